From an optimization exercise on the open Yosys and OpenROAD flow, aimed at small area; shortcuts taken in it are not production practice.
Only simulation tests tie the RTL to the original design; equivalence was not proved.
Runs are listed by start time; runs that overlapped did not see each other's results, and the first one shown may already differ from the original design.
The series may have gaps, and a smaller design here may also do less where the tests do not look.
No driver is modelled on the clock port, so clocking that relies on it looks cheaper here than on a real chip.
Power is estimated from default activity; no workload was simulated.

**flow/run.sh**
```bash
#!/bin/bash
# synth_recipe.tcl (not shown) runs the flow's synth.tcl, then flattens the netlist and writes it again
# the make line also repeats each setting of config.mk as NAME=value (left out here)
make -C /OpenROAD-flow-scripts/flow DESIGN_CONFIG=/design/flow/config.mk WORK_HOME=/design/flow/orfs CLKGATE_MAP_FILE= SYNTH_SCRIPT=/design/flow/synth_recipe.tcl finish
```
**flow/config.mk**
```make
export PLATFORM = sky130hd
export DESIGN_NAME = Pong_Top
export DESIGN_NICKNAME = Pong_Top
export VERILOG_FILES = /design/flow/design.v
export SDC_FILE = /design/flow/constraint.sdc
export NUM_CORES = 4
export LEC_CHECK = 0
export CAP_MARGIN = 20
export CORE_MARGIN = 2
export CORE_UTILIZATION = 40
export SLEW_MARGIN = 20
```
**flow/design.v**
```verilog
module debounce (input i_clk, input i_rst, input i_switch, output o_LED);
parameter MAX = 255;
reg [7:0] r_counter;
reg r_switch;
always @ (posedge i_clk)
	begin
	if (i_rst)
		begin
		r_switch <= 1'b0;
		r_counter <= 0;
		end
	else if (i_switch != r_switch && r_counter < MAX)
		begin
		r_counter <= r_counter + 1;
		end
	else if (r_counter == MAX)
		begin
		r_switch <= i_switch;
		r_counter <= 0;
		end
	else
		begin
		r_counter <= 0;
		end
	end
	assign o_LED = r_switch;
endmodule
module sync_generator(input i_Clk, input i_Rst, output reg [9:0] o_col_num, output reg[9:0] o_row_num, output o_h_sync, output o_v_sync);
parameter TOTAL_COLS = 800;
parameter TOTAL_ROWS = 525;
parameter ACTIVE_COLS = 640;
parameter ACTIVE_ROWS = 480;
always @ (posedge i_Clk)
	begin
	if (i_Rst)
		begin
		o_col_num <= 0;
		o_row_num <= 0;
		end
	else if (o_col_num < TOTAL_COLS)
		begin
		o_col_num <= o_col_num + 1;
		end
	else
		begin
		o_col_num <= 0;
		if (o_row_num < TOTAL_ROWS)
			begin
			o_row_num <= o_row_num + 1;
			end
		else
			begin
			o_row_num <= 0;
			end
		end
	end
assign o_h_sync = o_col_num < (ACTIVE_COLS) ? 1'b1 : 1'b0;
assign o_v_sync = o_row_num < (ACTIVE_ROWS) ? 1'b1 : 1'b0;
endmodule
module PorchShit(input i_Clk, input i_Rst, input i_Vsync, input i_Hsync, input [9:0] i_col_num, input [9:0] i_row_num, output o_Vsync, output o_Hsync);
parameter TOTAL_COLS = 800;
parameter TOTAL_ROWS = 525;
parameter ACTIVE_COLS = 640;
parameter ACTIVE_ROWS = 480;
parameter H_FrontPorch = 18;
parameter H_BackPorch = 50;
parameter V_FrontPorch = 10;
parameter V_BackPorch = 33;
reg r_Hporch;
reg r_Vporch;
always @ (posedge i_Clk) 
	begin
	if (i_Rst)
		r_Hporch <= 1'b0;
	else if ((i_col_num < (ACTIVE_COLS + H_FrontPorch)) | (i_col_num > (TOTAL_COLS - H_BackPorch - 2)))
		r_Hporch <= 1'b1;
	else 
		r_Hporch <= 1'b0;
	end
always @ (posedge i_Clk)
	begin
	if (i_Rst)
		r_Vporch <= 1'b0;
	else if ((i_row_num < (ACTIVE_ROWS + V_FrontPorch)) | (i_row_num > (TOTAL_ROWS - V_BackPorch)))
		r_Vporch <= 1'b1;
	else
		r_Vporch <= 1'b0;
	end
assign o_Hsync = i_Hsync | r_Hporch;
assign o_Vsync = i_Vsync | r_Vporch;
endmodule
module Pong (input i_Clk, input i_Rst, input i_left_up, input i_left_down, input i_right_up, input i_right_down, input [9:0] i_col_num, input [9:0] i_row_num, output [2:0] o_reds, output [2:0] o_greens, output [2:0] o_blues);
parameter ACTIVE_COLS = 640;
parameter ACTIVE_ROWS = 480;
reg [8:0] r_left_mover;
reg [8:0] r_right_mover;
reg r_left_up;
reg r_left_down;
reg r_right_up;
reg r_right_down;
always @ (posedge i_Clk)
	begin
	r_left_up <= i_left_up;
	r_left_down <= i_left_down;
	if (i_Rst)
		begin
		r_left_up <= 1'b0;
		r_left_down <= 1'b0;
		r_left_mover <= 240;
		end
	else if ((r_left_up == 0) && (i_left_up == 1))  
		begin
		if (r_left_mover > 31)
			r_left_mover <= r_left_mover - 30;
		else
			r_left_mover <= 450;
		end
	else if ((r_left_down == 0) && (i_left_down == 1))  
		begin
		if (r_left_mover < 449)
			r_left_mover <= r_left_mover + 30;
		else
			r_left_mover <= 30;
		end
	else
		r_left_mover <= r_left_mover;
	end
always @ (posedge i_Clk)
	begin
	r_right_up <= i_right_up;
	r_right_down <= i_right_down;
	if (i_Rst)
		begin
		r_right_up <= 1'b0;
		r_right_down <= 1'b0;
		r_right_mover <= 240;
		end
	else if ((r_right_down == 0) && (i_right_down == 1))	 
		begin
		if (r_right_mover < 449)
			r_right_mover <= r_right_mover + 30;
		else
			r_right_mover <= 30;
		end
	else if ((r_right_up == 0) && (i_right_up == 1))
		begin
		if (r_right_mover > 31)
			r_right_mover <= r_right_mover - 30;
		else
			r_right_mover <= 450;
		end
	else
		r_right_mover <= r_right_mover;
	end
reg [2:0] r_rightPaddle_blues;
reg [2:0] r_rightPaddle_greens;
reg [2:0] r_rightPaddle_reds;
reg [2:0] r_leftPaddle_blues;
reg [2:0] r_leftPaddle_greens;
reg [2:0] r_leftPaddle_reds;
always @ (posedge i_Clk)
	begin
	if (i_Rst)
		begin
		r_rightPaddle_blues <= 3'b000;
		r_rightPaddle_greens <= 3'b000;
		r_rightPaddle_reds <= 3'b000;
		r_leftPaddle_blues <= 3'b000;
		r_leftPaddle_greens <= 3'b000;
		r_leftPaddle_reds <= 3'b000;
		end
	else if (i_col_num > 5 && i_col_num < 10)
		begin
		if (i_row_num > (r_left_mover - 30) && i_row_num < (r_left_mover + 30))
			begin
			r_leftPaddle_blues <= 3'b111;
			r_leftPaddle_greens <= 3'b111;
			r_leftPaddle_reds <= 3'b111;
			end
		else
			begin
			r_leftPaddle_blues <= 3'b000;
			r_leftPaddle_greens <= 3'b000;
			r_leftPaddle_reds <= 3'b000;
			end
		end	
	else if (i_col_num > (ACTIVE_COLS - 10) && i_col_num < (ACTIVE_COLS - 5))
		begin
		if (i_row_num > (r_right_mover - 30) && i_row_num < (r_right_mover + 30))
			begin
			r_rightPaddle_blues <= 3'b111;
			r_rightPaddle_greens <= 3'b111;
			r_rightPaddle_reds <= 3'b111;
			end
		else
			begin
			r_rightPaddle_blues <= 3'b000;
			r_rightPaddle_greens <= 3'b000;
			r_rightPaddle_reds <= 3'b000;
			end
		end
	else
		begin
		r_rightPaddle_blues <= 3'b000;
		r_rightPaddle_greens <= 3'b000;
		r_rightPaddle_reds <= 3'b000;
		r_leftPaddle_blues <= 3'b000;
		r_leftPaddle_greens <= 3'b000;
		r_leftPaddle_reds <= 3'b000;
		end
	end
reg [8:0] r_ball_row_center;
reg [9:0] r_ball_col_center;
parameter START = 0;
parameter MOVERIGHT = 1;
parameter MOVELEFT = 2;
parameter OUT = 3;	
reg [2:0] BALLSTATE;  
parameter STRAIGHT = 0;
parameter UP = 1;
parameter DOWN = 2;
reg [2:0] VERTICALSTATE;
reg r_tenth;
reg [3:0] r_clk_divider;
parameter DIVIDER_MAX = 15;  
wire w_ball_step = (r_clk_divider >= DIVIDER_MAX) && (r_tenth == 1'b0);
always @ (posedge i_Clk)
	begin
	if (i_Rst)
		begin
		r_tenth <= 1'b0;
		r_clk_divider <= 0;
		end
	else if (r_clk_divider < DIVIDER_MAX)
		r_clk_divider <= r_clk_divider + 1;
	else
		begin
		r_tenth <= ~r_tenth;
		r_clk_divider <= 0;
		end
	end
reg [9:0] r_delay;  
always @ (posedge i_Clk)
	begin
	if (i_Rst)
		begin
		r_ball_row_center <= 240;
		r_ball_col_center <= 15;
		BALLSTATE <= OUT;
		VERTICALSTATE <= STRAIGHT;
		r_delay <= 0;
		end
	else if (w_ball_step)
	case(BALLSTATE)
		START:
			begin
			r_ball_row_center <= 240;
			r_ball_col_center <= 15;
			BALLSTATE <= MOVERIGHT;
			VERTICALSTATE <= STRAIGHT;
			end
		MOVERIGHT:	
			begin
			if (r_ball_col_center < (ACTIVE_COLS - 15))
				begin
				r_ball_col_center <= r_ball_col_center + 1;
				case (VERTICALSTATE)
					STRAIGHT:
						r_ball_row_center <= r_ball_row_center;
					UP:
						begin
						if (r_ball_row_center > 5)
							r_ball_row_center <= r_ball_row_center - 1;
						else
							r_ball_row_center <= 474;
						end
					DOWN:
						begin
						if (r_ball_row_center < 474)
							r_ball_row_center <= r_ball_row_center + 1;
						else
							r_ball_row_center <= 5;
						end
				endcase
				end
			else
				begin
				if ((r_ball_row_center >= r_right_mover - 30) && (r_ball_row_center <= r_right_mover + 30))
					begin
					BALLSTATE <= MOVELEFT;
					if (r_ball_row_center == r_right_mover)
						VERTICALSTATE <= STRAIGHT;
					else if (r_ball_row_center > r_right_mover)
						VERTICALSTATE <= DOWN;
					else
						VERTICALSTATE <= UP;
					end
				else
					BALLSTATE <= OUT;
				end
			end
		MOVELEFT:
			begin
			if (r_ball_col_center > 15)
				begin
				r_ball_col_center <= r_ball_col_center - 1;
				case (VERTICALSTATE)
					STRAIGHT:
						r_ball_row_center <= r_ball_row_center;
					UP:
						begin
						if (r_ball_row_center > 5)
							r_ball_row_center <= r_ball_row_center - 1;
						else
							r_ball_row_center <= 474;
						end
					DOWN:
						begin
						if (r_ball_row_center < 474)
							r_ball_row_center <= r_ball_row_center + 1;
						else
							r_ball_row_center <= 5;
						end
				endcase
				end
			else
				begin
				if ((r_ball_row_center >= r_left_mover - 30) && (r_ball_row_center <= r_left_mover + 30))
					begin
					BALLSTATE <= MOVERIGHT;
					if (r_ball_row_center == r_left_mover)
						VERTICALSTATE <= STRAIGHT;
					else if (r_ball_row_center > r_left_mover)
						VERTICALSTATE <= DOWN;
					else
						VERTICALSTATE <= UP;
					end
				else
					BALLSTATE <= OUT;
				end
			end
		OUT:
			begin
			if (r_delay < 1000)
				r_delay <= r_delay + 1;
			else
				begin
				r_delay <= 0;
				BALLSTATE <= START;
				end
			end
		endcase
	end
reg [2:0] r_ball_reds;
reg [2:0] r_ball_blues;
reg [2:0] r_ball_greens;
always @ (posedge i_Clk)
	begin
	if (i_Rst)
		begin
		r_ball_blues <= 3'b000;
		r_ball_reds <= 3'b000;
		r_ball_greens <= 3'b000;
		end
	else if ((i_col_num > r_ball_col_center - 5) && (i_col_num <= r_ball_col_center + 5))
		begin
		if ((i_row_num > r_ball_row_center - 5) && (i_row_num <= r_ball_row_center + 5))
			begin
			r_ball_blues <= 3'b111;
			r_ball_reds <= 3'b111;
			r_ball_greens <= 3'b111;
			end
		else
			begin
			r_ball_blues <= 3'b000;
			r_ball_reds <= 3'b000;
			r_ball_greens <= 3'b000;
			end
		end
	else
		begin
		r_ball_blues <= 3'b000;
		r_ball_reds <= 3'b000;
		r_ball_greens <= 3'b000;
		end
	end
assign o_reds = r_leftPaddle_reds | r_rightPaddle_reds | r_ball_reds;
assign o_blues = r_leftPaddle_blues | r_rightPaddle_blues | r_ball_blues;
assign o_greens = r_ball_greens | r_leftPaddle_greens | r_rightPaddle_greens;
endmodule
module Pong_Top (input i_Clk, input i_Rst, input i_Switch_2, input i_Switch_1, input i_Switch_3, input i_Switch_4,
   output o_VGA_HSync,
   output o_VGA_VSync,
   output o_VGA_Red_0,
   output o_VGA_Red_1,
   output o_VGA_Red_2,
   output o_VGA_Grn_0,
   output o_VGA_Grn_1,
   output o_VGA_Grn_2,
   output o_VGA_Blu_0,
   output o_VGA_Blu_1,
   output o_VGA_Blu_2);
wire w_switch_1;
wire w_switch_2;
wire w_switch_3;
wire w_switch_4;
debounce debounceinit(.i_clk(i_Clk), .i_rst(i_Rst), .i_switch(i_Switch_1), .o_LED(w_switch_1));
debounce debounceinit2(.i_clk(i_Clk), .i_rst(i_Rst), .i_switch(i_Switch_2), .o_LED(w_switch_2));
debounce debounceinit3(.i_clk(i_Clk), .i_rst(i_Rst), .i_switch(i_Switch_3), .o_LED(w_switch_3));
debounce debounceinit4(.i_clk(i_Clk), .i_rst(i_Rst), .i_switch(i_Switch_4), .o_LED(w_switch_4));
wire [9:0] w_col_num;
wire [9:0] w_row_num;
wire w_firstHsync;
wire w_firstVsync;
sync_generator sync_generatorinit(.i_Clk(i_Clk), .i_Rst(i_Rst), .o_col_num(w_col_num), .o_row_num(w_row_num), .o_h_sync(w_firstHsync), .o_v_sync(w_firstVsync));
wire [2:0] w_reds;
wire [2:0] w_blues;
wire [2:0] w_greens;
Pong Ponginit(.i_Clk(i_Clk), .i_Rst(i_Rst), .i_left_up(w_switch_1), .i_left_down(w_switch_2), .i_right_up(w_switch_3), .i_right_down(w_switch_4), .i_col_num(w_col_num), .i_row_num(w_row_num), .o_reds(w_reds), .o_greens(w_greens), .o_blues(w_blues));
wire w_FinalVsync;
wire w_FinalHsync;
PorchShit PorchShitinit(.i_Clk(i_Clk), .i_Rst(i_Rst), .i_Vsync(w_firstVsync), .i_Hsync(w_firstHsync), .i_col_num(w_col_num), .i_row_num(w_row_num), .o_Vsync(w_FinalVsync), .o_Hsync(w_FinalHsync));
assign o_VGA_HSync = w_FinalHsync;
assign o_VGA_VSync = w_FinalVsync;
assign o_VGA_Red_0 = w_reds[0];
assign o_VGA_Red_1 = w_reds[1];
assign o_VGA_Red_2 = w_reds[2];
assign o_VGA_Grn_0 = w_greens[0];
assign o_VGA_Grn_1 = w_greens[1];
assign o_VGA_Grn_2 = w_greens[2];
assign o_VGA_Blu_0 = w_blues[0];
assign o_VGA_Blu_1 = w_blues[1];
assign o_VGA_Blu_2 = w_blues[2];
endmodule	
```
**flow/constraint.sdc**
```tcl
create_clock -name core_clock -period 40.0 [get_ports {i_Clk}]
set_input_delay 8.0000 -clock core_clock [delete_from_list [all_inputs] [get_ports {i_Clk}]]
set_output_delay 8.0000 -clock core_clock [all_outputs]
set_load 0.01 [all_outputs]
```
==> results.ini, run 1 <==
[layout]
area_growth_pct = 9.46
diodes = 0
drive_gt1_frac = 0.0477
nets = 1350
final_area_mm2 = 0.0107

[clock_tree]
cts.repair.resized = 0
cts_hold_buf = 0
numCtsBuffers = 17
post_cts_buffers = 0
cts_tree = done
clk_transition_reported_paths_ps = 60
htree_levels = 4
cts-root-buf = clkbuf_16
cts_sinks = 119
clkLatencyLatePin_ps = 430
cts.path.max_buffers = 2

[floorplanning]
die_area_mm2 = 0.0257
initial_core_util = 0.404
io_pins = 17
num_rows = 57
fp.coreArea_mm2 = 0.0242
die_y_um = 160
die_w_um = 160

[yosys]
syn_area_mm2 = 0.00977
synth_simple_gate_area_frac = 0.225
synth-edff-count = 0
ys_top_cells_by_count = ha_1, nor2_1, dfxtp_1
synth.distinct_cells = 76
yosys.area.top_type = dfxtp_1
yosysWarnings = 4
synth_fp_nets = 1369
synth_xor_area_frac = 0.103
synth.area.top_cells = dfxtp_1, ha_1, xnor2_1, nor2_1, xor2_1
yosysSeqAreaShare = 0.244
synth_compound_area_frac = 0.189
synth_ff_type = dfxtp_1
synth.avg_cell_area_um2 = 8.00
synth_seq_cells = 119
synth_top_family_by_area = simple AND/OR/NAND/NOR gates
synthAdderAreaFrac = 0.190
synth_mux_area_frac = 0.00410
syn_inst = 1222
yosysMostFrequentCell = ha_1
synth_top_area_frac = 0.244
async_flop_share = 0

[global_routing]
antenna_found_initial = 0
track_usage = 0.196
grt-ovfl-total = 0
grt_pass1_vias = 8145
grt_start_max_net_pins = 45
grt_pass1_wl_um = 41300

[critical_path]
cpPeakStageDelay_ps = 660
worstPathRequired_ps = 32000
worstSetupStartpointType = flip-flop
path_class = reg2out
crit_path_max_fanout = 13
cp-end-kind = primary output
arrival_ps = 2000
path_cells = and4_1 > o21bai_1 > clkdlybuf4s50_1
slowest_stage = dfxtp_1

[power_and_ir_drop]
max-vdd-ir-drop_mv = 0.0270
power_density_mw_per_mm2 = 26.3
power.total_mw = 0.282
p_leak_nw = 4.41

[detailed_routing]
ant_nets = 0
wl_um = 24700
dr.pass1.iters = 6
drcViolationCount = 0
routed-via-count = 8561
via_per_inst = 5.56
drtIter0Drc = 547
post_drt_wl_per_cell_um = 16.0

[timing]
fin_ws_ps = 30000
setup_viol = 0
maxSlewViolCount = 0
period_minus_slack_ps = 10000
fmax_mhz = 100
finalHoldViolations = 0
tns_ps = 0
fin_crit_sh = 0.250
whs_ps = 446
slew_headroom = 0.377
skew_ps = 10.6
tightest_slew_ps = 927
rsz0062_at_grt = false

[min_path]
min_path_type = reg2reg

[placed_design]
hpwlAfterDp_um = 18100
gp_congestion = 0.890
io_buffers = 16
postPlaceCellArea_mm2 = 0.0101
pre_cts_ws_ps = 30210

[run]
drv_cap = 0

[run_status]
status = complete, no violations

## final timing paths
check        slack, ps                                         start                                     end  cells after the start
max              30000  sync_generatorinit.o_row_num[6]$_SDFFE_PP0P_                             o_VGA_VSync                      3
min                450         debounceinit3.r_counter[0]$_SDFF_PP0_   debounceinit3.r_counter[0]$_SDFF_PP0_                      1
max reg2reg      35980         Ponginit.r_left_mover[1]$_SDFFE_PP0P_  Ponginit.VERTICALSTATE[0]$_SDFFE_PP0P_                     13
min reg2reg        450         debounceinit3.r_counter[0]$_SDFF_PP0_   debounceinit3.r_counter[0]$_SDFF_PP0_                      1
## per-layer routing
layer  up-vias  share of wire  global-route usage  routed length [um]
li1       4361              -                   -                   -
met1      3998           0.47               0.257               11600
met2       168           0.47               0.331               11700
met3        34          0.033              0.0284                 819
met4         0          0.021              0.0651                 528
met5         -              0                   0                   0
## flip-flops by register name, indices dropped and copies added (netlist names), 4 cells and up
| name | count |
|---|---|
| Ponginit.r_ball_col_center | 10 |
| Ponginit.r_ball_row_center | 9 |
| Ponginit.r_clk_divider | 4 |
| Ponginit.r_delay | 10 |
| Ponginit.r_left_mover | 8 |
| Ponginit.r_right_mover | 8 |
| debounceinit.r_counter | 8 |
| debounceinit2.r_counter | 8 |
| debounceinit3.r_counter | 8 |
| debounceinit4.r_counter | 8 |
| sync_generatorinit.o_col_num | 10 |
| sync_generatorinit.o_row_num | 10 |
## placed cells by master, fill, tap and decap left out, drive strengths merged, types with 11 or more instances in the layout
cell type / netlist / layout
a21o: 13 / 13
a21oi: 67 / 67
a31oi: 14 / 14
and2: 11 / 11
and3: 22 / 22
clkbuf: 39 / 17
clkdlybuf4s50: 0 / 15
dfxtp: 119 / 119
ha: 140 / 140
inv: 50 / 61
nand2: 87 / 87
nand2b: 20 / 20
nand3: 52 / 52
nand4: 27 / 27
nor2: 132 / 132
nor2b: 17 / 17
nor3: 31 / 31
o211ai: 13 / 13
o21a: 30 / 30
o21ai: 65 / 65
or2: 11 / 11
or3: 14 / 14
xnor2: 61 / 61
xor2: 51 / 51
## area by class of cell
cell class / instances / area [um^2]
well taps: 324 / 405
flip-flops and latches: 119 / 2380
inverters: 51 / 191
repair buffers: 21 / 193
clock buffers: 17 / 425
multi-input cells: 993 / 6940
fillers: 2432 / 13500
clock inverters: 15 / 156
## through the flow
step / utilization / std cells
floorplan: - / 1222
global placement: 0.418 / 1508
detailed placement: 0.418 / 1508
CTS: 0.442 / 1540
global route: 0.442 / 1540
finish: 0.442 / 1540
## cells by family (layout without fill, tap and decap cells)
group | after synthesis | count (layout)
adder cells (fa/ha/maj) | 149 | 149
AO/OA/AOI/OAI | 277 | 277
flip-flops | 119 | 119
buffers and inverters | 110 | 104
multiplexers | 4 | 4
XOR/XNOR | 113 | 113
AND/OR/NAND/NOR | 450 | 450
## critical path, delay by kind of cell (launching register included)
kind	cells	cell delay, ps
flops	1	660
buf+inv	1	490
simple gates	1	350
compound gates	1	80
## power breakdown
group | total, mW | internal, mW | switching, mW
logic | 0.00657 | 0.00258 | 0.00398
registers | 0.121 | 0.120 | 0.00131
clock network | 0.154 | 0.0884 | 0.0658
==> inputs of run 2 (changes only) <==
==> flow/design.v (replaced) <==
module Pong_Top (input i_Clk, input i_Rst, input i_Switch_2, input i_Switch_1, input i_Switch_3, input i_Switch_4,
   output o_VGA_HSync,
   output o_VGA_VSync,
   output o_VGA_Red_0,
   output o_VGA_Red_1,
   output o_VGA_Red_2,
   output o_VGA_Grn_0,
   output o_VGA_Grn_1,
   output o_VGA_Grn_2,
   output o_VGA_Blu_0,
   output o_VGA_Blu_1,
   output o_VGA_Blu_2);
wire [3:0] w_raw = {i_Switch_4, i_Switch_3, i_Switch_2, i_Switch_1};
reg  [7:0] r_cnt [0:3];
reg  [3:0] r_sw;      
reg  [3:0] r_prev;    
wire [3:0] w_rise = r_sw & ~r_prev;
genvar g;
generate for (g = 0; g < 4; g = g + 1) begin : db
  always @(posedge i_Clk) begin
    r_prev[g] <= r_sw[g];
    if (i_Rst) begin
      r_sw[g] <= 1'b0;
      r_cnt[g] <= 8'd0;
    end else if (&r_cnt[g]) begin
      r_sw[g] <= w_raw[g];
      r_cnt[g] <= 8'd0;
    end else if (w_raw[g] != r_sw[g])
      r_cnt[g] <= r_cnt[g] + 8'd1;
    else
      r_cnt[g] <= 8'd0;
  end
end endgenerate
reg [9:0] r_col;    
reg [4:0] r_rq;     
reg [4:0] r_rr;     
wire w_col_end = r_col[9] & r_col[8] & r_col[5];               
wire w_row_end = r_rq[4] & r_rq[0] & (&r_rr[3:0]);              
wire w_rr_end  = r_rr[4] & r_rr[3] & r_rr[2] & r_rr[0];         
always @(posedge i_Clk) begin
  if (i_Rst) begin
    r_col <= 10'd0;
    r_rq <= 5'd0;
    r_rr <= 5'd0;
  end else if (!w_col_end)
    r_col <= r_col + 10'd1;
  else begin
    r_col <= 10'd0;
    if (w_row_end) begin
      r_rq <= 5'd0;
      r_rr <= 5'd0;
    end else if (w_rr_end) begin
      r_rq <= r_rq + 5'd1;
      r_rr <= 5'd0;
    end else
      r_rr <= r_rr + 5'd1;
  end
end
reg r_vsync;
always @(posedge i_Clk)
  r_vsync <= i_Rst | ~(r_rq == 5'd16 && r_rr >= 5'd10 && r_rr <= 5'd12);    
assign o_VGA_HSync = ~(r_col >= 10'd659 && r_col <= 10'd749);
assign o_VGA_VSync = r_vsync;
reg [3:0] r_kl, r_kr;    
always @(posedge i_Clk) begin
  if (i_Rst)
    r_kl <= 4'd8;
  else if (w_rise[0])
    r_kl <= (r_kl == 4'd1) ? 4'd15 : r_kl - 4'd1;
  else if (w_rise[1])
    r_kl <= (r_kl == 4'd15) ? 4'd1 : r_kl + 4'd1;
end
always @(posedge i_Clk) begin
  if (i_Rst)
    r_kr <= 4'd8;
  else if (w_rise[3])
    r_kr <= (r_kr == 4'd15) ? 4'd1 : r_kr + 4'd1;
  else if (w_rise[2])
    r_kr <= (r_kr == 4'd1) ? 4'd15 : r_kr - 4'd1;
end
localparam S_START = 2'd0, S_RIGHT = 2'd1, S_LEFT = 2'd2, S_OUT = 2'd3;
reg [1:0] r_state;
reg       r_vmove;     
reg       r_vdir;      
reg [4:0] r_bq;        
reg [4:0] r_br;        
reg [9:0] r_bc;        
reg [4:0] r_div;
wire w_step = (r_div == 5'd15);
always @(posedge i_Clk) begin
  if (i_Rst)
    r_div <= 5'd0;
  else
    r_div <= r_div + 5'd1;
end
wire w_at_right = r_bc[9] & r_bc[6] & r_bc[5] & r_bc[4] & r_bc[0];    
wire w_at_left  = ~|r_bc[9:4];                                      
wire w_at_delay = (&r_bc[9:4]) & (&r_bc[2:0]);                       
wire [3:0] w_k = r_state[0] ? r_kr : r_kl;
wire w_q_eq = (r_bq == {1'b0, w_k});
wire w_q_lo = (r_bq + 5'd1 == {1'b0, w_k});
wire w_q_hi = (r_bq == {1'b0, w_k} + 5'd1);
wire w_r0   = (r_br == 5'd0);
wire w_hit  = w_q_eq | w_q_lo | (w_q_hi & w_r0);
wire w_same = w_q_eq & w_r0;
wire w_down = (w_q_eq & ~w_r0) | (w_q_hi & w_r0);
wire w_top = (r_bq == 5'd0) && (r_br == 5'd5);      
wire w_bot = (r_bq == 5'd15) && (r_br == 5'd24);    
always @(posedge i_Clk) begin
  if (i_Rst) begin
    r_state <= S_OUT;
    r_vmove <= 1'b0;
    r_vdir <= 1'b0;
    r_bq <= 5'd8;
    r_br <= 5'd0;
    r_bc <= 10'd15;
  end else if (w_step) begin
    case (r_state)
      S_START: begin
        r_bq <= 5'd8;
        r_br <= 5'd0;
        r_bc <= 10'd15;
        r_vmove <= 1'b0;
        r_state <= S_RIGHT;
      end
      S_RIGHT, S_LEFT: begin
        if (r_state[0] ? !w_at_right : !w_at_left) begin
          r_bc <= r_state[0] ? r_bc + 10'd1 : r_bc - 10'd1;
          if (r_vmove) begin
            if (r_vdir) begin
              if (w_bot) begin
                r_bq <= 5'd0;
                r_br <= 5'd5;
              end else if (r_br == 5'd29) begin
                r_bq <= r_bq + 5'd1;
                r_br <= 5'd0;
              end else
                r_br <= r_br + 5'd1;
            end else begin
              if (w_top) begin
                r_bq <= 5'd15;
                r_br <= 5'd24;
              end else if (r_br == 5'd0) begin
                r_bq <= r_bq - 5'd1;
                r_br <= 5'd29;
              end else
                r_br <= r_br - 5'd1;
            end
          end
        end else if (w_hit) begin
          r_state <= r_state[0] ? S_LEFT : S_RIGHT;
          r_vmove <= ~w_same;
          r_vdir <= w_down;
        end else begin
          r_state <= S_OUT;
          r_vdir <= r_state[0];
          r_bc <= 10'd15;
        end
      end
      S_OUT: begin
        if (w_at_delay)
          r_state <= S_START;
        else
          r_bc <= r_bc + 10'd1;
      end
    endcase
  end
end
wire w_parked = (r_state == S_OUT) || (r_state == S_START);
wire [9:0] w_bcol = w_parked ? (r_vdir ? 10'd625 : 10'd15) : r_bc;
wire [5:0] w_dr = {1'b0, r_rr} + 6'd32 - {1'b0, r_br};    
wire [4:0] w_dq = r_rq - r_bq;
wire w_ball_row = ((w_dq == 5'd0) && (w_dr >= 6'd28) && (w_dr <= 6'd37)) ||
                  ((w_dq == 5'd1) && (w_dr <= 6'd7)) ||
                  ((w_dq == 5'h1f) && (w_dr >= 6'd58));
wire [10:0] w_dc = {1'b0, r_col} + 11'd4 - {1'b0, w_bcol};
wire w_ball_col = (w_dc <= 11'd9);
wire w_pad_l = (r_col >= 10'd6) && (r_col <= 10'd9) &&
               ((r_rq == {1'b0, r_kl}) || ((r_rq + 5'd1 == {1'b0, r_kl}) && (r_rr != 5'd0)));
wire w_pad_r = (r_col >= 10'd631) && (r_col <= 10'd634) &&
               ((r_rq == {1'b0, r_kr}) || ((r_rq + 5'd1 == {1'b0, r_kr}) && (r_rr != 5'd0)));
reg r_white;
always @(posedge i_Clk)
  r_white <= ~i_Rst & (w_pad_l | w_pad_r | (w_ball_row & w_ball_col));
assign o_VGA_Red_0 = r_white;
assign o_VGA_Red_1 = r_white;
assign o_VGA_Red_2 = r_white;
assign o_VGA_Grn_0 = r_white;
assign o_VGA_Grn_1 = r_white;
assign o_VGA_Grn_2 = r_white;
assign o_VGA_Blu_0 = r_white;
assign o_VGA_Blu_1 = r_white;
assign o_VGA_Blu_2 = r_white;
endmodule
==> run 2 against run 1 <==
Effect of this change:
- global-route usage down 2.9 points
- clock-buffer cell count is 8 lower
- synthesized cell count fell by 27%
- hold slack lost 55 ps
- register-to-register slack got worse by 110 ps
- power shrank 29%
- combinational power decreased by 3%
- largest power group is now sequential cells
==> results.ini, run 2 <==
[run_status]
status = complete, no violations

[yosys]
ys_top_cells_by_count = dfxtp_1, nor2_1, ha_1
yosys.area.top_type = dfxtp_1
yosysSeqAreaShare = 0.272  ; +0.0286
synth.distinct_cells = 84  ; +11%
synth-edff-count = 0  ; unchanged
synth.area.top_cells = dfxtp_1, ha_1, xnor2_1, nor2_1, xor2_1
synth_fp_nets = 961  ; -30%
yosysMostFrequentCell = dfxtp_1
synth_ff_type = dfxtp_1
synth.avg_cell_area_um2 = 8.19  ; +2.4%
synth_top_area_frac = 0.272  ; +0.0286
syn_area_mm2 = 0.00728  ; -26%
async_flop_share = 0  ; unchanged
syn_inst = 889  ; -27%
yosysWarnings = 2  ; -2
synth_seq_cells = 99  ; -17%

[layout]
final_common_cell = dfxtp_1
diodes = 0  ; unchanged
drive_gt1_frac = 0.0503  ; +0.00259
nets = 942  ; -30%
layout_common_cells = dfxtp_1, nor2_1, ha_1, nand2_1, a21oi_1
regMostFlops = r_cnt
final_area_mm2 = 0.00779  ; -27%
largest_reg_flops = 32
fin_util = 0.435  ; -0.00749
finalNonFillerCells = 1104  ; -28%
largestRegisters = r_cnt: 32 flops, r_bc: 10 flops, r_col: 10 flops
area_growth_pct = 7.00

[timing]
fin_ws_ps = 29930  ; -66.6 ps
finalHoldViolations = 0  ; unchanged
period_minus_slack_ps = 10070  ; +66.6 ps
setup_viol = 0  ; unchanged
maxSlewViolCount = 0  ; unchanged
tightest_slew_ps = 858  ; -69.4 ps
rsz0062_at_grt = false
tns_ps = 0  ; unchanged
slew_headroom = 0.427  ; +0.0507
skew_ps = 7.79  ; -2.77 ps
whs_ps = 391  ; -55.0 ps
fin_crit_sh = 0.252  ; +0.00167
fmax_mhz = 99.3  ; -0.66%

[critical_path]
worstPathRequired_ps = 32000  ; about the same
cp-end-kind = primary output
path_class = reg2out
crit_path_max_fanout = 6  ; -7
arrival_ps = 2070  ; +70 ps
r2r-start = r_state[0]$_SDFFE_PP1P_
worstSetupStartpointType = flip-flop
critPathLaunch = r_col[0]$_SDFF_PP0_

[clock_tree]
clkLatencyLatePin_ps = 360  ; -70 ps
htree_levels = 3  ; -1
clk_transition_reported_paths_ps = 70  ; about the same
cts-root-buf = clkbuf_16
cts_hold_buf = 0  ; unchanged
cts.repair.resized = 0  ; unchanged
cts_tree = done
numCtsBuffers = 9  ; -8
post_cts_buffers = 0  ; unchanged
cts_sinks = 99  ; -17%
cts.path.max_buffers = 2  ; unchanged

[min_path]
min_path_type = reg2reg
hp-start = r_sw[1]$_SDFFE_PP0P_

[power_and_ir_drop]
p_leak_nw = 3.12  ; -29%
p_sw_mw = 0.0474  ; -33%
power.total_mw = 0.199  ; -29%
switching_share = 0.238  ; -0.0148
p_seq_frac = 0.503  ; +0.074
power_frac_comb = 0.032  ; +0.009
max-vdd-ir-drop_mv = 0.0251  ; -7.0%
power_density_mw_per_mm2 = 25.6  ; -2.7%
power.internal_mw = 0.152  ; -28%
clkPwrFrac = 0.465  ; -0.083

[detailed_routing]
dr.pass1.iters = 5  ; -1
routed-via-count = 6063  ; -29%
drtIter0Drc = 294  ; -46%
ant_nets = 0  ; unchanged
drcViolationCount = 0  ; unchanged
wl_um = 15700  ; -36%
post_drt_wl_per_cell_um = 14.2  ; -11%
via_per_inst = 5.49  ; -1.2%

[global_routing]
antenna_found_initial = 0  ; unchanged
grt-ovfl-total = 0  ; unchanged
grt_pass1_wl_um = 27300  ; -34%
gr-usage-met1 = 0.221  ; -0.0354
met3_usage = 0.0325  ; +0.00405
top_usage_layer = met2
grt_pass1_vias = 5719  ; -30%
track_usage = 0.167  ; -0.0289
grt_start_max_net_pins = 46  ; +2.2%
gr-usage-met2 = 0.279  ; -0.0519

[placed_design]
pre_cts_ws_ps = 30120  ; -89.6 ps
postPlaceCellArea_mm2 = 0.00747  ; -26%
place_inst = 1088  ; -28%
gp_congestion = 0.817  ; -8.2%
hpwlAfterDp_um = 11500  ; -36%
io_buffers = 16  ; unchanged

[floorplanning]
num_rows = 49  ; -14%
die_y_um = 139  ; -13%
fp.coreArea_mm2 = 0.0179  ; -26%
initial_core_util = 0.406  ; +0.00230
io_pins = 17  ; unchanged
die_area_mm2 = 0.0193  ; -25%
die_w_um = 139  ; -13%

[run]
drv_cap = 0  ; unchanged

[run 2: cell count changes after synthesis, moves of 21 or more]
cell / previous run / this run
nand2_1: 87 / 58
clkbuf_1: 38 / 17
xnor2_1: 61 / 40
o21a_1: 30 / 2
ha_1: 140 / 63
nor2_1: 132 / 90
[run 2: critical path: stages (launching register included)]
cell             delay, ps
dfxtp_1                420
inv_1                  120
ha_1                   220
nor2_1                 120
a21oi_1                 80
o21ai_0                190
clkdlybuf4s50_1        570
[run 2: per-layer routing]
metal  routed length (um)  part of all wire
met4                  212             0.013
met2                 7240              0.46
met5                    0                 0
met1                 7780              0.50
met3                  465             0.030
[run 2: logic make-up (layout without fill, tap and decap cells)]
logic type / count (synthesis) / after routing / synth area share
buffers and inverters: 102 / 88 / 0.0653
AND/OR/NAND/NOR: 313 / 313 / 0.218
adder cells (fa/ha/maj): 66 / 66 / 0.117
AO/OA/AOI/OAI: 204 / 204 / 0.192
multiplexers: 25 / 25 / 0.0370
flip-flops: 99 / 99 / 0.272
XOR/XNOR: 80 / 80 / 0.0992
[run 2: area by class of cell]
type | instances | area, um^2
well taps | 229 | 287
repair buffers | 20 | 185
clock inverters | 7 | 92.6
fillers | 1800 | 10100
inverters | 52 | 195
flip-flops and latches | 99 | 1980
clock buffers | 9 | 225
multi-input cells | 688 | 4820
[run 2: path summary, 6_finish.rpt]
kind,slack [ps],cells after the start,endpoint
max,29930,6,o_VGA_HSync
min,390,0,r_prev[1]$_DFF_P_
max reg2reg,35870,13,r_white$_DFF_P_
min reg2reg,390,0,r_prev[1]$_DFF_P_
[run 2: power groups by stage]
stage	clock, mW	sequential, mW	combinational (mW)
2_1_floorplan	0	0.103	0.00462
3_3_place_gp	0	0.103	0.00631
3_5_place_dp	0	0.103	0.00637
4_1_cts	0.0955	0.100	0.00644
5_1_grt	0.0998	0.101	0.00726
6_report	0.0927	0.100	0.00638
==> inputs of run 3 (changes only) <==
--- a/flow/config.mk
+++ b/flow/config.mk
@@ -8,4 +8,5 @@
 export CAP_MARGIN = 20
 export CORE_MARGIN = 2
 export CORE_UTILIZATION = 40
+export CTS_BUF_LIST = sky130_fd_sc_hd__clkbuf_8
 export SLEW_MARGIN = 20
==> run 3 against run 2 <==
Effect of this change:
- clock-buffer cell count stayed put
- critical endpoint unchanged
- sequential share of layout area grew 0.34 points
- highest routed layer unchanged
- first-iteration DRC count up 28%
- global-route usage shrank 0.12 points
- combinational power barely moved
- maximum frequency fell by 0.19%
- critical path type unchanged
- power shrank 11%
==> results.ini, run 3 <==
[yosys]
syn_area_mm2 = 0.00728  ; unchanged
yosysSeqAreaShare = 0.272  ; unchanged
yosysMostFrequentCell = dfxtp_1
ys_top_cells_by_count = dfxtp_1, nor2_1, ha_1
synth.avg_cell_area_um2 = 8.19  ; unchanged
syn_inst = 889  ; unchanged
async_flop_share = 0  ; unchanged
synth_ff_type = dfxtp_1
synth-edff-count = 0  ; unchanged
synth.distinct_cells = 84  ; unchanged
synth_top_area_frac = 0.272  ; unchanged
yosysWarnings = 2  ; unchanged
synth.area.top_cells = dfxtp_1, ha_1, xnor2_1, nor2_1, xor2_1
synth_seq_cells = 99  ; unchanged
yosys.area.top_type = dfxtp_1
synth_fp_nets = 961  ; unchanged

[critical_path]
path_cells = inv_1 > ha_1 > nor2_1 > a21oi_1 > o21ai_0 > clkdlybuf4s50_1
cp_num_buf_inv = 2  ; unchanged
arrival_ps = 2090  ; +20 ps
timing.rr.end = r_white$_DFF_P_
worstPathRequired_ps = 32000  ; about the same
r2r-start = r_state[0]$_SDFFE_PP1P_
slowest_stage = clkdlybuf4s50_1
worstSetupStartpointType = flip-flop
path_class = reg2out
crit_path_max_fanout = 6  ; unchanged
cpPeakStageDelay_ps = 560  ; about the same
cp-end-kind = primary output
r2r_slack_ps = 35870  ; about the same
ff2ff_path_depth = 13  ; unchanged
path_delay_family = buffers and inverters

[min_path]
worstHoldPathCells = 0  ; unchanged
hp-start = r_sw[1]$_SDFFE_PP0P_
min_path_type = reg2reg
worstHoldEndpoint = r_prev[1]$_DFF_P_

[layout]
largest_reg_flops = 32  ; unchanged
area_growth_pct = 5.61
drive_gt1_frac = 0.0503  ; unchanged
regMostFlops = r_cnt
finalNonFillerCells = 1104  ; unchanged
layout_common_cells = dfxtp_1, nor2_1, ha_1, nand2_1, a21oi_1
nets = 942  ; unchanged
final_common_cell = dfxtp_1
diodes = 0  ; unchanged
largestRegisters = r_cnt: 32 flops, r_bc: 10 flops, r_col: 10 flops

[floorplanning]
die_w_um = 139  ; unchanged
initial_core_util = 0.406  ; unchanged
die_area_mm2 = 0.0193  ; unchanged
num_rows = 49  ; unchanged
io_pins = 17  ; unchanged
die_y_um = 139  ; unchanged
fp.coreArea_mm2 = 0.0179  ; unchanged

[clock_tree]
cts_hold_buf = 0  ; unchanged
cts_tree = done
htree_levels = 3  ; unchanged
cts.path.max_buffers = 2  ; unchanged
cts_sinks = 99  ; unchanged
post_cts_buffers = 0  ; unchanged
numCtsBuffers = 9  ; unchanged
clkLatencyLatePin_ps = 390  ; +30 ps
cts-root-buf = clkbuf_8
clk_transition_reported_paths_ps = 100  ; +30 ps
cts.repair.resized = 0  ; unchanged

[timing]
finalHoldViolations = 0  ; unchanged
maxSlewViolCount = 0  ; unchanged
tns_ps = 0  ; unchanged
fmax_mhz = 99.2  ; -0.19%
slew_headroom = 0.430  ; +0.00293
setup_viol = 0  ; unchanged
fin_crit_sh = 0.252  ; +0.000488
rsz0062_at_grt = false
tightest_slew_ps = 853  ; -4.39 ps
skew_ps = 10.5  ; +2.69 ps
period_minus_slack_ps = 10090  ; +19.5 ps

[detailed_routing]
post_drt_wl_per_cell_um = 14.2  ; -0.25%
drcViolationCount = 0  ; unchanged
dr.pass1.iters = 5  ; unchanged
routed-via-count = 6068  ; +0.082%
ant_nets = 0  ; unchanged
drtIter0Drc = 375  ; +28%
via_per_inst = 5.50  ; about the same
wl_um = 15700  ; -0.25%

[run_status]
status = complete, no violations

[global_routing]
antenna_found_initial = 0  ; unchanged
met3_usage = 0.0235  ; -0.00898
grt_pass1_wl_um = 27100  ; -0.78%
track_usage = 0.166  ; -0.00124
grt_start_max_net_pins = 46  ; unchanged
top_usage_layer = met2
gr-usage-met1 = 0.220  ; -0.00107
grt_pass1_vias = 5704  ; -0.26%
gr-usage-met2 = 0.277  ; -0.00259
grt-ovfl-total = 0  ; unchanged

[placed_design]
gp_congestion = 0.817  ; unchanged
hpwlAfterDp_um = 11500  ; unchanged
place_inst = 1088  ; unchanged
io_buffers = 16  ; unchanged

[run]
drv_cap = 0  ; unchanged

[power_and_ir_drop]
power.total_mw = 0.177  ; -11%
p_leak_nw = 3.08  ; -1.5%
max-vdd-ir-drop_mv = 0.0207  ; -17%
power_density_mw_per_mm2 = 23.1  ; -9.9%

run 3: cell counts after synthesis:
Identical to the previous run, type by type.
run 3: cell families after synthesis:
family / synth area share
AND/OR/NAND/NOR: 0.218
multiplexers: 0.0370
adder cells (fa/ha/maj): 0.117
buffers and inverters: 0.0653
XOR/XNOR: 0.0992
flip-flops: 0.272
AO/OA/AOI/OAI: 0.192
run 3: worst max-delay path by stage:
stage               cells after the start  slack [ps]              end                start
floorplan                               5       30880      o_VGA_HSync  r_col[0]$_SDFF_PP0_
detailed placement                      6       30120  r_vsync$_DFF_P_                i_Rst
CTS                                     6       29890      o_VGA_HSync  r_col[0]$_SDFF_PP0_
global placement                        6       30170  r_vsync$_DFF_P_                i_Rst
global route                            6       29740      o_VGA_HSync  r_col[0]$_SDFF_PP0_
finish                                  6       29910      o_VGA_HSync  r_col[0]$_SDFF_PP0_
run 3: power by group:
part	switching, mW	internal [mW]	leakage (nW)
registers	0.00104	0.0994	0.800
clock network	0.0399	0.0307	0.109
logic	0.00394	0.00241	2.17
total	0.0449	0.133	3.08
run 3: area by class of cell:
type | count | area [um^2]
Timing Repair Buffer | 20 | 185
Fill cell | 1815 | 10200
Multi-Input combinational cell | 688 | 4820
Sequential cell | 99 | 1980
Clock inverter | 7 | 92.6
Inverter | 52 | 195
Clock buffer | 9 | 124
Tap cell | 229 | 287
run 3: worst reg2reg max path: cells and delay by family (launching register included):
family | cells | cell delay [ps]
flip-flops | 1 | 890
buffers and inverters | 2 | 440
AO/OA/AOI/OAI | 4 | 1010
multiplexers | 2 | 410
AND/OR/NAND/NOR | 2 | 330
adder cells (fa/ha/maj) | 3 | 990
run 3: through the flow:
stage | util | worst slack [ps] | hold WS [ps] | cell area (um^2)
4_1_cts | 0.429 | 29890 | 400 | 7680
6_report | 0.429 | 29910 | 396 | 7680
3_5_place_dp | 0.417 | 30120 | 385 | 7470
3_3_place_gp | 0.417 | 30170 | 382 | 7470
2_1_floorplan | - | 30880 | 371 | 7280
5_1_grt | 0.429 | 29740 | 412 | 7680
run 3: metal layers:
metal  vias to the layer above  part of all wire
met5                         -                 0
met2                        75              0.46
li1                       3137                 -
met4                         0             0.017
met3                        20             0.026
met1                      2836              0.50
==> inputs of run 4 (changes only) <==
==> flow/design.v (replaced) <==
module Pong_Top (input i_Clk, input i_Rst, input i_Switch_2, input i_Switch_1, input i_Switch_3, input i_Switch_4,
   output o_VGA_HSync,
   output o_VGA_VSync,
   output o_VGA_Red_0,
   output o_VGA_Red_1,
   output o_VGA_Red_2,
   output o_VGA_Grn_0,
   output o_VGA_Grn_1,
   output o_VGA_Grn_2,
   output o_VGA_Blu_0,
   output o_VGA_Blu_1,
   output o_VGA_Blu_2);
function [9:0] inc10(input [9:0] x);
  integer i;
  reg c;
  begin
    c = 1'b1;
    for (i = 0; i < 10; i = i + 1) begin
      inc10[i] = x[i] ^ c;
      c = c & x[i];
    end
  end
endfunction
function [9:0] updn10(input [9:0] x, input dn);
  integer i;
  reg c;
  begin
    c = 1'b1;
    for (i = 0; i < 10; i = i + 1) begin
      updn10[i] = x[i] ^ c;
      c = c & (x[i] ^ dn);
    end
  end
endfunction
function [5:0] sub5(input [4:0] a, input [4:0] b);
  integer i;
  reg c;
  begin
    c = 1'b1;
    for (i = 0; i < 5; i = i + 1) begin
      sub5[i] = a[i] ^ ~b[i] ^ c;
      c = (a[i] & ~b[i]) | ((a[i] | ~b[i]) & c);
    end
    sub5[5] = ~c;
  end
endfunction
function [10:0] sub10(input [9:0] a, input [9:0] b);
  integer i;
  reg c;
  begin
    c = 1'b1;
    for (i = 0; i < 10; i = i + 1) begin
      sub10[i] = a[i] ^ ~b[i] ^ c;
      c = (a[i] & ~b[i]) | ((a[i] | ~b[i]) & c);
    end
    sub10[10] = ~c;
  end
endfunction
wire [3:0] w_raw = {i_Switch_4, i_Switch_3, i_Switch_2, i_Switch_1};
reg  [7:0] r_cnt0, r_cnt1, r_cnt2, r_cnt3;
reg  [3:0] r_sw;      
reg  [3:0] r_prev;    
wire [3:0] w_rise = r_sw & ~r_prev;
function [8:0] db_next(input [7:0] cnt, input raw, input sw, input rst);
  reg z7, term, fb, en;
  begin
    z7 = ~|cnt[6:0];
    term = cnt[7] & z7;
    fb = cnt[7] ^ cnt[5] ^ cnt[4] ^ cnt[3] ^ z7;
    en = (raw ^ sw) & ~term & ~rst;
    db_next[7:0] = en ? {cnt[6:0], fb} : 8'd0;
    db_next[8] = ~rst & (term ? raw : sw);
  end
endfunction
always @(posedge i_Clk) begin
  r_prev <= r_sw;
  {r_sw[0], r_cnt0} <= db_next(r_cnt0, w_raw[0], r_sw[0], i_Rst);
  {r_sw[1], r_cnt1} <= db_next(r_cnt1, w_raw[1], r_sw[1], i_Rst);
  {r_sw[2], r_cnt2} <= db_next(r_cnt2, w_raw[2], r_sw[2], i_Rst);
  {r_sw[3], r_cnt3} <= db_next(r_cnt3, w_raw[3], r_sw[3], i_Rst);
end
reg [9:0] r_col;    
reg [4:0] r_rq;     
reg [4:0] r_rr;     
wire w_col_end = r_col[9] & r_col[8] & r_col[5];               
wire w_row_end = r_rq[4] & r_rq[0] & (&r_rr[3:0]);              
wire w_rr_end  = r_rr[4] & r_rr[3] & r_rr[2] & r_rr[0];         
wire [9:0] w_col_inc = inc10(r_col);
wire [9:0] w_rr_inc = inc10({5'd0, r_rr});
wire [9:0] w_rq_inc = inc10({5'd0, r_rq});
always @(posedge i_Clk) begin
  r_col <= (i_Rst | w_col_end) ? 10'd0 : w_col_inc;
  if (i_Rst | (w_col_end & (w_row_end | w_rr_end)))
    r_rr <= 5'd0;
  else if (w_col_end)
    r_rr <= w_rr_inc[4:0];
  if (i_Rst | (w_col_end & w_row_end))
    r_rq <= 5'd0;
  else if (w_col_end & w_rr_end)
    r_rq <= w_rq_inc[4:0];
end
reg r_vsync;
always @(posedge i_Clk)
  r_vsync <= i_Rst | ~(r_rq == 5'd16 && (r_rr == 5'd10 || r_rr == 5'd11 || r_rr == 5'd12));
wire [10:0] w_h0 = sub10(r_col, 10'd659);
wire [10:0] w_h1 = sub10(10'd749, r_col);
assign o_VGA_HSync = w_h0[10] | w_h1[10];
assign o_VGA_VSync = r_vsync;
reg [3:0] r_kl, r_kr;    
function [3:0] k_step(input [3:0] k, input dn);
  reg [9:0] s;
  begin
    s = updn10({6'd0, k}, dn);
    k_step = s[3:0] | {{3{dn & (k == 4'd1)}}, (dn & (k == 4'd1)) | (~dn & (k == 4'd15))};
  end
endfunction
wire w_l_mv = w_rise[0] | w_rise[1];
wire w_r_mv = w_rise[2] | w_rise[3];
wire [3:0] w_kl_next = k_step(r_kl, w_rise[0]);           
wire [3:0] w_kr_next = k_step(r_kr, ~w_rise[3]);          
always @(posedge i_Clk) begin
  if (i_Rst)
    r_kl <= 4'd8;
  else if (w_l_mv)
    r_kl <= w_kl_next;
  if (i_Rst)
    r_kr <= 4'd8;
  else if (w_r_mv)
    r_kr <= w_kr_next;
end
localparam S_START = 2'd0, S_RIGHT = 2'd1, S_LEFT = 2'd2, S_OUT = 2'd3;
reg [1:0] r_state;
reg       r_vmove;     
reg       r_vdir;      
reg [3:0] r_bq;        
reg [4:0] r_br;        
reg [9:0] r_bs;        
reg [4:0] r_div;
wire [9:0] w_div_inc = inc10({5'd0, r_div});
wire w_step = (r_div == 5'd15);
always @(posedge i_Clk)
  r_div <= i_Rst ? 5'd0 : w_div_inc[4:0];
wire w_at_right = r_bs[9] & r_bs[6] & r_bs[5] & r_bs[3] & r_bs[2] & r_bs[0];    
wire w_at_left  = ~|r_bs[9:4] & ~r_bs[2];                                      
wire w_at_delay = (&r_bs[9:4]) & r_bs[1] & r_bs[0];                            
wire [3:0] w_k = r_state[0] ? r_kr : r_kl;
wire [5:0] w_e = sub5({1'b0, w_k}, {1'b0, r_bq});
wire w_e0  = (w_e == 6'd0);
wire w_e1  = (w_e == 6'd1);
wire w_em1 = (w_e == 6'h3f);
wire w_r0   = (r_br == 5'd0);
wire w_hit  = w_e0 | w_e1 | (w_em1 & w_r0);
wire w_same = w_e0 & w_r0;
wire w_down = (w_e0 & ~w_r0) | (w_em1 & w_r0);
wire w_moving = r_state[0] ? ~w_at_right : ~w_at_left;
wire w_top = (r_bq == 4'd0) && (r_br == 5'd5);      
wire w_bot = (r_bq == 4'd15) && (r_br == 5'd24);    
wire w_r29 = r_br[4] & r_br[3] & r_br[2] & r_br[0];
wire [9:0] w_br_step = updn10({5'd0, r_br}, ~r_vdir);
wire [9:0] w_bq_step = updn10({6'd0, r_bq}, ~r_vdir);
wire [9:0] w_bs_step = updn10(r_bs, r_state == S_LEFT);
always @(posedge i_Clk) begin
  if (i_Rst) begin
    r_state <= S_OUT;
    r_vdir <= 1'b0;
    r_bq <= 4'd8;
    r_br <= 5'd0;
    r_bs <= 10'd11;
  end else if (w_step) begin
    case (r_state)
      S_START: begin
        r_bq <= 4'd8;
        r_br <= 5'd0;
        r_bs <= 10'd11;
        r_vmove <= 1'b0;
        r_state <= S_RIGHT;
      end
      S_RIGHT, S_LEFT: begin
        if (w_moving) begin
          r_bs <= w_bs_step;
          if (r_vmove) begin
            if (r_vdir) begin
              if (w_bot) begin
                r_bq <= 4'd0;
                r_br <= 5'd5;
              end else if (w_r29) begin
                r_bq <= w_bq_step[3:0];
                r_br <= 5'd0;
              end else
                r_br <= w_br_step[4:0];
            end else begin
              if (w_top) begin
                r_bq <= 4'd15;
                r_br <= 5'd24;
              end else if (w_r0) begin
                r_bq <= w_bq_step[3:0];
                r_br <= 5'd29;
              end else
                r_br <= w_br_step[4:0];
            end
          end
        end else if (w_hit) begin
          r_state <= r_state[0] ? S_LEFT : S_RIGHT;
          r_vmove <= ~w_same;
          r_vdir <= w_down;
        end else begin
          r_state <= S_OUT;
          r_vdir <= r_state[0];
          r_bs <= 10'd11;
        end
      end
      S_OUT: begin
        if (w_at_delay)
          r_state <= S_START;
        else
          r_bs <= w_bs_step;
      end
    endcase
  end
end
wire w_parked = ~(r_state[0] ^ r_state[1]);    
wire [9:0] w_bcol = w_parked ? (r_vdir ? 10'd621 : 10'd11) : r_bs;
wire [5:0] w_dq = sub5(r_rq, {1'b0, r_bq});
wire [5:0] w_dr = sub5(r_rr, r_br);     
wire w_dr_lo = ~w_dr[5] | (w_dr[4:2] == 3'b111);                        
wire w_dr_hi = w_dr[5] | (w_dr[4:3] == 2'b00 & ~(w_dr[2] & w_dr[1]));   
wire w_ball_row = ((w_dq == 6'd0) & w_dr_lo & w_dr_hi) ||
                  ((w_dq == 6'd1) & w_dr[5] & ~w_dr[4] & ~w_dr[3]) ||    
                  ((w_dq == 6'h3f) & ~w_dr[5] & w_dr[4] & w_dr[3] & (w_dr[2] | w_dr[1]));               
wire [10:0] w_dc = sub10(r_col, w_bcol);
wire w_ball_col = ~w_dc[10] & ~|w_dc[9:4] & ~(w_dc[3] & (w_dc[2] | w_dc[1]));    
wire [3:0] w_kx = r_col[9] ? r_kr : r_kl;
wire [5:0] w_dp = sub5(r_rq, {1'b0, w_kx});
wire w_pad_col = (r_col == 10'd6) || (r_col == 10'd7) || (r_col == 10'd8) || (r_col == 10'd9) ||
                 (r_col == 10'd631) || (r_col == 10'd632) || (r_col == 10'd633) || (r_col == 10'd634);
wire w_pad = w_pad_col & ((w_dp == 6'd0) | ((w_dp == 6'h3f) & (r_rr != 5'd0)));
reg r_white;
always @(posedge i_Clk)
  r_white <= ~i_Rst & (w_pad | (w_ball_row & w_ball_col));
assign o_VGA_Red_0 = r_white;
assign o_VGA_Red_1 = r_white;
assign o_VGA_Red_2 = r_white;
assign o_VGA_Grn_0 = r_white;
assign o_VGA_Grn_1 = r_white;
assign o_VGA_Grn_2 = r_white;
assign o_VGA_Blu_0 = r_white;
assign o_VGA_Blu_1 = r_white;
assign o_VGA_Blu_2 = r_white;
endmodule
==> run 4 against run 3 <==
Effect of this change:
- register-to-register slack got worse by 1600 ps
- sequential power barely moved
- synthesized cell count fell by 26%
- global-route usage fell by 0.61 points
- wire length fell by 22%
- final cell count fell by 25%
- power fell by 4.7%
==> results.ini, run 4 <==
[critical_path]
crit_path_max_fanout = 5  ; -1
path_class = reg2out
ff2ff_path_depth = 22  ; +9
cp-end-kind = primary output
arrival_ps = 2260  ; +170 ps
worstPathRequired_ps = 32000  ; about the same
worstSetupStartpointType = flip-flop

[min_path]
min_path_type = reg2reg
worstHoldPathCells = 0  ; unchanged

[layout]
layout_common_cells = dfxtp_1, inv_1, nor2_1, nand2_1, ha_1
largestRegisters = r_bs: 10 flops, r_col: 10 flops
final_common_cell = dfxtp_1
area_growth_pct = 6.25
nFillCells = 1408  ; -22%
drive_gt1_frac = 0.0590  ; +0.00872
nets = 699  ; -26%
diodes = 0  ; unchanged

[timing]
period_minus_slack_ps = 10260  ; +172 ps
slew_headroom = 0.328  ; -0.102
fin_crit_sh = 0.256  ; +0.00431
tightest_slew_ps = 1000  ; +148 ps
setup_viol = 0  ; unchanged
skew_ps = 9.15  ; -1.33 ps
finalHoldViolations = 0  ; unchanged
whs_ps = 393  ; -2.75 ps
tns_ps = 0  ; unchanged
maxSlewViolCount = 0  ; unchanged
fmax_mhz = 97.5  ; -1.7%
rsz0062_at_grt = false

[global_routing]
grt_pass1_wl_um = 20900  ; -23%
grt_start_max_net_pins = 37  ; -20%
grt_pass1_vias = 4352  ; -24%
grt-ovfl-total = 0  ; unchanged
track_usage = 0.160  ; -0.00612
antenna_found_initial = 0  ; unchanged

[yosys]
synthAdderAreaFrac = 0.143  ; +0.0262
synth_ff_type = dfxtp_1
async_flop_share = 0  ; unchanged
synth_fp_nets = 714  ; -26%
synth.area.top_cells = dfxtp_1, fa_1, ha_1, xnor2_1, and2_1
syn_area_mm2 = 0.00589  ; -19%
synth_top_area_frac = 0.330  ; +0.0574
syn_inst = 654  ; -26%
yosysWarnings = 1  ; -1
synth.avg_cell_area_um2 = 9.00  ; +10%
yosysSeqAreaShare = 0.335  ; +0.0625
synth_seq_cells = 98  ; -1.0%
yosys.area.top_type = dfxtp_1
synth_simple_gate_area_frac = 0.232  ; +0.0140
synth_mux_area_frac = 0.0283  ; -0.00871
synth_top_family_by_area = simple AND/OR/NAND/NOR gates
synth_xor_area_frac = 0.0550  ; -0.0442
synth_compound_area_frac = 0.140  ; -0.0515
synth.distinct_cells = 65  ; -23%
synth-edff-count = 1  ; +1
yosysMostFrequentCell = dfxtp_1
ys_top_cells_by_count = dfxtp_1, inv_1, nor2_1

[detailed_routing]
post_drt_wl_per_cell_um = 14.7  ; +3.5%
ant_nets = 0  ; unchanged
drtIter0Drc = 271  ; -28%
via_per_inst = 5.44  ; -0.97%
dr.pass1.iters = 4  ; -1
drcViolationCount = 0  ; unchanged
wl_um = 12200  ; -22%
routed-via-count = 4507  ; -26%

[floorplanning]
die_area_mm2 = 0.0157  ; -19%
die_y_um = 125  ; -9.8%
fp.coreArea_mm2 = 0.0145  ; -19%
num_rows = 44  ; -10%
io_pins = 17  ; unchanged
die_w_um = 125  ; -9.8%
initial_core_util = 0.407  ; about the same

[clock_tree]
post_cts_buffers = 0  ; unchanged
clk_transition_reported_paths_ps = 100  ; about the same
cts_sinks = 98  ; -1.0%
htree_levels = 3  ; unchanged
cts_tree = done
clkLatencyLatePin_ps = 390  ; about the same
cts-root-buf = clkbuf_8
cts_hold_buf = 0  ; unchanged
cts.path.max_buffers = 2  ; unchanged
cts.repair.resized = 0  ; unchanged
numCtsBuffers = 9  ; unchanged

[placed_design]
gp_congestion = 0.857  ; +4.9%
hpwlAfterDp_um = 8830  ; -23%
io_buffers = 16  ; unchanged

[power_and_ir_drop]
max-vdd-ir-drop_mv = 0.0260  ; +26%
power.total_mw = 0.169  ; -4.7%
p_leak_nw = 2.45  ; -20%
power_density_mw_per_mm2 = 27.0  ; +17%

[run]
drv_cap = 0  ; unchanged

[run_status]
status = complete, no violations

run 4: cell count changes in the layout (fill, tap and decap cells not counted), sizes merged, moves of 12 or more:
cell   before  now
xnor2      41   22
a21oi      52   24
nand2      58   38
o21ai      48   20
nand3      48   19
mux2i      23   11
fa          3   22
nor2       90   43
xor2       38   15
ha         63   32
and2        3   27
run 4: per-layer routing:
metal	up-vias	global-route usage	part of all wire
li1	2286	-	-
met1	2143	0.212	0.48
met2	63	0.259	0.47
met3	15	0.0257	0.031
met4	0	0.0667	0.018
met5	-	0	0
run 4: critical path: stages (launching register included):
cell             delay (ps)
dfxtp_1                 440
ha_1                    240
inv_1                    80
ha_1                    180
a21oi_1                 140
nor3_1                   60
nor3_1                  150
o21ai_0                 100
clkdlybuf4s50_1         480
run 4: final timing paths:
kind,start,endpoint,slack (ps)
setup / recovery,r_col[1]$_SDFF_PP0_,o_VGA_HSync,29740
setup reg to reg,r_state[0]$_SDFFE_PP1P_,r_white$_DFF_P_,34250
hold reg to reg,r_sw[2]$_DFF_P_,r_prev[2]$_DFF_P_,390
hold / removal,r_sw[2]$_DFF_P_,r_prev[2]$_DFF_P_,390
run 4: area by class of cell:
type                            instances  area [um^2]  area share
Clock inverter                          6         57.6     0.00920
Tap cell                              184          230      0.0368
Sequential cell                        98         1970       0.315
Timing Repair Buffer                   18          175      0.0280
Inverter                               43          161      0.0258
Multi-Input combinational cell        469         3520       0.563
Clock buffer                           10          138      0.0220
run 4: power breakdown:
part	internal (mW)	total [mW]	switching [mW]
Combinational	0.00218	0.00535	0.00317
Clock	0.0259	0.0645	0.0386
Sequential	0.0986	0.0993	0.000724
run 4: stage by stage:
stage	worst slack, ps	cells	utilization	cell area [um^2]
final	29740	828	0.432	6260
after global routing	29560	828	0.432	6260
after floorplan	30700	654	-	5890
after CTS	29710	828	0.432	6260
after global placement	29870	812	0.419	6060
after detailed placement	29840	812	0.419	6060
run 4: cell families (layout without fill, tap and decap cells):
logic type / after synthesis / after routing
fa+ha+maj: 54 / 54
mux: 16 / 16
flops: 98 / 98
simple gates: 243 / 243
xor+xnor: 37 / 37
buf+inv: 87 / 77
compound gates: 119 / 119
==> inputs of run 5 (changes only) <==
==> flow/flow/run.sh (new file) <==
#!/bin/bash
# The standard layout (standard.sh, standard synthesis unchanged) with
# three area changes:
#  * ports are buffered with sky130_fd_sc_hd__buf_1,
#  * clock tree synthesis uses clkbuf_8 and inserts no dummy loads,
#  * after floorplan, each combinational cell is swapped to the smallest
#    drive strength of its own cell family (flow/downsize.tcl); later
#    repair steps resize again where slew, capacitance or timing need it.
# The make output goes to standard.log; each ORFS step logs under orfs/logs.
set -euo pipefail
F="$(pwd)/flow"
bash standard.sh \
  BUFFER_PORTS_ARGS="-buffer_cell sky130_fd_sc_hd__buf_1" \
  CTS_ARGS="-sink_clustering_enable -repair_clock_nets -dont_use_dummy_load -buf_list sky130_fd_sc_hd__clkbuf_8" \
  POST_FLOORPLAN_TCL="$F/downsize.tcl" \
  finish > standard.log 2>&1
==> flow/flow/downsize.tcl (new file) <==
# Swap every combinational cell to the smallest cell with the same function
# (same pins), leaving flip-flops, taps and fillers alone.
set db [ord::get_db]
set block [[$db getChip] getBlock]
set dont_use [list]
if {[info exists ::env(DONT_USE_CELLS)]} { set dont_use $::env(DONT_USE_CELLS) }
set n 0
set saved 0
foreach inst [$block getInsts] {
  set m [$inst getMaster]
  set name [$m getName]
  if {![string match "sky130_fd_sc_hd__*" $name]} continue
  if {[string match "*df*" $name] || [string match "*dl*" $name] || [string match "*tap*" $name] || [string match "*fill*" $name] || [string match "*decap*" $name] || [string match "*conb*" $name]} continue
  set lc [get_lib_cells -quiet */$name]
  if {$lc == ""} continue
  set family [regsub {_[0-9]+$} $name ""]
  set best $m
  set best_a [expr {[$m getWidth] * [$m getHeight]}]
  foreach e [get_lib_cells -quiet */${family}_*] {
    set en [get_name $e]
    if {[regsub {_[0-9]+$} $en ""] != $family} continue
    if {[lsearch -exact $dont_use $en] >= 0} continue
    if {![sta::equiv_cells $lc $e]} continue
    set em [$db findMaster $en]
    if {$em == "NULL" || $em == ""} continue
    set a [expr {[$em getWidth] * [$em getHeight]}]
    if {$a < $best_a} { set best $em; set best_a $a }
  }
  if {$best != $m} {
    set saved [expr {$saved + [$m getWidth] * [$m getHeight] - $best_a}]
    $inst swapMaster $best
    incr n
  }
}
puts "downsize: swapped $n cells, saved [expr {$saved / 1e6}] um2"
==> flow/standard.sh (new file) <==
#!/bin/bash
# synth_recipe.tcl (not shown) runs the flow's synth.tcl, then flattens the netlist and writes it again
# the make line also repeats each setting of config.mk as NAME=value (left out here)
make -C /OpenROAD-flow-scripts/flow DESIGN_CONFIG=/design/flow/config.mk WORK_HOME=/design/flow/orfs CLKGATE_MAP_FILE= SYNTH_SCRIPT=/design/flow/synth_recipe.tcl "${@:-finish}"
removed: flow/run.sh
==> run 5 against run 4 <==
Effect of this change:
- still clean on timing, DRC and antenna
- setup slack gained 260 ps
- critical path depth did not move
- clock skew grew 19 ps
- critical path type unchanged
- largest cell class unchanged
- highest routed layer unchanged
==> results.ini, run 5 <==
[floorplanning]
die_w_um = 125  ; unchanged
fp.coreArea_mm2 = 0.0145  ; unchanged
die_area_mm2 = 0.0157  ; unchanged
io_pins = 17  ; unchanged
initial_core_util = 0.407  ; unchanged
num_rows = 44  ; unchanged
die_y_um = 125  ; unchanged

[placed_design]
gp_congestion = 0.829  ; -3.3%
hpwlAfterDp_um = 8870  ; +0.40%
io_buffers = 16  ; unchanged
postPlaceCellArea_mm2 = 0.00591  ; -2.4%
pre_cts_ws_ps = 30140  ; +299 ps

[yosys]
yosysSeqAreaShare = 0.335  ; unchanged
synth.distinct_cells = 65  ; unchanged
syn_inst = 654  ; unchanged
async_flop_share = 0  ; unchanged
synth-edff-count = 1  ; unchanged
synth_simple_gate_area_frac = 0.232  ; unchanged
synth_seq_cells = 98  ; unchanged
synth_top_area_frac = 0.330  ; unchanged
yosysWarnings = 1  ; unchanged
synth_compound_area_frac = 0.140  ; unchanged
synth_mux_area_frac = 0.0283  ; unchanged
synthAdderAreaFrac = 0.143  ; unchanged
ys_top_cells_by_count = dfxtp_1, inv_1, nor2_1
synth_top_family_by_area = simple AND/OR/NAND/NOR gates
yosysMostFrequentCell = dfxtp_1
yosys.area.top_type = dfxtp_1
synth.avg_cell_area_um2 = 9.00  ; unchanged
synth.area.top_cells = dfxtp_1, fa_1, ha_1, xnor2_1, and2_1
synth_ff_type = dfxtp_1
synth_fp_nets = 714  ; unchanged
synth_xor_area_frac = 0.0550  ; unchanged
syn_area_mm2 = 0.00589  ; unchanged

[critical_path]
path_cells = ha_1 > inv_1 > ha_1 > a21oi_1 > nor3_1 > nor3_1 > o21ai_0 > buf_1
cp.depth = 8  ; unchanged
crit_path_max_fanout = 5  ; unchanged
critPathLaunch = r_col[1]$_SDFF_PP0_
worstSetupStartpointType = flip-flop
worstPathRequired_ps = 32000  ; about the same
r2r-start = r_state[0]$_SDFFE_PP1P_
ff2ff_path_depth = 22  ; unchanged
cp-end-kind = primary output
cpPeakStageDelay_ps = 440  ; -40 ps
slowest_stage = dfxtp_1
timing.rr.end = r_white$_DFF_P_
path_delay_family = flip-flops
r2r_slack_ps = 34460  ; +210 ps
arrival_ps = 2000  ; -260 ps
crit_end = o_VGA_HSync
cp_num_buf_inv = 2  ; unchanged
path_class = reg2out

[detailed_routing]
drcViolationCount = 0  ; unchanged
wl_um = 12000  ; -1.5%
drtIter0Drc = 219  ; -19%
routed-via-count = 4494  ; -0.29%
ant_nets = 0  ; unchanged
via_per_inst = 5.47  ; +0.56%
post_drt_wl_per_cell_um = 14.6  ; -0.62%
dr.pass1.iters = 4  ; unchanged

[clock_tree]
cts.path.max_buffers = 2  ; unchanged
post_cts_buffers = 0  ; unchanged
clkLatencyLatePin_ps = 380  ; about the same
cts_sinks = 98  ; unchanged
htree_levels = 3  ; unchanged
numCtsBuffers = 9  ; unchanged
cts_hold_buf = 0  ; unchanged
cts.repair.resized = 0  ; unchanged
clk_transition_reported_paths_ps = 80  ; -20 ps
cts_tree = done
cts-root-buf = clkbuf_8

[power_and_ir_drop]
p_sw_mw = 0.0336  ; -21%
power.internal_mw = 0.121  ; -4.7%
switching_share = 0.218  ; -0.0332
max-vdd-ir-drop_mv = 0.0195  ; -25%
power_frac_comb = 0.032  ; about the same
p_seq_frac = 0.643  ; +0.056
power.total_mw = 0.154  ; -8.8%
p_leak_nw = 2.33  ; -4.7%
clkPwrFrac = 0.325  ; -0.056
power_density_mw_per_mm2 = 25.6  ; -5.5%

[layout]
fin_util = 0.417  ; -0.0150
drive_gt1_frac = 0.0377  ; -0.0213
final_common_cell = dfxtp_1
nets = 699  ; unchanged
final_area_mm2 = 0.00604  ; -3.5%
largestRegisters = r_bs: 10 flops, r_col: 10 flops
diodes = 0  ; unchanged
area_growth_pct = 2.55
layout_common_cells = dfxtp_1, inv_1, nor2_1, nand2_1, ha_1

[timing]
maxSlewViolCount = 0  ; unchanged
finalHoldViolations = 0  ; unchanged
rsz0062_at_grt = false
fin_crit_sh = 0.250  ; -0.00644
setup_viol = 0  ; unchanged
tightest_slew_ps = 890  ; -112 ps
fin_ws_ps = 30000  ; +258 ps
fmax_mhz = 100  ; +2.6%
slew_headroom = 0.403  ; +0.0749
tns_ps = 0  ; unchanged
period_minus_slack_ps = 10000  ; -258 ps
skew_ps = 27.8  ; +18.6 ps

[global_routing]
grt_pass1_vias = 4425  ; +1.7%
antenna_found_initial = 0  ; unchanged
track_usage = 0.160  ; +0.000453
grt_pass1_wl_um = 20800  ; -0.60%
grt-ovfl-total = 0  ; unchanged
grt_start_max_net_pins = 37  ; unchanged

[min_path]
min_path_type = reg2reg

[run_status]
status = complete, no violations

[run]
drv_cap = 0  ; unchanged

run 5: final cells by class:
type                       count  area [um^2]
fill                        1436         8440
timing repair buffer          18         75.1
multi-input combinational    469         3480
sequential                    98         1970
inverter                      43          161
tap                          184          230
clock buffer                   9          124
run 5: power by group through the flow:
stage / Sequential, mW / Clock [mW] / Combinational (mW)
2_1_floorplan: 0.101 / 0 / 0.00386
3_3_place_gp: 0.101 / 0 / 0.00481
3_5_place_dp: 0.102 / 0 / 0.00504
4_1_cts: 0.0993 / 0.0522 / 0.00507
5_1_grt: 0.0994 / 0.0560 / 0.00588
6_report: 0.0992 / 0.0501 / 0.00495
run 5: worst min path at each step:
stage / startpoint / to / slack [ps] / cells past startpoint
after global placement: r_sw[2]$_DFF_P_ / r_prev[2]$_DFF_P_ / 380 / 0
after floorplan: r_sw[2]$_DFF_P_ / r_prev[2]$_DFF_P_ / 370 / 0
after detailed placement: r_sw[2]$_DFF_P_ / r_prev[2]$_DFF_P_ / 390 / 0
final: r_sw[2]$_DFF_P_ / r_prev[2]$_DFF_P_ / 390 / 0
after CTS: r_sw[2]$_DFF_P_ / r_prev[2]$_DFF_P_ / 400 / 0
after global routing: r_sw[2]$_DFF_P_ / r_prev[2]$_DFF_P_ / 410 / 0
run 5: layer usage:
| metal | vias up | global-route usage | part of all wire | wire, um |
|---|---|---|---|---|
| li1 | 2284 | - | - | - |
| met1 | 2132 | 0.207 | 0.47 | 5640 |
| met2 | 66 | 0.266 | 0.48 | 5730 |
| met3 | 12 | 0.0317 | 0.034 | 404 |
| met4 | 0 | 0.0601 | 0.017 | 208 |
| met5 | - | 0 | 0 | 0 |
run 5: metrics by stage:
step	instances	hold slack, ps
3_3_place_gp	812	380
2_1_floorplan	654	370
5_1_grt	821	407
3_5_place_dp	812	385
6_report	821	392
4_1_cts	821	398
run 5: cells by family after synthesis:
kind of cell | after synthesis
AOI/OAI and AO/OA | 119
xor gates and xnor gates | 37
adders and majority gates | 54
buffers and inverters | 87
DFF | 98
muxes | 16
and+or+nand+nor | 243
run 5: worst register-to-register path, delay by kind of cell (launching register included):
kind                       cells  cell delay, ps
AOI/OAI and AO/OA              3             570
DFF                            1             600
buffers and inverters          8             810
and+or+nand+nor                1             240
adders and majority gates     10            3250
==> inputs of run 6 (changes only) <==
--- a/flow/design.v
+++ b/flow/design.v
@@ -128,8 +128,8 @@
   else if (w_r_mv)
     r_kr <= w_kr_next;
 end
-localparam S_START = 2'd0, S_RIGHT = 2'd1, S_LEFT = 2'd2, S_OUT = 2'd3;
-reg [1:0] r_state;
+reg       r_parked;
+reg       r_dir;       
 reg       r_vmove;     
 reg       r_vdir;      
 reg [3:0] r_bq;        
@@ -142,8 +142,8 @@
   r_div <= i_Rst ? 5'd0 : w_div_inc[4:0];
 wire w_at_right = r_bs[9] & r_bs[6] & r_bs[5] & r_bs[3] & r_bs[2] & r_bs[0];    
 wire w_at_left  = ~|r_bs[9:4] & ~r_bs[2];                                      
-wire w_at_delay = (&r_bs[9:4]) & r_bs[1] & r_bs[0];                            
-wire [3:0] w_k = r_state[0] ? r_kr : r_kl;
+wire w_at_serve = (&r_bs[9:4]) & r_bs[2];                                      
+wire [3:0] w_k = r_dir ? r_kr : r_kl;
 wire [5:0] w_e = sub5({1'b0, w_k}, {1'b0, r_bq});
 wire w_e0  = (w_e == 6'd0);
 wire w_e1  = (w_e == 6'd1);
@@ -152,74 +152,65 @@
 wire w_hit  = w_e0 | w_e1 | (w_em1 & w_r0);
 wire w_same = w_e0 & w_r0;
 wire w_down = (w_e0 & ~w_r0) | (w_em1 & w_r0);
-wire w_moving = r_state[0] ? ~w_at_right : ~w_at_left;
+wire w_moving = r_dir ? ~w_at_right : ~w_at_left;
 wire w_top = (r_bq == 4'd0) && (r_br == 5'd5);      
 wire w_bot = (r_bq == 4'd15) && (r_br == 5'd24);    
 wire w_r29 = r_br[4] & r_br[3] & r_br[2] & r_br[0];
 wire [9:0] w_br_step = updn10({5'd0, r_br}, ~r_vdir);
 wire [9:0] w_bq_step = updn10({6'd0, r_bq}, ~r_vdir);
-wire [9:0] w_bs_step = updn10(r_bs, r_state == S_LEFT);
+wire [9:0] w_bs_step = updn10(r_bs, ~r_parked & ~r_dir);
 always @(posedge i_Clk) begin
   if (i_Rst) begin
-    r_state <= S_OUT;
-    r_vdir <= 1'b0;
+    r_parked <= 1'b1;
+    r_dir <= 1'b0;
     r_bq <= 4'd8;
     r_br <= 5'd0;
     r_bs <= 10'd11;
   end else if (w_step) begin
-    case (r_state)
-      S_START: begin
+    if (r_parked) begin
+      if (w_at_serve) begin
+        r_parked <= 1'b0;
+        r_dir <= 1'b1;
         r_bq <= 4'd8;
         r_br <= 5'd0;
         r_bs <= 10'd11;
         r_vmove <= 1'b0;
-        r_state <= S_RIGHT;
-      end
-      S_RIGHT, S_LEFT: begin
-        if (w_moving) begin
-          r_bs <= w_bs_step;
-          if (r_vmove) begin
-            if (r_vdir) begin
-              if (w_bot) begin
-                r_bq <= 4'd0;
-                r_br <= 5'd5;
-              end else if (w_r29) begin
-                r_bq <= w_bq_step[3:0];
-                r_br <= 5'd0;
-              end else
-                r_br <= w_br_step[4:0];
-            end else begin
-              if (w_top) begin
-                r_bq <= 4'd15;
-                r_br <= 5'd24;
-              end else if (w_r0) begin
-                r_bq <= w_bq_step[3:0];
-                r_br <= 5'd29;
-              end else
-                r_br <= w_br_step[4:0];
-            end
-          end
-        end else if (w_hit) begin
-          r_state <= r_state[0] ? S_LEFT : S_RIGHT;
-          r_vmove <= ~w_same;
-          r_vdir <= w_down;
+      end else
+        r_bs <= w_bs_step;
+    end else if (w_moving) begin
+      r_bs <= w_bs_step;
+      if (r_vmove) begin
+        if (r_vdir) begin
+          if (w_bot) begin
+            r_bq <= 4'd0;
+            r_br <= 5'd5;
+          end else if (w_r29) begin
+            r_bq <= w_bq_step[3:0];
+            r_br <= 5'd0;
+          end else
+            r_br <= w_br_step[4:0];
         end else begin
-          r_state <= S_OUT;
-          r_vdir <= r_state[0];
-          r_bs <= 10'd11;
+          if (w_top) begin
+            r_bq <= 4'd15;
+            r_br <= 5'd24;
+          end else if (w_r0) begin
+            r_bq <= w_bq_step[3:0];
+            r_br <= 5'd29;
+          end else
+            r_br <= w_br_step[4:0];
         end
       end
-      S_OUT: begin
-        if (w_at_delay)
-          r_state <= S_START;
-        else
-          r_bs <= w_bs_step;
-      end
-    endcase
-  end
-end
-wire w_parked = ~(r_state[0] ^ r_state[1]);    
-wire [9:0] w_bcol = w_parked ? (r_vdir ? 10'd621 : 10'd11) : r_bs;
+    end else if (w_hit) begin
+      r_dir <= ~r_dir;
+      r_vmove <= ~w_same;
+      r_vdir <= w_down;
+    end else begin
+      r_parked <= 1'b1;
+      r_bs <= 10'd11;
+    end
+  end
+end
+wire [9:0] w_bcol = r_parked ? (r_dir ? 10'd621 : 10'd11) : r_bs;
 wire [5:0] w_dq = sub5(r_rq, {1'b0, r_bq});
 wire [5:0] w_dr = sub5(r_rr, r_br);     
 wire w_dr_lo = ~w_dr[5] | (w_dr[4:2] == 3'b111);                        
==> run 6 against run 5 <==
Effect of this change:
- flip-flop and latch count unchanged
- first-iteration DRC count down 0.46%
- clock-buffer cell count unchanged
- clock skew grew 4.2 ps
- setup slack gained 52 ps
- via count down 6.3%
- maximum frequency rose by 0.52%
- sequential share of layout area increased by 1.6 points
- sequential power barely moved
- largest power group unchanged
- critical endpoint unchanged
==> results.ini, run 6 <==
[timing]
skew_ps = 32.0  ; +4.20 ps
period_minus_slack_ps = 9950  ; -51.5 ps
whs_ps = 398  ; +6.19 ps
rsz0062_at_grt = false
slew_headroom = 0.522  ; +0.119
setup_viol = 0  ; unchanged
fmax_mhz = 101  ; +0.52%
fin_crit_sh = 0.249  ; -0.00129
tightest_slew_ps = 713  ; -177 ps
maxSlewViolCount = 0  ; unchanged
tns_ps = 0  ; unchanged
finalHoldViolations = 0  ; unchanged

[layout]
drive_gt1_frac = 0.0329  ; -0.00473
nets = 666  ; -4.7%
finalNonFillerCells = 787  ; -4.1%
diodes = 0  ; unchanged
layout_common_cells = dfxtp_1, nand2_1, inv_1, nor2_1, and2_1
area_growth_pct = 2.96
nFillCells = 1344  ; -6.4%
largestRegisters = r_bs: 10 flops, r_col: 10 flops
final_common_cell = dfxtp_1

[critical_path]
crit_path_max_fanout = 5  ; unchanged
cp-end-kind = primary output
worstSetupStartpointType = flip-flop
path_class = reg2out
cpPeakStageDelay_ps = 430  ; about the same
worstPathRequired_ps = 32000  ; about the same
r2r-start = r_dir$_SDFFE_PP0P_
path_cells = ha_1 > inv_1 > ha_1 > a21oi_1 > nor3_1 > nor4_1 > o31ai_1 > buf_1
critPathLaunch = r_col[1]$_SDFF_PP0_
cpMostUsedCell = ha_1
slowest_stage = dfxtp_1
arrival_ps = 1950  ; -50 ps

[floorplanning]
io_pins = 17  ; unchanged
die_w_um = 123  ; -2.2%
die_area_mm2 = 0.0150  ; -4.4%
initial_core_util = 0.406  ; about the same
die_y_um = 123  ; -2.2%
num_rows = 43  ; -2.3%
fp.coreArea_mm2 = 0.0138  ; -4.5%

[placed_design]
place_inst = 778  ; -4.2%
hpwlAfterDp_um = 7830  ; -12%
gp_congestion = 0.856  ; +3.3%
io_buffers = 16  ; unchanged

[yosys]
synth_top_area_frac = 0.342  ; +0.0122
syn_area_mm2 = 0.00562  ; -4.6%
synth_seq_cells = 98  ; unchanged
syn_inst = 612  ; -6.4%
yosysMostFrequentCell = dfxtp_1
yosys.area.top_type = dfxtp_1
synth.area.top_cells = dfxtp_1, fa_1, ha_1, xnor2_1, and2_1
synth.avg_cell_area_um2 = 9.18  ; +2.0%
yosysWarnings = 1  ; unchanged
async_flop_share = 0  ; unchanged
synth-edff-count = 2  ; +1
synth_fp_nets = 669  ; -6.3%
yosysSeqAreaShare = 0.353  ; +0.0178
synth_ff_type = dfxtp_1
synth.distinct_cells = 64  ; -1.5%
ys_top_cells_by_count = dfxtp_1, nand2_1, inv_1

[clock_tree]
htree_levels = 3  ; unchanged
clkLatencyLatePin_ps = 370  ; about the same
cts.repair.resized = 0  ; unchanged
cts-root-buf = clkbuf_8
cts_hold_buf = 0  ; unchanged
cts.path.max_buffers = 2  ; unchanged
clk_transition_reported_paths_ps = 100  ; +20 ps
post_cts_buffers = 0  ; unchanged
cts_tree = done
cts_sinks = 98  ; unchanged
numCtsBuffers = 9  ; unchanged

[global_routing]
antenna_found_initial = 0  ; unchanged
grt_pass1_wl_um = 19000  ; -8.8%
track_usage = 0.156  ; -0.00452
grt_pass1_vias = 4079  ; -7.8%
grt-ovfl-total = 0  ; unchanged
grt_start_max_net_pins = 43  ; +16%

[detailed_routing]
via_per_inst = 5.35  ; -2.2%
ant_nets = 0  ; unchanged
drcViolationCount = 0  ; unchanged
routed-via-count = 4213  ; -6.3%
post_drt_wl_per_cell_um = 13.7  ; -6.0%
drtIter0Drc = 218  ; -0.46%
wl_um = 10800  ; -9.9%
dr.pass1.iters = 4  ; unchanged

[power_and_ir_drop]
max-vdd-ir-drop_mv = 0.0245  ; +26%
p_leak_nw = 2.09  ; -10%
power_density_mw_per_mm2 = 26.7  ; +4.6%

[min_path]
hp-start = r_sw[3]$_DFF_P_
min_path_type = reg2reg

[run_status]
status = complete, no violations

[run]
drv_cap = 0  ; unchanged

## run 6: cell count changes in the layout (fill, tap and decap cells not counted), moves of 6 or more
cell      delta
or4_1        -7
a211oi_1     -7
and3_1      -19
nor2_1       -6
nor3_1       +7
and2_1       +9
o21ai_0      +9
xnor2_1     +11
o31ai_1      -8
xor2_1       -7
nand4_1      +6
## run 6: report_power, final
group | total [mW] | switching (mW) | internal, mW
registers | 0.0994 | 0.000688 | 0.0987
logic | 0.00507 | 0.00311 | 0.00196
clock network | 0.0501 | 0.0299 | 0.0202
## run 6: cell type report
| class | instances | area (um^2) | share of cell area |
|---|---|---|---|
| clock buffers | 9 | 124 | 0.0214 |
| inverters | 39 | 146 | 0.0253 |
| multi-input cells | 442 | 3220 | 0.557 |
| flip-flops and latches | 98 | 1980 | 0.343 |
| well taps | 180 | 225 | 0.0389 |
| repair buffers | 19 | 83.8 | 0.0145 |
## run 6: logic make-up (layout without fill, tap and decap cells)
logic type      after synthesis  after routing  share of synthesized area
simple gates                234            234                      0.237
compound gates              102            102                      0.118
flops                        98             98                      0.353
buf+inv                      72             67                     0.0601
fa+ha+maj                    51             51                      0.143
xor+xnor                     41             41                     0.0639
mux                          14             14                     0.0258
## run 6: worst paths after layout
path                            depth (start not counted)  slack (ps)                 to
worst max-delay path                                    8       30050        o_VGA_HSync
worst min-delay path                                    0         400  r_prev[3]$_DFF_P_
worst max register to register                         16       35140    r_white$_DFF_P_
worst min register to register                          0         400  r_prev[3]$_DFF_P_
## run 6: layer usage
layer | vias to the layer above | GRT usage | wire (um)
li1 | 2119 | - | -
met1 | 2030 | 0.198 | 5180
met2 | 56 | 0.269 | 5230
met3 | 8 | 0.0321 | 316
met4 | 0 | 0.0388 | 70
met5 | - | 0 | 0
## run 6: worst max-delay path: cells and delay by family (launching register included)
family          cells  cell delay [ps]
simple gates        2              290
compound gates      2              270
buf+inv             2              190
flops               1              430
fa+ha+maj           2              400
## run 6: per-stage QoR
stage	setup slack, ps	util	power [mW]	cell area (um^2)
4_1_cts	30050	0.418	0.157	5790
3_5_place_dp	30460	0.409	0.107	5660
3_3_place_gp	30560	0.409	0.106	5660
5_1_grt	29850	0.418	0.162	5790
6_report	30050	0.418	0.155	5790
2_1_floorplan	30720	-	0.105	5620
==> inputs of run 7 (changes only) <==
--- a/flow/flow/run.sh
+++ b/flow/flow/run.sh
@@ -11,6 +11,6 @@
 F="$(pwd)/flow"
 bash standard.sh \
   BUFFER_PORTS_ARGS="-buffer_cell sky130_fd_sc_hd__buf_1" \
-  CTS_ARGS="-sink_clustering_enable -repair_clock_nets -dont_use_dummy_load -buf_list sky130_fd_sc_hd__clkbuf_8" \
+  CTS_ARGS="-sink_clustering_enable -repair_clock_nets -dont_use_dummy_load -buf_list \"sky130_fd_sc_hd__clkbuf_4 sky130_fd_sc_hd__clkbuf_8\" -sink_clustering_size 8 -sink_clustering_max_diameter 30" \
   POST_FLOORPLAN_TCL="$F/downsize.tcl" \
   finish > standard.log 2>&1
==> run 7 against run 6 <==
Effect of this change:
- the run now fails in 4_1_cts
- synthesized cell count unchanged
- area after synthesis unchanged
==> results.ini, run 7 <==
[floorplanning]
die_w_um = 123  ; unchanged
io_pins = 17  ; unchanged
num_rows = 43  ; unchanged
initial_core_util = 0.406  ; unchanged
die_y_um = 123  ; unchanged

[yosys]
synth.avg_cell_area_um2 = 9.18  ; unchanged
synth.distinct_cells = 64  ; unchanged
yosysMostFrequentCell = dfxtp_1
ys_top_cells_by_count = dfxtp_1, nand2_1, inv_1
yosysWarnings = 1  ; unchanged
synth_seq_cells = 98  ; unchanged
synth_fp_nets = 669  ; unchanged
yosysSeqAreaShare = 0.353  ; unchanged
syn_area_mm2 = 0.00562  ; unchanged
synth_ff_type = dfxtp_1
yosys.area.top_type = dfxtp_1
synth_top_area_frac = 0.342  ; unchanged
syn_inst = 612  ; unchanged
async_flop_share = 0  ; unchanged
synth.area.top_cells = dfxtp_1, fa_1, ha_1, xnor2_1, and2_1
synth-edff-count = 2  ; unchanged

[placed_design]
io_buffers = 16  ; unchanged
gp_congestion = 0.856  ; unchanged
hpwlAfterDp_um = 7830  ; unchanged
place_inst = 778  ; unchanged

[run_status]
status = stopped before the end
stop_error = [ERROR STA-0564] clock_tree_synthesis positional arguments not supported.
lastStage = 4_1_cts

==> run 7: cell counts after synthesis <==
No cell type changed its count.
==> run 7: kinds of logic after synthesis <==
logic type                 Yosys count  share of synthesized area
xor gates and xnor gates            41                     0.0639
AOI/OAI and AO/OA                  102                      0.118
adders and majority gates           51                      0.143
DFF                                 98                      0.353
buffers and inverters               72                     0.0601
muxes                               14                     0.0258
and+or+nand+nor                    234                      0.237
==> run 7: worst max path at each step <==
stage | slack (ps) | endpoint | depth (start not counted) | start
3_5_place_dp | 30460 | o_VGA_HSync | 8 | r_col[1]$_SDFF_PP0_
2_1_floorplan | 30720 | o_VGA_HSync | 7 | r_col[1]$_SDFF_PP0_
3_3_place_gp | 30560 | o_VGA_HSync | 8 | r_col[1]$_SDFF_PP0_
==> run 7: power groups by stage <==
stage	registers [mW]	logic (mW)	clock network [mW]
after detailed placement	0.102	0.00504	0
after global placement	0.102	0.00484	0
after floorplan	0.102	0.00376	0
==> run 7: through the flow <==
step	hold WS (ps)	area, um^2	setup slack, ps
floorplan	372	5620	30720
global placement	381	5660	30560
detailed placement	392	5660	30460
==> inputs of run 8 (changes only) <==
--- a/flow/design.v
+++ b/flow/design.v
@@ -218,8 +218,13 @@
 wire w_ball_row = ((w_dq == 6'd0) & w_dr_lo & w_dr_hi) ||
                   ((w_dq == 6'd1) & w_dr[5] & ~w_dr[4] & ~w_dr[3]) ||    
                   ((w_dq == 6'h3f) & ~w_dr[5] & w_dr[4] & w_dr[3] & (w_dr[2] | w_dr[1]));               
-wire [10:0] w_dc = sub10(r_col, w_bcol);
-wire w_ball_col = ~w_dc[10] & ~|w_dc[9:4] & ~(w_dc[3] & (w_dc[2] | w_dc[1]));    
+wire [10:0] w_dc = sub10(r_col, r_bs);
+wire [10:0] w_p0 = sub10(r_col, 10'd11);
+wire [10:0] w_p1 = sub10(10'd20, r_col);
+wire [10:0] w_p2 = sub10(r_col, 10'd621);
+wire [10:0] w_p3 = sub10(10'd630, r_col);
+wire w_ball_col = r_parked ? (r_dir ? ~w_p2[10] & ~w_p3[10] : ~w_p0[10] & ~w_p1[10]) :
+                  (~w_dc[10] & ~|w_dc[9:4] & ~(w_dc[3] & (w_dc[2] | w_dc[1])));    
 wire [3:0] w_kx = r_col[9] ? r_kr : r_kl;
 wire [5:0] w_dp = sub5(r_rq, {1'b0, w_kx});
 wire w_pad_col = (r_col == 10'd6) || (r_col == 10'd7) || (r_col == 10'd8) || (r_col == 10'd9) ||
--- a/flow/flow/run.sh
+++ b/flow/flow/run.sh
@@ -11,6 +11,6 @@
 F="$(pwd)/flow"
 bash standard.sh \
   BUFFER_PORTS_ARGS="-buffer_cell sky130_fd_sc_hd__buf_1" \
-  CTS_ARGS="-sink_clustering_enable -repair_clock_nets -dont_use_dummy_load -buf_list \"sky130_fd_sc_hd__clkbuf_4 sky130_fd_sc_hd__clkbuf_8\" -sink_clustering_size 8 -sink_clustering_max_diameter 30" \
+  CTS_ARGS="-sink_clustering_enable -repair_clock_nets -dont_use_dummy_load -buf_list sky130_fd_sc_hd__clkbuf_8" \
   POST_FLOORPLAN_TCL="$F/downsize.tcl" \
   finish > standard.log 2>&1
==> run 8 against run 7 <==
Effect of this change:
- area after synthesis grew 0.18%
- now clean on timing, DRC and antenna
- synthesized cell count up 1.8%
==> results.ini, run 8 <==
[timing]
slew_headroom = 0.290
tns_ps = 0
rsz0062_at_grt = false
fin_crit_sh = 0.243
period_minus_slack_ps = 9730
maxSlewViolCount = 0
tightest_slew_ps = 1060
setup_viol = 0
finalHoldViolations = 0
fmax_mhz = 103
skew_ps = 31.8
whs_ps = 402
fin_ws_ps = 30270

[detailed_routing]
post_drt_wl_per_cell_um = 13.7
drtIter0Drc = 162
dr.pass1.iters = 4
routed-via-count = 4280
via_per_inst = 5.38
wl_um = 10900
ant_nets = 0
drcViolationCount = 0

[power_and_ir_drop]
clkPwrFrac = 0.323
power.total_mw = 0.155
p_leak_nw = 2.16
power_frac_comb = 0.036
switching_share = 0.219
power.internal_mw = 0.121
power_density_mw_per_mm2 = 26.6
p_seq_frac = 0.641
max-vdd-ir-drop_mv = 0.0165
p_sw_mw = 0.0340

[global_routing]
grt_pass1_vias = 4200
track_usage = 0.157
grt_start_max_net_pins = 43
grt_pass1_wl_um = 19100
grt-ovfl-total = 0
antenna_found_initial = 0

[yosys]
synth-edff-count = 2  ; unchanged
yosysWarnings = 1  ; unchanged
yosysSeqAreaShare = 0.352  ; -0.000627
async_flop_share = 0  ; unchanged
syn_area_mm2 = 0.00563  ; +0.18%
syn_inst = 623  ; +1.8%
synth.distinct_cells = 62  ; -3.1%
yosysMostFrequentCell = dfxtp_1
synth.area.top_cells = dfxtp_1, fa_1, ha_1, xnor2_1, and2_1
synth_seq_cells = 98  ; unchanged
synth.avg_cell_area_um2 = 9.04  ; -1.6%
synth_fp_nets = 681  ; +1.8%
synth_ff_type = dfxtp_1
ys_top_cells_by_count = dfxtp_1, nand2_1, and2_1, nor2_1, inv_1
synth_top_area_frac = 0.341  ; -0.000608
yosys.area.top_type = dfxtp_1

[critical_path]
worstPathRequired_ps = 32000
cpPeakStageDelay_ps = 420
path_delay_family = adder cells
arrival_ps = 1730
crit_path_max_fanout = 5
cpMostUsedCell = ha_1
slowest_stage = dfxtp_1
path_class = reg2out
cp-end-kind = primary output
path_cells = ha_1 > inv_1 > ha_1 > a21oi_1 > o221ai_1 > buf_1
cp_num_buf_inv = 2
worstSetupStartpointType = flip-flop

[clock_tree]
numCtsBuffers = 9
cts_sinks = 98
cts.path.max_buffers = 2
post_cts_buffers = 0
clkLatencyLatePin_ps = 370
clk_transition_reported_paths_ps = 100
cts-root-buf = clkbuf_8
htree_levels = 3
cts.repair.resized = 0
cts_hold_buf = 0
cts_tree = done

[placed_design]
io_buffers = 16  ; unchanged
gp_congestion = 0.828  ; -3.2%
pre_cts_ws_ps = 30670  ; +201 ps
hpwlAfterDp_um = 8050  ; +2.7%

[floorplanning]
fp.coreArea_mm2 = 0.0138
initial_core_util = 0.407  ; +0.000724
die_w_um = 123  ; about the same
num_rows = 43  ; unchanged
die_area_mm2 = 0.0150
die_y_um = 123  ; about the same
io_pins = 17  ; unchanged

[min_path]
min_path_type = reg2reg

[layout]
nFillCells = 1378
nets = 676
final_common_cell = dfxtp_1
area_growth_pct = 3.73
largestRegisters = r_bs: 10 flops, r_col: 10 flops
layout_common_cells = dfxtp_1, nand2_1, nor2_1, and2_1, inv_1
diodes = 0
drive_gt1_frac = 0.0308

[run]
drv_cap = 0

[run_status]
status = complete, no violations

-- run 8: cell count changes after synthesis, moves of 4 or more --
cell,before,now
o21ai_0,29,15
buf_2,6,2
a21oi_1,26,20
nand2_1,41,50
a211oi_1,6,12
clkbuf_1,10,17
a31oi_1,3,9
nor4_1,11,15
nand4_1,13,8
and2_1,36,40
nor4_2,4,0
nand2b_1,4,9
-- run 8: kinds of logic (layout without fill, tap and decap cells) --
logic type | Yosys count | count (layout) | share of synthesized area
muxes | 13 | 13 | 0.0236
adders and majority gates | 52 | 52 | 0.145
buffers and inverters | 73 | 66 | 0.0571
AOI/OAI and AO/OA | 97 | 97 | 0.121
DFF | 98 | 98 | 0.352
xor gates and xnor gates | 41 | 41 | 0.0638
and+or+nand+nor | 249 | 249 | 0.238
-- run 8: area by class of cell --
class,count,area [um^2],area share
Inverter,40,150,0.0257
Tap cell,180,225,0.0386
Clock buffer,9,124,0.0212
Multi-Input combinational cell,452,3290,0.563
Sequential cell,98,1980,0.339
Timing Repair Buffer,17,68.8,0.0118
-- run 8: worst paths after layout --
| kind | start | to | slack, ps | cells past startpoint |
|---|---|---|---|---|
| hold / removal | r_sw[3]$_DFF_P_ | r_prev[3]$_DFF_P_ | 400 | 0 |
| setup / recovery | r_col[0]$_SDFF_PP0_ | o_VGA_HSync | 30270 | 6 |
| setup reg to reg | r_bs[0]$_SDFFE_PP1P_ | r_white$_DFF_P_ | 35020 | 16 |
| hold reg to reg | r_sw[3]$_DFF_P_ | r_prev[3]$_DFF_P_ | 400 | 0 |
-- run 8: through the flow --
stage | util | instances | area, um^2
final | 0.422 | 796 | 5840
after floorplan | - | 623 | 5630
after detailed placement | 0.413 | 787 | 5720
after CTS | 0.422 | 796 | 5840
after global placement | 0.413 | 787 | 5710
after global routing | 0.422 | 796 | 5840
-- run 8: per-layer routing --
layer / vias up / GRT usage / part of all wire / wire (um)
li1: 2145 / - / - / -
met1: 2065 / 0.196 / 0.45 / 4900
met2: 58 / 0.274 / 0.50 / 5420
met3: 12 / 0.0325 / 0.036 / 397
met4: 0 / 0.0474 / 0.014 / 155
met5: - / 0 / 0 / 0
-- run 8: power groups by stage --
stage                     Combinational (mW)  Clock [mW]  Sequential, mW
final                                0.00551      0.0502          0.0994
after global routing                 0.00648      0.0562          0.0995
after CTS                            0.00564      0.0528          0.0994
after detailed placement             0.00565           0           0.102
after global placement               0.00539           0           0.102
after floorplan                      0.00410           0           0.101
==> inputs of run 9 (changes only) <==
--- a/flow/design.v
+++ b/flow/design.v
@@ -32,6 +32,17 @@
     end
   end
 endfunction
+function [9:0] tog10(input [9:0] x, input en, input dn);
+  integer i;
+  reg c;
+  begin
+    c = en;
+    for (i = 0; i < 10; i = i + 1) begin
+      tog10[i] = x[i] ^ c;
+      c = c & (x[i] ^ dn);
+    end
+  end
+endfunction
 function [5:0] sub5(input [4:0] a, input [4:0] b);
   integer i;
   reg c;
@@ -85,19 +96,16 @@
 wire w_col_end = r_col[9] & r_col[8] & r_col[5];               
 wire w_row_end = r_rq[4] & r_rq[0] & (&r_rr[3:0]);              
 wire w_rr_end  = r_rr[4] & r_rr[3] & r_rr[2] & r_rr[0];         
-wire [9:0] w_col_inc = inc10(r_col);
-wire [9:0] w_rr_inc = inc10({5'd0, r_rr});
-wire [9:0] w_rq_inc = inc10({5'd0, r_rq});
+wire [9:0] w_col_inc;
+wire [4:0] w_rr_inc, w_rq_inc;
+assign w_col_inc[0] = ~r_col[0];
+inc_n #(9) u_col_inc (.x(r_col[9:1]), .en(r_col[0]), .y(w_col_inc[9:1]));
+inc_n #(5) u_rr_inc (.x(r_rr), .en(w_col_end), .y(w_rr_inc));
+inc_n #(5) u_rq_inc (.x(r_rq), .en(w_col_end & w_rr_end), .y(w_rq_inc));
 always @(posedge i_Clk) begin
   r_col <= (i_Rst | w_col_end) ? 10'd0 : w_col_inc;
-  if (i_Rst | (w_col_end & (w_row_end | w_rr_end)))
-    r_rr <= 5'd0;
-  else if (w_col_end)
-    r_rr <= w_rr_inc[4:0];
-  if (i_Rst | (w_col_end & w_row_end))
-    r_rq <= 5'd0;
-  else if (w_col_end & w_rr_end)
-    r_rq <= w_rq_inc[4:0];
+  r_rr <= (i_Rst | (w_col_end & (w_row_end | w_rr_end))) ? 5'd0 : w_rr_inc;
+  r_rq <= (i_Rst | (w_col_end & w_row_end)) ? 5'd0 : w_rq_inc;
 end
 reg r_vsync;
 always @(posedge i_Clk)
@@ -107,26 +115,26 @@
 assign o_VGA_HSync = w_h0[10] | w_h1[10];
 assign o_VGA_VSync = r_vsync;
 reg [3:0] r_kl, r_kr;    
-function [3:0] k_step(input [3:0] k, input dn);
-  reg [9:0] s;
-  begin
-    s = updn10({6'd0, k}, dn);
-    k_step = s[3:0] | {{3{dn & (k == 4'd1)}}, (dn & (k == 4'd1)) | (~dn & (k == 4'd15))};
-  end
-endfunction
-wire w_l_mv = w_rise[0] | w_rise[1];
-wire w_r_mv = w_rise[2] | w_rise[3];
-wire [3:0] w_kl_next = k_step(r_kl, w_rise[0]);           
-wire [3:0] w_kr_next = k_step(r_kr, ~w_rise[3]);          
-always @(posedge i_Clk) begin
-  if (i_Rst)
-    r_kl <= 4'd8;
-  else if (w_l_mv)
-    r_kl <= w_kl_next;
-  if (i_Rst)
-    r_kr <= 4'd8;
-  else if (w_r_mv)
-    r_kr <= w_kr_next;
+function [3:0] k_wrap(input [3:0] s, input [3:0] k, input mv, input dn);
+  reg wd, wu;
+  begin
+    wd = mv & dn & (k == 4'd1);
+    wu = mv & ~dn & (k == 4'd15);
+    k_wrap = s | {{3{wd}}, wd | wu};
+  end
+endfunction
+wire w_kl_mv = w_rise[0] | w_rise[1];
+wire w_kl_dn = w_rise[0];           
+wire w_kr_mv = w_rise[2] | w_rise[3];
+wire w_kr_dn = ~w_rise[3];          
+wire [3:0] w_kl_s, w_kr_s;
+tgl_n #(4) u_kl_step (.x(r_kl), .en(w_kl_mv), .dn(w_kl_dn), .y(w_kl_s));
+tgl_n #(4) u_kr_step (.x(r_kr), .en(w_kr_mv), .dn(w_kr_dn), .y(w_kr_s));
+wire [3:0] w_kl_next = k_wrap(w_kl_s, r_kl, w_kl_mv, w_kl_dn);
+wire [3:0] w_kr_next = k_wrap(w_kr_s, r_kr, w_kr_mv, w_kr_dn);
+always @(posedge i_Clk) begin
+  r_kl <= i_Rst ? 4'd8 : w_kl_next;
+  r_kr <= i_Rst ? 4'd8 : w_kr_next;
 end
 reg       r_parked;
 reg       r_dir;       
@@ -136,18 +144,21 @@
 reg [4:0] r_br;        
 reg [9:0] r_bs;        
 reg [4:0] r_div;
-wire [9:0] w_div_inc = inc10({5'd0, r_div});
+wire [4:0] w_div_inc;
+assign w_div_inc[0] = ~r_div[0];
+inc_n #(4) u_div_inc (.x(r_div[4:1]), .en(r_div[0]), .y(w_div_inc[4:1]));
 wire w_step = (r_div == 5'd15);
 always @(posedge i_Clk)
-  r_div <= i_Rst ? 5'd0 : w_div_inc[4:0];
+  r_div <= i_Rst ? 5'd0 : w_div_inc;
 wire w_at_right = r_bs[9] & r_bs[6] & r_bs[5] & r_bs[3] & r_bs[2] & r_bs[0];    
 wire w_at_left  = ~|r_bs[9:4] & ~r_bs[2];                                      
 wire w_at_serve = (&r_bs[9:4]) & r_bs[2];                                      
 wire [3:0] w_k = r_dir ? r_kr : r_kl;
-wire [5:0] w_e = sub5({1'b0, w_k}, {1'b0, r_bq});
-wire w_e0  = (w_e == 6'd0);
-wire w_e1  = (w_e == 6'd1);
-wire w_em1 = (w_e == 6'h3f);
+wire [5:0] w_e6 = sub5({1'b0, w_k}, {1'b0, r_bq});
+wire [4:0] w_e = {w_e6[5], w_e6[3:0]};
+wire w_e0  = (w_e == 5'd0);
+wire w_e1  = (w_e == 5'd1);
+wire w_em1 = (w_e == 5'h1f);
 wire w_r0   = (r_br == 5'd0);
 wire w_hit  = w_e0 | w_e1 | (w_em1 & w_r0);
 wire w_same = w_e0 & w_r0;
@@ -156,61 +167,56 @@
 wire w_top = (r_bq == 4'd0) && (r_br == 5'd5);      
 wire w_bot = (r_bq == 4'd15) && (r_br == 5'd24);    
 wire w_r29 = r_br[4] & r_br[3] & r_br[2] & r_br[0];
-wire [9:0] w_br_step = updn10({5'd0, r_br}, ~r_vdir);
-wire [9:0] w_bq_step = updn10({6'd0, r_bq}, ~r_vdir);
-wire [9:0] w_bs_step = updn10(r_bs, ~r_parked & ~r_dir);
+wire w_carry = r_vdir ? w_r29 : w_r0;      
+wire w_wrap  = r_vdir ? w_bot : w_top;      
+wire w_serve = w_step & r_parked & w_at_serve;
+wire w_en_bs = w_step & (r_parked ? ~w_at_serve : w_moving);
+wire w_ld_bs = i_Rst | w_serve | (w_step & ~r_parked & ~w_moving & ~w_hit);
+wire w_en_row = w_step & ~r_parked & w_moving & r_vmove;
+wire w_ld_row = i_Rst | w_serve;
+wire [9:0] w_bs_step;
+wire [4:0] w_br_step;
+wire [3:0] w_bq_step;
+tgl_n #(10) u_bs_step (.x(r_bs), .en(w_en_bs), .dn(~r_parked & ~r_dir), .y(w_bs_step));
+tgl_n #(5) u_br_step (.x(r_br), .en(w_en_row & ~w_carry & ~w_wrap), .dn(~r_vdir), .y(w_br_step));
+tgl_n #(4) u_bq_step (.x(r_bq), .en(w_en_row & w_carry), .dn(~r_vdir), .y(w_bq_step));
+always @(posedge i_Clk) begin
+  r_bs <= w_ld_bs ? 10'd11 : w_bs_step;
+  if (w_ld_row) begin
+    r_bq <= 4'd8;
+    r_br <= 5'd0;
+  end else if (w_en_row & w_wrap) begin
+    r_bq <= r_vdir ? 4'd0 : 4'd15;
+    r_br <= r_vdir ? 5'd5 : 5'd24;
+  end else if (w_en_row & w_carry) begin
+    r_bq <= w_bq_step;
+    r_br <= r_vdir ? 5'd0 : 5'd29;
+  end else begin
+    r_bq <= w_bq_step;
+    r_br <= w_br_step;
+  end
+end
 always @(posedge i_Clk) begin
   if (i_Rst) begin
     r_parked <= 1'b1;
     r_dir <= 1'b0;
-    r_bq <= 4'd8;
-    r_br <= 5'd0;
-    r_bs <= 10'd11;
   end else if (w_step) begin
     if (r_parked) begin
       if (w_at_serve) begin
         r_parked <= 1'b0;
         r_dir <= 1'b1;
-        r_bq <= 4'd8;
-        r_br <= 5'd0;
-        r_bs <= 10'd11;
         r_vmove <= 1'b0;
+      end
+    end else if (!w_moving) begin
+      if (w_hit) begin
+        r_dir <= ~r_dir;
+        r_vmove <= ~w_same;
+        r_vdir <= w_down;
       end else
-        r_bs <= w_bs_step;
-    end else if (w_moving) begin
-      r_bs <= w_bs_step;
-      if (r_vmove) begin
-        if (r_vdir) begin
-          if (w_bot) begin
-            r_bq <= 4'd0;
-            r_br <= 5'd5;
-          end else if (w_r29) begin
-            r_bq <= w_bq_step[3:0];
-            r_br <= 5'd0;
-          end else
-            r_br <= w_br_step[4:0];
-        end else begin
-          if (w_top) begin
-            r_bq <= 4'd15;
-            r_br <= 5'd24;
-          end else if (w_r0) begin
-            r_bq <= w_bq_step[3:0];
-            r_br <= 5'd29;
-          end else
-            r_br <= w_br_step[4:0];
-        end
-      end
-    end else if (w_hit) begin
-      r_dir <= ~r_dir;
-      r_vmove <= ~w_same;
-      r_vdir <= w_down;
-    end else begin
-      r_parked <= 1'b1;
-      r_bs <= 10'd11;
-    end
-  end
-end
-wire [9:0] w_bcol = r_parked ? (r_dir ? 10'd621 : 10'd11) : r_bs;
+        r_parked <= 1'b1;
+    end
+  end
+end
 wire [5:0] w_dq = sub5(r_rq, {1'b0, r_bq});
 wire [5:0] w_dr = sub5(r_rr, r_br);     
 wire w_dr_lo = ~w_dr[5] | (w_dr[4:2] == 3'b111);                        
@@ -243,3 +249,42 @@
 assign o_VGA_Blu_1 = r_white;
 assign o_VGA_Blu_2 = r_white;
 endmodule
+module inc_bit (input x, input ci, output y, output co);
+  assign y = x ^ ci;
+  assign co = ci & x;
+endmodule
+module inc_n #(parameter N = 5) (input [N-1:0] x, input en, output [N-1:0] y);
+  wire [N-1:0] c;
+  assign c[0] = en;
+  genvar i;
+  generate for (i = 0; i < N - 1; i = i + 1) begin : g
+    inc_bit u (.x(x[i]), .ci(c[i]), .y(y[i]), .co(c[i+1]));
+  end endgenerate
+  assign y[N-1] = x[N-1] ^ c[N-1];
+endmodule
+module tgl_bit (input x, input ci, input dn, output y, output co);
+  assign y = x ^ ci;
+  assign co = ci & (x ^ dn);
+endmodule
+module tgl_n #(parameter N = 10) (input [N-1:0] x, input en, input dn, output [N-1:0] y);
+  wire [N-1:0] c;
+  assign c[0] = en;
+  genvar i;
+  generate for (i = 0; i < N - 1; i = i + 1) begin : g
+    tgl_bit u (.x(x[i]), .ci(c[i]), .dn(dn), .y(y[i]), .co(c[i+1]));
+  end endgenerate
+  assign y[N-1] = x[N-1] ^ c[N-1];
+endmodule
+module sub_bit (input a, input b, input ci, output y, output co);
+  assign y = a ^ ~b ^ ci;
+  assign co = (a & ~b) | ((a | ~b) & ci);
+endmodule
+module sub_n #(parameter N = 5) (input [N-1:0] a, input [N-1:0] b, output [N:0] y);
+  wire [N:0] c;
+  assign c[0] = 1'b1;
+  genvar i;
+  generate for (i = 0; i < N; i = i + 1) begin : g
+    sub_bit u (.a(a[i]), .b(b[i]), .ci(c[i]), .y(y[i]), .co(c[i+1]));
+  end endgenerate
+  assign y[N] = ~c[N];
+endmodule
--- a/flow/config.mk
+++ b/flow/config.mk
@@ -10,3 +10,4 @@
 export CORE_UTILIZATION = 40
 export CTS_BUF_LIST = sky130_fd_sc_hd__clkbuf_8
 export SLEW_MARGIN = 20
+export SYNTH_HIERARCHICAL = 1
==> run 9 against run 8 <==
Effect of this change:
- area after synthesis fell by 3.3%
- critical endpoint unchanged
- utilization rose by 0.54 points
- sequential power barely moved
- wire length fell by 12%
==> results.ini, run 9 <==
[run_status]
status = complete, no violations

[global_routing]
track_usage = 0.144  ; -0.0130
grt-ovfl-total = 0  ; unchanged
grt_start_max_net_pins = 34  ; -21%
antenna_found_initial = 0  ; unchanged
grt_pass1_wl_um = 16900  ; -11%
grt_pass1_vias = 3684  ; -12%

[placed_design]
hpwlAfterDp_um = 7130  ; -11%
io_buffers = 16  ; unchanged
gp_congestion = 0.843  ; +1.8%

[yosys]
syn_area_mm2 = 0.00544  ; -3.3%
synth.area.top_cells = dfxtp_1, xor2_1, and2_1, fa_1, ha_1
synth_top_area_frac = 0.353  ; +0.0116
synth_ff_type = dfxtp_1
synth_seq_cells = 98  ; unchanged
yosysWarnings = 7  ; +6
synth_simple_gate_area_frac = 0.239  ; +0.00165
synth.distinct_cells = 67  ; +8.1%
yosysSeqAreaShare = 0.364  ; +0.0120
synth_compound_area_frac = 0.0800  ; -0.0409
synth-edff-count = 2  ; unchanged
synth.avg_cell_area_um2 = 9.93  ; +9.9%
yosysMostFrequentCell = dfxtp_1
synth_mux_area_frac = 0.0251  ; +0.00149
async_flop_share = 0  ; unchanged
synth_xor_area_frac = 0.111  ; +0.0472
synth_fp_nets = 600  ; -12%
yosys.area.top_type = dfxtp_1
synth_top_family_by_area = simple AND/OR/NAND/NOR gates
syn_inst = 548  ; -12%
synthAdderAreaFrac = 0.136  ; -0.00886
ys_top_cells_by_count = dfxtp_1, and2_1, xor2_1

[critical_path]
cpPeakStageDelay_ps = 550  ; +130 ps
path_cells = a21o_1 > o21ai_0 > a31oi_1 > nand4_1 > buf_1
arrival_ps = 1580  ; -150 ps
ff2ff_path_depth = 16  ; unchanged
worstPathRequired_ps = 32000  ; about the same
r2r-start = r_col[1]$_SDFF_PP0_
crit_path_max_fanout = 11  ; +6
slowest_stage = dfxtp_1
r2r_slack_ps = 34860  ; -160 ps
path_class = reg2out
cp_num_buf_inv = 1  ; -1
timing.rr.end = r_white$_DFF_P_
cp-end-kind = primary output
worstSetupStartpointType = flip-flop
path_delay_family = flip-flops

[timing]
fin_crit_sh = 0.240  ; -0.00351
tightest_slew_ps = 906  ; -149 ps
finalHoldViolations = 0  ; unchanged
fmax_mhz = 104  ; +1.5%
skew_ps = 27.2  ; -4.57 ps
period_minus_slack_ps = 9580  ; -140 ps
setup_viol = 0  ; unchanged
tns_ps = 0  ; unchanged
rsz0062_at_grt = false
maxSlewViolCount = 0  ; unchanged
slew_headroom = 0.393  ; +0.103

[clock_tree]
cts_sinks = 98  ; unchanged
clk_transition_reported_paths_ps = 90  ; about the same
numCtsBuffers = 9  ; unchanged
cts_hold_buf = 0  ; unchanged
cts_tree = done
cts.path.max_buffers = 2  ; unchanged
cts-root-buf = clkbuf_8
post_cts_buffers = 0  ; unchanged
cts.repair.resized = 0  ; unchanged
clkLatencyLatePin_ps = 380  ; about the same
htree_levels = 3  ; unchanged

[detailed_routing]
wl_um = 9550  ; -12%
routed-via-count = 3670  ; -14%
dr.pass1.iters = 4  ; unchanged
drcViolationCount = 0  ; unchanged
drtIter0Drc = 189  ; +17%
via_per_inst = 5.01  ; -6.9%
post_drt_wl_per_cell_um = 13.0  ; -4.6%
ant_nets = 0  ; unchanged

[min_path]
worstHoldEndpoint = r_prev[3]$_DFF_P_
min_path_type = reg2reg
hp-start = r_sw[3]$_DFF_P_
worstHoldPathCells = 0  ; unchanged

[floorplanning]
io_pins = 17  ; unchanged
die_w_um = 121  ; -1.6%
num_rows = 42  ; -2.3%
initial_core_util = 0.411  ; +0.00398
die_area_mm2 = 0.0146  ; -3.2%
die_y_um = 121  ; -1.6%
fp.coreArea_mm2 = 0.0132  ; -4.2%

[power_and_ir_drop]
power_density_mw_per_mm2 = 27.3  ; +2.6%
power.total_mw = 0.154  ; -0.44%
p_leak_nw = 2.53  ; +17%
max-vdd-ir-drop_mv = 0.0253  ; +53%

[layout]
layout_common_cells = dfxtp_1, and2_1, xor2_1, inv_1
drive_gt1_frac = 0.0305  ; -0.000324
diodes = 0  ; unchanged
final_common_cell = dfxtp_1
largestRegisters = r_bs: 10 flops, r_col: 10 flops
nets = 611  ; -9.6%
area_growth_pct = 4.05

[run]
drv_cap = 0  ; unchanged

-- run 9: cell count changes after synthesis, sizes merged, moves of 7 or more --
cell    previous run  this run
a211oi            13         5
a21oi             20        11
and2              40        77
clkbuf            17         4
nand2             50        21
nand3             17        10
nor2              40        24
nor3              25        13
o21ai             15         4
xnor2             34        12
xor2               7        57
-- run 9: worst max path at each step --
stage	start	end	slack, ps	depth (start not counted)
CTS	r_col[2]$_SDFF_PP0_	o_VGA_HSync	30400	5
global placement	i_Rst	r_br[1]$_SDFF_PP0_	30800	5
detailed placement	i_Rst	r_br[1]$_SDFF_PP0_	30770	5
floorplan	r_col[2]$_SDFF_PP0_	o_VGA_HSync	30900	5
finish	r_col[2]$_SDFF_PP0_	o_VGA_HSync	30420	5
global route	r_col[1]$_SDFF_PP0_	o_VGA_HSync	30270	5
-- run 9: kinds of logic after synthesis --
logic type,Yosys count
DFF,98
adders and majority gates,46
muxes,13
xor gates and xnor gates,69
AOI/OAI and AO/OA,58
and+or+nand+nor,211
buffers and inverters,53
-- run 9: layout make-up --
| type | instances | area, um^2 |
|---|---|---|
| Timing Repair Buffer | 18 | 75.1 |
| Tap cell | 176 | 220 |
| Multi-Input combinational cell | 397 | 3130 |
| Sequential cell | 98 | 1980 |
| Inverter | 35 | 131 |
| Clock buffer | 9 | 124 |
| Fill cell | 1300 | 7580 |
-- run 9: power by group --
group	leakage, nW	switching (mW)	internal [mW]
clock network	0.0647	0.0298	0.0202
logic	1.67	0.00274	0.00188
registers	0.794	0.00101	0.0987
-- run 9: modules after synthesis (local to each module, per instance), a selection --
module,times used,cells
Pong_Top,1,454
inc_bit,19,1
tgl_bit,22,3
-- run 9: stage by stage --
step / std cells / setup slack [ps] / cell area (um^2) / utilization / hold WS, ps
final: 733 / 30420 / 5660 / 0.428 / 398
after global routing: 733 / 30270 / 5660 / 0.428 / 416
after detailed placement: 724 / 30770 / 5540 / 0.418 / 389
after floorplan: 548 / 30900 / 5440 / - / 375
after global placement: 724 / 30800 / 5540 / 0.418 / 383
after CTS: 733 / 30400 / 5660 / 0.428 / 400
-- run 9: routing by layer --
metal  part of all wire  vias up  global-route usage
met5                  0        -                   0
met4              0.012        0              0.0392
met1               0.49     1733               0.179
li1                   -     1882                   -
met2               0.47       47               0.242
met3              0.031        8              0.0443
-- run 9: worst register-to-register path, cell delays in order (launching register included) --
cell and delay, ps:
dfxtp_1 500, inv_1 120, fa_1 420, inv_1 70
fa_1 150, inv_1 50, fa_1 390, fa_1 400
fa_1 400, fa_1 400, fa_1 400, fa_1 390
fa_1 490, nand4b_1 100, or3_1 360, a221o_1 300
o32ai_1 110
==> inputs of run 10 (changes only) <==
==> flow/flow/run.sh (replaced) <==
#!/bin/bash
# The standard layout (standard.sh, standard synthesis unchanged) with
# three area changes:
#  * ports are buffered with sky130_fd_sc_hd__buf_1,
#  * clock tree synthesis uses clkbuf_8 and inserts no dummy loads; after
#    it, clock buffers driving at most 10 sinks become clkbuf_4
#    (flow/clkdown.tcl),
#  * after floorplan, each combinational cell is swapped to the smallest
#    drive strength of its own cell family (flow/downsize.tcl); later
#    repair steps resize again where slew, capacitance or timing need it.
# The make output goes to standard.log; each ORFS step logs under orfs/logs.
set -euo pipefail
F="$(pwd)/flow"
bash standard.sh \
  BUFFER_PORTS_ARGS="-buffer_cell sky130_fd_sc_hd__buf_1" \
  CTS_ARGS="-sink_clustering_enable -repair_clock_nets -dont_use_dummy_load -buf_list sky130_fd_sc_hd__clkbuf_8" \
  POST_FLOORPLAN_TCL="$F/downsize.tcl" \
  POST_CTS_TCL="$F/clkdown.tcl" \
  finish > standard.log 2>&1
==> flow/flow/clkdown.tcl (new file) <==
# After clock tree synthesis: clock buffers that drive few sinks are swapped
# to a smaller clock buffer (the footprint shrinks, so placement stays legal).
set db [ord::get_db]
set block [[$db getChip] getBlock]
set small [$db findMaster sky130_fd_sc_hd__clkbuf_4]
set n 0
foreach inst [$block getInsts] {
  if {[[$inst getMaster] getName] != "sky130_fd_sc_hd__clkbuf_8"} continue
  set fan 0
  foreach it [$inst getITerms] {
    if {[$it isOutputSignal]} {
      set net [$it getNet]
      if {$net != "NULL"} { set fan [expr {[llength [$net getITerms]] - 1}] }
    }
  }
  if {$fan <= 10} {
    $inst swapMaster $small
    incr n
  }
}
puts "clkdown: swapped $n clock buffers to clkbuf_4"
==> run 10 against run 9 <==
Effect of this change:
- critical path depth did not move
- clock-buffer cell count did not move
- sequential power hardly changed
- combinational power about the same
- sequential share of layout area increased by 0.12 points
- clock skew is 7.0 ps higher
- synthesized cell count unchanged
- final cell count is the same
- wire length down 0.27%
- first-iteration DRC count is 5.8% higher
- power is 2.4% lower
==> results.ini, run 10 <==
[detailed_routing]
drcViolationCount = 0  ; unchanged
via_per_inst = 5.03  ; +0.44%
dr.pass1.iters = 4  ; unchanged
routed-via-count = 3686  ; +0.44%
ant_nets = 0  ; unchanged
drtIter0Drc = 200  ; +5.8%
post_drt_wl_per_cell_um = 13.0  ; -0.27%
wl_um = 9530  ; -0.27%

[floorplanning]
die_w_um = 121  ; unchanged
fp.coreArea_mm2 = 0.0132  ; unchanged
die_area_mm2 = 0.0146  ; unchanged
die_y_um = 121  ; unchanged
num_rows = 42  ; unchanged
io_pins = 17  ; unchanged
initial_core_util = 0.411  ; unchanged

[global_routing]
antenna_found_initial = 0  ; unchanged
track_usage = 0.144  ; unchanged
grt_pass1_wl_um = 16900  ; about the same
grt_pass1_vias = 3685  ; +0.027%
grt_start_max_net_pins = 34  ; unchanged
grt-ovfl-total = 0  ; unchanged

[run_status]
status = complete, no violations

[placed_design]
hpwlAfterDp_um = 7130  ; unchanged
io_buffers = 16  ; unchanged
place_inst = 724  ; unchanged
pre_cts_ws_ps = 30770  ; unchanged
postPlaceCellArea_mm2 = 0.00554  ; unchanged
gp_congestion = 0.843  ; unchanged

[timing]
rsz0062_at_grt = false
whs_ps = 399  ; +0.143 ps
setup_viol = 0  ; unchanged
fin_ws_ps = 30300  ; -119 ps
fmax_mhz = 103  ; -1.2%
tns_ps = 0  ; unchanged
tightest_slew_ps = 903  ; -3.57 ps
skew_ps = 34.2  ; +6.97 ps
maxSlewViolCount = 0  ; unchanged
period_minus_slack_ps = 9700  ; +119 ps
fin_crit_sh = 0.243  ; +0.00297
finalHoldViolations = 0  ; unchanged
slew_headroom = 0.396  ; +0.00239

[clock_tree]
clk_transition_reported_paths_ps = 110  ; +20 ps
cts_tree = done
cts_sinks = 98  ; unchanged
clkLatencyLatePin_ps = 460  ; +80 ps

[yosys]
async_flop_share = 0  ; unchanged
synth_top_area_frac = 0.353  ; unchanged
yosysSeqAreaShare = 0.364  ; unchanged
synth.area.top_cells = dfxtp_1, xor2_1, and2_1, fa_1, ha_1
synth-edff-count = 2  ; unchanged
syn_area_mm2 = 0.00544  ; unchanged
synth.avg_cell_area_um2 = 9.93  ; unchanged
yosys.area.top_type = dfxtp_1
ys_top_cells_by_count = dfxtp_1, and2_1, xor2_1
synth_fp_nets = 600  ; unchanged
yosysMostFrequentCell = dfxtp_1
synth_seq_cells = 98  ; unchanged
syn_inst = 548  ; unchanged
synth.distinct_cells = 67  ; unchanged
synth_ff_type = dfxtp_1
yosysWarnings = 7  ; unchanged

[power_and_ir_drop]
p_leak_nw = 2.52  ; -0.31%
power_density_mw_per_mm2 = 26.7  ; -2.1%
max-vdd-ir-drop_mv = 0.0252  ; -0.22%
power.total_mw = 0.151  ; -2.4%

[layout]
final_common_cell = dfxtp_1
final_area_mm2 = 0.00565  ; -0.33%
nets = 611  ; unchanged
fin_util = 0.426  ; -0.00142
seq_area_mm2 = 0.00198  ; unchanged
drive_gt1_frac = 0.0305  ; unchanged
layout_common_cells = dfxtp_1, and2_1, xor2_1, inv_1
area_growth_pct = 3.70
nFillCells = 1299  ; -0.077%
finalNonFillerCells = 733  ; unchanged
largestRegisters = r_bs: 10 flops, r_col: 10 flops
multi_input_area_mm2 = 0.00313  ; unchanged
diodes = 0  ; unchanged

[critical_path]
worstPathRequired_ps = 32000  ; about the same
cp-end-kind = primary output
crit_path_max_fanout = 10  ; -1
r2r_slack_ps = 34850  ; about the same
arrival_ps = 1700  ; +120 ps
worstSetupStartpointType = flip-flop
path_class = reg2out

[run]
drv_cap = 0  ; unchanged

[min_path]
min_path_type = reg2reg

-- run 10: layout make-up --
type                    instances  share of cell area
well taps                     176              0.0390
clock buffers                   9              0.0186
repair buffers                 18              0.0133
multi-input cells             397               0.555
inverters                      35              0.0233
flip-flops and latches         98               0.351
-- run 10: worst max-delay path, stage by stage, from the launching register on --
cell,delay (ps)
dfxtp_1,520
a21o_1,190
o21ai_0,80
a31oi_1,190
nand4_1,110
buf_1,150
-- run 10: routing by layer --
metal  global-route usage  up-vias  share of wire  wire, um
met3               0.0443        7          0.044       418
met5                    0        -              0         0
met4               0.0392        0          0.010       100
li1                     -     1882              -         -
met2                0.242       54           0.47      4450
met1                0.179     1743           0.48      4560
-- run 10: logic make-up after synthesis --
| kind of cell | synth area share |
|---|---|
| simple gates | 0.239 |
| xor+xnor | 0.111 |
| flops | 0.364 |
| fa+ha+maj | 0.136 |
| compound gates | 0.0800 |
| mux | 0.0251 |
| buf+inv | 0.0446 |
-- run 10: path summary, 6_finish.rpt --
path	to	cells past startpoint	start
worst min-delay path	r_prev[3]$_DFF_P_	0	r_sw[3]$_DFF_P_
worst min register to register	r_prev[3]$_DFF_P_	0	r_sw[3]$_DFF_P_
worst max-delay path	o_VGA_HSync	5	r_col[1]$_SDFF_PP0_
worst max register to register	r_white$_DFF_P_	16	r_col[1]$_SDFF_PP0_
-- run 10: per-module statistics from Yosys (local to each module, per instance), a selection --
module,flops+latches,area [um^2]
Pong_Top,98,4600
tgl_bit,0,23.8
inc_bit,0,12.5
-- run 10: where the power goes --
group / switching, mW / leakage, nW / internal (mW)
Sequential: 0.00100 / 0.794 / 0.0987
Clock: 0.0295 / 0.0569 / 0.0168
Combinational: 0.00273 / 1.67 / 0.00188
==> inputs of run 11 (changes only) <==
--- a/flow/design.v
+++ b/flow/design.v
@@ -140,9 +140,12 @@
 reg       r_dir;       
 reg       r_vmove;     
 reg       r_vdir;      
-reg [3:0] r_bq;        
-reg [4:0] r_br;        
-reg [9:0] r_bs;        
+reg [3:0] r_bqn;       
+reg [4:0] r_brn;       
+reg [9:0] r_bsn;       
+wire [3:0] r_bq = ~r_bqn;
+wire [4:0] r_br = ~r_brn;
+wire [9:0] r_bs = ~r_bsn;
 reg [4:0] r_div;
 wire [4:0] w_div_inc;
 assign w_div_inc[0] = ~r_div[0];
@@ -177,23 +180,23 @@
 wire [9:0] w_bs_step;
 wire [4:0] w_br_step;
 wire [3:0] w_bq_step;
-tgl_n #(10) u_bs_step (.x(r_bs), .en(w_en_bs), .dn(~r_parked & ~r_dir), .y(w_bs_step));
-tgl_n #(5) u_br_step (.x(r_br), .en(w_en_row & ~w_carry & ~w_wrap), .dn(~r_vdir), .y(w_br_step));
-tgl_n #(4) u_bq_step (.x(r_bq), .en(w_en_row & w_carry), .dn(~r_vdir), .y(w_bq_step));
-always @(posedge i_Clk) begin
-  r_bs <= w_ld_bs ? 10'd11 : w_bs_step;
+tgl_n #(10) u_bs_step (.x(r_bsn), .en(w_en_bs), .dn(r_parked | r_dir), .y(w_bs_step));
+tgl_n #(5) u_br_step (.x(r_brn), .en(w_en_row & ~w_carry & ~w_wrap), .dn(r_vdir), .y(w_br_step));
+tgl_n #(4) u_bq_step (.x(r_bqn), .en(w_en_row & w_carry), .dn(r_vdir), .y(w_bq_step));
+always @(posedge i_Clk) begin
+  r_bsn <= w_ld_bs ? ~10'd11 : w_bs_step;
   if (w_ld_row) begin
-    r_bq <= 4'd8;
-    r_br <= 5'd0;
+    r_bqn <= ~4'd8;
+    r_brn <= ~5'd0;
   end else if (w_en_row & w_wrap) begin
-    r_bq <= r_vdir ? 4'd0 : 4'd15;
-    r_br <= r_vdir ? 5'd5 : 5'd24;
+    r_bqn <= r_vdir ? ~4'd0 : ~4'd15;
+    r_brn <= r_vdir ? ~5'd5 : ~5'd24;
   end else if (w_en_row & w_carry) begin
-    r_bq <= w_bq_step;
-    r_br <= r_vdir ? 5'd0 : 5'd29;
+    r_bqn <= w_bq_step;
+    r_brn <= r_vdir ? ~5'd0 : ~5'd29;
   end else begin
-    r_bq <= w_bq_step;
-    r_br <= w_br_step;
+    r_bqn <= w_bq_step;
+    r_brn <= w_br_step;
   end
 end
 always @(posedge i_Clk) begin
--- a/flow/flow/run.sh
+++ b/flow/flow/run.sh
@@ -3,7 +3,7 @@
 # three area changes:
 #  * ports are buffered with sky130_fd_sc_hd__buf_1,
 #  * clock tree synthesis uses clkbuf_8 and inserts no dummy loads; after
-#    it, clock buffers driving at most 10 sinks become clkbuf_4
+#    it, clock buffers driving at most 12 sinks become clkbuf_4
 #    (flow/clkdown.tcl),
 #  * after floorplan, each combinational cell is swapped to the smallest
 #    drive strength of its own cell family (flow/downsize.tcl); later
--- a/flow/flow/clkdown.tcl
+++ b/flow/flow/clkdown.tcl
@@ -13,7 +13,7 @@
       if {$net != "NULL"} { set fan [expr {[llength [$net getITerms]] - 1}] }
     }
   }
-  if {$fan <= 10} {
+  if {$fan <= 12} {
     $inst swapMaster $small
     incr n
   }
==> run 11 against run 10 <==
Effect of this change:
- hold slack got worse by 9.8 ps
- wire length is 0.87% higher
- combinational power grew 0.9%
- global-route usage grew 0.096 points
- setup slack better by 24 ps
- clock skew decreased by 3.6 ps
- maximum frequency grew 0.24%
- synthesized cell count fell by 0.91%
==> results.ini, run 11 <==
[run_status]
status = complete, no violations

[timing]
tightest_slew_ps = 847  ; -56.0 ps
rsz0062_at_grt = false
setup_viol = 0  ; unchanged
slew_headroom = 0.432  ; +0.0362
tns_ps = 0  ; unchanged
finalHoldViolations = 0  ; unchanged
fmax_mhz = 103  ; +0.24%
period_minus_slack_ps = 9680  ; -23.6 ps
maxSlewViolCount = 0  ; unchanged
fin_crit_sh = 0.242  ; -0.000590
skew_ps = 30.6  ; -3.56 ps

[yosys]
synth_mux_area_frac = 0.0301  ; +0.00506
synth.avg_cell_area_um2 = 9.95  ; +0.13%
yosys.area.top_type = dfxtp_1
synth_fp_nets = 595  ; -0.83%
synth_xor_area_frac = 0.112  ; +0.000874
synth_top_family_by_area = simple AND/OR/NAND/NOR gates
yosysSeqAreaShare = 0.367  ; +0.00287
yosysMostFrequentCell = dfxtp_1
synth.area.top_cells = dfxtp_1, xor2_1, and2_1, fa_1, ha_1
synthAdderAreaFrac = 0.137  ; +0.00107
yosysWarnings = 7  ; unchanged
async_flop_share = 0  ; unchanged
synth-edff-count = 2  ; unchanged
synth_compound_area_frac = 0.0771  ; -0.00284
synth_ff_type = dfxtp_1
ys_top_cells_by_count = dfxtp_1, and2_1, xor2_1
synth_seq_cells = 98  ; unchanged
synth_top_area_frac = 0.356  ; +0.00278
synth.distinct_cells = 64  ; -4.5%
synth_simple_gate_area_frac = 0.235  ; -0.00391
syn_inst = 543  ; -0.91%
syn_area_mm2 = 0.00540  ; -0.78%

[floorplanning]
io_pins = 17  ; unchanged
initial_core_util = 0.410  ; -0.00159
die_w_um = 120  ; -0.38%
die_y_um = 120  ; -0.38%
die_area_mm2 = 0.0144  ; -0.75%
num_rows = 42  ; unchanged
fp.coreArea_mm2 = 0.0132  ; -0.40%

[placed_design]
io_buffers = 16  ; unchanged
gp_congestion = 0.820  ; -2.8%
hpwlAfterDp_um = 7180  ; +0.63%

[global_routing]
antenna_found_initial = 0  ; unchanged
grt_pass1_vias = 3709  ; +0.65%
grt-ovfl-total = 0  ; unchanged
grt_pass1_wl_um = 17000  ; +0.29%
track_usage = 0.145  ; +0.000962
grt_start_max_net_pins = 33  ; -2.9%

[critical_path]
cp_num_buf_inv = 1  ; unchanged
cp-end-kind = primary output
crit_end = o_VGA_HSync
slowest_stage = dfxtp_1
path_cells = a21o_1 > o21ai_0 > a21oi_1 > nand4b_1 > buf_1
r2r-start = r_col[0]$_SDFF_PP0_
timing.rr.end = r_white$_DFF_P_
ff2ff_path_depth = 16  ; unchanged
arrival_ps = 1680  ; -20 ps
r2r_slack_ps = 34860  ; about the same
worstSetupStartpointType = flip-flop
cp.depth = 5  ; unchanged
crit_path_max_fanout = 8  ; -2
critPathLaunch = r_col[1]$_SDFF_PP0_
cpPeakStageDelay_ps = 520  ; about the same
path_delay_family = flip-flops
worstPathRequired_ps = 32000  ; about the same
path_class = reg2out

[clock_tree]
cts_sinks = 98  ; unchanged
cts_tree = done
clkLatencyLatePin_ps = 460  ; about the same
clk_transition_reported_paths_ps = 120  ; about the same

[power_and_ir_drop]
p_leak_nw = 2.39  ; -5.1%
power_density_mw_per_mm2 = 26.4  ; -1.2%
power.total_mw = 0.148  ; -1.7%
max-vdd-ir-drop_mv = 0.0201  ; -20%

[layout]
drive_gt1_frac = 0.0414  ; +0.0109
fin_util = 0.426  ; -0.000578
area_growth_pct = 3.96
layout_common_cells = dfxtp_1, and2_1, xor2_1, inv_1, nor2_1
largestRegisters = r_bsn: 10 flops, r_col: 10 flops
diodes = 0  ; unchanged
final_common_cell = dfxtp_1
nets = 609  ; -0.33%

[detailed_routing]
post_drt_wl_per_cell_um = 13.1  ; +1.1%
dr_wl_met3_um = 278  ; -33%
routed-via-count = 3658  ; -0.76%
via_per_inst = 5.00  ; -0.49%
met1_length_um = 4500  ; -1.4%
drtIter0Drc = 154  ; -23%
routed.top_layer = met4
dr.pass1.iters = 7  ; +3
drcViolationCount = 0  ; unchanged
wl_um = 9610  ; +0.87%
ant_nets = 0  ; unchanged
met2_length_um = 4690  ; +5.5%

[run]
drv_cap = 0  ; unchanged

[min_path]
min_path_type = reg2reg

-- run 11: worst min path at each step --
stage	startpoint	endpoint	slack, ps	cells after the start
after floorplan	r_sw[0]$_DFF_P_	r_prev[0]$_DFF_P_	380	0
after global placement	r_sw[3]$_DFF_P_	r_prev[3]$_DFF_P_	380	0
after detailed placement	r_sw[3]$_DFF_P_	r_prev[3]$_DFF_P_	390	0
after global routing	r_sw[3]$_DFF_P_	r_prev[3]$_DFF_P_	380	0
final	r_sw[3]$_DFF_P_	r_prev[3]$_DFF_P_	390	0
-- run 11: cell families after synthesis --
| family | Yosys count |
|---|---|
| buffers and inverters | 49 |
| muxes | 16 |
| DFF | 98 |
| xor gates and xnor gates | 69 |
| AOI/OAI and AO/OA | 55 |
| adders and majority gates | 46 |
| and+or+nand+nor | 210 |
-- run 11: routing by layer --
layer,vias to the layer above,track usage
li1,1865,-
met1,1746,0.182
met2,37,0.246
met3,10,0.0335
met4,0,0.0507
met5,-,0
-- run 11: metrics by stage --
stage	worst slack (ps)	std cells	hold WS [ps]	area, um^2
final	30320	731	389	5620
after floorplan	31030	543	375	5400
after global routing	30140	731	379	5620
after detailed placement	30700	722	391	5530
after global placement	30730	722	384	5530
-- run 11: report_power, final --
group	internal, mW	switching [mW]
sequential	0.0987	0.000937
combinational	0.00195	0.00271
clock	0.0137	0.0300
-- run 11: per-module statistics from Yosys, one instance, submodules excluded, excerpt --
module,cells,cell area (um^2),flip-flops and latches
tgl_bit,3,23.8,0
Pong_Top,449,4560,98
inc_bit,1,12.5,0
-- run 11: layout make-up --
class,instances,area (um^2)
multi-input cells,396,3130
clock buffers,9,86.3
inverters,35,131
flip-flops and latches,98,1980
fillers,1283,7570
well taps,176,220
repair buffers,17,67.6
==> inputs of run 12 (changes only) <==
--- a/flow/flow/run.sh
+++ b/flow/flow/run.sh
@@ -3,7 +3,7 @@
 # three area changes:
 #  * ports are buffered with sky130_fd_sc_hd__buf_1,
 #  * clock tree synthesis uses clkbuf_8 and inserts no dummy loads; after
-#    it, clock buffers driving at most 12 sinks become clkbuf_4
+#    it, clock buffers driving at most 10 sinks become clkbuf_4
 #    (flow/clkdown.tcl),
 #  * after floorplan, each combinational cell is swapped to the smallest
 #    drive strength of its own cell family (flow/downsize.tcl); later
--- a/flow/flow/clkdown.tcl
+++ b/flow/flow/clkdown.tcl
@@ -13,7 +13,7 @@
       if {$net != "NULL"} { set fan [expr {[llength [$net getITerms]] - 1}] }
     }
   }
-  if {$fan <= 12} {
+  if {$fan <= 10} {
     $inst swapMaster $small
     incr n
   }
==> run 12 against run 11 <==
Effect of this change:
- global-route usage did not move
- sequential power barely moved
- register-to-register slack barely moved
- utilization rose by 0.095 points
- wire length fell by 0.22%
- setup slack barely moved
- clock power rose by 5.0%
- power rose by 1.5%
- area after synthesis did not move
- first-iteration DRC count fell by 7.8%
==> results.ini, run 12 <==
[yosys]
yosysWarnings = 7  ; unchanged
yosysSeqAreaShare = 0.367  ; unchanged
yosysMostFrequentCell = dfxtp_1
synth_ff_type = dfxtp_1
synth.area.top_cells = dfxtp_1, xor2_1, and2_1, fa_1, ha_1
ys_top_cells_by_count = dfxtp_1, and2_1, xor2_1
async_flop_share = 0  ; unchanged
yosys.area.top_type = dfxtp_1
synth-edff-count = 2  ; unchanged
synth_top_area_frac = 0.356  ; unchanged
syn_inst = 543  ; unchanged
synth_seq_cells = 98  ; unchanged
synth.distinct_cells = 64  ; unchanged
syn_area_mm2 = 0.00540  ; unchanged
synth.avg_cell_area_um2 = 9.95  ; unchanged
synth_fp_nets = 595  ; unchanged

[critical_path]
cp-end-kind = primary output
worstSetupStartpointType = flip-flop
arrival_ps = 1680  ; about the same
path_class = reg2out
crit_path_max_fanout = 8  ; unchanged
worstPathRequired_ps = 32000  ; about the same

[global_routing]
track_usage = 0.145  ; unchanged
grt_pass1_vias = 3708  ; -0.027%
grt_start_max_net_pins = 33  ; unchanged
grt-ovfl-total = 0  ; unchanged
antenna_found_initial = 0  ; unchanged
grt_pass1_wl_um = 17000  ; unchanged

[layout]
nets = 609  ; unchanged
nFillCells = 1282  ; -0.078%
layout_common_cells = dfxtp_1, and2_1, xor2_1, inv_1, nor2_1
diodes = 0  ; unchanged
finalNonFillerCells = 731  ; unchanged
drive_gt1_frac = 0.0414  ; unchanged
final_area_mm2 = 0.00563  ; +0.22%
final_common_cell = dfxtp_1
largestRegisters = r_bsn: 10 flops, r_col: 10 flops
area_growth_pct = 4.19

[timing]
whs_ps = 403  ; +14.1 ps
finalHoldViolations = 0  ; unchanged
slew_headroom = 0.434  ; +0.00239
rsz0062_at_grt = false
maxSlewViolCount = 0  ; unchanged
fin_crit_sh = 0.242  ; about the same
tightest_slew_ps = 843  ; -3.56 ps
period_minus_slack_ps = 9680  ; -0.200 ps
skew_ps = 36.6  ; +5.93 ps
fmax_mhz = 103  ; about the same
setup_viol = 0  ; unchanged
tns_ps = 0  ; unchanged

[detailed_routing]
drcViolationCount = 0  ; unchanged
drtIter0Drc = 142  ; -7.8%
routed-via-count = 3668  ; +0.27%
via_per_inst = 5.02  ; +0.27%
wl_um = 9590  ; -0.22%
dr.pass1.iters = 5  ; -2
post_drt_wl_per_cell_um = 13.1  ; -0.22%
ant_nets = 0  ; unchanged

[power_and_ir_drop]
switching_share = 0.225  ; -0.00234
power.internal_mw = 0.116  ; +1.8%
clkPwrFrac = 0.306  ; +0.011
power_density_mw_per_mm2 = 26.7  ; +1.3%
power_frac_comb = 0.031  ; about the same
power.total_mw = 0.150  ; +1.5%
p_leak_nw = 2.40  ; +0.22%
max-vdd-ir-drop_mv = 0.0198  ; -1.2%
p_sw_mw = 0.0338  ; +0.44%
p_seq_frac = 0.663  ; -0.010

[placed_design]
place_inst = 722  ; unchanged
io_buffers = 16  ; unchanged
hpwlAfterDp_um = 7180  ; unchanged
gp_congestion = 0.820  ; unchanged
postPlaceCellArea_mm2 = 0.00553  ; unchanged

[floorplanning]
die_w_um = 120  ; unchanged
initial_core_util = 0.410  ; unchanged
die_y_um = 120  ; unchanged
fp.coreArea_mm2 = 0.0132  ; unchanged
num_rows = 42  ; unchanged
io_pins = 17  ; unchanged
die_area_mm2 = 0.0144  ; unchanged

[clock_tree]
clk_transition_reported_paths_ps = 100  ; -20 ps
cts_tree = done
clkLatencyLatePin_ps = 460  ; about the same
cts_sinks = 98  ; unchanged

[min_path]
min_path_type = reg2reg

[run]
drv_cap = 0  ; unchanged

[run_status]
status = complete, no violations

run 12: cell counts after synthesis:
Identical to the previous run, type by type.
run 12: cell families (layout without fill, tap and decap cells):
logic type / count (synthesis) / in the layout / share of synthesized area
and+or+nand+nor: 210 / 210 / 0.235
adders and majority gates: 46 / 46 / 0.137
muxes: 16 / 16 / 0.0301
buffers and inverters: 49 / 61 / 0.0415
DFF: 98 / 98 / 0.367
AOI/OAI and AO/OA: 55 / 55 / 0.0771
xor gates and xnor gates: 69 / 69 / 0.112
run 12: modules after synthesis, one instance, submodules excluded, excerpt:
module / cell area, um^2 / flops+latches / cells inside
Pong_Top: 4560 / 98 / 449
inc_bit: 12.5 / 0 / 1
tgl_bit: 23.8 / 0 / 3
run 12: final cells by class:
class | instances | area (um^2) | area share
Clock buffer | 9 | 98.8 | 0.0176
Inverter | 35 | 131 | 0.0233
Multi-Input combinational cell | 396 | 3130 | 0.556
Sequential cell | 98 | 1980 | 0.352
Tap cell | 176 | 220 | 0.0391
Timing Repair Buffer | 17 | 67.6 | 0.0120
run 12: per-layer routing:
metal / share of wire / up-vias / track usage
met4: 0.015 / 0 / 0.0507
met3: 0.036 / 11 / 0.0335
met5: 0 / - / 0
met1: 0.46 / 1741 / 0.182
met2: 0.49 / 51 / 0.246
li1: - / 1865 / -
run 12: path summary, 6_finish.rpt:
path              depth (start not counted)  slack, ps                 to                 from
setup / recovery                          5      30320        o_VGA_HSync  r_col[1]$_SDFF_PP0_
hold / removal                            0        400  r_prev[1]$_DFF_P_      r_sw[1]$_DFF_P_
setup reg to reg                         16      34860    r_white$_DFF_P_  r_col[0]$_SDFF_PP0_
hold reg to reg                           0        400  r_prev[1]$_DFF_P_      r_sw[1]$_DFF_P_
run 12: power groups by stage:
stage | clock (mW) | combinational (mW) | sequential [mW]
6_report | 0.0459 | 0.00466 | 0.0996
5_1_grt | 0.0522 | 0.00553 | 0.0999
3_5_place_dp | 0 | 0.00477 | 0.102
3_3_place_gp | 0 | 0.00445 | 0.102
2_1_floorplan | 0 | 0.00346 | 0.102
run 12: critical path, stage by stage, from the launching register on:
cell,delay (ps)
dfxtp_1,520
a21o_1,180
o21ai_0,70
a21oi_1,190
nand4b_1,110
buf_1,150
run 12: through the flow:
step | setup WS [ps] | utilization
after detailed placement | 30700 | 0.419
final | 30320 | 0.427
after global placement | 30730 | 0.419
after global routing | 30130 | 0.427
after floorplan | 31030 | -
==> inputs of run 13 (changes only) <==
--- a/flow/design.v
+++ b/flow/design.v
@@ -265,18 +265,30 @@
   end endgenerate
   assign y[N-1] = x[N-1] ^ c[N-1];
 endmodule
-module tgl_bit (input x, input ci, input dn, output y, output co);
+module tgl_bit (input x, input ci, input dn, output y, output co_n);
   assign y = x ^ ci;
-  assign co = ci & (x ^ dn);
+  assign co_n = ~(ci & (x ^ dn));
+endmodule
+module tgl_bit_n (input x, input ci_n, input dn, output y, output co);
+  assign y = ~(x ^ ci_n);
+  assign co = ~(ci_n | ~(x ^ dn));
 endmodule
 module tgl_n #(parameter N = 10) (input [N-1:0] x, input en, input dn, output [N-1:0] y);
-  wire [N-1:0] c;
+  wire [N-1:0] c;      
   assign c[0] = en;
   genvar i;
   generate for (i = 0; i < N - 1; i = i + 1) begin : g
-    tgl_bit u (.x(x[i]), .ci(c[i]), .dn(dn), .y(y[i]), .co(c[i+1]));
+    if (i % 2 == 0) begin : e
+      tgl_bit u (.x(x[i]), .ci(c[i]), .dn(dn), .y(y[i]), .co_n(c[i+1]));
+    end else begin : o
+      tgl_bit_n u (.x(x[i]), .ci_n(c[i]), .dn(dn), .y(y[i]), .co(c[i+1]));
+    end
   end endgenerate
-  assign y[N-1] = x[N-1] ^ c[N-1];
+  if ((N - 1) % 2 == 0) begin : le
+    assign y[N-1] = x[N-1] ^ c[N-1];
+  end else begin : lo
+    assign y[N-1] = ~(x[N-1] ^ c[N-1]);
+  end
 endmodule
 module sub_bit (input a, input b, input ci, output y, output co);
   assign y = a ^ ~b ^ ci;
==> run 13 against run 12 <==
Effect of this change:
- register-to-register slack worse by 70 ps
- power barely moved
- sequential power is essentially flat
- still clean
- setup slack better by 1.4 ps
- final cell count unchanged
- flip-flop and latch count is the same
- via count is 1.4% lower
- largest cell class unchanged
- hold slack got worse by 2.2 ps
- sequential share of layout area grew 0.31 points
- synthesized cell count is the same
- clock skew shrank 5.0 ps
- non-clock buffer count did not move
==> results.ini, run 13 <==
[layout]
largestRegisters = r_bsn: 10 flops, r_col: 10 flops
layout_common_cells = dfxtp_1, and2_1, nor2_1, inv_1, xor2_1
drive_gt1_frac = 0.0414  ; unchanged
fin_util = 0.425  ; -0.00201
area_growth_pct = 4.35
final_common_cell = dfxtp_1
nets = 609  ; unchanged
nFillCells = 1318  ; +2.8%
diodes = 0  ; unchanged

[global_routing]
grt-ovfl-total = 0  ; unchanged
track_usage = 0.140  ; -0.00503
grt_pass1_vias = 3588  ; -3.2%
grt_pass1_wl_um = 16300  ; -3.9%
antenna_found_initial = 0  ; unchanged
grt_start_max_net_pins = 33  ; unchanged

[timing]
finalHoldViolations = 0  ; unchanged
period_minus_slack_ps = 9680  ; -1.40 ps
slew_headroom = 0.435  ; +0.000636
fin_crit_sh = 0.242  ; about the same
tns_ps = 0  ; unchanged
tightest_slew_ps = 842  ; -0.947 ps
setup_viol = 0  ; unchanged
fmax_mhz = 103  ; about the same
skew_ps = 31.5  ; -5.04 ps
rsz0062_at_grt = false
maxSlewViolCount = 0  ; unchanged

[yosys]
ys_top_cells_by_count = dfxtp_1, and2_1, nor2_1
synth.distinct_cells = 64  ; unchanged
yosysMostFrequentCell = dfxtp_1
synth_seq_cells = 98  ; unchanged
synth.avg_cell_area_um2 = 9.85  ; -1.0%
yosys.area.top_type = dfxtp_1
yosysSeqAreaShare = 0.371  ; +0.00378
yosysWarnings = 7  ; unchanged
synth_ff_type = dfxtp_1
synth.area.top_cells = dfxtp_1, fa_1, and2_1, xor2_1, ha_1
synth-edff-count = 2  ; unchanged
syn_inst = 543  ; unchanged
synth_top_area_frac = 0.359  ; +0.00366
async_flop_share = 0  ; unchanged
syn_area_mm2 = 0.00535  ; -1.0%
synth_fp_nets = 595  ; unchanged

[power_and_ir_drop]
p_sw_mw = 0.0327  ; -3.2%
p_leak_nw = 2.31  ; -3.5%
max-vdd-ir-drop_mv = 0.0236  ; +19%
power_frac_comb = 0.031  ; about the same
power_density_mw_per_mm2 = 26.9  ; +0.80%
switching_share = 0.218  ; -0.00713
clkPwrFrac = 0.305  ; about the same
power.internal_mw = 0.117  ; +0.85%
p_seq_frac = 0.664  ; about the same

[floorplanning]
die_w_um = 120  ; -0.49%
fp.coreArea_mm2 = 0.0131  ; -0.40%
die_y_um = 120  ; -0.49%
die_area_mm2 = 0.0143  ; -0.99%
num_rows = 42  ; unchanged
initial_core_util = 0.407  ; -0.00255
io_pins = 17  ; unchanged

[detailed_routing]
wl_um = 9420  ; -1.7%
drcViolationCount = 0  ; unchanged
ant_nets = 0  ; unchanged
via_per_inst = 4.95  ; -1.4%
routed-via-count = 3617  ; -1.4%
drtIter0Drc = 148  ; +4.2%
dr.pass1.iters = 4  ; -1
post_drt_wl_per_cell_um = 12.9  ; -1.7%

[critical_path]
cpPeakStageDelay_ps = 520  ; about the same
slowest_stage = dfxtp_1
path_cells = a21o_1 > o21ai_0 > a21oi_1 > nand4b_1 > buf_1
cp_num_buf_inv = 1  ; unchanged
cp-end-kind = primary output
path_delay_family = flip-flops
path_class = reg2out
worstPathRequired_ps = 32000  ; about the same
crit_path_max_fanout = 8  ; unchanged
arrival_ps = 1680  ; about the same
worstSetupStartpointType = flip-flop

[clock_tree]
clk_transition_reported_paths_ps = 100  ; about the same
clkLatencyLatePin_ps = 460  ; about the same
cts_sinks = 98  ; unchanged
cts_tree = done

[min_path]
min_path_type = reg2reg

[run]
drv_cap = 0  ; unchanged

[placed_design]
gp_congestion = 0.787  ; -4.0%
io_buffers = 16  ; unchanged
hpwlAfterDp_um = 7110  ; -0.93%

[run_status]
status = complete, no violations

-- run 13: layout make-up --
class                   instances  area (um^2)  area share
well taps                     176          220      0.0395
multi-input cells             396         3070       0.551
flip-flops and latches         98         1980       0.355
clock buffers                   9          105      0.0188
repair buffers                 17         67.6      0.0121
inverters                      35          131      0.0235
-- run 13: routing by layer --
| layer | global-route usage | up-vias | wire [um] |
|---|---|---|---|
| li1 | - | 1860 | - |
| met5 | 0 | - | 0 |
| met4 | 0.0419 | 0 | 126 |
| met1 | 0.171 | 1727 | 4410 |
| met2 | 0.246 | 21 | 4680 |
| met3 | 0.0328 | 9 | 208 |
-- run 13: Yosys stat by module (local to each module, per instance), excerpt --
module / flip-flops and latches / cells inside / times used
tgl_bit_n: 0 / 3 / 9
inc_bit: 0 / 1 / 19
Pong_Top: 98 / 449 / 1
tgl_bit: 0 / 3 / 13
-- run 13: power groups by stage --
stage | Clock, mW | Sequential (mW) | Combinational (mW)
after floorplan | 0 | 0.102 | 0.00346
after global placement | 0 | 0.102 | 0.00443
after detailed placement | 0 | 0.102 | 0.00466
after global routing | 0.0520 | 0.0999 | 0.00540
final | 0.0459 | 0.0997 | 0.00460
-- run 13: logic make-up (layout without fill, tap and decap cells) --
logic type / Yosys count / in the layout / share of synthesized area
adder cells (fa/ha/maj): 46 / 46 / 0.139
XOR/XNOR: 69 / 69 / 0.113
AO/OA/AOI/OAI: 55 / 55 / 0.0779
AND/OR/NAND/NOR: 210 / 210 / 0.227
buffers and inverters: 49 / 61 / 0.0419
multiplexers: 16 / 16 / 0.0304
flip-flops: 98 / 98 / 0.371
-- run 13: path summary, 6_finish.rpt --
| check | start | endpoint | slack, ps | cells past startpoint |
|---|---|---|---|---|
| worst min-delay path | r_sw[1]$_DFF_P_ | r_prev[1]$_DFF_P_ | 400 | 0 |
| worst max register to register | r_col[0]$_SDFF_PP0_ | r_white$_DFF_P_ | 34790 | 16 |
| worst min register to register | r_sw[1]$_DFF_P_ | r_prev[1]$_DFF_P_ | 400 | 0 |
| worst max-delay path | r_col[1]$_SDFF_PP0_ | o_VGA_HSync | 30320 | 5 |
-- run 13: stage by stage --
step	instances	power (mW)	worst slack, ps	area (um^2)	hold slack (ps)
after floorplan	543	0.105	31030	5350	375
after global placement	722	0.106	30720	5470	383
after detailed placement	722	0.107	30670	5470	390
after global routing	731	0.157	30140	5580	410
final	731	0.150	30320	5580	401
==> inputs of run 14 (changes only) <==
--- a/flow/flow/run.sh
+++ b/flow/flow/run.sh
@@ -3,7 +3,7 @@
 # three area changes:
 #  * ports are buffered with sky130_fd_sc_hd__buf_1,
 #  * clock tree synthesis uses clkbuf_8 and inserts no dummy loads; after
-#    it, clock buffers driving at most 10 sinks become clkbuf_4
+#    it, clock buffers driving at most 12 sinks become clkbuf_4
 #    (flow/clkdown.tcl),
 #  * after floorplan, each combinational cell is swapped to the smallest
 #    drive strength of its own cell family (flow/downsize.tcl); later
--- a/flow/flow/clkdown.tcl
+++ b/flow/flow/clkdown.tcl
@@ -13,7 +13,7 @@
       if {$net != "NULL"} { set fan [expr {[llength [$net getITerms]] - 1}] }
     }
   }
-  if {$fan <= 10} {
+  if {$fan <= 12} {
     $inst swapMaster $small
     incr n
   }
--- a/flow/config.mk
+++ b/flow/config.mk
@@ -7,7 +7,7 @@
 export LEC_CHECK = 0
 export CAP_MARGIN = 20
 export CORE_MARGIN = 2
-export CORE_UTILIZATION = 40
+export CORE_UTILIZATION = 65
 export CTS_BUF_LIST = sky130_fd_sc_hd__clkbuf_8
 export SLEW_MARGIN = 20
 export SYNTH_HIERARCHICAL = 1
==> run 14 against run 13 <==
Effect of this change:
- via count up 0.91%
- flip-flop and latch count unchanged
- still clean
- utilization up 25 points
- global-route usage up 9.1 points
- largest power group unchanged
==> results.ini, run 14 <==
[run_status]
status = complete, no violations

[layout]
drive_gt1_frac = 0.0414  ; unchanged
nFillCells = 710  ; -46%
nets = 609  ; unchanged
multi_input_area_mm2 = 0.00307  ; unchanged
final_common_cell = dfxtp_1
seq_area_mm2 = 0.00198  ; unchanged
largestRegisters = r_bsn: 10 flops, r_col: 10 flops
layout_common_cells = dfxtp_1, and2_1, nor2_1, inv_1, xor2_1
diodes = 0  ; unchanged
area_growth_pct = 2.34
final_area_mm2 = 0.00547  ; -1.9%

[floorplanning]
io_pins = 17  ; unchanged
fp.coreArea_mm2 = 0.00809  ; -38%
num_rows = 33  ; -21%
die_area_mm2 = 0.00897  ; -37%
die_y_um = 94.7  ; -21%
die_w_um = 94.7  ; -21%
initial_core_util = 0.661  ; +0.254

[yosys]
synth.distinct_cells = 64  ; unchanged
yosys.area.top_type = dfxtp_1
synth-edff-count = 2  ; unchanged
async_flop_share = 0  ; unchanged
syn_inst = 543  ; unchanged
ys_top_cells_by_count = dfxtp_1, and2_1, nor2_1
yosysSeqAreaShare = 0.371  ; unchanged
synth_seq_cells = 98  ; unchanged
synth_ff_type = dfxtp_1
synth.avg_cell_area_um2 = 9.85  ; unchanged
yosysMostFrequentCell = dfxtp_1
synth.area.top_cells = dfxtp_1, fa_1, and2_1, xor2_1, ha_1
syn_area_mm2 = 0.00535  ; unchanged
synth_top_area_frac = 0.359  ; unchanged
yosysWarnings = 7  ; unchanged
synth_fp_nets = 595  ; unchanged

[critical_path]
arrival_ps = 1620  ; -60 ps
cp-end-kind = primary output
worstSetupStartpointType = flip-flop
worstPathRequired_ps = 32000  ; about the same
crit_path_max_fanout = 8  ; unchanged
path_class = reg2out

[detailed_routing]
met1_length_um = 4050  ; -8.2%
met2_length_um = 5090  ; +8.7%
wl_um = 9500  ; +0.80%
dr.pass1.iters = 4  ; unchanged
dr_wl_met3_um = 274  ; +32%
ant_nets = 0  ; unchanged
drtIter0Drc = 128  ; -14%
post_drt_wl_per_cell_um = 14.4  ; +12%
routed.top_layer = met4
via_per_inst = 5.53  ; +12%
drcViolationCount = 0  ; unchanged
routed-via-count = 3650  ; +0.91%

[power_and_ir_drop]
max-vdd-ir-drop_mv = 0.0200  ; -15%
power_density_mw_per_mm2 = 26.9  ; -0.12%
p_leak_nw = 2.31  ; -0.34%

[global_routing]
grt_pass1_vias = 3678  ; +2.5%
track_usage = 0.231  ; +0.0910
grt_start_max_net_pins = 33  ; unchanged
grt_pass1_wl_um = 16400  ; +0.76%
grt-ovfl-total = 0  ; unchanged
antenna_found_initial = 0  ; unchanged

[timing]
tightest_slew_ps = 835  ; -7.45 ps
period_minus_slack_ps = 9620  ; -57.8 ps
setup_viol = 0  ; unchanged
fmax_mhz = 104  ; +0.60%
fin_crit_sh = 0.241  ; -0.00145
slew_headroom = 0.440  ; +0.00500
tns_ps = 0  ; unchanged
finalHoldViolations = 0  ; unchanged
rsz0062_at_grt = false
skew_ps = 36.6  ; +5.07 ps
maxSlewViolCount = 0  ; unchanged

[clock_tree]
clkLatencyLatePin_ps = 430  ; -30 ps
cts_sinks = 98  ; unchanged
clk_transition_reported_paths_ps = 100  ; about the same
cts_tree = done

[run]
drv_cap = 0  ; unchanged

[placed_design]
hpwlAfterDp_um = 7180  ; +0.95%
postPlaceCellArea_mm2 = 0.00539  ; -1.6%
gp_congestion = 0.835  ; +6.2%
io_buffers = 16  ; unchanged

[min_path]
min_path_type = reg2reg

==> run 14: cell counts after synthesis <==
No cell type changed its count.
==> run 14: area by class of cell <==
cell class | instances | share of cell area
clock buffers | 9 | 0.0158
well taps | 105 | 0.0240
flip-flops and latches | 98 | 0.362
repair buffers | 17 | 0.0123
inverters | 35 | 0.0240
multi-input cells | 396 | 0.562
==> run 14: cell families (layout without fill, tap and decap cells) <==
| kind of cell | count (synthesis) | count (layout) | share of synthesized area |
|---|---|---|---|
| fa+ha+maj | 46 | 46 | 0.139 |
| xor+xnor | 69 | 69 | 0.113 |
| mux | 16 | 16 | 0.0304 |
| flops | 98 | 98 | 0.371 |
| buf+inv | 49 | 61 | 0.0419 |
| compound gates | 55 | 55 | 0.0779 |
| simple gates | 210 | 210 | 0.227 |
==> run 14: routing by layer <==
layer / global-route usage / vias to the layer above
li1: - / 1858
met1: 0.272 / 1755
met2: 0.425 / 32
met3: 0.0415 / 5
met4: 0.0737 / 0
met5: 0 / -
==> run 14: power by group <==
group          switching, mW  leakage (nW)  total [mW]  internal [mW]
Sequential          0.000934         0.795      0.0997         0.0987
Combinational        0.00279          1.46     0.00474        0.00196
Clock                 0.0289        0.0492      0.0426         0.0137
Total                 0.0326          2.31       0.147          0.114
==> run 14: final timing paths <==
check | startpoint | endpoint | slack [ps] | cells past startpoint
min reg2reg | r_sw[1]$_DFF_P_ | r_prev[1]$_DFF_P_ | 400 | 0
max reg2reg | r_col[0]$_SDFF_PP0_ | r_white$_DFF_P_ | 34900 | 16
min | r_sw[1]$_DFF_P_ | r_prev[1]$_DFF_P_ | 400 | 0
max | r_col[1]$_SDFF_PP0_ | o_VGA_HSync | 30380 | 5
==> run 14: through the flow <==
| stage | setup WS (ps) | utilization | hold WS (ps) | power [mW] | instances |
|---|---|---|---|---|---|
| detailed placement | 30710 | 0.665 | 389 | 0.107 | 651 |
| floorplan | 31030 | - | 375 | 0.105 | 543 |
| global placement | 30740 | 0.665 | 386 | 0.106 | 651 |
| global route | 30280 | 0.676 | 423 | 0.153 | 660 |
| finish | 30380 | 0.676 | 400 | 0.147 | 660 |
==> run 14: Yosys stat by module, one instance, submodules excluded, a selection <==
module     copies in the design  area (um^2)  flip-flops and latches
tgl_bit                      13         21.3                       0
tgl_bit_n                     9         21.3                       0
Pong_Top                      1         4560                      98
inc_bit                      19         12.5                       0
==> run 14: critical path: stages (launching register included) <==
cell and delay (ps):
dfxtp_1 530, a21o_1 180, o21ai_0 70, a21oi_1 170
nand4b_1 100, buf_1 160

-- static timing again, ports no longer ideal --
The results above use ideal ports. As a check the final layouts listed here were re-extracted and re-timed, cells and wires unchanged.
Step 1 sets driving cells, clkbuf_16 on the clock port and buf_2 on the other inputs (assumed; they add their load-dependent delay and slew).
Step 2 adds t to the input delays and takes it off the output delays; t is the mean of the earliest and latest rising clock arrival at the registers after step 1. Input paths then give back, and output paths get back, about the clock's delay inside the block.
Slacks: no drivers / after step 1 / after step 2; pairs: no drivers / after step 1.
| run | shift t [ns] | setup WS [ns] | slew at the worst register clock pin (ns) |
|---|---|---|---|
| run 1 | 0.465 | 30.001 / 29.958 / 30.207 | 0.07 / 0.07 |
| run 2 | 0.395 | 29.934 / 29.893 / 30.090 | 0.08 / 0.08 |
| run 3 | 0.421 | 29.915 / 29.876 / 30.104 | 0.11 / 0.11 |
| run 4 | 0.418 | 29.742 / 29.707 / 29.871 | 0.10 / 0.10 |
| run 5 | 0.402 | 30.000 / 29.963 / 30.143 | 0.11 / 0.11 |
| run 6 | 0.387 | 30.051 / 30.017 / 30.404 | 0.10 / 0.10 |
| run 8 | 0.385 | 30.275 / 30.240 / 30.625 | 0.10 / 0.10 |
| run 9 | 0.396 | 30.415 / 30.383 / 30.744 | 0.10 / 0.10 |
| run 10 | 0.477 | 30.296 / 30.267 / 30.742 | 0.11 / 0.11 |
| run 11 | 0.473 | 30.320 / 30.288 / 30.731 | 0.12 / 0.12 |
| run 12 | 0.477 | 30.320 / 30.288 / 30.686 | 0.12 / 0.12 |
| run 13 | 0.472 | 30.322 / 30.290 / 30.652 | 0.10 / 0.10 |
| run 14 | 0.449 | 30.380 / 30.345 / 30.713 | 0.12 / 0.12 |
After both steps every run listed still meets setup and hold.
